Context: an optimization exercise on an open-source flow, tuned for small area. The choices shown serve that exercise and are no tape-out recipe.
In this exercise RTL edits were held to simulation tests only and were not proved equivalent to the original.
Order is by start time. A run may have started before the one above it ended, and the first run may already hold edits.
The series may have gaps, and a smaller design here may also do less where the tests do not look.
Power figures rest on the tool's default switching activity, not on a simulated workload.

File: design/flow/sawtooth_wave.hex
00
00
00
00
00
00
00
00
00
00
00
00
00
00
00
00
01
01
01
01
01
01
01
01
01
01
01
01
01
01
01
01
02
02
02
02
02
02
02
02
02
02
02
02
02
02
02
02
03
03
03
03
03
03
03
03
03
03
03
03
03
03
03
03
04
04
04
04
04
04
04
04
04
04
04
04
04
04
04
04
05
05
05
05
05
05
05
05
05
05
05
05
05
05
05
05
06
06
06
06
06
06
06
06
06
06
06
06
06
06
06
06
07
07
07
07
07
07
07
07
07
07
07
07
07
07
07
07
08
08
08
08
08
08
08
08
08
08
08
08
08
08
08
08
09
09
09
09
09
09
09
09
09
09
09
09
09
09
09
09
0a
0a
0a
0a
0a
0a
0a
0a
0a
0a
0a
0a
0a
0a
0a
0a
0b
0b
0b
0b
0b
0b
0b
0b
0b
0b
0b
0b
0b
0b
0b
0b
0c
0c
0c
0c
0c
0c
0c
0c
0c
0c
0c
0c
0c
0c
0c
0c
0d
0d
0d
0d
0d
0d
0d
0d
0d
0d
0d
0d
0d
0d
0d
0d
0e
0e
0e
0e
0e
0e
0e
0e
0e
0e
0e
0e
0e
0e
0e
0e
0f
0f
0f
0f
0f
0f
0f
0f
0f
0f
0f
0f
0f
0f
0f
0f
10
10
10
10
10
10
10
10
10
10
10
10
10
10
10
10
11
11
11
11
11
11
11
11
11
11
11
11
11
11
11
11
12
12
12
12
12
12
12
12
12
12
12
12
12
12
12
12
13
13
13
13
13
13
13
13
13
13
13
13
13
13
13
13
14
14
14
14
14
14
14
14
14
14
14
14
14
14
14
14
15
15
15
15
15
15
15
15
15
15
15
15
15
15
15
15
16
16
16
16
16
16
16
16
16
16
16
16
16
16
16
16
17
17
17
17
17
17
17
17
17
17
17
17
17
17
17
17
18
18
18
18
18
18
18
18
18
18
18
18
18
18
18
18
19
19
19
19
19
19
19
19
19
19
19
19
19
19
19
19
1a
1a
1a
1a
1a
1a
1a
1a
1a
1a
1a
1a
1a
1a
1a
1a
1b
1b
1b
1b
1b
1b
1b
1b
1b
1b
1b
1b
1b
1b
1b
1b
1c
1c
1c
1c
1c
1c
1c
1c
1c
1c
1c
1c
1c
1c
1c
1c
1d
1d
1d
1d
1d
1d
1d
1d
1d
1d
1d
1d
1d
1d
1d
1d
1e
1e
1e
1e
1e
1e
1e
1e
1e
1e
1e
1e
1e
1e
1e
1e
1f
1f
1f
1f
1f
1f
1f
1f
1f
1f
1f
1f
1f
1f
1f
1f
20
20
20
20
20
20
20
20
20
20
20
20
20
20
20
20
21
21
21
21
21
21
21
21
21
21
21
21
21
21
21
21
22
22
22
22
22
22
22
22
22
22
22
22
22
22
22
22
23
23
23
23
23
23
23
23
23
23
23
23
23
23
23
23
24
24
24
24
24
24
24
24
24
24
24
24
24
24
24
24
25
25
25
25
25
25
25
25
25
25
25
25
25
25
25
25
26
26
26
26
26
26
26
26
26
26
26
26
26
26
26
26
27
27
27
27
27
27
27
27
27
27
27
27
27
27
27
27
28
28
28
28
28
28
28
28
28
28
28
28
28
28
28
28
29
29
29
29
29
29
29
29
29
29
29
29
29
29
29
29
2a
2a
2a
2a
2a
2a
2a
2a
2a
2a
2a
2a
2a
2a
2a
2a
2b
2b
2b
2b
2b
2b
2b
2b
2b
2b
2b
2b
2b
2b
2b
2b
2c
2c
2c
2c
2c
2c
2c
2c
2c
2c
2c
2c
2c
2c
2c
2c
2d
2d
2d
2d
2d
2d
2d
2d
2d
2d
2d
2d
2d
2d
2d
2d
2e
2e
2e
2e
2e
2e
2e
2e
2e
2e
2e
2e
2e
2e
2e
2e
2f
2f
2f
2f
2f
2f
2f
2f
2f
2f
2f
2f
2f
2f
2f
2f
30
30
30
30
30
30
30
30
30
30
30
30
30
30
30
30
31
31
31
31
31
31
31
31
31
31
31
31
31
31
31
31
32
32
32
32
32
32
32
32
32
32
32
32
32
32
32
32
33
33
33
33
33
33
33
33
33
33
33
33
33
33
33
33
34
34
34
34
34
34
34
34
34
34
34
34
34
34
34
34
35
35
35
35
35
35
35
35
35
35
35
35
35
35
35
35
36
36
36
36
36
36
36
36
36
36
36
36
36
36
36
36
37
37
37
37
37
37
37
37
37
37
37
37
37
37
37
37
38
38
38
38
38
38
38
38
38
38
38
38
38
38
38
38
39
39
39
39
39
39
39
39
39
39
39
39
39
39
39
39
3a
3a
3a
3a
3a
3a
3a
3a
3a
3a
3a
3a
3a
3a
3a
3a
3b
3b
3b
3b
3b
3b
3b
3b
3b
3b
3b
3b
3b
3b
3b
3b
3c
3c
3c
3c
3c
3c
3c
3c
3c
3c
3c
3c
3c
3c
3c
3c
3d
3d
3d
3d
3d
3d
3d
3d
3d
3d
3d
3d
3d
3d
3d
3d
3e
3e
3e
3e
3e
3e
3e
3e
3e
3e
3e
3e
3e
3e
3e
3e
3f
3f
3f
3f
3f
3f
3f
3f
3f
3f
3f
3f
3f
3f
3f
3f
40
40
40
40
40
40
40
40
40
40
40
40
40
40
40
40
41
41
41
41
41
41
41
41
41
41
41
41
41
41
41
41
42
42
42
42
42
42
42
42
42
42
42
42
42
42
42
42
43
43
43
43
43
43
43
43
43
43
43
43
43
43
43
43
44
44
44
44
44
44
44
44
44
44
44
44
44
44
44
44
45
45
45
45
45
45
45
45
45
45
45
45
45
45
45
45
46
46
46
46
46
46
46
46
46
46
46
46
46
46
46
46
47
47
47
47
47
47
47
47
47
47
47
47
47
47
47
47
48
48
48
48
48
48
48
48
48
48
48
48
48
48
48
48
49
49
49
49
49
49
49
49
49
49
49
49
49
49
49
49
4a
4a
4a
4a
4a
4a
4a
4a
4a
4a
4a
4a
4a
4a
4a
4a
4b
4b
4b
4b
4b
4b
4b
4b
4b
4b
4b
4b
4b
4b
4b
4b
4c
4c
4c
4c
4c
4c
4c
4c
4c
4c
4c
4c
4c
4c
4c
4c
4d
4d
4d
4d
4d
4d
4d
4d
4d
4d
4d
4d
4d
4d
4d
4d
4e
4e
4e
4e
4e
4e
4e
4e
4e
4e
4e
4e
4e
4e
4e
4e
4f
4f
4f
4f
4f
4f
4f
4f
4f
4f
4f
4f
4f
4f
4f
4f
50
50
50
50
50
50
50
50
50
50
50
50
50
50
50
50
51
51
51
51
51
51
51
51
51
51
51
51
51
51
51
51
52
52
52
52
52
52
52
52
52
52
52
52
52
52
52
52
53
53
53
53
53
53
53
53
53
53
53
53
53
53
53
53
54
54
54
54
54
54
54
54
54
54
54
54
54
54
54
54
55
55
55
55
55
55
55
55
55
55
55
55
55
55
55
55
56
56
56
56
56
56
56
56
56
56
56
56
56
56
56
56
57
57
57
57
57
57
57
57
57
57
57
57
57
57
57
57
58
58
58
58
58
58
58
58
58
58
58
58
58
58
58
58
59
59
59
59
59
59
59
59
59
59
59
59
59
59
59
59
5a
5a
5a
5a
5a
5a
5a
5a
5a
5a
5a
5a
5a
5a
5a
5a
5b
5b
5b
5b
5b
5b
5b
5b
5b
5b
5b
5b
5b
5b
5b
5b
5c
5c
5c
5c
5c
5c
5c
5c
5c
5c
5c
5c
5c
5c
5c
5c
5d
5d
5d
5d
5d
5d
5d
5d
5d
5d
5d
5d
5d
5d
5d
5d
5e
5e
5e
5e
5e
5e
5e
5e
5e
5e
5e
5e
5e
5e
5e
5e
5f
5f
5f
5f
5f
5f
5f
5f
5f
5f
5f
5f
5f
5f
5f
5f
60
60
60
60
60
60
60
60
60
60
60
60
60
60
60
60
61
61
61
61
61
61
61
61
61
61
61
61
61
61
61
61
62
62
62
62
62
62
62
62
62
62
62
62
62
62
62
62
63
63
63
63
63
63
63
63
63
63
63
63
63
63
63
63
64
64
64
64
64
64
64
64
64
64
64
64
64
64
64
64
65
65
65
65
65
65
65
65
65
65
65
65
65
65
65
65
66
66
66
66
66
66
66
66
66
66
66
66
66
66
66
66
67
67
67
67
67
67
67
67
67
67
67
67
67
67
67
67
68
68
68
68
68
68
68
68
68
68
68
68
68
68
68
68
69
69
69
69
69
69
69
69
69
69
69
69
69
69
69
69
6a
6a
6a
6a
6a
6a
6a
6a
6a
6a
6a
6a
6a
6a
6a
6a
6b
6b
6b
6b
6b
6b
6b
6b
6b
6b
6b
6b
6b
6b
6b
6b
6c
6c
6c
6c
6c
6c
6c
6c
6c
6c
6c
6c
6c
6c
6c
6c
6d
6d
6d
6d
6d
6d
6d
6d
6d
6d
6d
6d
6d
6d
6d
6d
6e
6e
6e
6e
6e
6e
6e
6e
6e
6e
6e
6e
6e
6e
6e
6e
6f
6f
6f
6f
6f
6f
6f
6f
6f
6f
6f
6f
6f
6f
6f
6f
70
70
70
70
70
70
70
70
70
70
70
70
70
70
70
70
71
71
71
71
71
71
71
71
71
71
71
71
71
71
71
71
72
72
72
72
72
72
72
72
72
72
72
72
72
72
72
72
73
73
73
73
73
73
73
73
73
73
73
73
73
73
73
73
74
74
74
74
74
74
74
74
74
74
74
74
74
74
74
74
75
75
75
75
75
75
75
75
75
75
75
75
75
75
75
75
76
76
76
76
76
76
76
76
76
76
76
76
76
76
76
76
77
77
77
77
77
77
77
77
77
77
77
77
77
77
77
77
78
78
78
78
78
78
78
78
78
78
78
78
78
78
78
78
79
79
79
79
79
79
79
79
79
79
79
79
79
79
79
79
7a
7a
7a
7a
7a
7a
7a
7a
7a
7a
7a
7a
7a
7a
7a
7a
7b
7b
7b
7b
7b
7b
7b
7b
7b
7b
7b
7b
7b
7b
7b
7b
7c
7c
7c
7c
7c
7c
7c
7c
7c
7c
7c
7c
7c
7c
7c
7c
7d
7d
7d
7d
7d
7d
7d
7d
7d
7d
7d
7d
7d
7d
7d
7d
7e
7e
7e
7e
7e
7e
7e
7e
7e
7e
7e
7e
7e
7e
7e
7e
7f
7f
7f
7f
7f
7f
7f
7f
7f
7f
7f
7f
7f
7f
7f
7f
80
80
80
80
80
80
80
80
80
80
80
80
80
80
80
80
81
81
81
81
81
81
81
81
81
81
81
81
81
81
81
81
82
82
82
82
82
82
82
82
82
82
82
82
82
82
82
82
83
83
83
83
83
83
83
83
83
83
83
83
83
83
83
83
84
84
84
84
84
84
84
84
84
84
84
84
84
84
84
84
85
85
85
85
85
85
85
85
85
85
85
85
85
85
85
85
86
86
86
86
86
86
86
86
86
86
86
86
86
86
86
86
87
87
87
87
87
87
87
87
87
87
87
87
87
87
87
87
88
88
88
88
88
88
88
88
88
88
88
88
88
88
88
88
89
89
89
89
89
89
89
89
89
89
89
89
89
89
89
89
8a
8a
8a
8a
8a
8a
8a
8a
8a
8a
8a
8a
8a
8a
8a
8a
8b
8b
8b
8b
8b
8b
8b
8b
8b
8b
8b
8b
8b
8b
8b
8b
8c
8c
8c
8c
8c
8c
8c
8c
8c
8c
8c
8c
8c
8c
8c
8c
8d
8d
8d
8d
8d
8d
8d
8d
8d
8d
8d
8d
8d
8d
8d
8d
8e
8e
8e
8e
8e
8e
8e
8e
8e
8e
8e
8e
8e
8e
8e
8e
8f
8f
8f
8f
8f
8f
8f
8f
8f
8f
8f
8f
8f
8f
8f
8f
90
90
90
90
90
90
90
90
90
90
90
90
90
90
90
90
91
91
91
91
91
91
91
91
91
91
91
91
91
91
91
91
92
92
92
92
92
92
92
92
92
92
92
92
92
92
92
92
93
93
93
93
93
93
93
93
93
93
93
93
93
93
93
93
94
94
94
94
94
94
94
94
94
94
94
94
94
94
94
94
95
95
95
95
95
95
95
95
95
95
95
95
95
95
95
95
96
96
96
96
96
96
96
96
96
96
96
96
96
96
96
96
97
97
97
97
97
97
97
97
97
97
97
97
97
97
97
97
98
98
98
98
98
98
98
98
98
98
98
98
98
98
98
98
99
99
99
99
99
99
99
99
99
99
99
99
99
99
99
99
9a
9a
9a
9a
9a
9a
9a
9a
9a
9a
9a
9a
9a
9a
9a
9a
9b
9b
9b
9b
9b
9b
9b
9b
9b
9b
9b
9b
9b
9b
9b
9b
9c
9c
9c
9c
9c
9c
9c
9c
9c
9c
9c
9c
9c
9c
9c
9c
9d
9d
9d
9d
9d
9d
9d
9d
9d
9d
9d
9d
9d
9d
9d
9d
9e
9e
9e
9e
9e
9e
9e
9e
9e
9e
9e
9e
9e
9e
9e
9e
9f
9f
9f
9f
9f
9f
9f
9f
9f
9f
9f
9f
9f
9f
9f
9f
a0
a0
a0
a0
a0
a0
a0
a0
a0
a0
a0
a0
a0
a0
a0
a0
a1
a1
a1
a1
a1
a1
a1
a1
a1
a1
a1
a1
a1
a1
a1
a1
a2
a2
a2
a2
a2
a2
a2
a2
a2
a2
a2
a2
a2
a2
a2
a2
a3
a3
a3
a3
a3
a3
a3
a3
a3
a3
a3
a3
a3
a3
a3
a3
a4
a4
a4
a4
a4
a4
a4
a4
a4
a4
a4
a4
a4
a4
a4
a4
a5
a5
a5
a5
a5
a5
a5
a5
a5
a5
a5
a5
a5
a5
a5
a5
a6
a6
a6
a6
a6
a6
a6
a6
a6
a6
a6
a6
a6
a6
a6
a6
a7
a7
a7
a7
a7
a7
a7
a7
a7
a7
a7
a7
a7
a7
a7
a7
a8
a8
a8
a8
a8
a8
a8
a8
a8
a8
a8
a8
a8
a8
a8
a8
a9
a9
a9
a9
a9
a9
a9
a9
a9
a9
a9
a9
a9
a9
a9
a9
aa
aa
aa
aa
aa
aa
aa
aa
aa
aa
aa
aa
aa
aa
aa
aa
ab
ab
ab
ab
ab
ab
ab
ab
ab
ab
ab
ab
ab
ab
ab
ab
ac
ac
ac
ac
ac
ac
ac
ac
ac
ac
ac
ac
ac
ac
ac
ac
ad
ad
ad
ad
ad
ad
ad
ad
ad
ad
ad
ad
ad
ad
ad
ad
ae
ae
ae
ae
ae
ae
ae
ae
ae
ae
ae
ae
ae
ae
ae
ae
af
af
af
af
af
af
af
af
af
af
af
af
af
af
af
af
b0
b0
b0
b0
b0
b0
b0
b0
b0
b0
b0
b0
b0
b0
b0
b0
b1
b1
b1
b1
b1
b1
b1
b1
b1
b1
b1
b1
b1
b1
b1
b1
b2
b2
b2
b2
b2
b2
b2
b2
b2
b2
b2
b2
b2
b2
b2
b2
b3
b3
b3
b3
b3
b3
b3
b3
b3
b3
b3
b3
b3
b3
b3
b3
b4
b4
b4
b4
b4
b4
b4
b4
b4
b4
b4
b4
b4
b4
b4
b4
b5
b5
b5
b5
b5
b5
b5
b5
b5
b5
b5
b5
b5
b5
b5
b5
b6
b6
b6
b6
b6
b6
b6
b6
b6
b6
b6
b6
b6
b6
b6
b6
b7
b7
b7
b7
b7
b7
b7
b7
b7
b7
b7
b7
b7
b7
b7
b7
b8
b8
b8
b8
b8
b8
b8
b8
b8
b8
b8
b8
b8
b8
b8
b8
b9
b9
b9
b9
b9
b9
b9
b9
b9
b9
b9
b9
b9
b9
b9
b9
ba
ba
ba
ba
ba
ba
ba
ba
ba
ba
ba
ba
ba
ba
ba
ba
bb
bb
bb
bb
bb
bb
bb
bb
bb
bb
bb
bb
bb
bb
bb
bb
bc
bc
bc
bc
bc
bc
bc
bc
bc
bc
bc
bc
bc
bc
bc
bc
bd
bd
bd
bd
bd
bd
bd
bd
bd
bd
bd
bd
bd
bd
bd
bd
be
be
be
be
be
be
be
be
be
be
be
be
be
be
be
be
bf
bf
bf
bf
bf
bf
bf
bf
bf
bf
bf
bf
bf
bf
bf
bf
c0
c0
c0
c0
c0
c0
c0
c0
c0
c0
c0
c0
c0
c0
c0
c0
c1
c1
c1
c1
c1
c1
c1
c1
c1
c1
c1
c1
c1
c1
c1
c1
c2
c2
c2
c2
c2
c2
c2
c2
c2
c2
c2
c2
c2
c2
c2
c2
c3
c3
c3
c3
c3
c3
c3
c3
c3
c3
c3
c3
c3
c3
c3
c3
c4
c4
c4
c4
c4
c4
c4
c4
c4
c4
c4
c4
c4
c4
c4
c4
c5
c5
c5
c5
c5
c5
c5
c5
c5
c5
c5
c5
c5
c5
c5
c5
c6
c6
c6
c6
c6
c6
c6
c6
c6
c6
c6
c6
c6
c6
c6
c6
c7
c7
c7
c7
c7
c7
c7
c7
c7
c7
c7
c7
c7
c7
c7
c7
c8
c8
c8
c8
c8
c8
c8
c8
c8
c8
c8
c8
c8
c8
c8
c8
c9
c9
c9
c9
c9
c9
c9
c9
c9
c9
c9
c9
c9
c9
c9
c9
ca
ca
ca
ca
ca
ca
ca
ca
ca
ca
ca
ca
ca
ca
ca
ca
cb
cb
cb
cb
cb
cb
cb
cb
cb
cb
cb
cb
cb
cb
cb
cb
cc
cc
cc
cc
cc
cc
cc
cc
cc
cc
cc
cc
cc
cc
cc
cc
cd
cd
cd
cd
cd
cd
cd
cd
cd
cd
cd
cd
cd
cd
cd
cd
ce
ce
ce
ce
ce
ce
ce
ce
ce
ce
ce
ce
ce
ce
ce
ce
cf
cf
cf
cf
cf
cf
cf
cf
cf
cf
cf
cf
cf
cf
cf
cf
d0
d0
d0
d0
d0
d0
d0
d0
d0
d0
d0
d0
d0
d0
d0
d0
d1
d1
d1
d1
d1
d1
d1
d1
d1
d1
d1
d1
d1
d1
d1
d1
d2
d2
d2
d2
d2
d2
d2
d2
d2
d2
d2
d2
d2
d2
d2
d2
d3
d3
d3
d3
d3
d3
d3
d3
d3
d3
d3
d3
d3
d3
d3
d3
d4
d4
d4
d4
d4
d4
d4
d4
d4
d4
d4
d4
d4
d4
d4
d4
d5
d5
d5
d5
d5
d5
d5
d5
d5
d5
d5
d5
d5
d5
d5
d5
d6
d6
d6
d6
d6
d6
d6
d6
d6
d6
d6
d6
d6
d6
d6
d6
d7
d7
d7
d7
d7
d7
d7
d7
d7
d7
d7
d7
d7
d7
d7
d7
d8
d8
d8
d8
d8
d8
d8
d8
d8
d8
d8
d8
d8
d8
d8
d8
d9
d9
d9
d9
d9
d9
d9
d9
d9
d9
d9
d9
d9
d9
d9
d9
da
da
da
da
da
da
da
da
da
da
da
da
da
da
da
da
db
db
db
db
db
db
db
db
db
db
db
db
db
db
db
db
dc
dc
dc
dc
dc
dc
dc
dc
dc
dc
dc
dc
dc
dc
dc
dc
dd
dd
dd
dd
dd
dd
dd
dd
dd
dd
dd
dd
dd
dd
dd
dd
de
de
de
de
de
de
de
de
de
de
de
de
de
de
de
de
df
df
df
df
df
df
df
df
df
df
df
df
df
df
df
df
e0
e0
e0
e0
e0
e0
e0
e0
e0
e0
e0
e0
e0
e0
e0
e0
e1
e1
e1
e1
e1
e1
e1
e1
e1
e1
e1
e1
e1
e1
e1
e1
e2
e2
e2
e2
e2
e2
e2
e2
e2
e2
e2
e2
e2
e2
e2
e2
e3
e3
e3
e3
e3
e3
e3
e3
e3
e3
e3
e3
e3
e3
e3
e3
e4
e4
e4
e4
e4
e4
e4
e4
e4
e4
e4
e4
e4
e4
e4
e4
e5
e5
e5
e5
e5
e5
e5
e5
e5
e5
e5
e5
e5
e5
e5
e5
e6
e6
e6
e6
e6
e6
e6
e6
e6
e6
e6
e6
e6
e6
e6
e6
e7
e7
e7
e7
e7
e7
e7
e7
e7
e7
e7
e7
e7
e7
e7
e7
e8
e8
e8
e8
e8
e8
e8
e8
e8
e8
e8
e8
e8
e8
e8
e8
e9
e9
e9
e9
e9
e9
e9
e9
e9
e9
e9
e9
e9
e9
e9
e9
ea
ea
ea
ea
ea
ea
ea
ea
ea
ea
ea
ea
ea
ea
ea
ea
eb
eb
eb
eb
eb
eb
eb
eb
eb
eb
eb
eb
eb
eb
eb
eb
ec
ec
ec
ec
ec
ec
ec
ec
ec
ec
ec
ec
ec
ec
ec
ec
ed
ed
ed
ed
ed
ed
ed
ed
ed
ed
ed
ed
ed
ed
ed
ed
ee
ee
ee
ee
ee
ee
ee
ee
ee
ee
ee
ee
ee
ee
ee
ee
ef
ef
ef
ef
ef
ef
ef
ef
ef
ef
ef
ef
ef
ef
ef
ef
f0
f0
f0
f0
f0
f0
f0
f0
f0
f0
f0
f0
f0
f0
f0
f0
f1
f1
f1
f1
f1
f1
f1
f1
f1
f1
f1
f1
f1
f1
f1
f1
f2
f2
f2
f2
f2
f2
f2
f2
f2
f2
f2
f2
f2
f2
f2
f2
f3
f3
f3
f3
f3
f3
f3
f3
f3
f3
f3
f3
f3
f3
f3
f3
f4
f4
f4
f4
f4
f4
f4
f4
f4
f4
f4
f4
f4
f4
f4
f4
f5
f5
f5
f5
f5
f5
f5
f5
f5
f5
f5
f5
f5
f5
f5
f5
f6
f6
f6
f6
f6
f6
f6
f6
f6
f6
f6
f6
f6
f6
f6
f6
f7
f7
f7
f7
f7
f7
f7
f7
f7
f7
f7
f7
f7
f7
f7
f7
f8
f8
f8
f8
f8
f8
f8
f8
f8
f8
f8
f8
f8
f8
f8
f8
f9
f9
f9
f9
f9
f9
f9
f9
f9
f9
f9
f9
f9
f9
f9
f9
fa
fa
fa
fa
fa
fa
fa
fa
fa
fa
fa
fa
fa
fa
fa
fa
fb
fb
fb
fb
fb
fb
fb
fb
fb
fb
fb
fb
fb
fb
fb
fb
fc
fc
fc
fc
fc
fc
fc
fc
fc
fc
fc
fc
fc
fc
fc
fc
fd
fd
fd
fd
fd
fd
fd
fd
fd
fd
fd
fd
fd
fd
fd
fd
fe
fe
fe
fe
fe
fe
fe
fe
fe
fe
fe
fe
fe
fe
fe
fe
ff
ff
ff
ff
ff
ff
ff
ff
ff
ff
ff
ff
ff
ff
ff
ff
File: design/flow/sine_wave.hex
80
80
80
80
80
80
81
81
81
81
81
82
82
82
82
82
83
83
83
83
83
84
84
84
84
84
85
85
85
85
85
86
86
86
86
86
87
87
87
87
87
88
88
88
88
88
88
89
89
89
89
89
8a
8a
8a
8a
8a
8b
8b
8b
8b
8b
8c
8c
8c
8c
8c
8d
8d
8d
8d
8d
8e
8e
8e
8e
8e
8f
8f
8f
8f
8f
8f
90
90
90
90
90
91
91
91
91
91
92
92
92
92
92
93
93
93
93
93
94
94
94
94
94
95
95
95
95
95
95
96
96
96
96
96
97
97
97
97
97
98
98
98
98
98
99
99
99
99
99
9a
9a
9a
9a
9a
9a
9b
9b
9b
9b
9b
9c
9c
9c
9c
9c
9d
9d
9d
9d
9d
9e
9e
9e
9e
9e
9e
9f
9f
9f
9f
9f
a0
a0
a0
a0
a0
a1
a1
a1
a1
a1
a2
a2
a2
a2
a2
a2
a3
a3
a3
a3
a3
a4
a4
a4
a4
a4
a5
a5
a5
a5
a5
a5
a6
a6
a6
a6
a6
a7
a7
a7
a7
a7
a7
a8
a8
a8
a8
a8
a9
a9
a9
a9
a9
aa
aa
aa
aa
aa
aa
ab
ab
ab
ab
ab
ac
ac
ac
ac
ac
ac
ad
ad
ad
ad
ad
ae
ae
ae
ae
ae
ae
af
af
af
af
af
b0
b0
b0
b0
b0
b0
b1
b1
b1
b1
b1
b2
b2
b2
b2
b2
b2
b3
b3
b3
b3
b3
b4
b4
b4
b4
b4
b4
b5
b5
b5
b5
b5
b5
b6
b6
b6
b6
b6
b7
b7
b7
b7
b7
b7
b8
b8
b8
b8
b8
b8
b9
b9
b9
b9
b9
ba
ba
ba
ba
ba
ba
bb
bb
bb
bb
bb
bb
bc
bc
bc
bc
bc
bc
bd
bd
bd
bd
bd
bd
be
be
be
be
be
bf
bf
bf
bf
bf
bf
c0
c0
c0
c0
c0
c0
c1
c1
c1
c1
c1
c1
c2
c2
c2
c2
c2
c2
c3
c3
c3
c3
c3
c3
c4
c4
c4
c4
c4
c4
c5
c5
c5
c5
c5
c5
c6
c6
c6
c6
c6
c6
c6
c7
c7
c7
c7
c7
c7
c8
c8
c8
c8
c8
c8
c9
c9
c9
c9
c9
c9
ca
ca
ca
ca
ca
ca
cb
cb
cb
cb
cb
cb
cb
cc
cc
cc
cc
cc
cc
cd
cd
cd
cd
cd
cd
cd
ce
ce
ce
ce
ce
ce
cf
cf
cf
cf
cf
cf
cf
d0
d0
d0
d0
d0
d0
d1
d1
d1
d1
d1
d1
d1
d2
d2
d2
d2
d2
d2
d2
d3
d3
d3
d3
d3
d3
d4
d4
d4
d4
d4
d4
d4
d5
d5
d5
d5
d5
d5
d5
d6
d6
d6
d6
d6
d6
d6
d7
d7
d7
d7
d7
d7
d7
d8
d8
d8
d8
d8
d8
d8
d9
d9
d9
d9
d9
d9
d9
da
da
da
da
da
da
da
da
db
db
db
db
db
db
db
dc
dc
dc
dc
dc
dc
dc
dd
dd
dd
dd
dd
dd
dd
dd
de
de
de
de
de
de
de
de
df
df
df
df
df
df
df
e0
e0
e0
e0
e0
e0
e0
e0
e1
e1
e1
e1
e1
e1
e1
e1
e2
e2
e2
e2
e2
e2
e2
e2
e3
e3
e3
e3
e3
e3
e3
e3
e4
e4
e4
e4
e4
e4
e4
e4
e4
e5
e5
e5
e5
e5
e5
e5
e5
e6
e6
e6
e6
e6
e6
e6
e6
e6
e7
e7
e7
e7
e7
e7
e7
e7
e8
e8
e8
e8
e8
e8
e8
e8
e8
e9
e9
e9
e9
e9
e9
e9
e9
e9
ea
ea
ea
ea
ea
ea
ea
ea
ea
ea
eb
eb
eb
eb
eb
eb
eb
eb
eb
ec
ec
ec
ec
ec
ec
ec
ec
ec
ec
ed
ed
ed
ed
ed
ed
ed
ed
ed
ed
ee
ee
ee
ee
ee
ee
ee
ee
ee
ee
ef
ef
ef
ef
ef
ef
ef
ef
ef
ef
ef
f0
f0
f0
f0
f0
f0
f0
f0
f0
f0
f0
f1
f1
f1
f1
f1
f1
f1
f1
f1
f1
f1
f2
f2
f2
f2
f2
f2
f2
f2
f2
f2
f2
f3
f3
f3
f3
f3
f3
f3
f3
f3
f3
f3
f3
f4
f4
f4
f4
f4
f4
f4
f4
f4
f4
f4
f4
f4
f5
f5
f5
f5
f5
f5
f5
f5
f5
f5
f5
f5
f5
f6
f6
f6
f6
f6
f6
f6
f6
f6
f6
f6
f6
f6
f6
f7
f7
f7
f7
f7
f7
f7
f7
f7
f7
f7
f7
f7
f7
f7
f8
f8
f8
f8
f8
f8
f8
f8
f8
f8
f8
f8
f8
f8
f8
f9
f9
f9
f9
f9
f9
f9
f9
f9
f9
f9
f9
f9
f9
f9
f9
f9
fa
fa
fa
fa
fa
fa
fa
fa
fa
fa
fa
fa
fa
fa
fa
fa
fa
fa
fa
fb
fb
fb
fb
fb
fb
fb
fb
fb
fb
fb
fb
fb
fb
fb
fb
fb
fb
fb
fb
fc
fc
fc
fc
fc
fc
fc
fc
fc
fc
fc
fc
fc
fc
fc
fc
fc
fc
fc
fc
fc
fc
fc
fc
fd
fd
fd
fd
fd
fd
fd
fd
fd
fd
fd
fd
fd
fd
fd
fd
fd
fd
fd
fd
fd
fd
fd
fd
fd
fd
fd
fd
fd
fe
fe
fe
fe
fe
fe
fe
fe
fe
fe
fe
fe
fe
fe
fe
fe
fe
fe
fe
fe
fe
fe
fe
fe
fe
fe
fe
fe
fe
fe
fe
fe
fe
fe
fe
fe
fe
fe
fe
fe
fe
fe
fe
ff
ff
ff
ff
ff
ff
ff
ff
ff
ff
ff
ff
ff
ff
ff
ff
ff
ff
ff
ff
ff
ff
ff
ff
ff
ff
ff
ff
ff
ff
ff
ff
ff
ff
ff
ff
ff
ff
ff
ff
ff
ff
ff
ff
ff
ff
ff
ff
ff
ff
ff
ff
ff
ff
ff
ff
ff
ff
ff
ff
ff
ff
ff
ff
ff
ff
ff
ff
ff
ff
ff
ff
ff
ff
ff
ff
ff
ff
ff
ff
ff
ff
ff
ff
ff
ff
ff
ff
ff
ff
ff
ff
ff
ff
ff
ff
ff
ff
ff
ff
ff
ff
ff
ff
ff
ff
ff
ff
ff
ff
ff
ff
ff
ff
ff
fe
fe
fe
fe
fe
fe
fe
fe
fe
fe
fe
fe
fe
fe
fe
fe
fe
fe
fe
fe
fe
fe
fe
fe
fe
fe
fe
fe
fe
fe
fe
fe
fe
fe
fe
fe
fe
fe
fe
fe
fe
fe
fe
fd
fd
fd
fd
fd
fd
fd
fd
fd
fd
fd
fd
fd
fd
fd
fd
fd
fd
fd
fd
fd
fd
fd
fd
fd
fd
fd
fd
fd
fc
fc
fc
fc
fc
fc
fc
fc
fc
fc
fc
fc
fc
fc
fc
fc
fc
fc
fc
fc
fc
fc
fc
fc
fb
fb
fb
fb
fb
fb
fb
fb
fb
fb
fb
fb
fb
fb
fb
fb
fb
fb
fb
fb
fa
fa
fa
fa
fa
fa
fa
fa
fa
fa
fa
fa
fa
fa
fa
fa
fa
fa
fa
f9
f9
f9
f9
f9
f9
f9
f9
f9
f9
f9
f9
f9
f9
f9
f9
f9
f8
f8
f8
f8
f8
f8
f8
f8
f8
f8
f8
f8
f8
f8
f8
f7
f7
f7
f7
f7
f7
f7
f7
f7
f7
f7
f7
f7
f7
f7
f6
f6
f6
f6
f6
f6
f6
f6
f6
f6
f6
f6
f6
f6
f5
f5
f5
f5
f5
f5
f5
f5
f5
f5
f5
f5
f5
f4
f4
f4
f4
f4
f4
f4
f4
f4
f4
f4
f4
f4
f3
f3
f3
f3
f3
f3
f3
f3
f3
f3
f3
f3
f2
f2
f2
f2
f2
f2
f2
f2
f2
f2
f2
f1
f1
f1
f1
f1
f1
f1
f1
f1
f1
f1
f0
f0
f0
f0
f0
f0
f0
f0
f0
f0
f0
ef
ef
ef
ef
ef
ef
ef
ef
ef
ef
ef
ee
ee
ee
ee
ee
ee
ee
ee
ee
ee
ed
ed
ed
ed
ed
ed
ed
ed
ed
ed
ec
ec
ec
ec
ec
ec
ec
ec
ec
ec
eb
eb
eb
eb
eb
eb
eb
eb
eb
ea
ea
ea
ea
ea
ea
ea
ea
ea
ea
e9
e9
e9
e9
e9
e9
e9
e9
e9
e8
e8
e8
e8
e8
e8
e8
e8
e8
e7
e7
e7
e7
e7
e7
e7
e7
e6
e6
e6
e6
e6
e6
e6
e6
e6
e5
e5
e5
e5
e5
e5
e5
e5
e4
e4
e4
e4
e4
e4
e4
e4
e4
e3
e3
e3
e3
e3
e3
e3
e3
e2
e2
e2
e2
e2
e2
e2
e2
e1
e1
e1
e1
e1
e1
e1
e1
e0
e0
e0
e0
e0
e0
e0
e0
df
df
df
df
df
df
df
de
de
de
de
de
de
de
de
dd
dd
dd
dd
dd
dd
dd
dd
dc
dc
dc
dc
dc
dc
dc
db
db
db
db
db
db
db
da
da
da
da
da
da
da
da
d9
d9
d9
d9
d9
d9
d9
d8
d8
d8
d8
d8
d8
d8
d7
d7
d7
d7
d7
d7
d7
d6
d6
d6
d6
d6
d6
d6
d5
d5
d5
d5
d5
d5
d5
d4
d4
d4
d4
d4
d4
d4
d3
d3
d3
d3
d3
d3
d2
d2
d2
d2
d2
d2
d2
d1
d1
d1
d1
d1
d1
d1
d0
d0
d0
d0
d0
d0
cf
cf
cf
cf
cf
cf
cf
ce
ce
ce
ce
ce
ce
cd
cd
cd
cd
cd
cd
cd
cc
cc
cc
cc
cc
cc
cb
cb
cb
cb
cb
cb
cb
ca
ca
ca
ca
ca
ca
c9
c9
c9
c9
c9
c9
c8
c8
c8
c8
c8
c8
c7
c7
c7
c7
c7
c7
c6
c6
c6
c6
c6
c6
c6
c5
c5
c5
c5
c5
c5
c4
c4
c4
c4
c4
c4
c3
c3
c3
c3
c3
c3
c2
c2
c2
c2
c2
c2
c1
c1
c1
c1
c1
c1
c0
c0
c0
c0
c0
c0
bf
bf
bf
bf
bf
bf
be
be
be
be
be
bd
bd
bd
bd
bd
bd
bc
bc
bc
bc
bc
bc
bb
bb
bb
bb
bb
bb
ba
ba
ba
ba
ba
ba
b9
b9
b9
b9
b9
b8
b8
b8
b8
b8
b8
b7
b7
b7
b7
b7
b7
b6
b6
b6
b6
b6
b5
b5
b5
b5
b5
b5
b4
b4
b4
b4
b4
b4
b3
b3
b3
b3
b3
b2
b2
b2
b2
b2
b2
b1
b1
b1
b1
b1
b0
b0
b0
b0
b0
b0
af
af
af
af
af
ae
ae
ae
ae
ae
ae
ad
ad
ad
ad
ad
ac
ac
ac
ac
ac
ac
ab
ab
ab
ab
ab
aa
aa
aa
aa
aa
aa
a9
a9
a9
a9
a9
a8
a8
a8
a8
a8
a7
a7
a7
a7
a7
a7
a6
a6
a6
a6
a6
a5
a5
a5
a5
a5
a5
a4
a4
a4
a4
a4
a3
a3
a3
a3
a3
a2
a2
a2
a2
a2
a2
a1
a1
a1
a1
a1
a0
a0
a0
a0
a0
9f
9f
9f
9f
9f
9e
9e
9e
9e
9e
9e
9d
9d
9d
9d
9d
9c
9c
9c
9c
9c
9b
9b
9b
9b
9b
9a
9a
9a
9a
9a
9a
99
99
99
99
99
98
98
98
98
98
97
97
97
97
97
96
96
96
96
96
95
95
95
95
95
95
94
94
94
94
94
93
93
93
93
93
92
92
92
92
92
91
91
91
91
91
90
90
90
90
90
8f
8f
8f
8f
8f
8f
8e
8e
8e
8e
8e
8d
8d
8d
8d
8d
8c
8c
8c
8c
8c
8b
8b
8b
8b
8b
8a
8a
8a
8a
8a
89
89
89
89
89
88
88
88
88
88
88
87
87
87
87
87
86
86
86
86
86
85
85
85
85
85
84
84
84
84
84
83
83
83
83
83
82
82
82
82
82
81
81
81
81
81
80
80
80
80
80
80
7f
7f
7f
7f
7f
7e
7e
7e
7e
7e
7d
7d
7d
7d
7d
7c
7c
7c
7c
7c
7b
7b
7b
7b
7b
7a
7a
7a
7a
7a
79
79
79
79
79
78
78
78
78
78
77
77
77
77
77
77
76
76
76
76
76
75
75
75
75
75
74
74
74
74
74
73
73
73
73
73
72
72
72
72
72
71
71
71
71
71
70
70
70
70
70
70
6f
6f
6f
6f
6f
6e
6e
6e
6e
6e
6d
6d
6d
6d
6d
6c
6c
6c
6c
6c
6b
6b
6b
6b
6b
6a
6a
6a
6a
6a
6a
69
69
69
69
69
68
68
68
68
68
67
67
67
67
67
66
66
66
66
66
65
65
65
65
65
65
64
64
64
64
64
63
63
63
63
63
62
62
62
62
62
61
61
61
61
61
61
60
60
60
60
60
5f
5f
5f
5f
5f
5e
5e
5e
5e
5e
5d
5d
5d
5d
5d
5d
5c
5c
5c
5c
5c
5b
5b
5b
5b
5b
5a
5a
5a
5a
5a
5a
59
59
59
59
59
58
58
58
58
58
58
57
57
57
57
57
56
56
56
56
56
55
55
55
55
55
55
54
54
54
54
54
53
53
53
53
53
53
52
52
52
52
52
51
51
51
51
51
51
50
50
50
50
50
4f
4f
4f
4f
4f
4f
4e
4e
4e
4e
4e
4d
4d
4d
4d
4d
4d
4c
4c
4c
4c
4c
4b
4b
4b
4b
4b
4b
4a
4a
4a
4a
4a
4a
49
49
49
49
49
48
48
48
48
48
48
47
47
47
47
47
47
46
46
46
46
46
45
45
45
45
45
45
44
44
44
44
44
44
43
43
43
43
43
43
42
42
42
42
42
42
41
41
41
41
41
40
40
40
40
40
40
3f
3f
3f
3f
3f
3f
3e
3e
3e
3e
3e
3e
3d
3d
3d
3d
3d
3d
3c
3c
3c
3c
3c
3c
3b
3b
3b
3b
3b
3b
3a
3a
3a
3a
3a
3a
39
39
39
39
39
39
39
38
38
38
38
38
38
37
37
37
37
37
37
36
36
36
36
36
36
35
35
35
35
35
35
34
34
34
34
34
34
34
33
33
33
33
33
33
32
32
32
32
32
32
32
31
31
31
31
31
31
30
30
30
30
30
30
30
2f
2f
2f
2f
2f
2f
2e
2e
2e
2e
2e
2e
2e
2d
2d
2d
2d
2d
2d
2d
2c
2c
2c
2c
2c
2c
2b
2b
2b
2b
2b
2b
2b
2a
2a
2a
2a
2a
2a
2a
29
29
29
29
29
29
29
28
28
28
28
28
28
28
27
27
27
27
27
27
27
26
26
26
26
26
26
26
25
25
25
25
25
25
25
25
24
24
24
24
24
24
24
23
23
23
23
23
23
23
22
22
22
22
22
22
22
22
21
21
21
21
21
21
21
21
20
20
20
20
20
20
20
1f
1f
1f
1f
1f
1f
1f
1f
1e
1e
1e
1e
1e
1e
1e
1e
1d
1d
1d
1d
1d
1d
1d
1d
1c
1c
1c
1c
1c
1c
1c
1c
1b
1b
1b
1b
1b
1b
1b
1b
1b
1a
1a
1a
1a
1a
1a
1a
1a
19
19
19
19
19
19
19
19
19
18
18
18
18
18
18
18
18
17
17
17
17
17
17
17
17
17
16
16
16
16
16
16
16
16
16
15
15
15
15
15
15
15
15
15
15
14
14
14
14
14
14
14
14
14
13
13
13
13
13
13
13
13
13
13
12
12
12
12
12
12
12
12
12
12
11
11
11
11
11
11
11
11
11
11
10
10
10
10
10
10
10
10
10
10
10
0f
0f
0f
0f
0f
0f
0f
0f
0f
0f
0f
0e
0e
0e
0e
0e
0e
0e
0e
0e
0e
0e
0d
0d
0d
0d
0d
0d
0d
0d
0d
0d
0d
0c
0c
0c
0c
0c
0c
0c
0c
0c
0c
0c
0c
0b
0b
0b
0b
0b
0b
0b
0b
0b
0b
0b
0b
0b
0a
0a
0a
0a
0a
0a
0a
0a
0a
0a
0a
0a
0a
09
09
09
09
09
09
09
09
09
09
09
09
09
09
08
08
08
08
08
08
08
08
08
08
08
08
08
08
08
07
07
07
07
07
07
07
07
07
07
07
07
07
07
07
06
06
06
06
06
06
06
06
06
06
06
06
06
06
06
06
06
05
05
05
05
05
05
05
05
05
05
05
05
05
05
05
05
05
05
05
04
04
04
04
04
04
04
04
04
04
04
04
04
04
04
04
04
04
04
04
03
03
03
03
03
03
03
03
03
03
03
03
03
03
03
03
03
03
03
03
03
03
03
03
02
02
02
02
02
02
02
02
02
02
02
02
02
02
02
02
02
02
02
02
02
02
02
02
02
02
02
02
02
01
01
01
01
01
01
01
01
01
01
01
01
01
01
01
01
01
01
01
01
01
01
01
01
01
01
01
01
01
01
01
01
01
01
01
01
01
01
01
01
01
01
01
00
00
00
00
00
00
00
00
00
00
00
00
00
00
00
00
00
00
00
00
00
00
00
00
00
00
00
00
00
00
00
00
00
00
00
00
00
00
00
00
00
00
00
00
00
00
00
00
00
00
00
00
00
00
00
00
00
00
00
00
00
00
00
00
00
00
00
00
00
00
00
00
00
00
00
00
00
00
00
00
00
00
00
00
00
00
00
00
00
00
00
00
00
00
00
00
00
00
00
00
00
00
00
00
00
00
00
00
00
00
00
00
00
00
00
01
01
01
01
01
01
01
01
01
01
01
01
01
01
01
01
01
01
01
01
01
01
01
01
01
01
01
01
01
01
01
01
01
01
01
01
01
01
01
01
01
01
01
02
02
02
02
02
02
02
02
02
02
02
02
02
02
02
02
02
02
02
02
02
02
02
02
02
02
02
02
02
03
03
03
03
03
03
03
03
03
03
03
03
03
03
03
03
03
03
03
03
03
03
03
03
04
04
04
04
04
04
04
04
04
04
04
04
04
04
04
04
04
04
04
04
05
05
05
05
05
05
05
05
05
05
05
05
05
05
05
05
05
05
05
06
06
06
06
06
06
06
06
06
06
06
06
06
06
06
06
06
07
07
07
07
07
07
07
07
07
07
07
07
07
07
07
08
08
08
08
08
08
08
08
08
08
08
08
08
08
08
09
09
09
09
09
09
09
09
09
09
09
09
09
09
0a
0a
0a
0a
0a
0a
0a
0a
0a
0a
0a
0a
0a
0b
0b
0b
0b
0b
0b
0b
0b
0b
0b
0b
0b
0b
0c
0c
0c
0c
0c
0c
0c
0c
0c
0c
0c
0c
0d
0d
0d
0d
0d
0d
0d
0d
0d
0d
0d
0e
0e
0e
0e
0e
0e
0e
0e
0e
0e
0e
0f
0f
0f
0f
0f
0f
0f
0f
0f
0f
0f
10
10
10
10
10
10
10
10
10
10
10
11
11
11
11
11
11
11
11
11
11
12
12
12
12
12
12
12
12
12
12
13
13
13
13
13
13
13
13
13
13
14
14
14
14
14
14
14
14
14
15
15
15
15
15
15
15
15
15
15
16
16
16
16
16
16
16
16
16
17
17
17
17
17
17
17
17
17
18
18
18
18
18
18
18
18
19
19
19
19
19
19
19
19
19
1a
1a
1a
1a
1a
1a
1a
1a
1b
1b
1b
1b
1b
1b
1b
1b
1b
1c
1c
1c
1c
1c
1c
1c
1c
1d
1d
1d
1d
1d
1d
1d
1d
1e
1e
1e
1e
1e
1e
1e
1e
1f
1f
1f
1f
1f
1f
1f
1f
20
20
20
20
20
20
20
21
21
21
21
21
21
21
21
22
22
22
22
22
22
22
22
23
23
23
23
23
23
23
24
24
24
24
24
24
24
25
25
25
25
25
25
25
25
26
26
26
26
26
26
26
27
27
27
27
27
27
27
28
28
28
28
28
28
28
29
29
29
29
29
29
29
2a
2a
2a
2a
2a
2a
2a
2b
2b
2b
2b
2b
2b
2b
2c
2c
2c
2c
2c
2c
2d
2d
2d
2d
2d
2d
2d
2e
2e
2e
2e
2e
2e
2e
2f
2f
2f
2f
2f
2f
30
30
30
30
30
30
30
31
31
31
31
31
31
32
32
32
32
32
32
32
33
33
33
33
33
33
34
34
34
34
34
34
34
35
35
35
35
35
35
36
36
36
36
36
36
37
37
37
37
37
37
38
38
38
38
38
38
39
39
39
39
39
39
39
3a
3a
3a
3a
3a
3a
3b
3b
3b
3b
3b
3b
3c
3c
3c
3c
3c
3c
3d
3d
3d
3d
3d
3d
3e
3e
3e
3e
3e
3e
3f
3f
3f
3f
3f
3f
40
40
40
40
40
40
41
41
41
41
41
42
42
42
42
42
42
43
43
43
43
43
43
44
44
44
44
44
44
45
45
45
45
45
45
46
46
46
46
46
47
47
47
47
47
47
48
48
48
48
48
48
49
49
49
49
49
4a
4a
4a
4a
4a
4a
4b
4b
4b
4b
4b
4b
4c
4c
4c
4c
4c
4d
4d
4d
4d
4d
4d
4e
4e
4e
4e
4e
4f
4f
4f
4f
4f
4f
50
50
50
50
50
51
51
51
51
51
51
52
52
52
52
52
53
53
53
53
53
53
54
54
54
54
54
55
55
55
55
55
55
56
56
56
56
56
57
57
57
57
57
58
58
58
58
58
58
59
59
59
59
59
5a
5a
5a
5a
5a
5a
5b
5b
5b
5b
5b
5c
5c
5c
5c
5c
5d
5d
5d
5d
5d
5d
5e
5e
5e
5e
5e
5f
5f
5f
5f
5f
60
60
60
60
60
61
61
61
61
61
61
62
62
62
62
62
63
63
63
63
63
64
64
64
64
64
65
65
65
65
65
65
66
66
66
66
66
67
67
67
67
67
68
68
68
68
68
69
69
69
69
69
6a
6a
6a
6a
6a
6a
6b
6b
6b
6b
6b
6c
6c
6c
6c
6c
6d
6d
6d
6d
6d
6e
6e
6e
6e
6e
6f
6f
6f
6f
6f
70
70
70
70
70
70
71
71
71
71
71
72
72
72
72
72
73
73
73
73
73
74
74
74
74
74
75
75
75
75
75
76
76
76
76
76
77
77
77
77
77
77
78
78
78
78
78
79
79
79
79
79
7a
7a
7a
7a
7a
7b
7b
7b
7b
7b
7c
7c
7c
7c
7c
7d
7d
7d
7d
7d
7e
7e
7e
7e
7e
7f
7f
7f
7f
7f
File: design/flow/square_wave.hex
ff
ff
ff
ff
ff
ff
ff
ff
ff
ff
ff
ff
ff
ff
ff
ff
ff
ff
ff
ff
ff
ff
ff
ff
ff
ff
ff
ff
ff
ff
ff
ff
ff
ff
ff
ff
ff
ff
ff
ff
ff
ff
ff
ff
ff
ff
ff
ff
ff
ff
ff
ff
ff
ff
ff
ff
ff
ff
ff
ff
ff
ff
ff
ff
ff
ff
ff
ff
ff
ff
ff
ff
ff
ff
ff
ff
ff
ff
ff
ff
ff
ff
ff
ff
ff
ff
ff
ff
ff
ff
ff
ff
ff
ff
ff
ff
ff
ff
ff
ff
ff
ff
ff
ff
ff
ff
ff
ff
ff
ff
ff
ff
ff
ff
ff
ff
ff
ff
ff
ff
ff
ff
ff
ff
ff
ff
ff
ff
ff
ff
ff
ff
ff
ff
ff
ff
ff
ff
ff
ff
ff
ff
ff
ff
ff
ff
ff
ff
ff
ff
ff
ff
ff
ff
ff
ff
ff
ff
ff
ff
ff
ff
ff
ff
ff
ff
ff
ff
ff
ff
ff
ff
ff
ff
ff
ff
ff
ff
ff
ff
ff
ff
ff
ff
ff
ff
ff
ff
ff
ff
ff
ff
ff
ff
ff
ff
ff
ff
ff
ff
ff
ff
ff
ff
ff
ff
ff
ff
ff
ff
ff
ff
ff
ff
ff
ff
ff
ff
ff
ff
ff
ff
ff
ff
ff
ff
ff
ff
ff
ff
ff
ff
ff
ff
ff
ff
ff
ff
ff
ff
ff
ff
ff
ff
ff
ff
ff
ff
ff
ff
ff
ff
ff
ff
ff
ff
ff
ff
ff
ff
ff
ff
ff
ff
ff
ff
ff
ff
ff
ff
ff
ff
ff
ff
ff
ff
ff
ff
ff
ff
ff
ff
ff
ff
ff
ff
ff
ff
ff
ff
ff
ff
ff
ff
ff
ff
ff
ff
ff
ff
ff
ff
ff
ff
ff
ff
ff
ff
ff
ff
ff
ff
ff
ff
ff
ff
ff
ff
ff
ff
ff
ff
ff
ff
ff
ff
ff
ff
ff
ff
ff
ff
ff
ff
ff
ff
ff
ff
ff
ff
ff
ff
ff
ff
ff
ff
ff
ff
ff
ff
ff
ff
ff
ff
ff
ff
ff
ff
ff
ff
ff
ff
ff
ff
ff
ff
ff
ff
ff
ff
ff
ff
ff
ff
ff
ff
ff
ff
ff
ff
ff
ff
ff
ff
ff
ff
ff
ff
ff
ff
ff
ff
ff
ff
ff
ff
ff
ff
ff
ff
ff
ff
ff
ff
ff
ff
ff
ff
ff
ff
ff
ff
ff
ff
ff
ff
ff
ff
ff
ff
ff
ff
ff
ff
ff
ff
ff
ff
ff
ff
ff
ff
ff
ff
ff
ff
ff
ff
ff
ff
ff
ff
ff
ff
ff
ff
ff
ff
ff
ff
ff
ff
ff
ff
ff
ff
ff
ff
ff
ff
ff
ff
ff
ff
ff
ff
ff
ff
ff
ff
ff
ff
ff
ff
ff
ff
ff
ff
ff
ff
ff
ff
ff
ff
ff
ff
ff
ff
ff
ff
ff
ff
ff
ff
ff
ff
ff
ff
ff
ff
ff
ff
ff
ff
ff
ff
ff
ff
ff
ff
ff
ff
ff
ff
ff
ff
ff
ff
ff
ff
ff
ff
ff
ff
ff
ff
ff
ff
ff
ff
ff
ff
ff
ff
ff
ff
ff
ff
ff
ff
ff
ff
ff
ff
ff
ff
ff
ff
ff
ff
ff
ff
ff
ff
ff
ff
ff
ff
ff
ff
ff
ff
ff
ff
ff
ff
ff
ff
ff
ff
ff
ff
ff
ff
ff
ff
ff
ff
ff
ff
ff
ff
ff
ff
ff
ff
ff
ff
ff
ff
ff
ff
ff
ff
ff
ff
ff
ff
ff
ff
ff
ff
ff
ff
ff
ff
ff
ff
ff
ff
ff
ff
ff
ff
ff
ff
ff
ff
ff
ff
ff
ff
ff
ff
ff
ff
ff
ff
ff
ff
ff
ff
ff
ff
ff
ff
ff
ff
ff
ff
ff
ff
ff
ff
ff
ff
ff
ff
ff
ff
ff
ff
ff
ff
ff
ff
ff
ff
ff
ff
ff
ff
ff
ff
ff
ff
ff
ff
ff
ff
ff
ff
ff
ff
ff
ff
ff
ff
ff
ff
ff
ff
ff
ff
ff
ff
ff
ff
ff
ff
ff
ff
ff
ff
ff
ff
ff
ff
ff
ff
ff
ff
ff
ff
ff
ff
ff
ff
ff
ff
ff
ff
ff
ff
ff
ff
ff
ff
ff
ff
ff
ff
ff
ff
ff
ff
ff
ff
ff
ff
ff
ff
ff
ff
ff
ff
ff
ff
ff
ff
ff
ff
ff
ff
ff
ff
ff
ff
ff
ff
ff
ff
ff
ff
ff
ff
ff
ff
ff
ff
ff
ff
ff
ff
ff
ff
ff
ff
ff
ff
ff
ff
ff
ff
ff
ff
ff
ff
ff
ff
ff
ff
ff
ff
ff
ff
ff
ff
ff
ff
ff
ff
ff
ff
ff
ff
ff
ff
ff
ff
ff
ff
ff
ff
ff
ff
ff
ff
ff
ff
ff
ff
ff
ff
ff
ff
ff
ff
ff
ff
ff
ff
ff
ff
ff
ff
ff
ff
ff
ff
ff
ff
ff
ff
ff
ff
ff
ff
ff
ff
ff
ff
ff
ff
ff
ff
ff
ff
ff
ff
ff
ff
ff
ff
ff
ff
ff
ff
ff
ff
ff
ff
ff
ff
ff
ff
ff
ff
ff
ff
ff
ff
ff
ff
ff
ff
ff
ff
ff
ff
ff
ff
ff
ff
ff
ff
ff
ff
ff
ff
ff
ff
ff
ff
ff
ff
ff
ff
ff
ff
ff
ff
ff
ff
ff
ff
ff
ff
ff
ff
ff
ff
ff
ff
ff
ff
ff
ff
ff
ff
ff
ff
ff
ff
ff
ff
ff
ff
ff
ff
ff
ff
ff
ff
ff
ff
ff
ff
ff
ff
ff
ff
ff
ff
ff
ff
ff
ff
ff
ff
ff
ff
ff
ff
ff
ff
ff
ff
ff
ff
ff
ff
ff
ff
ff
ff
ff
ff
ff
ff
ff
ff
ff
ff
ff
ff
ff
ff
ff
ff
ff
ff
ff
ff
ff
ff
ff
ff
ff
ff
ff
ff
ff
ff
ff
ff
ff
ff
ff
ff
ff
ff
ff
ff
ff
ff
ff
ff
ff
ff
ff
ff
ff
ff
ff
ff
ff
ff
ff
ff
ff
ff
ff
ff
ff
ff
ff
ff
ff
ff
ff
ff
ff
ff
ff
ff
ff
ff
ff
ff
ff
ff
ff
ff
ff
ff
ff
ff
ff
ff
ff
ff
ff
ff
ff
ff
ff
ff
ff
ff
ff
ff
ff
ff
ff
ff
ff
ff
ff
ff
ff
ff
ff
ff
ff
ff
ff
ff
ff
ff
ff
ff
ff
ff
ff
ff
ff
ff
ff
ff
ff
ff
ff
ff
ff
ff
ff
ff
ff
ff
ff
ff
ff
ff
ff
ff
ff
ff
ff
ff
ff
ff
ff
ff
ff
ff
ff
ff
ff
ff
ff
ff
ff
ff
ff
ff
ff
ff
ff
ff
ff
ff
ff
ff
ff
ff
ff
ff
ff
ff
ff
ff
ff
ff
ff
ff
ff
ff
ff
ff
ff
ff
ff
ff
ff
ff
ff
ff
ff
ff
ff
ff
ff
ff
ff
ff
ff
ff
ff
ff
ff
ff
ff
ff
ff
ff
ff
ff
ff
ff
ff
ff
ff
ff
ff
ff
ff
ff
ff
ff
ff
ff
ff
ff
ff
ff
ff
ff
ff
ff
ff
ff
ff
ff
ff
ff
ff
ff
ff
ff
ff
ff
ff
ff
ff
ff
ff
ff
ff
ff
ff
ff
ff
ff
ff
ff
ff
ff
ff
ff
ff
ff
ff
ff
ff
ff
ff
ff
ff
ff
ff
ff
ff
ff
ff
ff
ff
ff
ff
ff
ff
ff
ff
ff
ff
ff
ff
ff
ff
ff
ff
ff
ff
ff
ff
ff
ff
ff
ff
ff
ff
ff
ff
ff
ff
ff
ff
ff
ff
ff
ff
ff
ff
ff
ff
ff
ff
ff
ff
ff
ff
ff
ff
ff
ff
ff
ff
ff
ff
ff
ff
ff
ff
ff
ff
ff
ff
ff
ff
ff
ff
ff
ff
ff
ff
ff
ff
ff
ff
ff
ff
ff
ff
ff
ff
ff
ff
ff
ff
ff
ff
ff
ff
ff
ff
ff
ff
ff
ff
ff
ff
ff
ff
ff
ff
ff
ff
ff
ff
ff
ff
ff
ff
ff
ff
ff
ff
ff
ff
ff
ff
ff
ff
ff
ff
ff
ff
ff
ff
ff
ff
ff
ff
ff
ff
ff
ff
ff
ff
ff
ff
ff
ff
ff
ff
ff
ff
ff
ff
ff
ff
ff
ff
ff
ff
ff
ff
ff
ff
ff
ff
ff
ff
ff
ff
ff
ff
ff
ff
ff
ff
ff
ff
ff
ff
ff
ff
ff
ff
ff
ff
ff
ff
ff
ff
ff
ff
ff
ff
ff
ff
ff
ff
ff
ff
ff
ff
ff
ff
ff
ff
ff
ff
ff
ff
ff
ff
ff
ff
ff
ff
ff
ff
ff
ff
ff
ff
ff
ff
ff
ff
ff
ff
ff
ff
ff
ff
ff
ff
ff
ff
ff
ff
ff
ff
ff
ff
ff
ff
ff
ff
ff
ff
ff
ff
ff
ff
ff
ff
ff
ff
ff
ff
ff
ff
ff
ff
ff
ff
ff
ff
ff
ff
ff
ff
ff
ff
ff
ff
ff
ff
ff
ff
ff
ff
ff
ff
ff
ff
ff
ff
ff
ff
ff
ff
ff
ff
ff
ff
ff
ff
ff
ff
ff
ff
ff
ff
ff
ff
ff
ff
ff
ff
ff
ff
ff
ff
ff
ff
ff
ff
ff
ff
ff
ff
ff
ff
ff
ff
ff
ff
ff
ff
ff
ff
ff
ff
ff
ff
ff
ff
ff
ff
ff
ff
ff
ff
ff
ff
ff
ff
ff
ff
ff
ff
ff
ff
ff
ff
ff
ff
ff
ff
ff
ff
ff
ff
ff
ff
ff
ff
ff
ff
ff
ff
ff
ff
ff
ff
ff
ff
ff
ff
ff
ff
ff
ff
ff
ff
ff
ff
ff
ff
ff
ff
ff
ff
ff
ff
ff
ff
ff
ff
ff
ff
ff
ff
ff
ff
ff
ff
ff
ff
ff
ff
ff
ff
ff
ff
ff
ff
ff
ff
ff
ff
ff
ff
ff
ff
ff
ff
ff
ff
ff
ff
ff
ff
ff
ff
ff
ff
ff
ff
ff
ff
ff
ff
ff
ff
ff
ff
ff
ff
ff
ff
ff
ff
ff
ff
ff
ff
ff
ff
ff
ff
ff
ff
ff
ff
ff
ff
ff
ff
ff
ff
ff
ff
ff
ff
ff
ff
ff
ff
ff
ff
ff
ff
ff
ff
ff
ff
ff
ff
ff
ff
ff
ff
ff
ff
ff
ff
ff
ff
ff
ff
ff
ff
ff
ff
ff
ff
ff
ff
ff
ff
ff
ff
ff
ff
ff
ff
ff
ff
ff
ff
ff
ff
ff
ff
ff
ff
ff
ff
ff
ff
ff
ff
ff
ff
ff
ff
ff
ff
ff
ff
ff
ff
ff
ff
ff
ff
ff
ff
ff
ff
ff
ff
ff
ff
ff
ff
ff
ff
ff
ff
ff
ff
ff
ff
ff
ff
ff
ff
ff
ff
ff
ff
ff
ff
ff
ff
ff
ff
ff
ff
ff
ff
ff
ff
ff
ff
ff
ff
ff
ff
ff
ff
ff
ff
ff
ff
ff
ff
ff
ff
ff
ff
ff
ff
ff
ff
ff
ff
ff
ff
ff
ff
ff
ff
ff
ff
ff
ff
ff
ff
ff
ff
ff
ff
ff
ff
ff
ff
ff
ff
ff
ff
ff
ff
ff
ff
ff
ff
ff
ff
ff
ff
ff
ff
ff
ff
ff
ff
ff
ff
ff
ff
ff
ff
ff
ff
ff
ff
ff
ff
ff
ff
ff
ff
ff
ff
ff
ff
ff
ff
ff
ff
ff
ff
ff
ff
ff
ff
ff
ff
ff
ff
ff
ff
ff
ff
ff
ff
ff
ff
ff
ff
ff
ff
ff
ff
ff
ff
ff
ff
ff
ff
ff
ff
ff
ff
ff
ff
ff
ff
ff
ff
ff
ff
ff
ff
ff
ff
ff
ff
ff
ff
ff
ff
ff
ff
ff
ff
ff
ff
ff
ff
ff
ff
ff
ff
ff
ff
ff
ff
ff
ff
ff
ff
ff
ff
ff
ff
ff
ff
ff
ff
ff
ff
ff
ff
ff
ff
ff
ff
ff
ff
ff
ff
ff
ff
ff
ff
ff
ff
ff
ff
ff
ff
ff
ff
ff
ff
ff
ff
ff
ff
ff
ff
ff
ff
ff
ff
ff
ff
ff
ff
ff
ff
ff
ff
ff
ff
ff
ff
ff
ff
ff
ff
ff
ff
ff
ff
ff
ff
ff
ff
ff
00
00
00
00
00
00
00
00
00
00
00
00
00
00
00
00
00
00
00
00
00
00
00
00
00
00
00
00
00
00
00
00
00
00
00
00
00
00
00
00
00
00
00
00
00
00
00
00
00
00
00
00
00
00
00
00
00
00
00
00
00
00
00
00
00
00
00
00
00
00
00
00
00
00
00
00
00
00
00
00
00
00
00
00
00
00
00
00
00
00
00
00
00
00
00
00
00
00
00
00
00
00
00
00
00
00
00
00
00
00
00
00
00
00
00
00
00
00
00
00
00
00
00
00
00
00
00
00
00
00
00
00
00
00
00
00
00
00
00
00
00
00
00
00
00
00
00
00
00
00
00
00
00
00
00
00
00
00
00
00
00
00
00
00
00
00
00
00
00
00
00
00
00
00
00
00
00
00
00
00
00
00
00
00
00
00
00
00
00
00
00
00
00
00
00
00
00
00
00
00
00
00
00
00
00
00
00
00
00
00
00
00
00
00
00
00
00
00
00
00
00
00
00
00
00
00
00
00
00
00
00
00
00
00
00
00
00
00
00
00
00
00
00
00
00
00
00
00
00
00
00
00
00
00
00
00
00
00
00
00
00
00
00
00
00
00
00
00
00
00
00
00
00
00
00
00
00
00
00
00
00
00
00
00
00
00
00
00
00
00
00
00
00
00
00
00
00
00
00
00
00
00
00
00
00
00
00
00
00
00
00
00
00
00
00
00
00
00
00
00
00
00
00
00
00
00
00
00
00
00
00
00
00
00
00
00
00
00
00
00
00
00
00
00
00
00
00
00
00
00
00
00
00
00
00
00
00
00
00
00
00
00
00
00
00
00
00
00
00
00
00
00
00
00
00
00
00
00
00
00
00
00
00
00
00
00
00
00
00
00
00
00
00
00
00
00
00
00
00
00
00
00
00
00
00
00
00
00
00
00
00
00
00
00
00
00
00
00
00
00
00
00
00
00
00
00
00
00
00
00
00
00
00
00
00
00
00
00
00
00
00
00
00
00
00
00
00
00
00
00
00
00
00
00
00
00
00
00
00
00
00
00
00
00
00
00
00
00
00
00
00
00
00
00
00
00
00
00
00
00
00
00
00
00
00
00
00
00
00
00
00
00
00
00
00
00
00
00
00
00
00
00
00
00
00
00
00
00
00
00
00
00
00
00
00
00
00
00
00
00
00
00
00
00
00
00
00
00
00
00
00
00
00
00
00
00
00
00
00
00
00
00
00
00
00
00
00
00
00
00
00
00
00
00
00
00
00
00
00
00
00
00
00
00
00
00
00
00
00
00
00
00
00
00
00
00
00
00
00
00
00
00
00
00
00
00
00
00
00
00
00
00
00
00
00
00
00
00
00
00
00
00
00
00
00
00
00
00
00
00
00
00
00
00
00
00
00
00
00
00
00
00
00
00
00
00
00
00
00
00
00
00
00
00
00
00
00
00
00
00
00
00
00
00
00
00
00
00
00
00
00
00
00
00
00
00
00
00
00
00
00
00
00
00
00
00
00
00
00
00
00
00
00
00
00
00
00
00
00
00
00
00
00
00
00
00
00
00
00
00
00
00
00
00
00
00
00
00
00
00
00
00
00
00
00
00
00
00
00
00
00
00
00
00
00
00
00
00
00
00
00
00
00
00
00
00
00
00
00
00
00
00
00
00
00
00
00
00
00
00
00
00
00
00
00
00
00
00
00
00
00
00
00
00
00
00
00
00
00
00
00
00
00
00
00
00
00
00
00
00
00
00
00
00
00
00
00
00
00
00
00
00
00
00
00
00
00
00
00
00
00
00
00
00
00
00
00
00
00
00
00
00
00
00
00
00
00
00
00
00
00
00
00
00
00
00
00
00
00
00
00
00
00
00
00
00
00
00
00
00
00
00
00
00
00
00
00
00
00
00
00
00
00
00
00
00
00
00
00
00
00
00
00
00
00
00
00
00
00
00
00
00
00
00
00
00
00
00
00
00
00
00
00
00
00
00
00
00
00
00
00
00
00
00
00
00
00
00
00
00
00
00
00
00
00
00
00
00
00
00
00
00
00
00
00
00
00
00
00
00
00
00
00
00
00
00
00
00
00
00
00
00
00
00
00
00
00
00
00
00
00
00
00
00
00
00
00
00
00
00
00
00
00
00
00
00
00
00
00
00
00
00
00
00
00
00
00
00
00
00
00
00
00
00
00
00
00
00
00
00
00
00
00
00
00
00
00
00
00
00
00
00
00
00
00
00
00
00
00
00
00
00
00
00
00
00
00
00
00
00
00
00
00
00
00
00
00
00
00
00
00
00
00
00
00
00
00
00
00
00
00
00
00
00
00
00
00
00
00
00
00
00
00
00
00
00
00
00
00
00
00
00
00
00
00
00
00
00
00
00
00
00
00
00
00
00
00
00
00
00
00
00
00
00
00
00
00
00
00
00
00
00
00
00
00
00
00
00
00
00
00
00
00
00
00
00
00
00
00
00
00
00
00
00
00
00
00
00
00
00
00
00
00
00
00
00
00
00
00
00
00
00
00
00
00
00
00
00
00
00
00
00
00
00
00
00
00
00
00
00
00
00
00
00
00
00
00
00
00
00
00
00
00
00
00
00
00
00
00
00
00
00
00
00
00
00
00
00
00
00
00
00
00
00
00
00
00
00
00
00
00
00
00
00
00
00
00
00
00
00
00
00
00
00
00
00
00
00
00
00
00
00
00
00
00
00
00
00
00
00
00
00
00
00
00
00
00
00
00
00
00
00
00
00
00
00
00
00
00
00
00
00
00
00
00
00
00
00
00
00
00
00
00
00
00
00
00
00
00
00
00
00
00
00
00
00
00
00
00
00
00
00
00
00
00
00
00
00
00
00
00
00
00
00
00
00
00
00
00
00
00
00
00
00
00
00
00
00
00
00
00
00
00
00
00
00
00
00
00
00
00
00
00
00
00
00
00
00
00
00
00
00
00
00
00
00
00
00
00
00
00
00
00
00
00
00
00
00
00
00
00
00
00
00
00
00
00
00
00
00
00
00
00
00
00
00
00
00
00
00
00
00
00
00
00
00
00
00
00
00
00
00
00
00
00
00
00
00
00
00
00
00
00
00
00
00
00
00
00
00
00
00
00
00
00
00
00
00
00
00
00
00
00
00
00
00
00
00
00
00
00
00
00
00
00
00
00
00
00
00
00
00
00
00
00
00
00
00
00
00
00
00
00
00
00
00
00
00
00
00
00
00
00
00
00
00
00
00
00
00
00
00
00
00
00
00
00
00
00
00
00
00
00
00
00
00
00
00
00
00
00
00
00
00
00
00
00
00
00
00
00
00
00
00
00
00
00
00
00
00
00
00
00
00
00
00
00
00
00
00
00
00
00
00
00
00
00
00
00
00
00
00
00
00
00
00
00
00
00
00
00
00
00
00
00
00
00
00
00
00
00
00
00
00
00
00
00
00
00
00
00
00
00
00
00
00
00
00
00
00
00
00
00
00
00
00
00
00
00
00
00
00
00
00
00
00
00
00
00
00
00
00
00
00
00
00
00
00
00
00
00
00
00
00
00
00
00
00
00
00
00
00
00
00
00
00
00
00
00
00
00
00
00
00
00
00
00
00
00
00
00
00
00
00
00
00
00
00
00
00
00
00
00
00
00
00
00
00
00
00
00
00
00
00
00
00
00
00
00
00
00
00
00
00
00
00
00
00
00
00
00
00
00
00
00
00
00
00
00
00
00
00
00
00
00
00
00
00
00
00
00
00
00
00
00
00
00
00
00
00
00
00
00
00
00
00
00
00
00
00
00
00
00
00
00
00
00
00
00
00
00
00
00
00
00
00
00
00
00
00
00
00
00
00
00
00
00
00
00
00
00
00
00
00
00
00
00
00
00
00
00
00
00
00
00
00
00
00
00
00
00
00
00
00
00
00
00
00
00
00
00
00
00
00
00
00
00
00
00
00
00
00
00
00
00
00
00
00
00
00
00
00
00
00
00
00
00
00
00
00
00
00
00
00
00
00
00
00
00
00
00
00
00
00
00
00
00
00
00
00
00
00
00
00
00
00
00
00
00
00
00
00
00
00
00
00
00
00
00
00
00
00
00
00
00
00
00
00
00
00
00
00
00
00
00
00
00
00
00
00
00
00
00
00
00
00
00
00
00
00
00
00
00
00
00
00
00
00
00
00
00
00
00
00
00
00
00
00
00
00
00
00
00
00
00
00
00
00
00
00
00
00
00
00
00
00
00
00
00
00
00
00
00
00
00
00
00
00
00
00
00
00
00
00
00
00
00
00
00
00
00
00
00
00
00
00
00
00
00
00
00
00
00
00
00
00
00
00
00
00
00
00
00
00
00
00
00
00
00
00
00
00
00
00
00
00
00
00
00
00
00
00
00
00
00
00
00
00
00
00
00
00
00
00
00
00
00
00
00
00
00
00
00
00
00
00
00
00
00
00
00
00
00
00
00
00
00
00
00
00
00
00
00
00
00
00
00
00
00
00
00
00
00
00
00
00
00
00
00
00
00
00
00
00
00
00
00
00
00
00
00
00
00
00
00
00
00
00
00
00
00
00
00
00
00
00
00
00
00
00
00
00
00
00
00
00
00
00
00
00
00
00
00
00
00
00
00
00
00
00
00
00
00
00
00
00
00
00
File: design/flow/triangular_wave.hex
00
00
00
00
00
00
00
00
01
01
01
01
01
01
01
01
02
02
02
02
02
02
02
02
03
03
03
03
03
03
03
03
04
04
04
04
04
04
04
04
05
05
05
05
05
05
05
05
06
06
06
06
06
06
06
06
07
07
07
07
07
07
07
07
08
08
08
08
08
08
08
08
09
09
09
09
09
09
09
09
0a
0a
0a
0a
0a
0a
0a
0a
0b
0b
0b
0b
0b
0b
0b
0b
0c
0c
0c
0c
0c
0c
0c
0c
0d
0d
0d
0d
0d
0d
0d
0d
0e
0e
0e
0e
0e
0e
0e
0e
0f
0f
0f
0f
0f
0f
0f
0f
10
10
10
10
10
10
10
10
11
11
11
11
11
11
11
11
12
12
12
12
12
12
12
12
13
13
13
13
13
13
13
13
14
14
14
14
14
14
14
14
15
15
15
15
15
15
15
15
16
16
16
16
16
16
16
16
17
17
17
17
17
17
17
17
18
18
18
18
18
18
18
18
19
19
19
19
19
19
19
19
1a
1a
1a
1a
1a
1a
1a
1a
1b
1b
1b
1b
1b
1b
1b
1b
1c
1c
1c
1c
1c
1c
1c
1c
1d
1d
1d
1d
1d
1d
1d
1d
1e
1e
1e
1e
1e
1e
1e
1e
1f
1f
1f
1f
1f
1f
1f
1f
20
20
20
20
20
20
20
20
21
21
21
21
21
21
21
21
22
22
22
22
22
22
22
22
23
23
23
23
23
23
23
23
24
24
24
24
24
24
24
24
25
25
25
25
25
25
25
25
26
26
26
26
26
26
26
26
27
27
27
27
27
27
27
27
28
28
28
28
28
28
28
28
29
29
29
29
29
29
29
29
2a
2a
2a
2a
2a
2a
2a
2a
2b
2b
2b
2b
2b
2b
2b
2b
2c
2c
2c
2c
2c
2c
2c
2c
2d
2d
2d
2d
2d
2d
2d
2d
2e
2e
2e
2e
2e
2e
2e
2e
2f
2f
2f
2f
2f
2f
2f
2f
30
30
30
30
30
30
30
30
31
31
31
31
31
31
31
31
32
32
32
32
32
32
32
32
33
33
33
33
33
33
33
33
34
34
34
34
34
34
34
34
35
35
35
35
35
35
35
35
36
36
36
36
36
36
36
36
37
37
37
37
37
37
37
37
38
38
38
38
38
38
38
38
39
39
39
39
39
39
39
39
3a
3a
3a
3a
3a
3a
3a
3a
3b
3b
3b
3b
3b
3b
3b
3b
3c
3c
3c
3c
3c
3c
3c
3c
3d
3d
3d
3d
3d
3d
3d
3d
3e
3e
3e
3e
3e
3e
3e
3e
3f
3f
3f
3f
3f
3f
3f
3f
40
40
40
40
40
40
40
40
41
41
41
41
41
41
41
41
42
42
42
42
42
42
42
42
43
43
43
43
43
43
43
43
44
44
44
44
44
44
44
44
45
45
45
45
45
45
45
45
46
46
46
46
46
46
46
46
47
47
47
47
47
47
47
47
48
48
48
48
48
48
48
48
49
49
49
49
49
49
49
49
4a
4a
4a
4a
4a
4a
4a
4a
4b
4b
4b
4b
4b
4b
4b
4b
4c
4c
4c
4c
4c
4c
4c
4c
4d
4d
4d
4d
4d
4d
4d
4d
4e
4e
4e
4e
4e
4e
4e
4e
4f
4f
4f
4f
4f
4f
4f
4f
50
50
50
50
50
50
50
50
51
51
51
51
51
51
51
51
52
52
52
52
52
52
52
52
53
53
53
53
53
53
53
53
54
54
54
54
54
54
54
54
55
55
55
55
55
55
55
55
56
56
56
56
56
56
56
56
57
57
57
57
57
57
57
57
58
58
58
58
58
58
58
58
59
59
59
59
59
59
59
59
5a
5a
5a
5a
5a
5a
5a
5a
5b
5b
5b
5b
5b
5b
5b
5b
5c
5c
5c
5c
5c
5c
5c
5c
5d
5d
5d
5d
5d
5d
5d
5d
5e
5e
5e
5e
5e
5e
5e
5e
5f
5f
5f
5f
5f
5f
5f
5f
60
60
60
60
60
60
60
60
61
61
61
61
61
61
61
61
62
62
62
62
62
62
62
62
63
63
63
63
63
63
63
63
64
64
64
64
64
64
64
64
65
65
65
65
65
65
65
65
66
66
66
66
66
66
66
66
67
67
67
67
67
67
67
67
68
68
68
68
68
68
68
68
69
69
69
69
69
69
69
69
6a
6a
6a
6a
6a
6a
6a
6a
6b
6b
6b
6b
6b
6b
6b
6b
6c
6c
6c
6c
6c
6c
6c
6c
6d
6d
6d
6d
6d
6d
6d
6d
6e
6e
6e
6e
6e
6e
6e
6e
6f
6f
6f
6f
6f
6f
6f
6f
70
70
70
70
70
70
70
70
71
71
71
71
71
71
71
71
72
72
72
72
72
72
72
72
73
73
73
73
73
73
73
73
74
74
74
74
74
74
74
74
75
75
75
75
75
75
75
75
76
76
76
76
76
76
76
76
77
77
77
77
77
77
77
77
78
78
78
78
78
78
78
78
79
79
79
79
79
79
79
79
7a
7a
7a
7a
7a
7a
7a
7a
7b
7b
7b
7b
7b
7b
7b
7b
7c
7c
7c
7c
7c
7c
7c
7c
7d
7d
7d
7d
7d
7d
7d
7d
7e
7e
7e
7e
7e
7e
7e
7e
7f
7f
7f
7f
7f
7f
7f
7f
80
80
80
80
80
80
80
80
81
81
81
81
81
81
81
81
82
82
82
82
82
82
82
82
83
83
83
83
83
83
83
83
84
84
84
84
84
84
84
84
85
85
85
85
85
85
85
85
86
86
86
86
86
86
86
86
87
87
87
87
87
87
87
87
88
88
88
88
88
88
88
88
89
89
89
89
89
89
89
89
8a
8a
8a
8a
8a
8a
8a
8a
8b
8b
8b
8b
8b
8b
8b
8b
8c
8c
8c
8c
8c
8c
8c
8c
8d
8d
8d
8d
8d
8d
8d
8d
8e
8e
8e
8e
8e
8e
8e
8e
8f
8f
8f
8f
8f
8f
8f
8f
90
90
90
90
90
90
90
90
91
91
91
91
91
91
91
91
92
92
92
92
92
92
92
92
93
93
93
93
93
93
93
93
94
94
94
94
94
94
94
94
95
95
95
95
95
95
95
95
96
96
96
96
96
96
96
96
97
97
97
97
97
97
97
97
98
98
98
98
98
98
98
98
99
99
99
99
99
99
99
99
9a
9a
9a
9a
9a
9a
9a
9a
9b
9b
9b
9b
9b
9b
9b
9b
9c
9c
9c
9c
9c
9c
9c
9c
9d
9d
9d
9d
9d
9d
9d
9d
9e
9e
9e
9e
9e
9e
9e
9e
9f
9f
9f
9f
9f
9f
9f
9f
a0
a0
a0
a0
a0
a0
a0
a0
a1
a1
a1
a1
a1
a1
a1
a1
a2
a2
a2
a2
a2
a2
a2
a2
a3
a3
a3
a3
a3
a3
a3
a3
a4
a4
a4
a4
a4
a4
a4
a4
a5
a5
a5
a5
a5
a5
a5
a5
a6
a6
a6
a6
a6
a6
a6
a6
a7
a7
a7
a7
a7
a7
a7
a7
a8
a8
a8
a8
a8
a8
a8
a8
a9
a9
a9
a9
a9
a9
a9
a9
aa
aa
aa
aa
aa
aa
aa
aa
ab
ab
ab
ab
ab
ab
ab
ab
ac
ac
ac
ac
ac
ac
ac
ac
ad
ad
ad
ad
ad
ad
ad
ad
ae
ae
ae
ae
ae
ae
ae
ae
af
af
af
af
af
af
af
af
b0
b0
b0
b0
b0
b0
b0
b0
b1
b1
b1
b1
b1
b1
b1
b1
b2
b2
b2
b2
b2
b2
b2
b2
b3
b3
b3
b3
b3
b3
b3
b3
b4
b4
b4
b4
b4
b4
b4
b4
b5
b5
b5
b5
b5
b5
b5
b5
b6
b6
b6
b6
b6
b6
b6
b6
b7
b7
b7
b7
b7
b7
b7
b7
b8
b8
b8
b8
b8
b8
b8
b8
b9
b9
b9
b9
b9
b9
b9
b9
ba
ba
ba
ba
ba
ba
ba
ba
bb
bb
bb
bb
bb
bb
bb
bb
bc
bc
bc
bc
bc
bc
bc
bc
bd
bd
bd
bd
bd
bd
bd
bd
be
be
be
be
be
be
be
be
bf
bf
bf
bf
bf
bf
bf
bf
c0
c0
c0
c0
c0
c0
c0
c0
c1
c1
c1
c1
c1
c1
c1
c1
c2
c2
c2
c2
c2
c2
c2
c2
c3
c3
c3
c3
c3
c3
c3
c3
c4
c4
c4
c4
c4
c4
c4
c4
c5
c5
c5
c5
c5
c5
c5
c5
c6
c6
c6
c6
c6
c6
c6
c6
c7
c7
c7
c7
c7
c7
c7
c7
c8
c8
c8
c8
c8
c8
c8
c8
c9
c9
c9
c9
c9
c9
c9
c9
ca
ca
ca
ca
ca
ca
ca
ca
cb
cb
cb
cb
cb
cb
cb
cb
cc
cc
cc
cc
cc
cc
cc
cc
cd
cd
cd
cd
cd
cd
cd
cd
ce
ce
ce
ce
ce
ce
ce
ce
cf
cf
cf
cf
cf
cf
cf
cf
d0
d0
d0
d0
d0
d0
d0
d0
d1
d1
d1
d1
d1
d1
d1
d1
d2
d2
d2
d2
d2
d2
d2
d2
d3
d3
d3
d3
d3
d3
d3
d3
d4
d4
d4
d4
d4
d4
d4
d4
d5
d5
d5
d5
d5
d5
d5
d5
d6
d6
d6
d6
d6
d6
d6
d6
d7
d7
d7
d7
d7
d7
d7
d7
d8
d8
d8
d8
d8
d8
d8
d8
d9
d9
d9
d9
d9
d9
d9
d9
da
da
da
da
da
da
da
da
db
db
db
db
db
db
db
db
dc
dc
dc
dc
dc
dc
dc
dc
dd
dd
dd
dd
dd
dd
dd
dd
de
de
de
de
de
de
de
de
df
df
df
df
df
df
df
df
e0
e0
e0
e0
e0
e0
e0
e0
e1
e1
e1
e1
e1
e1
e1
e1
e2
e2
e2
e2
e2
e2
e2
e2
e3
e3
e3
e3
e3
e3
e3
e3
e4
e4
e4
e4
e4
e4
e4
e4
e5
e5
e5
e5
e5
e5
e5
e5
e6
e6
e6
e6
e6
e6
e6
e6
e7
e7
e7
e7
e7
e7
e7
e7
e8
e8
e8
e8
e8
e8
e8
e8
e9
e9
e9
e9
e9
e9
e9
e9
ea
ea
ea
ea
ea
ea
ea
ea
eb
eb
eb
eb
eb
eb
eb
eb
ec
ec
ec
ec
ec
ec
ec
ec
ed
ed
ed
ed
ed
ed
ed
ed
ee
ee
ee
ee
ee
ee
ee
ee
ef
ef
ef
ef
ef
ef
ef
ef
f0
f0
f0
f0
f0
f0
f0
f0
f1
f1
f1
f1
f1
f1
f1
f1
f2
f2
f2
f2
f2
f2
f2
f2
f3
f3
f3
f3
f3
f3
f3
f3
f4
f4
f4
f4
f4
f4
f4
f4
f5
f5
f5
f5
f5
f5
f5
f5
f6
f6
f6
f6
f6
f6
f6
f6
f7
f7
f7
f7
f7
f7
f7
f7
f8
f8
f8
f8
f8
f8
f8
f8
f9
f9
f9
f9
f9
f9
f9
f9
fa
fa
fa
fa
fa
fa
fa
fa
fb
fb
fb
fb
fb
fb
fb
fb
fc
fc
fc
fc
fc
fc
fc
fc
fd
fd
fd
fd
fd
fd
fd
fd
fe
fe
fe
fe
fe
fe
fe
fe
ff
ff
ff
ff
ff
ff
ff
ff
ff
ff
ff
ff
ff
ff
ff
ff
fe
fe
fe
fe
fe
fe
fe
fe
fd
fd
fd
fd
fd
fd
fd
fd
fc
fc
fc
fc
fc
fc
fc
fc
fb
fb
fb
fb
fb
fb
fb
fb
fa
fa
fa
fa
fa
fa
fa
fa
f9
f9
f9
f9
f9
f9
f9
f9
f8
f8
f8
f8
f8
f8
f8
f8
f7
f7
f7
f7
f7
f7
f7
f7
f6
f6
f6
f6
f6
f6
f6
f6
f5
f5
f5
f5
f5
f5
f5
f5
f4
f4
f4
f4
f4
f4
f4
f4
f3
f3
f3
f3
f3
f3
f3
f3
f2
f2
f2
f2
f2
f2
f2
f2
f1
f1
f1
f1
f1
f1
f1
f1
f0
f0
f0
f0
f0
f0
f0
f0
ef
ef
ef
ef
ef
ef
ef
ef
ee
ee
ee
ee
ee
ee
ee
ee
ed
ed
ed
ed
ed
ed
ed
ed
ec
ec
ec
ec
ec
ec
ec
ec
eb
eb
eb
eb
eb
eb
eb
eb
ea
ea
ea
ea
ea
ea
ea
ea
e9
e9
e9
e9
e9
e9
e9
e9
e8
e8
e8
e8
e8
e8
e8
e8
e7
e7
e7
e7
e7
e7
e7
e7
e6
e6
e6
e6
e6
e6
e6
e6
e5
e5
e5
e5
e5
e5
e5
e5
e4
e4
e4
e4
e4
e4
e4
e4
e3
e3
e3
e3
e3
e3
e3
e3
e2
e2
e2
e2
e2
e2
e2
e2
e1
e1
e1
e1
e1
e1
e1
e1
e0
e0
e0
e0
e0
e0
e0
e0
df
df
df
df
df
df
df
df
de
de
de
de
de
de
de
de
dd
dd
dd
dd
dd
dd
dd
dd
dc
dc
dc
dc
dc
dc
dc
dc
db
db
db
db
db
db
db
db
da
da
da
da
da
da
da
da
d9
d9
d9
d9
d9
d9
d9
d9
d8
d8
d8
d8
d8
d8
d8
d8
d7
d7
d7
d7
d7
d7
d7
d7
d6
d6
d6
d6
d6
d6
d6
d6
d5
d5
d5
d5
d5
d5
d5
d5
d4
d4
d4
d4
d4
d4
d4
d4
d3
d3
d3
d3
d3
d3
d3
d3
d2
d2
d2
d2
d2
d2
d2
d2
d1
d1
d1
d1
d1
d1
d1
d1
d0
d0
d0
d0
d0
d0
d0
d0
cf
cf
cf
cf
cf
cf
cf
cf
ce
ce
ce
ce
ce
ce
ce
ce
cd
cd
cd
cd
cd
cd
cd
cd
cc
cc
cc
cc
cc
cc
cc
cc
cb
cb
cb
cb
cb
cb
cb
cb
ca
ca
ca
ca
ca
ca
ca
ca
c9
c9
c9
c9
c9
c9
c9
c9
c8
c8
c8
c8
c8
c8
c8
c8
c7
c7
c7
c7
c7
c7
c7
c7
c6
c6
c6
c6
c6
c6
c6
c6
c5
c5
c5
c5
c5
c5
c5
c5
c4
c4
c4
c4
c4
c4
c4
c4
c3
c3
c3
c3
c3
c3
c3
c3
c2
c2
c2
c2
c2
c2
c2
c2
c1
c1
c1
c1
c1
c1
c1
c1
c0
c0
c0
c0
c0
c0
c0
c0
bf
bf
bf
bf
bf
bf
bf
bf
be
be
be
be
be
be
be
be
bd
bd
bd
bd
bd
bd
bd
bd
bc
bc
bc
bc
bc
bc
bc
bc
bb
bb
bb
bb
bb
bb
bb
bb
ba
ba
ba
ba
ba
ba
ba
ba
b9
b9
b9
b9
b9
b9
b9
b9
b8
b8
b8
b8
b8
b8
b8
b8
b7
b7
b7
b7
b7
b7
b7
b7
b6
b6
b6
b6
b6
b6
b6
b6
b5
b5
b5
b5
b5
b5
b5
b5
b4
b4
b4
b4
b4
b4
b4
b4
b3
b3
b3
b3
b3
b3
b3
b3
b2
b2
b2
b2
b2
b2
b2
b2
b1
b1
b1
b1
b1
b1
b1
b1
b0
b0
b0
b0
b0
b0
b0
b0
af
af
af
af
af
af
af
af
ae
ae
ae
ae
ae
ae
ae
ae
ad
ad
ad
ad
ad
ad
ad
ad
ac
ac
ac
ac
ac
ac
ac
ac
ab
ab
ab
ab
ab
ab
ab
ab
aa
aa
aa
aa
aa
aa
aa
aa
a9
a9
a9
a9
a9
a9
a9
a9
a8
a8
a8
a8
a8
a8
a8
a8
a7
a7
a7
a7
a7
a7
a7
a7
a6
a6
a6
a6
a6
a6
a6
a6
a5
a5
a5
a5
a5
a5
a5
a5
a4
a4
a4
a4
a4
a4
a4
a4
a3
a3
a3
a3
a3
a3
a3
a3
a2
a2
a2
a2
a2
a2
a2
a2
a1
a1
a1
a1
a1
a1
a1
a1
a0
a0
a0
a0
a0
a0
a0
a0
9f
9f
9f
9f
9f
9f
9f
9f
9e
9e
9e
9e
9e
9e
9e
9e
9d
9d
9d
9d
9d
9d
9d
9d
9c
9c
9c
9c
9c
9c
9c
9c
9b
9b
9b
9b
9b
9b
9b
9b
9a
9a
9a
9a
9a
9a
9a
9a
99
99
99
99
99
99
99
99
98
98
98
98
98
98
98
98
97
97
97
97
97
97
97
97
96
96
96
96
96
96
96
96
95
95
95
95
95
95
95
95
94
94
94
94
94
94
94
94
93
93
93
93
93
93
93
93
92
92
92
92
92
92
92
92
91
91
91
91
91
91
91
91
90
90
90
90
90
90
90
90
8f
8f
8f
8f
8f
8f
8f
8f
8e
8e
8e
8e
8e
8e
8e
8e
8d
8d
8d
8d
8d
8d
8d
8d
8c
8c
8c
8c
8c
8c
8c
8c
8b
8b
8b
8b
8b
8b
8b
8b
8a
8a
8a
8a
8a
8a
8a
8a
89
89
89
89
89
89
89
89
88
88
88
88
88
88
88
88
87
87
87
87
87
87
87
87
86
86
86
86
86
86
86
86
85
85
85
85
85
85
85
85
84
84
84
84
84
84
84
84
83
83
83
83
83
83
83
83
82
82
82
82
82
82
82
82
81
81
81
81
81
81
81
81
80
80
80
80
80
80
80
80
7f
7f
7f
7f
7f
7f
7f
7f
7e
7e
7e
7e
7e
7e
7e
7e
7d
7d
7d
7d
7d
7d
7d
7d
7c
7c
7c
7c
7c
7c
7c
7c
7b
7b
7b
7b
7b
7b
7b
7b
7a
7a
7a
7a
7a
7a
7a
7a
79
79
79
79
79
79
79
79
78
78
78
78
78
78
78
78
77
77
77
77
77
77
77
77
76
76
76
76
76
76
76
76
75
75
75
75
75
75
75
75
74
74
74
74
74
74
74
74
73
73
73
73
73
73
73
73
72
72
72
72
72
72
72
72
71
71
71
71
71
71
71
71
70
70
70
70
70
70
70
70
6f
6f
6f
6f
6f
6f
6f
6f
6e
6e
6e
6e
6e
6e
6e
6e
6d
6d
6d
6d
6d
6d
6d
6d
6c
6c
6c
6c
6c
6c
6c
6c
6b
6b
6b
6b
6b
6b
6b
6b
6a
6a
6a
6a
6a
6a
6a
6a
69
69
69
69
69
69
69
69
68
68
68
68
68
68
68
68
67
67
67
67
67
67
67
67
66
66
66
66
66
66
66
66
65
65
65
65
65
65
65
65
64
64
64
64
64
64
64
64
63
63
63
63
63
63
63
63
62
62
62
62
62
62
62
62
61
61
61
61
61
61
61
61
60
60
60
60
60
60
60
60
5f
5f
5f
5f
5f
5f
5f
5f
5e
5e
5e
5e
5e
5e
5e
5e
5d
5d
5d
5d
5d
5d
5d
5d
5c
5c
5c
5c
5c
5c
5c
5c
5b
5b
5b
5b
5b
5b
5b
5b
5a
5a
5a
5a
5a
5a
5a
5a
59
59
59
59
59
59
59
59
58
58
58
58
58
58
58
58
57
57
57
57
57
57
57
57
56
56
56
56
56
56
56
56
55
55
55
55
55
55
55
55
54
54
54
54
54
54
54
54
53
53
53
53
53
53
53
53
52
52
52
52
52
52
52
52
51
51
51
51
51
51
51
51
50
50
50
50
50
50
50
50
4f
4f
4f
4f
4f
4f
4f
4f
4e
4e
4e
4e
4e
4e
4e
4e
4d
4d
4d
4d
4d
4d
4d
4d
4c
4c
4c
4c
4c
4c
4c
4c
4b
4b
4b
4b
4b
4b
4b
4b
4a
4a
4a
4a
4a
4a
4a
4a
49
49
49
49
49
49
49
49
48
48
48
48
48
48
48
48
47
47
47
47
47
47
47
47
46
46
46
46
46
46
46
46
45
45
45
45
45
45
45
45
44
44
44
44
44
44
44
44
43
43
43
43
43
43
43
43
42
42
42
42
42
42
42
42
41
41
41
41
41
41
41
41
40
40
40
40
40
40
40
40
3f
3f
3f
3f
3f
3f
3f
3f
3e
3e
3e
3e
3e
3e
3e
3e
3d
3d
3d
3d
3d
3d
3d
3d
3c
3c
3c
3c
3c
3c
3c
3c
3b
3b
3b
3b
3b
3b
3b
3b
3a
3a
3a
3a
3a
3a
3a
3a
39
39
39
39
39
39
39
39
38
38
38
38
38
38
38
38
37
37
37
37
37
37
37
37
36
36
36
36
36
36
36
36
35
35
35
35
35
35
35
35
34
34
34
34
34
34
34
34
33
33
33
33
33
33
33
33
32
32
32
32
32
32
32
32
31
31
31
31
31
31
31
31
30
30
30
30
30
30
30
30
2f
2f
2f
2f
2f
2f
2f
2f
2e
2e
2e
2e
2e
2e
2e
2e
2d
2d
2d
2d
2d
2d
2d
2d
2c
2c
2c
2c
2c
2c
2c
2c
2b
2b
2b
2b
2b
2b
2b
2b
2a
2a
2a
2a
2a
2a
2a
2a
29
29
29
29
29
29
29
29
28
28
28
28
28
28
28
28
27
27
27
27
27
27
27
27
26
26
26
26
26
26
26
26
25
25
25
25
25
25
25
25
24
24
24
24
24
24
24
24
23
23
23
23
23
23
23
23
22
22
22
22
22
22
22
22
21
21
21
21
21
21
21
21
20
20
20
20
20
20
20
20
1f
1f
1f
1f
1f
1f
1f
1f
1e
1e
1e
1e
1e
1e
1e
1e
1d
1d
1d
1d
1d
1d
1d
1d
1c
1c
1c
1c
1c
1c
1c
1c
1b
1b
1b
1b
1b
1b
1b
1b
1a
1a
1a
1a
1a
1a
1a
1a
19
19
19
19
19
19
19
19
18
18
18
18
18
18
18
18
17
17
17
17
17
17
17
17
16
16
16
16
16
16
16
16
15
15
15
15
15
15
15
15
14
14
14
14
14
14
14
14
13
13
13
13
13
13
13
13
12
12
12
12
12
12
12
12
11
11
11
11
11
11
11
11
10
10
10
10
10
10
10
10
0f
0f
0f
0f
0f
0f
0f
0f
0e
0e
0e
0e
0e
0e
0e
0e
0d
0d
0d
0d
0d
0d
0d
0d
0c
0c
0c
0c
0c
0c
0c
0c
0b
0b
0b
0b
0b
0b
0b
0b
0a
0a
0a
0a
0a
0a
0a
0a
09
09
09
09
09
09
09
09
08
08
08
08
08
08
08
08
07
07
07
07
07
07
07
07
06
06
06
06
06
06
06
06
05
05
05
05
05
05
05
05
04
04
04
04
04
04
04
04
03
03
03
03
03
03
03
03
02
02
02
02
02
02
02
02
01
01
01
01
01
01
01
01
00
00
00
00
00
00
00
00
File: design/flow/run.sh
#!/bin/bash
# synth_recipe.tcl (not shown) runs the flow's synth.tcl, then flattens the netlist and writes it again
# the make line also repeats each setting of config.mk as NAME=value (left out here)
make -C /OpenROAD-flow-scripts/flow DESIGN_CONFIG=/design/flow/config.mk WORK_HOME=/design/flow/orfs CLKGATE_MAP_FILE= SYNTH_SCRIPT=/design/flow/synth_recipe.tcl finish
File: design/flow/config.mk
export PLATFORM = sky130hd
export DESIGN_NAME = dds_core
export DESIGN_NICKNAME = dds_core
export VERILOG_FILES = /design/flow/design.v
export SDC_FILE = /design/flow/constraint.sdc
export NUM_CORES = 4
export LEC_CHECK = 0
export CAP_MARGIN = 20
export CORE_MARGIN = 2
export CORE_UTILIZATION = 40
export SLEW_MARGIN = 20
export SYNTH_MEMORY_MAX_BITS = 65536
File: design/flow/constraint.sdc
create_clock -name core_clock -period 15.0 [get_ports {clk}]
set_input_delay 3.0000 -clock core_clock [delete_from_list [all_inputs] [get_ports {clk}]]
set_output_delay 3.0000 -clock core_clock [all_outputs]
set_load 0.01 [all_outputs]
File: design/flow/design.v
`timescale 1ns / 1ps
module sine_rom(
    input clk,
    input rst,
    input en,
    input[11:0] a,
    output[7:0] spo
    );
    reg[7:0] mem[0:4095];
    reg[11:0] a_q;
    initial $readmemh("sine_wave.hex", mem);
    always@(posedge clk)
    begin
        if (rst) a_q <= 12'd0;
        else if (en) a_q <= a;
    end
    assign spo = mem[a_q];
endmodule
module square_rom(
    input clk,
    input rst,
    input en,
    input[11:0] a,
    output[7:0] spo
    );
    reg[7:0] mem[0:4095];
    reg[11:0] a_q;
    initial $readmemh("square_wave.hex", mem);
    always@(posedge clk)
    begin
        if (rst) a_q <= 12'd0;
        else if (en) a_q <= a;
    end
    assign spo = mem[a_q];
endmodule
module triangle_rom(
    input clk,
    input rst,
    input en,
    input[11:0] a,
    output[7:0] spo
    );
    reg[7:0] mem[0:4095];
    reg[11:0] a_q;
    initial $readmemh("triangular_wave.hex", mem);
    always@(posedge clk)
    begin
        if (rst) a_q <= 12'd0;
        else if (en) a_q <= a;
    end
    assign spo = mem[a_q];
endmodule
module sawtooth_rom(
    input clk,
    input rst,
    input en,
    input[11:0] a,
    output[7:0] spo
    );
    reg[7:0] mem[0:4095];
    reg[11:0] a_q;
    initial $readmemh("sawtooth_wave.hex", mem);
    always@(posedge clk)
    begin
        if (rst) a_q <= 12'd0;
        else if (en) a_q <= a;
    end
    assign spo = mem[a_q];
endmodule
`timescale 1ns / 1ps
module mult(
    input CLK,
    input rst,
    input en,
    input signed[7:0] A,
    input signed[7:0] B,
    output reg signed[15:0] P
    );
    always@(posedge CLK)
    begin
        if (rst) P <= 16'sd0;
        else if (en) P <= A * B;
    end
endmodule
`timescale 1ns / 1ps
module full_adder(
    input clk,
    input rst,
    input en,
    input[11:0] freq_ctl,
    output[7:0] sine_wave,
    output[7:0] square_wave,
    output[7:0] triangle_wave,
    output[7:0] sawtooth_wave
    );
    reg[11:0] addr;
    always@(posedge clk)
    begin
        if (rst)
            addr <= 12'd0;
        else if (en)
            addr <= addr + freq_ctl;
    end
    sine_rom sine(
        .a(addr),
        .clk(clk),
        .rst(rst),
        .en(en),
        .spo(sine_wave)
    );
    square_rom square(
        .a(addr),
        .clk(clk),
        .rst(rst),
        .en(en),
        .spo(square_wave)
    );
    triangle_rom triangle(
        .a(addr),
        .clk(clk),
        .rst(rst),
        .en(en),
        .spo(triangle_wave)
    );
    sawtooth_rom sawtooth(
        .a(addr),
        .clk(clk),
        .rst(rst),
        .en(en),
        .spo(sawtooth_wave)
    );
endmodule
`timescale 1ns / 1ps
module wave_out(
    input clk,
    input rst,
    input en,
    input[1:0] wave_selector,
    input[11:0] freq_ctl,
    output reg[7:0] output_wave
    );
    wire[7:0] sin_input;
    wire[7:0] squ_input;
    wire[7:0] tri_input;
    wire[7:0] saw_input;
    full_adder full_adder_embed(
        .clk(clk),
        .rst(rst),
        .en(en),
        .freq_ctl(freq_ctl),
        .sine_wave(sin_input),
        .square_wave(squ_input),
        .triangle_wave(tri_input),
        .sawtooth_wave(saw_input)
        );
    always@(posedge clk)
    begin
        if (rst)
            output_wave <= 8'd0;
        else if (en)
        begin
            case(wave_selector)
                2'd0: output_wave <= sin_input;
                2'd1: output_wave <= squ_input;
                2'd2: output_wave <= tri_input;
                2'd3: output_wave <= saw_input;
            endcase
        end
    end
endmodule
`timescale 1ns / 1ps
module am_gen(
    input clk,
    input rst,
    input en,
    output signed[7:0] sin_s,
    output signed[7:0] sin_c
    );
    parameter freq_s = 7'd64;
    parameter freq_c = 11'd1920;
    parameter cnt_width = 8'd15;
    reg [cnt_width-1:0] cnt_s;
    reg [cnt_width-1:0] cnt_c;
    wire [11:0] addr_s;
    wire [11:0] addr_c;
    wire signed[7:0] raw_s;
    wire signed[7:0] raw_c;
    always @(posedge clk) 
    begin
        if (rst)
        begin
            cnt_s <= 0;
            cnt_c <= 0;
        end
        else if (en)
        begin
            cnt_s <= cnt_s + freq_s;
            cnt_c <= cnt_c + freq_c; 
        end
    end
    assign addr_s = cnt_s[cnt_width-1:cnt_width-12]; 
    assign addr_c = cnt_c[cnt_width-1:cnt_width-12]; 
    assign sin_s = raw_s + 8'd128;
    assign sin_c = raw_c + 8'd128;
    sine_rom sine_am_s(
        .a(addr_s),
        .clk(clk),
        .rst(rst),
        .en(en),
        .spo(raw_s)
    );
    sine_rom sine_am_c(
        .a(addr_c),
        .clk(clk),
        .rst(rst),
        .en(en),
        .spo(raw_c)
    );
endmodule
`timescale 1ns / 1ps
module am_out(
    input clk,
    input rst,
    input en,
    output reg[7:0] am_wave
    );
    wire[7:0] sc;
    wire[7:0] ss;
    wire[15:0] raw;
    reg[7:0] raw_tmp;
    am_gen am_gen_out(
        .clk(clk),
        .rst(rst),
        .en(en),
        .sin_s(ss),
        .sin_c(sc)
        );
    mult mult_am(
        .CLK(clk),
        .rst(rst),
        .en(en),
        .A(ss),
        .B(sc),
        .P(raw)
        );
    always@(*)
    begin
        raw_tmp = raw[15:8];
    end
    always@(posedge clk)
    begin
        if (rst)
            am_wave <= 8'd0;
        else if (en)
            am_wave <= raw_tmp + 8'd128;
    end
endmodule
`timescale 1ns / 1ps
module dac_mux(
    input mode,
    input[7:0] am,
    input[7:0] dds,
    output reg[7:0] dac
    );
    always@(*)
    begin
        if(mode == 1)
        begin
            dac = dds;
        end
        else
        begin
            dac = am;
        end
    end
endmodule
`timescale 1ns / 1ps
module theory_freq(
    input clk,
    input rst,
    input[11:0] freq_ctl,
    output reg[3:0] thou_count,
    output reg[3:0] hund_count,
    output reg[3:0] ten_count,
    output reg[3:0] one_count
    );
    reg[26:0] theo_freq;
    always@(posedge clk)
    begin
        if (rst)
        begin
            theo_freq <= 27'd0;
            one_count <= 4'd0;
            ten_count <= 4'd0;
            hund_count <= 4'd0;
            thou_count <= 4'd0;
        end
        else
        begin
            theo_freq <= freq_ctl * 10000 / 4096;
            one_count <= theo_freq % 10;
            ten_count <= theo_freq / 10 % 10;
            hund_count <= theo_freq / 100 % 10;
            thou_count <= theo_freq / 1000;
        end
    end
endmodule
`timescale 1ns / 1ps
module freq_ctl_data(
    input clk,
    input rst,
    input[11:0] freq_ctl,
    output reg[15:0] freq_ctl_data
    );
    reg[3:0] thou;
    reg[3:0] hund;
    reg[3:0] ten;
    reg[3:0] one;
    always@(posedge clk)
    begin
        if (rst)
        begin
            thou <= 4'd0;
            hund <= 4'd0;
            ten <= 4'd0;
            one <= 4'd0;
            freq_ctl_data <= 16'd0;
        end
        else
        begin
            one <= freq_ctl % 10;
            ten <= freq_ctl / 10 % 10;
            hund <= freq_ctl / 100 % 10;
            thou <= freq_ctl / 1000;
            freq_ctl_data[15:12] <= thou;
            freq_ctl_data[11:8] <= hund;
            freq_ctl_data[7:4] <= ten;
            freq_ctl_data[3:0] <= one;
        end
    end
endmodule
`timescale 1ns / 1ps
module dds_core(
    input clk,
    input rst,
    input mode,               
    input[1:0] wave_select,   
    input[11:0] freq_ctl,
    output[7:0] dac,
    output[15:0] theo_freq_bcd,
    output[15:0] freq_ctl_bcd
    );
    wire[7:0] dds_mux;
    wire[7:0] am_mux;
    wave_out wave_out_dds(
        .clk(clk),
        .rst(rst),
        .en(mode),
        .wave_selector(wave_select),
        .freq_ctl(freq_ctl),
        .output_wave(dds_mux)
        );
    am_out am_out_dynamic(
        .clk(clk),
        .rst(rst),
        .en(~mode),
        .am_wave(am_mux)
        );
    dac_mux dac_mux_dynamic(
        .mode(mode),
        .am(am_mux),
        .dds(dds_mux),
        .dac(dac)
        );
    theory_freq theory_freq_embed(
        .clk(clk),
        .rst(rst),
        .freq_ctl(freq_ctl),
        .thou_count(theo_freq_bcd[15:12]),
        .hund_count(theo_freq_bcd[11:8]),
        .ten_count(theo_freq_bcd[7:4]),
        .one_count(theo_freq_bcd[3:0])
        );
    freq_ctl_data freq_ctl_data_dds(
        .clk(clk),
        .rst(rst),
        .freq_ctl(freq_ctl),
        .freq_ctl_data(freq_ctl_bcd)
        );
endmodule
==> results by group, run 1 <==
Synth
  • FFs w/ async S/R, synth: 0
  • List of most frequent post-synthesis cells: nor2_1, nand2_1, a21oi_1
  • Syn Nets: 5072
  • EDFF count, synth: 0
  • Post-synth top area share: 0.113
  • Syn. warnings: 12
  • Sequential share of the synthesized area: 0.113
  • Most frequent cell after synthesis: nor2_1
  • Synth area leader: dfxtp_1
  • Ranking of synthesized cells by area: dfxtp_1, a21oi_1, ha_1
  • Synth Flop Type: dfxtp_1
  • Post-synthesis register bit count: 183
  • Post-synth cell types: 120
  • Mapped cell area: 32400 um^2
  • Cell count after synthesis: 4799
  • Post-Syn Area per Cell: 6.75 um^2

Power and ir drop
  • Pwr dens: 236 nW/um^2
  • Clk pwr share: 0.062
  • Pint: roughly 0.0035 W
  • Sw Pwr: 0.00458 W
  • IR drop worst, VDD: 0.411 mV
  • Logic pwr share: 0.860
  • Sw Ratio: 0.570
  • Seq pwr share: 0.078
  • Pleak: 13.3 nW

Timing
  • Slew headroom: 0.282
  • Period minus WS final: approximately 14 ns
  • Fin Setup TNS: 0 ns
  • Max Slew Vio Count: 0
  • Worst-margin pin slew: 1.07 ns
  • Final count of hold timing violations: 0
  • Max Clk Rate: 71.7 MHz
  • Final Cycle Share: 0.930
  • RSZ-0062 raised after global routing: false
  • Worst hold slack: between 0.4 and 0.5 ns
  • Setup Skew: 0.0247 ns
  • # setup viols final: 0

Routing
  • Vias per inst: 6.35
  • DR iter-0 viols: ~4400
  • Wirelength per Cell: 19.4 um
  • WL final: 110 mm
  • Routed vias: 36000
  • Pre-antenna DRT Iters: 6
  • Residual DRC count: 0
  • ANT nets after route: 0

Cells and area
  • FILL cells: 8469
  • Sequential cell area: 3660 um^2
  • P&R area growth vs syn: 5.27%
  • Fin nets: ~4900
  • Design Area, Final: around 34000 um^2
  • Final design utilization: 0.424
  • Layout cell share with drive strength beyond 1: 0.0627
  • Multi-input logic area: 26500 um^2

Clocking
  • Cts repair resizes: 0
  • CTS tree: yes
  • H-tree depth: 4
  • Clock sink count: about 180
  • Worst skew pair latency: 0.50 ns
  • CTS Buf Count: 17
  • Hold_buf cts: 0
  • CTS root buffer: clkbuf_16
  • Post-CTS Setup Inserts: 0
  • Maximum clock path buffer count: 2
  • Worst-path clk slew: 0.10 ns

Critical path
  • Endpoint class of the critical path: flip-flop
  • WP buf/inv: 5
  • Crit path kind: input port to flip-flop
  • Critical-path top delay cell: nor2_1
  • CP delay by family, top: compound AO/OA/AOI/OAI gates
  • Startpoint Class: input port
  • Max FO, Critical Path: 20
  • Worst stage delay on the critical path: 0.82 ns
  • Critical path's most frequent cell: nand2_1
  • CP arrival: 14.38 ns
  • Worst path required time: 15.43 ns

Die
  • Die width: 289 um
  • Core area: ~80000 um^2
  • Die ar.: about 83000 um^2
  • Die H: 289 um
  • Num ports: 57
  • Starting Density: 0.403
  • Site Rows: 104

Global route
  • Initial antenna violation count: 1
  • Vias in the first global route: 32700
  • Overflow after GRT: 0
  • Gr usage total: 0.256
  • First-pass GRT wire length: 178 mm
  • Largest net degree at the start of global routing: 91

Placement
  • Global placer's final weighted congestion: 0.950
  • DP Area: 33500 um^2
  • DP Wirelength: 78.2 mm
  • Port Buf Inserts: 55

Hold path
  • Type of the most critical hold path: flip-flop to flip-flop

Status
  • Status: no timing/DRC/antenna violations

Run
  • Max-cap check violation count: 0
## power by group through the flow
stage	Clock, W	Sequential [W]	Combinational [W]
CTS	0.000513	0.000627	0.00683
finish	0.000496	0.000627	0.00691
floorplan	0	0.000621	0.00550
global route	0.000528	0.000635	0.00774
global placement	0	0.000638	0.00677
detailed placement	0	0.000639	0.00680
## cells in the final DEF, fill, tap and decap left out, types with 39 or more instances in the layout
| master | instances |
|---|---|
| o211ai_1 | 85 |
| clkdlybuf4s50_1 | 53 |
| a221oi_1 | 43 |
| dfxtp_1 | 183 |
| a21o_1 | 39 |
| xnor2_1 | 153 |
| a211oi_1 | 74 |
| o22ai_1 | 63 |
| nand2_1 | 500 |
| o31ai_1 | 41 |
| or2_2 | 60 |
| a21oi_1 | 472 |
| fa_1 | 76 |
| nand4_1 | 46 |
| ha_1 | 180 |
| and2_1 | 59 |
| o21ai_0 | 412 |
| inv_1 | 198 |
| nor2b_1 | 52 |
| buf_4 | 80 |
| nor3_1 | 121 |
| nand3_1 | 123 |
| mux2i_1 | 89 |
| nor2_1 | 508 |
| a31oi_1 | 103 |
| xor2_1 | 44 |
## kinds of logic after synthesis
kind of cell	after synthesis	share of synthesized area
AO/OA/AOI/OAI	1768	0.357
AND/OR/NAND/NOR	1662	0.240
buffers and inverters	586	0.0699
adder cells (fa/ha/maj)	272	0.121
XOR/XNOR	203	0.0564
flip-flops	183	0.113
multiplexers	124	0.0427
other	1	0.000116
## path summary, 6_finish.rpt
kind,slack [ns],start,endpoint,depth (start not counted)
setup / recovery,1.05,freq_ctl[1],freq_ctl_data_dds.one[3],37
hold / removal,0.43,freq_ctl_data_dds.hund[1],freq_ctl_data_dds.freq_ctl_data[9],1
setup reg to reg,3.66,theory_freq_embed.theo_freq[12],theory_freq_embed.one_count[2],30
hold reg to reg,0.43,freq_ctl_data_dds.hund[1],freq_ctl_data_dds.freq_ctl_data[9],1
## flip-flops by register name, indices dropped and copies added (netlist names), 8 cells and up
name	flops
am_out_dynamic.am_gen_out.cnt_c	8
wave_out_dds.tri_input	8
freq_ctl_data_dds.freq_ctl_data	15
wave_out_dds.output_wave	8
wave_out_dds.full_adder_embed.sawtooth.a_q	12
am_out_dynamic.am_wave	8
wave_out_dds.sin_input	8
am_out_dynamic.mult_am.P	8
am_out_dynamic.am_gen_out.sine_am_c.a_q	8
wave_out_dds.saw_input	8
am_out_dynamic.am_gen_out.raw_s	8
am_out_dynamic.am_gen_out.sine_am_s.a_q	9
am_out_dynamic.am_gen_out.raw_c	8
wave_out_dds.full_adder_embed.addr	12
am_out_dynamic.am_gen_out.cnt_s	9
theory_freq_embed.theo_freq	14
## layer usage
metal	up-vias	wire length [um]	track usage
li1	17200	-	-
met1	16900	48600	0.355
met2	1666	49700	0.413
met3	239	8190	0.0310
met4	0	3180	0.0839
met5	-	0	0
## area by class of cell
type,count,share of cell area
clock inverters,14,0.00583
inverters,228,0.0251
repair buffers,134,0.0335
clock buffers,18,0.0126
multi-input cells,4030,0.777
well taps,1060,0.0389
diodes,1,0.0000734
flip-flops and latches,183,0.107
## stage by stage
stage,instances,setup slack (ns),power [W]
final,5668,1.05,0.00804
after global routing,5668,0.188,0.00890
after global placement,5635,0.840,0.00741
after floorplan,4799,3.43,0.00612
after CTS,5667,1.24,0.00797
after detailed placement,5635,0.733,0.00744
==> inputs of run 2 (changes only) <==
==> design/flow/design.v (replaced) <==
`timescale 1ns / 1ps
module dds_core(
    input clk,
    input rst,
    input mode,               
    input[1:0] wave_select,   
    input[11:0] freq_ctl,
    output[7:0] dac,
    output[15:0] theo_freq_bcd,
    output[15:0] freq_ctl_bcd
    );
    localparam [7167:0] QSIN = 7168'hfffffffffffffffffffffffffffffffffffffffffffffffffffffffffffffffffffffffffffffffffffffffffffffffffffffbf7efdfbf7efdfbf7efdfbf7efdfbf7efdfbf7efdfbf7efdfbf7efdfbf7efdfbf7efdfbf7efbf7efdfbf7efdfbf7efdfbf7efdfbf7efdfbf7efdfbf7efdfbf3e7cf9f3e7cf9f3e7cf9f3e7cf9f3e7cf9f3e7cf9efdfbf7efdfbf7efdfbf7efdfbf7efdfbf7ebd7af5ebd7af5ebd7af5ebd7af5ebd7af3e7cf9f3e7cf9f3e7cf9f3e7cf9f3e3c78f1e3c78f1e3c78f1e3c78efdfbf7efdfbf7efdfbf7efdfbf6eddbb76eddbb76eddbb76edd7af5ebd7af5ebd7af5ebd7a74e9d3a74e9d3a74e9d3a73e7cf9f3e7cf9f3e7cf9f2e5cb972e5cb972e5cb8f1e3c78f1e3c78f1e3c3870e1c3870e1c3870dfbf7efdfbf7efdfbf7eeddbb76eddbb76eddb76eddbb76eddbb76ecd9b366cd9b366cd9af5ebd7af5ebd7af56ad5ab56ad5ab56ad3a74e9d3a74e9d3a3468d1a3468d1a33e7cf9f3e7cf9f366cd9b366cd9b365cb972e5cb972e4c993264c993264c78f1e3c78f1e3c58b162c58b162c3870e1c3870e1c183060c183060bf7efdfbf7efdebd7af5ebd7af5dbb76eddbb76edcb972e5cb972ddbb76eddbb76ad5ab56ad5ab566cd9b366cd9b162c58b162c57af5ebd7af5eb56ad5ab56ad56ad5ab56ad5a952a54a952a53a74e9d3a74a952a54a952a3468d1a3468d0a142850a13e7cf9f3e7cf9d3a74e9d3a6cd9b366cd9b3264c993264b972e5cb972e54a952a54a93264c9932644891224488f1e3c78f1e3468d1a3468d162c58b162c48912244890e1c3870e1c2850a14285060c183060c0810204080fdfbf7efdfbe7cf9f3e7af5ebd7af5e3c78f1e3c76eddbb76edd3a74e9d3a72e5cb972e1c3870e1c376eddbb76ed9b366cd9ab56ad5ab568d1a3468d19b366cd9b264c993264c58b162c583060c18305ebd7af5eb972e5cb972d5ab56ad58b162c58b15ab56ad5aa54a952a54a54a952a542850a14274e9d3a74e993264c992a54a952a54891224488d1a3468d122448912242850a142810204080f9f3e7cf9e3c78f1e3c74e9d3a74e1c3870e1b366cd9b3468d1a3468c993264c983060c182e5cb972e58b162c58a952a54a952850a14284c993264c912244891122448912040810203c78f1e3c78e1c3870e1a3468d1a3060c183058b162c58a142850a1224489122040810204070e1c3870c183060c142850a142040810203060c1830408102040408102040000000000;
    localparam [4095:0] AMTAB = 4096'h80818283838482817e7b78767576777b7f84898d90908e8a847d756f6a696a6e757e8891989c9c9991877c70665f5d5f65707d8b98a1a7a7a3988b7b6c5f5652555d6b7b8d9ca9b0b1ab9f8f7c69594f4a4d5766798da0afb7b8b1a4927d68564a44475162778da2b2bbbdb6a9947e68554741434e5f758ca2b3bdbfb9ab978069554741434d5e748aa0b2bdbfb9ab98816b574942444e5e73899daeb9bbb6a997836e5b4e4748516072869aa9b3b5b1a696847160544f4f5763738495a2aaada9a0938474675d58585e6875828f9aa0a3a0998f84786e666363676e77818a91959795908a827b75716f6f72767b808488898a898784817e7d7c7c7c7d7e7f807f7e7e7d7c7c7d7e8183868889898784807b7672706f71757b828990949695908981776e686363666e78838f989fa29f998f8274685e59585d677483939fa9aca9a194847363574f4f5560708395a5b0b4b2a89986725f5148474e5b6e8297a9b5bab8ad9d88725e4d444249576b8197aab8bebcb19f8a735d4c42404755698096aab8bebcb2a18b755f4e43414755687e94a8b5bcbab1a18c77625147454a56687c91a3b0b7b6ae9f8c7966574d4b4f59697b8e9eaab0afa89c8c7b6a5d5553565f6c7b8b98a2a7a6a1978a7d70655f5d5f66707c8791989c9c9790887e756e6a696b6f757d848a8e908f8d89847f7b78767677797c7e818283838281808080;
    reg [11:0] acc;      
    reg [11:0] aq;       
    reg [7:0]  dds_q;    
    wire [10:0] h = aq[10:0];
    wire [10:0] j = ({1'b0, h[9:0] ^ {10{h[10]}}}) + {10'd0, h[10]};
    wire [6:0]  q = QSIN[j[9:0]*7 +: 7] | {7{j[10]}};
    wire        hz = (h == 11'd0);
    wire [7:0]  sine = (aq[11] & hz) ? 8'd128 : {~aq[11], q ^ {7{aq[11]}}};
    reg [7:0] wave;
    always @(*) begin
        case (wave_select)
            2'd0: wave = sine;
            2'd1: wave = {8{~aq[11]}};
            2'd2: wave = aq[10:3] ^ {8{aq[11]}};
            default: wave = aq[11:4];
        endcase
    end
    always @(posedge clk) begin
        if (rst) begin
            acc <= 12'd0;
            aq <= 12'd0;
            dds_q <= 8'd0;
        end else if (mode) begin
            acc <= acc + freq_ctl;
            aq <= acc;
            dds_q <= wave;
        end
    end
    reg [9:0] am_st;
    always @(posedge clk) begin
        if (rst)
            am_st <= {1'b1, 9'd509};
        else if (!mode) begin
            am_st[8:0] <= am_st[8:0] + 9'd1;
            am_st[9] <= am_st[9] & ~(&am_st[8:0]);
        end
    end
    wire [7:0] am = am_st[9] ? {am_st[1], 7'd0} : AMTAB[am_st[8:0]*8 +: 8];
    assign dac = mode ? dds_q : am;
    reg [11:0] fc1, fc2;
    reg rst_q;
    always @(posedge clk) begin
        fc1 <= freq_ctl;
        rst_q <= rst;
        fc2 <= (rst | rst_q) ? 12'd0 : fc1;
    end
    function [15:0] bin2bcd(input [11:0] v);
        integer i;
        reg [27:0] sh;
        begin
            sh = {16'd0, v};
            for (i = 0; i < 12; i = i + 1) begin
                if (sh[15:12] > 4) sh[15:12] = sh[15:12] + 4'd3;
                if (sh[19:16] > 4) sh[19:16] = sh[19:16] + 4'd3;
                if (sh[23:20] > 4) sh[23:20] = sh[23:20] + 4'd3;
                if (sh[27:24] > 4) sh[27:24] = sh[27:24] + 4'd3;
                sh = sh << 1;
            end
            bin2bcd = sh[27:12];
        end
    endfunction
    assign freq_ctl_bcd = bin2bcd(fc2);
    wire [14:0] p1 = {3'b0, fc2} + {1'b0, fc2, 2'b0};
    wire [10:0] r1 = p1[10:0];
    wire [13:0] p2 = {3'b0, r1} + {1'b0, r1, 2'b0};
    wire [9:0]  r2 = p2[9:0];
    wire [12:0] p3 = {3'b0, r2} + {1'b0, r2, 2'b0};
    wire [8:0]  r3 = p3[8:0];
    wire [11:0] p4 = {3'b0, r3} + {1'b0, r3, 2'b0};
    assign theo_freq_bcd = {p1[14:11], p2[13:10], p3[12:9], p4[11:8]};
endmodule
==> design/flow/flow/run.sh (new file) <==
#!/bin/bash
# Standard synthesis, then the combinational logic between the standard
# synthesis's registers is re-mapped by ABC with an area-oriented script
# (registers, their names and cell types are kept as they are), then the
# standard ORFS layout from floorplan to finish.
set -euo pipefail
R=$PWD/orfs/results/sky130hd/dds_core/base
bash standard.sh synth > synth.log 2>&1
cp $R/1_2_yosys.v $R/1_2_yosys_std.v
LIB=$FLOW_HOME/platforms/sky130hd/lib/sky130_fd_sc_hd__tt_025C_1v80.lib
DU="$(sed -n "/DONT_USE_CELLS +=/,/^#/p" $FLOW_HOME/platforms/sky130hd/config.mk | grep -o "sky130_fd_sc_hd__[a-z0-9_]*" | sed "s/^/-dont_use /" | tr "\n" " ") -dont_use sky130_fd_sc_hd__fa* -dont_use sky130_fd_sc_hd__ha*"
cat > resyn.ys <<EOF
read_liberty -ignore_miss_func $LIB
read_verilog $R/1_2_yosys_std.v
hierarchy -top $FLOW_TOP
setattr -mod -set keep_hierarchy 1 sky130_fd_sc_hd__*df*
flatten
hierarchy -top $FLOW_TOP
blackbox sky130_fd_sc_hd__*df*
delete t:\$scopeinfo
opt_clean -purge
opt_clean
abc -liberty $LIB $DU -script $PWD/flow/resyn.abc
opt_clean -purge
read_liberty -lib -ignore_miss_func $LIB
hilomap -singleton -hicell sky130_fd_sc_hd__conb_1 HI -locell sky130_fd_sc_hd__conb_1 LO
insbuf -buf sky130_fd_sc_hd__buf_4 A X
splitnets
opt_clean -purge
check -assert
tee -o resyn_stat.log stat -liberty $LIB
write_verilog -noattr -nohex -nodec -noexpr $R/1_2_yosys.v
EOF
yosys -s resyn.ys > resyn.log 2>&1
rm -f $R/1_synth.odb $R/1_synth.sdc
bash standard.sh > layout.log 2>&1
==> design/flow/flow/resyn.abc (new file) <==
strash
&get -n
&deepsyn -T 120
&put
strash
dch -f
map -a
==> design/flow/standard.sh (new file) <==
#!/bin/bash
# synth_recipe.tcl (not shown) runs the flow's synth.tcl, then flattens the netlist and writes it again
# the make line also repeats each setting of config.mk as NAME=value (left out here)
make -C /OpenROAD-flow-scripts/flow DESIGN_CONFIG=/design/flow/config.mk WORK_HOME=/design/flow/orfs CLKGATE_MAP_FILE= SYNTH_SCRIPT=/design/flow/synth_recipe.tcl "${@:-finish}"
--- a/design/flow/config.mk
+++ b/design/flow/config.mk
@@ -7,2 +7,3 @@
 export LEC_CHECK = 0
+export ABC_AREA = 1
 export CAP_MARGIN = 20
removed: design/flow/sawtooth_wave.hex
removed: design/flow/sine_wave.hex
removed: design/flow/square_wave.hex
removed: design/flow/triangular_wave.hex
removed: design/flow/run.sh
==> results by group, run 2 <==
Status
  • Status: no timing/DRC/antenna violations

Die
  • Core area: 21000 um^2 (-74%)
  • Starting Density: 0.406 (+0.00293)
  • Die width: 150 um (-48%)
  • Site Rows: 53 (-49%)
  • Num ports: 57 (unchanged)
  • Die H: 150 um (-48%)
  • Die ar.: 22400 um^2 (-73%)

Critical path
  • R2R cell count: 25 (-17%)
  • CP arrival: 6.65 ns (-7.73 ns)
  • Crit path kind: flip-flop to primary output
  • WP buf/inv: 13 (+8)
  • Worst R2R Setup Slack: 8.93 ns (+5.27 ns)
  • Critical-path top delay cell: clkdlybuf4s50_1
  • Startpoint Class: flip-flop
  • Worst stage delay on the critical path: 0.48 ns (-0.34 ns)
  • Crit path launch: fc2[10]
  • Stages on worst setup path: 42 (+14%)
  • Endpoint class of the critical path: primary output
  • R2r startpoint: aq[1]
  • Max FO, Critical Path: 5 (-75%)
  • Critical path's most frequent cell: clkinv_1
  • Worst path required time: 12.00 ns (-3.43 ns)
  • CP delay by family, top: simple AND/OR/NAND/NOR gates
  • Setup crit end: freq_ctl_bcd[2]
  • Reg2reg end: dds_q[1]

Synth
  • Syn. warnings: 1 (-11)
  • Cell count after synthesis: 1572 (-67%)
  • Post-Syn Area per Cell: 5.41 um^2 (-20%)
  • Syn Nets: 1589 (-69%)
  • Mapped cell area: 8500 um^2 (-74%)

Timing
  • Period minus WS final: 9.65 ns (-4.30 ns)
  • Fin Setup TNS: 0 ns (unchanged)
  • Final Cycle Share: 0.643 (-0.286)
  • Final count of hold timing violations: 0 (unchanged)
  • Worst-margin pin slew: 1.03 ns (-0.0358 ns)
  • Setup Skew: 0.00419 ns (-0.0205 ns)
  • Max Slew Vio Count: 0 (unchanged)
  • RSZ-0062 raised after global routing: false
  • Max Clk Rate: 104 MHz (+45%)
  • Slew headroom: 0.309 (+0.0264)
  • Setup ws final: 5.35 ns (+4.30 ns)
  • # setup viols final: 0 (unchanged)

Routing
  • WL final: 41.2 mm (-63%)
  • DR iter-0 viols: 1358 (-69%)
  • Vias per inst: 6.12 (-3.7%)
  • Residual DRC count: 0 (unchanged)
  • Routed vias: 11900 (-67%)
  • Pre-antenna DRT Iters: 7 (+1)
  • ANT nets after route: 0 (unchanged)
  • Wirelength per Cell: 21.2 um (+9.6%)

Placement
  • DP Worst Slack: 5.76 ns (+5.03 ns)
  • Port Buf Inserts: 55 (unchanged)
  • Global placer's final weighted congestion: 1.12 (+18%)
  • DP Wirelength: 31.6 mm (-60%)

Global route
  • Largest net degree at the start of global routing: 40 (-56%)
  • Overflow after GRT: 0 (unchanged)
  • Initial antenna violation count: 0 (-1)
  • First-pass GRT wire length: 62.4 mm (-65%)
  • Gr usage total: 0.361 (+0.105)
  • Vias in the first global route: 10800 (-67%)

Clocking
  • Clock sink count: 67 (-63%)
  • Maximum clock path buffer count: 2 (unchanged)
  • CTS tree: yes
  • Hold_buf cts: 0 (unchanged)
  • Cts repair resizes: 0 (unchanged)
  • Worst skew pair latency: 0.32 ns (-0.18 ns)
  • CTS Buf Count: 9 (-8)
  • Post-CTS Setup Inserts: 0 (unchanged)
  • Worst-path clk slew: 0.05 ns (-0.05 ns)
  • H-tree depth: 3 (-1)
  • CTS root buffer: clkbuf_16

Cells and area
  • Fin nets: 1676 (-66%)
  • P&R area growth vs syn: 15.6%
  • Layout cell share with drive strength beyond 1: 0.0349 (-0.0279)
  • Most frequent cells in the layout: nor2_1, clkinv_1, nand2_1
  • FILL cells: 2340 (-72%)
  • Commonest non-fill, non-tap cell in the layout: nor2_1

Hold path
  • Type of the most critical hold path: flip-flop to flip-flop

Power and ir drop
  • IR drop worst, VDD: 0.0886 mV (-78%)
  • Pleak: 3.66 nW (-73%)
  • Pwr dens: 121 nW/um^2 (-48%)

Run
  • Max-cap check violation count: 0 (unchanged)
==> run 2: final cells by class <==
class                           count  area (um^2)  share of cell area
Clock inverter                      6         43.8             0.00446
Timing Repair Buffer               78          723              0.0736
Antenna cell                        1         2.50            0.000255
Multi-Input combinational cell   1231         6130               0.623
Inverter                          272         1020               0.104
Sequential cell                    67         1340               0.136
Tap cell                          275          344              0.0350
Clock buffer                        9          225              0.0229
==> run 2: worst min path at each step <==
stage | to | slack [ns] | cells after the start | from
2_1_floorplan | fc2[0] | 0.39 | 2 | fc1[0]
3_3_place_gp | fc2[9] | 0.39 | 2 | fc1[9]
3_5_place_dp | fc2[10] | 0.39 | 2 | fc1[10]
4_1_cts | fc2[10] | 0.40 | 2 | fc1[10]
5_1_grt | fc2[10] | 0.42 | 2 | fc1[10]
6_report | fc2[9] | 0.40 | 2 | fc1[9]
==> run 2: power by group <==
| part | switching [W] | internal (W) | total, W |
|---|---|---|---|
| Clock | 0.0000747 | 0.000110 | 0.000185 |
| Sequential | 0.0000149 | 0.000191 | 0.000206 |
| Combinational | 0.000482 | 0.000322 | 0.000803 |
==> run 2: layer usage <==
metal | wire length, um | global-route usage | up-vias
met4 | 2630 | 0.179 | 0
met2 | 17700 | 0.562 | 837
met3 | 4880 | 0.0976 | 218
li1 | - | - | 5537
met5 | 0 | 0 | -
met1 | 16000 | 0.460 | 5276
==> run 2: worst reg2reg max path: cells and delay by family, from the launching register on <==
family          cells  cell delay (ns)
simple gates        9             2.10
compound gates      9             1.85
buf+inv             7             1.59
flops               1             0.36
==> run 2: through the flow <==
stage / power [W] / std cells / instance area, um^2 / hold slack [ns] / utilization
global placement: 0.000993 / 1923 / 9560 / 0.392 / 0.456
detailed placement: 0.000993 / 1923 / 9560 / 0.394 / 0.456
finish: 0.00119 / 1939 / 9830 / 0.404 / 0.469
CTS: 0.00118 / 1938 / 9830 / 0.403 / 0.469
floorplan: 0.000689 / 1572 / 8500 / 0.388 / -
global route: 0.00128 / 1938 / 9830 / 0.419 / 0.469
==> inputs of run 3 (changes only) <==
--- a/design/flow/design.v
+++ b/design/flow/design.v
@@ -12,3 +12,4 @@
     localparam [7167:0] QSIN = 7168'hfffffffffffffffffffffffffffffffffffffffffffffffffffffffffffffffffffffffffffffffffffffffffffffffffffffbf7efdfbf7efdfbf7efdfbf7efdfbf7efdfbf7efdfbf7efdfbf7efdfbf7efdfbf7efdfbf7efbf7efdfbf7efdfbf7efdfbf7efdfbf7efdfbf7efdfbf7efdfbf3e7cf9f3e7cf9f3e7cf9f3e7cf9f3e7cf9f3e7cf9efdfbf7efdfbf7efdfbf7efdfbf7efdfbf7ebd7af5ebd7af5ebd7af5ebd7af5ebd7af3e7cf9f3e7cf9f3e7cf9f3e7cf9f3e3c78f1e3c78f1e3c78f1e3c78efdfbf7efdfbf7efdfbf7efdfbf6eddbb76eddbb76eddbb76edd7af5ebd7af5ebd7af5ebd7a74e9d3a74e9d3a74e9d3a73e7cf9f3e7cf9f3e7cf9f2e5cb972e5cb972e5cb8f1e3c78f1e3c78f1e3c3870e1c3870e1c3870dfbf7efdfbf7efdfbf7eeddbb76eddbb76eddb76eddbb76eddbb76ecd9b366cd9b366cd9af5ebd7af5ebd7af56ad5ab56ad5ab56ad3a74e9d3a74e9d3a3468d1a3468d1a33e7cf9f3e7cf9f366cd9b366cd9b365cb972e5cb972e4c993264c993264c78f1e3c78f1e3c58b162c58b162c3870e1c3870e1c183060c183060bf7efdfbf7efdebd7af5ebd7af5dbb76eddbb76edcb972e5cb972ddbb76eddbb76ad5ab56ad5ab566cd9b366cd9b162c58b162c57af5ebd7af5eb56ad5ab56ad56ad5ab56ad5a952a54a952a53a74e9d3a74a952a54a952a3468d1a3468d0a142850a13e7cf9f3e7cf9d3a74e9d3a6cd9b366cd9b3264c993264b972e5cb972e54a952a54a93264c9932644891224488f1e3c78f1e3468d1a3468d162c58b162c48912244890e1c3870e1c2850a14285060c183060c0810204080fdfbf7efdfbe7cf9f3e7af5ebd7af5e3c78f1e3c76eddbb76edd3a74e9d3a72e5cb972e1c3870e1c376eddbb76ed9b366cd9ab56ad5ab568d1a3468d19b366cd9b264c993264c58b162c583060c18305ebd7af5eb972e5cb972d5ab56ad58b162c58b15ab56ad5aa54a952a54a54a952a542850a14274e9d3a74e993264c992a54a952a54891224488d1a3468d122448912242850a142810204080f9f3e7cf9e3c78f1e3c74e9d3a74e1c3870e1b366cd9b3468d1a3468c993264c983060c182e5cb972e58b162c58a952a54a952850a14284c993264c912244891122448912040810203c78f1e3c78e1c3870e1a3468d1a3060c183058b162c58a142850a1224489122040810204070e1c3870c183060c142850a142040810203060c1830408102040408102040000000000;
-    localparam [4095:0] AMTAB = 4096'h80818283838482817e7b78767576777b7f84898d90908e8a847d756f6a696a6e757e8891989c9c9991877c70665f5d5f65707d8b98a1a7a7a3988b7b6c5f5652555d6b7b8d9ca9b0b1ab9f8f7c69594f4a4d5766798da0afb7b8b1a4927d68564a44475162778da2b2bbbdb6a9947e68554741434e5f758ca2b3bdbfb9ab978069554741434d5e748aa0b2bdbfb9ab98816b574942444e5e73899daeb9bbb6a997836e5b4e4748516072869aa9b3b5b1a696847160544f4f5763738495a2aaada9a0938474675d58585e6875828f9aa0a3a0998f84786e666363676e77818a91959795908a827b75716f6f72767b808488898a898784817e7d7c7c7c7d7e7f807f7e7e7d7c7c7d7e8183868889898784807b7672706f71757b828990949695908981776e686363666e78838f989fa29f998f8274685e59585d677483939fa9aca9a194847363574f4f5560708395a5b0b4b2a89986725f5148474e5b6e8297a9b5bab8ad9d88725e4d444249576b8197aab8bebcb19f8a735d4c42404755698096aab8bebcb2a18b755f4e43414755687e94a8b5bcbab1a18c77625147454a56687c91a3b0b7b6ae9f8c7966574d4b4f59697b8e9eaab0afa89c8c7b6a5d5553565f6c7b8b98a2a7a6a1978a7d70655f5d5f66707c8791989c9c9790887e756e6a696b6f757d848a8e908f8d89847f7b78767677797c7e818283838281808080;
+    localparam [2047:0] AMQ = 2048'h8096aab8bebcb2a18b755f4e43414755687e94a8b5bcbab1a18c77625147454a56687c91a3b0b7b6ae9f8c7966574d4b4f59697b8e9eaab0afa89c8c7b6a5d5553565f6c7b8b98a2a7a6a1978a7d70655f5d5f66707c8791989c9c9790887e756e6a696b6f757d848a8e908f8d89847f7b78767677797c7e818283838281808080;
+    localparam [1023:0] AMC = 1024'h15103fcc004000c0014100000144400304455540c015555030055540000155550000055503f0105403fc315500f300010000c00040430f0014000c00455003f13000000000000c03c30300f3c3000330fc030ffc003cff30030cff000033ff000000000000000000000000000000000000000000000000000000000000000000;
     reg [11:0] acc;      
@@ -31,4 +32,9 @@
     always @(posedge clk) begin
+        if (rst)
+            acc <= 12'd0;
+        else
+            acc <= acc + (freq_ctl & {12{mode}});
+    end
+    always @(posedge clk) begin
         if (rst) begin
-            acc <= 12'd0;
             aq <= 12'd0;
@@ -36,3 +42,2 @@
         end else if (mode) begin
-            acc <= acc + freq_ctl;
             aq <= acc;
@@ -42,2 +47,3 @@
     reg [9:0] am_st;
+    wire am_en = ~mode;
     always @(posedge clk) begin
@@ -45,8 +51,14 @@
             am_st <= {1'b1, 9'd509};
-        else if (!mode) begin
-            am_st[8:0] <= am_st[8:0] + 9'd1;
-            am_st[9] <= am_st[9] & ~(&am_st[8:0]);
+        else begin
+            am_st[8:0] <= am_st[8:0] + {8'd0, am_en};
+            am_st[9] <= am_st[9] & ~(am_en & (&am_st[8:0]));
         end
     end
-    wire [7:0] am = am_st[9] ? {am_st[1], 7'd0} : AMTAB[am_st[8:0]*8 +: 8];
+    wire [8:0] ak = am_st[8:0];
+    wire       am_m = ak[7] & (ak[6:0] != 7'd0);
+    wire [7:0] am_rp = am_m ? (8'd0 - ak[7:0]) : ak[7:0];
+    wire [7:0] am_b = AMQ[am_rp*8 +: 8];
+    wire [1:0] am_c = AMC[ak*2 +: 2];
+    wire [7:0] am_v = (am_b ^ {8{ak[8] ^ am_m}}) + {{6{am_c[1]}}, am_c};
+    wire [7:0] am = am_st[9] ? {am_st[1], 7'd0} : am_v;
     assign dac = mode ? dds_q : am;
--- a/design/flow/flow/run.sh
+++ b/design/flow/flow/run.sh
@@ -35,2 +35,3 @@
 rm -f $R/1_synth.odb $R/1_synth.sdc
+export BUFFER_PORTS_ARGS="-buffer_cell sky130_fd_sc_hd__buf_1"
 bash standard.sh > layout.log 2>&1
==> design/flow/flow/resyn.abc (replaced) <==
strash
&get -n
&deepsyn -T 300
&put
strash
&get -n
&dch
&nf -a -p -F 8 -A 6 -R 1000
&put
--- a/design/flow/config.mk
+++ b/design/flow/config.mk
@@ -10,3 +10,6 @@
 export CORE_MARGIN = 2
-export CORE_UTILIZATION = 40
+export CORE_UTILIZATION = 45
+export CTS_BUF_LIST = sky130_fd_sc_hd__clkbuf_4 sky130_fd_sc_hd__clkbuf_8
+export CTS_CLUSTER_DIAMETER = 100
+export CTS_CLUSTER_SIZE = 30
 export SLEW_MARGIN = 20
==> results by group, run 3 <==
Placement
  • DP Wirelength: 16.5 mm (-48%)
  • Global placer's final weighted congestion: 0.977 (-13%)
  • Port Buf Inserts: 55 (unchanged)

Die
  • Site Rows: 46 (-13%)
  • Core area: 15900 um^2 (-24%)
  • Die ar.: 17300 um^2 (-23%)
  • Die H: 131 um (-12%)
  • Die width: 131 um (-12%)
  • Num ports: 57 (unchanged)
  • Starting Density: 0.460 (+0.0543)

Critical path
  • Worst path required time: 12.00 ns (about the same)
  • CP arrival: 7.60 ns (+0.95 ns)
  • Critical-path top delay cell: dfxtp_1
  • WP buf/inv: 3 (-10)
  • Max FO, Critical Path: 9 (+4)
  • Worst stage delay on the critical path: 0.49 ns (about the same)
  • Endpoint class of the critical path: primary output
  • Crit path kind: flip-flop to primary output
  • Startpoint Class: flip-flop
  • CP delay by family, top: compound AO/OA/AOI/OAI gates
  • Critical path's most frequent cell: nor2_1

Cells and area
  • Final design utilization: 0.512 (+0.0430)
  • Commonest non-fill, non-tap cell in the layout: nand2_1
  • Most frequent cells in the layout: nand2_1, o21ai_0, nor2_1
  • P&R area growth vs syn: 11.3%
  • Fin nets: 1203 (-28%)
  • Layout cell share with drive strength beyond 1: 0.0311 (-0.00381)
  • Ant diodes: 0 (-1)

Power and ir drop
  • Pleak: 2.90 nW (-21%)
  • Clk pwr share: 0.151 (-0.004)
  • Logic pwr share: 0.644 (-0.029)
  • Pint: 0.000531 W (-15%)
  • Seq pwr share: 0.205 (+0.033)
  • Sw Pwr: 0.000504 W (-12%)
  • Pwr Total: 0.00103 W (-13%)
  • Sw Ratio: 0.487 (+0.00863)
  • Pwr dens: 127 nW/um^2 (+4.7%)
  • IR drop worst, VDD: 0.0869 mV (-1.9%)

Global route
  • First-pass GRT wire length: 36.8 mm (-41%)
  • Vias in the first global route: 7464 (-31%)
  • Initial antenna violation count: 0 (unchanged)
  • Overflow after GRT: 0 (unchanged)
  • Largest net degree at the start of global routing: 38 (-5.0%)
  • Gr usage total: 0.249 (-0.113)

Timing
  • Slew headroom: 0.365 (+0.0561)
  • RSZ-0062 raised after global routing: false
  • Period minus WS final: 10.60 ns (+0.944 ns)
  • Fin Setup TNS: 0 ns (unchanged)
  • Setup Skew: 0.0113 ns (+0.00710 ns)
  • Final Cycle Share: 0.706 (+0.0630)
  • # setup viols final: 0 (unchanged)
  • Final count of hold timing violations: 0 (unchanged)
  • Max Slew Vio Count: 0 (unchanged)
  • Max Clk Rate: 94.4 MHz (-8.9%)
  • Worst-margin pin slew: 0.950 ns (-0.0835 ns)
  • Worst hold slack: 0.430 ns (+0.0258 ns)

Synth
  • Syn Nets: 1121 (-29%)
  • Cell count after synthesis: 1104 (-30%)
  • Syn. warnings: 1 (unchanged)
  • Post-Syn Area per Cell: 6.62 um^2 (+22%)
  • Mapped cell area: 7310 um^2 (-14%)

Hold path
  • Type of the most critical hold path: flip-flop to flip-flop

Routing
  • Wirelength per Cell: 15.7 um (-26%)
  • ANT nets after route: 0 (unchanged)
  • WL final: 22.1 mm (-46%)
  • Pre-antenna DRT Iters: 5 (-2)
  • DR iter-0 viols: 781 (-42%)
  • Vias per inst: 6.06 (-0.95%)
  • Routed vias: 8530 (-28%)
  • Residual DRC count: 0 (unchanged)

Clocking
  • CTS tree: yes
  • Clock sink count: 67 (unchanged)
  • Maximum clock path buffer count: 2 (unchanged)
  • Worst skew pair latency: 0.35 ns (+0.03 ns)
  • Hold_buf cts: 0 (unchanged)
  • Post-CTS Setup Inserts: 0 (unchanged)
  • Cts repair resizes: 0 (unchanged)
  • CTS root buffer: clkbuf_8
  • Worst-path clk slew: 0.07 ns (+0.02 ns)
  • H-tree depth: 3 (unchanged)
  • CTS Buf Count: 9 (unchanged)

Status
  • Status: no timing/DRC/antenna violations

Run
  • Max-cap check violation count: 0 (unchanged)
-- run 3: metrics by stage --
| stage | instances | cell area (um^2) | setup WS (ns) |
|---|---|---|---|
| finish | 1407 | 8130 | 4.40 |
| detailed placement | 1391 | 7920 | 4.82 |
| floorplan | 1104 | 7310 | 5.75 |
| CTS | 1407 | 8130 | 4.41 |
| global route | 1407 | 8130 | 3.40 |
| global placement | 1391 | 7920 | 5.02 |
-- run 3: path summary, 6_finish.rpt --
| kind | slack, ns | startpoint | end | cells past startpoint |
|---|---|---|---|---|
| setup / recovery | 4.40 | fc2[10] | freq_ctl_bcd[2] | 33 |
| hold / removal | 0.43 | fc1[9] | fc2[9] | 1 |
| setup reg to reg | 10.12 | aq[0] | dds_q[2] | 14 |
| hold reg to reg | 0.43 | fc1[9] | fc2[9] | 1 |
-- run 3: layout make-up --
class | count | area, um^2
Fill cell | 1675 | 7750
Multi-Input combinational cell | 1011 | 5880
Sequential cell | 67 | 1340
Timing Repair Buffer | 73 | 342
Tap cell | 216 | 270
Clock buffer | 10 | 138
Inverter | 24 | 90.1
Clock inverter | 6 | 72.6
-- run 3: worst register-to-register path: cells and delay by family, from the launching register on --
kind	cells	cell delay (ns)
flops	1	0.41
simple gates	7	2.33
compound gates	6	1.46
mux	1	0.58
-- run 3: per-layer routing --
metal  up-vias  share of wire  wire (um)  global-route usage
met5         -              0          0                   0
met4         0          0.026        573              0.0761
met3        62          0.069       1530              0.0359
met2       376           0.46      10100               0.404
met1      3835           0.45       9860               0.340
li1       4257              -          -                   -
-- run 3: power groups by stage --
| stage | Combinational [W] | Sequential [W] | Clock (W) |
|---|---|---|---|
| after floorplan | 0.000500 | 0.000210 | 0 |
| after global placement | 0.000656 | 0.000216 | 0 |
| after detailed placement | 0.000659 | 0.000216 | 0 |
| after CTS | 0.000662 | 0.000212 | 0.000161 |
| after global routing | 0.000741 | 0.000215 | 0.000169 |
| final | 0.000666 | 0.000212 | 0.000156 |
==> inputs of run 4 (changes only) <==
--- a/design/flow/design.v
+++ b/design/flow/design.v
@@ -21,3 +21,5 @@
     wire        hz = (h == 11'd0);
-    wire [7:0]  sine = (aq[11] & hz) ? 8'd128 : {~aq[11], q ^ {7{aq[11]}}};
+    wire       inv = aq[11] & ~(hz & ~wave_select[1]);
+    wire [6:0] lo = wave_select[1] ? aq[9:3] : q;
+    wire [7:0] st = {wave_select[1] & aq[10], lo} ^ {8{inv}};
     reg [7:0] wave;
@@ -25,5 +27,5 @@
         case (wave_select)
-            2'd0: wave = sine;
+            2'd0: wave = {~st[7], st[6:0]};
             2'd1: wave = {8{~aq[11]}};
-            2'd2: wave = aq[10:3] ^ {8{aq[11]}};
+            2'd2: wave = st;
             default: wave = aq[11:4];
--- a/design/flow/flow/run.sh
+++ b/design/flow/flow/run.sh
@@ -3,4 +3,5 @@
 # synthesis's registers is re-mapped by ABC with an area-oriented script
-# (registers, their names and cell types are kept as they are), then the
-# standard ORFS layout from floorplan to finish.
+# (registers, their names and cell types are kept as they are); ABC runs
+# with a few random seeds in parallel and the smallest netlist is kept.
+# Then the standard ORFS layout from floorplan to finish.
 set -euo pipefail
@@ -11,3 +12,5 @@
 DU="$(sed -n "/DONT_USE_CELLS +=/,/^#/p" $FLOW_HOME/platforms/sky130hd/config.mk | grep -o "sky130_fd_sc_hd__[a-z0-9_]*" | sed "s/^/-dont_use /" | tr "\n" " ") -dont_use sky130_fd_sc_hd__fa* -dont_use sky130_fd_sc_hd__ha*"
-cat > resyn.ys <<EOF
+for S in 0 1 2 3; do
+  sed "s/@SEED@/$S/" flow/resyn.abc > resyn_$S.abc
+  cat > resyn_$S.ys <<EOF
 read_liberty -ignore_miss_func $LIB
@@ -21,4 +24,3 @@
 opt_clean -purge
-opt_clean
-abc -liberty $LIB $DU -script $PWD/flow/resyn.abc
+abc -liberty $LIB $DU -script $PWD/resyn_$S.abc
 opt_clean -purge
@@ -30,6 +32,17 @@
 check -assert
-tee -o resyn_stat.log stat -liberty $LIB
-write_verilog -noattr -nohex -nodec -noexpr $R/1_2_yosys.v
+tee -o resyn_stat_$S.log stat -liberty $LIB
+write_verilog -noattr -nohex -nodec -noexpr $PWD/resyn_out_$S.v
 EOF
-yosys -s resyn.ys > resyn.log 2>&1
+  (yosys -s resyn_$S.ys > resyn_$S.log 2>&1 || true) &
+done
+wait
+best=""; bestA=""
+for S in 0 1 2 3; do
+  A=$(grep -i "chip area for module" resyn_stat_$S.log 2>/dev/null | awk '{print $NF}')
+  [ -n "$A" ] || continue
+  echo "seed $S area $A" >> resyn_pick.log
+  if [ -z "$best" ] || awk "BEGIN{exit !($A < $bestA)}"; then best=$S; bestA=$A; fi
+done
+echo "picked seed $best area $bestA" >> resyn_pick.log
+cp resyn_out_$best.v $R/1_2_yosys.v
 rm -f $R/1_synth.odb $R/1_synth.sdc
==> design/flow/flow/resyn.abc (replaced) <==
strash
&get -n
&deepsyn -T 300 -S @SEED@
&put
strash
&get -n
&dch
&nf -a -p -F 8 -A 6 -R 1000
&put
--- a/design/flow/config.mk
+++ b/design/flow/config.mk
@@ -11,5 +11,6 @@
 export CORE_UTILIZATION = 45
-export CTS_BUF_LIST = sky130_fd_sc_hd__clkbuf_4 sky130_fd_sc_hd__clkbuf_8
+export CTS_BUF_LIST = sky130_fd_sc_hd__clkbuf_4
 export CTS_CLUSTER_DIAMETER = 100
 export CTS_CLUSTER_SIZE = 30
+export GPL_TIMING_DRIVEN = 0
 export SLEW_MARGIN = 20
==> results by group, run 4 <==
Power and ir drop
  • Pwr Total: 0.000979 W (-5.3%)
  • Seq pwr share: 0.216 (+0.011)
  • Pleak: 2.91 nW (+0.49%)
  • Sw Ratio: 0.494 (+0.00728)
  • Sw Pwr: 0.000484 W (-3.9%)
  • Pint: 0.000495 W (-6.7%)
  • Pwr dens: 121 nW/um^2 (-4.5%)
  • Clk pwr share: 0.141 (-0.010)
  • Logic pwr share: 0.643 (about the same)
  • IR drop worst, VDD: 0.100 mV (+15%)

Placement
  • DP Wirelength: 17.0 mm (+2.8%)
  • DP Worst Slack: 5.16 ns (+0.337 ns)
  • Global placer's final weighted congestion: 0.979 (+0.26%)
  • Port Buf Inserts: 55 (unchanged)

Cells and area
  • Commonest non-fill, non-tap cell in the layout: nor2_1
  • Most frequent cells in the layout: nor2_1, nand2_1, a21oi_1
  • FILL cells: 1668 (-0.42%)
  • P&R area growth vs syn: 10.5%
  • Layout cell share with drive strength beyond 1: 0.0280 (-0.00308)
  • Fin nets: 1191 (-1.0%)
  • Ant diodes: 0 (unchanged)

Synth
  • Syn Nets: 1121 (unchanged)
  • Syn. warnings: 1 (unchanged)
  • Cell count after synthesis: 1104 (unchanged)
  • Mapped cell area: 7300 um^2 (-0.19%)
  • Post-Syn Area per Cell: 6.61 um^2 (-0.19%)

Timing
  • Max Clk Rate: 94.3 MHz (about the same)
  • Worst-margin pin slew: 1.04 ns (+0.0879 ns)
  • Slew headroom: 0.306 (-0.0588)
  • Setup ws final: 4.40 ns (-0.00610 ns)
  • Final count of hold timing violations: 0 (unchanged)
  • RSZ-0062 raised after global routing: false
  • Max Slew Vio Count: 0 (unchanged)
  • # setup viols final: 0 (unchanged)
  • Final Cycle Share: 0.707 (about the same)
  • Setup Skew: 0.0188 ns (+0.00750 ns)
  • Fin Setup TNS: 0 ns (unchanged)
  • Period minus WS final: 10.60 ns (+0.00610 ns)

Clocking
  • CTS Buf Count: 9 (unchanged)
  • Clock sink count: 67 (unchanged)
  • Post-CTS Setup Inserts: 0 (unchanged)
  • H-tree depth: 3 (unchanged)
  • Hold_buf cts: 0 (unchanged)
  • Maximum clock path buffer count: 2 (unchanged)
  • Worst skew pair latency: 0.42 ns (+0.07 ns)
  • CTS root buffer: clkbuf_4
  • Cts repair resizes: 0 (unchanged)
  • Worst-path clk slew: 0.13 ns (+0.06 ns)
  • CTS tree: yes

Die
  • Die width: 131 um (about the same)
  • Starting Density: 0.459 (-0.000866)
  • Die ar.: 17200 um^2 (-0.18%)
  • Site Rows: 46 (unchanged)
  • Core area: 15900 um^2 (unchanged)
  • Die H: 131 um (about the same)
  • Num ports: 57 (unchanged)

Critical path
  • Worst path required time: 12.00 ns (about the same)
  • Crit path kind: flip-flop to primary output
  • Max FO, Critical Path: 21 (+12)
  • CP arrival: 7.60 ns (about the same)
  • Startpoint Class: flip-flop
  • Critical-path top delay cell: dfxtp_1
  • Worst stage delay on the critical path: 0.87 ns (+0.38 ns)
  • Endpoint class of the critical path: primary output

Global route
  • First-pass GRT wire length: 37.5 mm (+1.9%)
  • Gr usage total: 0.256 (+0.00764)
  • Overflow after GRT: 0 (unchanged)
  • Vias in the first global route: 7667 (+2.7%)
  • Initial antenna violation count: 0 (unchanged)
  • Largest net degree at the start of global routing: 45 (+18%)

Routing
  • Routed vias: 8556 (+0.30%)
  • WL final: 22.9 mm (+3.4%)
  • DR iter-0 viols: 970 (+24%)
  • Vias per inst: 6.13 (+1.2%)
  • ANT nets after route: 0 (unchanged)
  • Pre-antenna DRT Iters: 6 (+1)
  • Wirelength per Cell: 16.4 um (+4.3%)
  • Residual DRC count: 0 (unchanged)

Run
  • Max-cap check violation count: 0 (unchanged)

Hold path
  • Type of the most critical hold path: flip-flop to flip-flop

Status
  • Status: no timing/DRC/antenna violations
-- run 4: layout make-up --
| cell class | instances | area (um^2) | share of cell area |
|---|---|---|---|
| Buffer | 2 | 15.0 | 0.00186 |
| Sequential cell | 67 | 1340 | 0.166 |
| Clock inverter | 7 | 100 | 0.0124 |
| Inverter | 30 | 113 | 0.0140 |
| Timing Repair Buffer | 59 | 263 | 0.0326 |
| Clock buffer | 9 | 67.6 | 0.00838 |
| Multi-Input combinational cell | 1005 | 5890 | 0.731 |
| Tap cell | 216 | 270 | 0.0335 |
-- run 4: worst max-delay path: cells and delay by family, from the launching register on --
kind,cells,cell delay (ns)
buffers and inverters,2,0.24
flip-flops,1,0.87
XOR/XNOR,2,0.43
AO/OA/AOI/OAI,6,1.32
AND/OR/NAND/NOR,15,3.90
adder cells (fa/ha/maj),1,0.41
-- run 4: final timing paths --
| path | from | endpoint | slack [ns] | cells after the start |
|---|---|---|---|---|
| setup / recovery | am_st[0] | dac[5] | 4.40 | 26 |
| hold / removal | fc1[4] | fc2[4] | 0.43 | 1 |
| setup reg to reg | aq[0] | dds_q[3] | 10.03 | 15 |
| hold reg to reg | fc1[4] | fc2[4] | 0.43 | 1 |
-- run 4: power groups by stage --
stage	logic, W	registers, W	clock network [W]
floorplan	0.000471	0.000208	0
finish	0.000630	0.000211	0.000138
detailed placement	0.000619	0.000215	0
global route	0.000698	0.000214	0.000149
global placement	0.000618	0.000214	0
CTS	0.000621	0.000211	0.000143
-- run 4: per-stage QoR --
step / hold WS (ns) / cells / cell area (um^2) / utilization
floorplan: 0.407 / 1104 / 7300 / -
global placement: 0.408 / 1375 / 7770 / 0.489
detailed placement: 0.412 / 1379 / 7890 / 0.497
CTS: 0.439 / 1395 / 8060 / 0.507
global route: 0.458 / 1395 / 8060 / 0.508
finish: 0.435 / 1395 / 8060 / 0.508
-- run 4: metal layers --
layer,wire [um],part of all wire,vias to the layer above,global-route usage
met3,1930,0.084,60,0.0386
met2,10100,0.44,422,0.413
li1,-,-,4191,-
met1,10300,0.45,3883,0.355
met5,0,0,-,0
met4,532,0.023,0,0.0737
==> inputs of run 5 (changes only) <==
--- a/design/flow/design.v
+++ b/design/flow/design.v
@@ -13,3 +13,3 @@
     localparam [2047:0] AMQ = 2048'h8096aab8bebcb2a18b755f4e43414755687e94a8b5bcbab1a18c77625147454a56687c91a3b0b7b6ae9f8c7966574d4b4f59697b8e9eaab0afa89c8c7b6a5d5553565f6c7b8b98a2a7a6a1978a7d70655f5d5f66707c8791989c9c9790887e756e6a696b6f757d848a8e908f8d89847f7b78767677797c7e818283838281808080;
-    localparam [1023:0] AMC = 1024'h15103fcc004000c0014100000144400304455540c015555030055540000155550000055503f0105403fc315500f300010000c00040430f0014000c00455003f13000000000000c03c30300f3c3000330fc030ffc003cff30030cff000033ff000000000000000000000000000000000000000000000000000000000000000000;
+    localparam [2047:0] AMC = 2048'h55550000055540301555500c0555444300044500000105000c000400cff0115000000000000000000000000000000000000000000000000000000000000000010000055503f0105403fc315500f300010000c00040430f0014000c00455003f1000000000000000000000000000000000000000000000000000000000000000003ff300003fcc30033fcf000ffc300fc3300030f3c03030f00c000000000003000000000000000000000000000000000000000000000000000000000000000000000000000000000000000000000000000000000000000000000000000000000;
     reg [11:0] acc;      
@@ -48,19 +48,33 @@
     end
-    reg [9:0] am_st;
+    reg [7:0] am_r;
+    reg am_d, am_h, am_f;
     wire am_en = ~mode;
     always @(posedge clk) begin
-        if (rst)
-            am_st <= {1'b1, 9'd509};
-        else begin
-            am_st[8:0] <= am_st[8:0] + {8'd0, am_en};
-            am_st[9] <= am_st[9] & ~(am_en & (&am_st[8:0]));
+        if (rst) begin
+            am_r <= 8'd3;
+            am_d <= 1'b1;
+            am_h <= 1'b1;
+            am_f <= 1'b1;
+        end else if (am_en) begin
+            if (!am_d) begin
+                if (am_r[7]) begin
+                    am_r <= 8'd127;
+                    am_d <= 1'b1;
+                end else
+                    am_r <= am_r + 8'd1;
+            end else begin
+                if (am_r == 8'd1) begin
+                    am_r <= 8'd0;
+                    am_d <= 1'b0;
+                    am_h <= ~am_h;
+                    am_f <= 1'b0;
+                end else
+                    am_r <= am_r - 8'd1;
+            end
         end
     end
-    wire [8:0] ak = am_st[8:0];
-    wire       am_m = ak[7] & (ak[6:0] != 7'd0);
-    wire [7:0] am_rp = am_m ? (8'd0 - ak[7:0]) : ak[7:0];
-    wire [7:0] am_b = AMQ[am_rp*8 +: 8];
-    wire [1:0] am_c = AMC[ak*2 +: 2];
-    wire [7:0] am_v = (am_b ^ {8{ak[8] ^ am_m}}) + {{6{am_c[1]}}, am_c};
-    wire [7:0] am = am_st[9] ? {am_st[1], 7'd0} : am_v;
+    wire [7:0] am_b = AMQ[am_r*8 +: 8];
+    wire [1:0] am_c = AMC[{am_h, am_d, am_r}*2 +: 2];
+    wire [7:0] am_v = (am_b ^ {8{am_h ^ am_d}}) + {{6{am_c[1]}}, am_c};
+    wire [7:0] am = am_f ? {~(am_r[1] & am_r[0]), 7'd0} : am_v;
     assign dac = mode ? dds_q : am;
--- a/design/flow/flow/run.sh
+++ b/design/flow/flow/run.sh
@@ -4,3 +4,3 @@
 # (registers, their names and cell types are kept as they are); ABC runs
-# with a few random seeds in parallel and the smallest netlist is kept.
+# with eight random seeds, four at a time, and the smallest netlist is kept.
 # Then the standard ORFS layout from floorplan to finish.
@@ -12,3 +12,4 @@
 DU="$(sed -n "/DONT_USE_CELLS +=/,/^#/p" $FLOW_HOME/platforms/sky130hd/config.mk | grep -o "sky130_fd_sc_hd__[a-z0-9_]*" | sed "s/^/-dont_use /" | tr "\n" " ") -dont_use sky130_fd_sc_hd__fa* -dont_use sky130_fd_sc_hd__ha*"
-for S in 0 1 2 3; do
+run_seed() {
+  S=$1
   sed "s/@SEED@/$S/" flow/resyn.abc > resyn_$S.abc
@@ -35,7 +36,10 @@
 EOF
-  (yosys -s resyn_$S.ys > resyn_$S.log 2>&1 || true) &
-done
+  yosys -s resyn_$S.ys > resyn_$S.log 2>&1 || true
+}
+for S in 0 1 2 3; do run_seed $S & done
+wait
+for S in 4 5 6 7; do run_seed $S & done
 wait
 best=""; bestA=""
-for S in 0 1 2 3; do
+for S in 0 1 2 3 4 5 6 7; do
   A=$(grep -i "chip area for module" resyn_stat_$S.log 2>/dev/null | awk '{print $NF}')
@@ -49,2 +53,3 @@
 export BUFFER_PORTS_ARGS="-buffer_cell sky130_fd_sc_hd__buf_1"
+export CTS_ARGS="-sink_clustering_enable -repair_clock_nets -dont_use_dummy_load -sink_clustering_size 30 -sink_clustering_max_diameter 100 -buf_list sky130_fd_sc_hd__clkbuf_8"
 bash standard.sh > layout.log 2>&1
==> design/flow/flow/resyn.abc (replaced) <==
strash
&get -n
&deepsyn -T 20 -S @SEED@
&put
strash
dch -f
amap -A 20 -F 4
--- a/design/flow/config.mk
+++ b/design/flow/config.mk
@@ -11,3 +11,3 @@
 export CORE_UTILIZATION = 45
-export CTS_BUF_LIST = sky130_fd_sc_hd__clkbuf_4
+export CTS_BUF_LIST = sky130_fd_sc_hd__clkbuf_8
 export CTS_CLUSTER_DIAMETER = 100
==> results by group, run 5 <==
Hold path
  • Worst Hold Launch: fc1[1]
  • Min-Delay Path Depth: 1 (unchanged)
  • Type of the most critical hold path: flip-flop to flip-flop
  • Sink of the worst hold path: fc2[1]

Clocking
  • Post-CTS Setup Inserts: 0 (unchanged)
  • CTS root buffer: clkbuf_8
  • CTS Buf Count: 9 (unchanged)
  • Hold_buf cts: 0 (unchanged)
  • CTS tree: yes
  • Cts repair resizes: 0 (unchanged)
  • Worst-path clk slew: 0.08 ns (-0.05 ns)
  • Maximum clock path buffer count: 2 (unchanged)
  • Worst skew pair latency: 0.35 ns (-0.07 ns)
  • H-tree depth: 3 (unchanged)
  • Clock sink count: 68 (+1.5%)

Cells and area
  • Most frequent cells in the layout: nor2_1, o21ai_0, clkinv_1
  • Layout cell share with drive strength beyond 1: 0.0141 (-0.0139)
  • Fin nets: 1299 (+9.1%)
  • Commonest non-fill, non-tap cell in the layout: nor2_1
  • P&R area growth vs syn: 9.00%
  • Ant diodes: 0 (unchanged)

Global route
  • M3 GR Usage: 0.0681 (+0.0295)
  • First-pass GRT wire length: 40.8 mm (+8.7%)
  • Largest net degree at the start of global routing: 29 (-36%)
  • Grt met2 use: 0.472 (+0.0593)
  • Busiest grt layer: met2
  • Initial antenna violation count: 0 (unchanged)
  • Met1 Use GR: 0.408 (+0.0527)
  • Vias in the first global route: 8201 (+7.0%)
  • Gr usage total: 0.303 (+0.0471)
  • Overflow after GRT: 0 (unchanged)

Placement
  • Port Buf Inserts: 55 (unchanged)
  • DP Wirelength: 19.7 mm (+16%)
  • DP Worst Slack: 5.55 ns (+0.389 ns)
  • Global placer's final weighted congestion: 1.01 (+3.5%)

Timing
  • Setup Skew: 0.0225 ns (+0.00369 ns)
  • Setup ws final: 5.12 ns (+0.724 ns)
  • Period minus WS final: 9.88 ns (-0.724 ns)
  • Slew headroom: 0.235 (-0.0712)
  • Final count of hold timing violations: 0 (unchanged)
  • Max Clk Rate: 101 MHz (+7.3%)
  • RSZ-0062 raised after global routing: false
  • Max Slew Vio Count: 0 (unchanged)
  • Worst-margin pin slew: 1.14 ns (+0.106 ns)
  • Final Cycle Share: 0.659 (-0.0483)
  • # setup viols final: 0 (unchanged)
  • Fin Setup TNS: 0 ns (unchanged)

Die
  • Die width: 129 um (-1.5%)
  • Die ar.: 16800 um^2 (-2.9%)
  • Num ports: 57 (unchanged)
  • Site Rows: 45 (-2.2%)
  • Core area: 15300 um^2 (-3.6%)
  • Starting Density: 0.462 (+0.00298)
  • Die H: 129 um (-1.5%)

Critical path
  • Worst R2R Setup Slack: 8.92 ns (-1.11 ns)
  • WP buf/inv: 11 (+9)
  • Worst stage delay on the critical path: 0.50 ns (-0.37 ns)
  • Startpoint Class: flip-flop
  • R2R cell count: 22 (+7)
  • R2r startpoint: aq[1]
  • Critical path's most frequent cell: clkinv_1
  • CP delay by family, top: simple AND/OR/NAND/NOR gates
  • Critical-path top delay cell: dfxtp_1
  • Endpoint class of the critical path: primary output
  • CP arrival: 6.88 ns (-0.72 ns)
  • Reg2reg end: dds_q[0]
  • Max FO, Critical Path: 8 (-62%)
  • Worst path required time: 12.00 ns (about the same)
  • Crit path kind: flip-flop to primary output

Power and ir drop
  • Pleak: 2.70 nW (-7.2%)
  • Pwr dens: 106 nW/um^2 (-13%)
  • IR drop worst, VDD: 0.0811 mV (-19%)

Synth
  • Post-Syn Area per Cell: 5.83 um^2 (-12%)
  • Syn Nets: 1231 (+9.8%)
  • Syn. warnings: 1 (unchanged)
  • Cell count after synthesis: 1214 (+10%)
  • Mapped cell area: 7080 um^2 (-3.0%)

Routing
  • Routed vias: 9243 (+8.0%)
  • Residual DRC count: 0 (unchanged)
  • Pre-antenna DRT Iters: 7 (+1)
  • DR iter-0 viols: 1289 (+33%)
  • Vias per inst: 6.20 (+1.1%)
  • WL final: 25.6 mm (+12%)
  • Wirelength per Cell: 17.2 um (+4.8%)
  • ANT nets after route: 0 (unchanged)

Status
  • Status: no timing/DRC/antenna violations

Run
  • Max-cap check violation count: 0 (unchanged)
## run 5: layer usage
metal,up-vias,wire length [um]
li1,4554,-
met1,4045,11000
met2,543,11000
met3,101,2520
met4,0,1010
met5,-,0
## run 5: how the worst max path moves through the flow
| stage | from | endpoint | depth (start not counted) |
|---|---|---|---|
| floorplan | fc2[11] | freq_ctl_bcd[2] | 41 |
| global route | fc2[11] | freq_ctl_bcd[2] | 42 |
| CTS | fc2[11] | freq_ctl_bcd[2] | 42 |
| global placement | fc2[11] | freq_ctl_bcd[2] | 42 |
| detailed placement | fc2[11] | freq_ctl_bcd[2] | 42 |
| finish | fc2[11] | freq_ctl_bcd[2] | 42 |
## run 5: per-stage QoR
step	hold slack, ns	cell area [um^2]	cells	power (W)	utilization
finish	0.419	7720	1491	0.000817	0.504
global route	0.439	7720	1491	0.000888	0.504
CTS	0.425	7710	1491	0.000811	0.503
detailed placement	0.421	7580	1482	0.000697	0.495
global placement	0.418	7550	1480	0.000696	0.493
floorplan	0.414	7080	1214	0.000565	-
## run 5: power breakdown
part	switching, W	total [W]	internal (W)
clock network	0.0000592	0.000113	0.0000534
logic	0.000335	0.000497	0.000162
registers	0.0000151	0.000208	0.000193
## run 5: final cells by class
cell class | count | area (um^2)
Buffer | 2 | 15.0
Clock buffer | 9 | 124
Fill cell | 1696 | 7600
Inverter | 161 | 604
Multi-Input combinational cell | 983 | 5120
Sequential cell | 68 | 1360
Tap cell | 211 | 264
Timing Repair Buffer | 57 | 226
==> inputs of run 6 (changes only) <==
--- a/design/flow/flow/run.sh
+++ b/design/flow/flow/run.sh
@@ -4,3 +4,4 @@
 # (registers, their names and cell types are kept as they are); ABC runs
-# with eight random seeds, four at a time, and the smallest netlist is kept.
+# with eight random seeds, four at a time, and the smallest netlist is kept;
+# a second round re-maps that netlist with four more seeds.
 # Then the standard ORFS layout from floorplan to finish.
@@ -13,3 +14,3 @@
 run_seed() {
-  S=$1
+  S=$1; IN=$2
   sed "s/@SEED@/$S/" flow/resyn.abc > resyn_$S.abc
@@ -17,3 +18,3 @@
 read_liberty -ignore_miss_func $LIB
-read_verilog $R/1_2_yosys_std.v
+read_verilog $IN
 hierarchy -top $FLOW_TOP
@@ -38,14 +39,23 @@
 }
-for S in 0 1 2 3; do run_seed $S & done
+pick() {
+  best=""; bestA=""
+  for S in "$@"; do
+    A=$(grep -i "chip area for module" resyn_stat_$S.log 2>/dev/null | awk '{print $NF}')
+    [ -n "$A" ] || continue
+    echo "seed $S area $A" >> resyn_pick.log
+    if [ -z "$best" ] || awk "BEGIN{exit !($A < $bestA)}"; then best=$S; bestA=$A; fi
+  done
+  echo "picked seed $best area $bestA" >> resyn_pick.log
+}
+# round 1: from the standard synthesis netlist
+for S in 0 1 2 3; do run_seed $S $R/1_2_yosys_std.v & done
 wait
-for S in 4 5 6 7; do run_seed $S & done
+for S in 4 5 6 7; do run_seed $S $R/1_2_yosys_std.v & done
 wait
-best=""; bestA=""
-for S in 0 1 2 3 4 5 6 7; do
-  A=$(grep -i "chip area for module" resyn_stat_$S.log 2>/dev/null | awk '{print $NF}')
-  [ -n "$A" ] || continue
-  echo "seed $S area $A" >> resyn_pick.log
-  if [ -z "$best" ] || awk "BEGIN{exit !($A < $bestA)}"; then best=$S; bestA=$A; fi
-done
-echo "picked seed $best area $bestA" >> resyn_pick.log
+pick 0 1 2 3 4 5 6 7
+cp resyn_out_$best.v resyn_round1.v
+# round 2: from the best round-1 netlist; keep it if nothing is smaller
+for S in 10 11 12 13; do run_seed $S $PWD/resyn_round1.v & done
+wait
+pick $best 10 11 12 13
 cp resyn_out_$best.v $R/1_2_yosys.v
@@ -53,3 +63,3 @@
 export BUFFER_PORTS_ARGS="-buffer_cell sky130_fd_sc_hd__buf_1"
-export CTS_ARGS="-sink_clustering_enable -repair_clock_nets -dont_use_dummy_load -sink_clustering_size 30 -sink_clustering_max_diameter 100 -buf_list sky130_fd_sc_hd__clkbuf_8"
+export CTS_ARGS="-sink_clustering_enable -repair_clock_nets -dont_use_dummy_load -sink_clustering_size 50 -sink_clustering_max_diameter 300 -buf_list sky130_fd_sc_hd__clkbuf_8"
 bash standard.sh > layout.log 2>&1
--- a/design/flow/config.mk
+++ b/design/flow/config.mk
@@ -12,4 +12,4 @@
 export CTS_BUF_LIST = sky130_fd_sc_hd__clkbuf_8
-export CTS_CLUSTER_DIAMETER = 100
-export CTS_CLUSTER_SIZE = 30
+export CTS_CLUSTER_DIAMETER = 300
+export CTS_CLUSTER_SIZE = 50
 export GPL_TIMING_DRIVEN = 0
==> results by group, run 6 <==
Cells and area
  • Most frequent cells in the layout: nor2_1, clkinv_1, o21ai_0
  • Commonest non-fill, non-tap cell in the layout: nor2_1
  • P&R area growth vs syn: 8.70%
  • Final design utilization: 0.504 (about the same)
  • Post-Layout Cell Count: 1509 (+1.2%)
  • Ant diodes: 0 (unchanged)
  • Fin nets: 1317 (+1.4%)
  • Layout cell share with drive strength beyond 1: 0.0116 (-0.00251)

Routing
  • Vias per inst: 6.16 (-0.67%)
  • Residual DRC count: 0 (unchanged)
  • Pre-antenna DRT Iters: 7 (unchanged)
  • DR iter-0 viols: 1036 (-20%)
  • Routed vias: 9292 (+0.53%)
  • Wirelength per Cell: 17.7 um (+2.8%)
  • WL final: 26.6 mm (+4.0%)
  • ANT nets after route: 0 (unchanged)

Timing
  • Period minus WS final: 10.32 ns (+0.445 ns)
  • Worst hold slack: 0.404 ns (-0.0155 ns)
  • Final count of hold timing violations: 0 (unchanged)
  • Max Clk Rate: 96.9 MHz (-4.3%)
  • Slew headroom: 0.293 (+0.0585)
  • Worst-margin pin slew: 1.06 ns (-0.0874 ns)
  • # setup viols final: 0 (unchanged)
  • Setup Skew: 0.0275 ns (+0.00502 ns)
  • Fin Setup TNS: 0 ns (unchanged)
  • RSZ-0062 raised after global routing: false
  • Max Slew Vio Count: 0 (unchanged)
  • Final Cycle Share: 0.688 (+0.0296)

Clocking
  • Cts repair resizes: 0 (unchanged)
  • Worst skew pair latency: 0.35 ns (about the same)
  • H-tree depth: 3 (unchanged)
  • Worst-path clk slew: 0.09 ns (about the same)
  • CTS root buffer: clkbuf_8
  • CTS Buf Count: 9 (unchanged)
  • Hold_buf cts: 0 (unchanged)
  • Clock sink count: 68 (unchanged)
  • Post-CTS Setup Inserts: 0 (unchanged)
  • CTS tree: yes
  • Maximum clock path buffer count: 2 (unchanged)

Status
  • Status: no timing/DRC/antenna violations

Global route
  • Initial antenna violation count: 0 (unchanged)
  • First-pass GRT wire length: 41.3 mm (+1.1%)
  • Largest net degree at the start of global routing: 35 (+21%)
  • Vias in the first global route: 8005 (-2.4%)
  • Gr usage total: 0.311 (+0.00754)
  • Overflow after GRT: 0 (unchanged)

Placement
  • Port Buf Inserts: 55 (unchanged)
  • DP Wirelength: 20.8 mm (+5.6%)
  • Global placer's final weighted congestion: 1.05 (+3.2%)
  • Placed cells: 1500 (+1.2%)

Power and ir drop
  • Sw Ratio: 0.504 (+0.00322)
  • Logic pwr share: 0.610 (+0.002)
  • Clk pwr share: 0.138 (about the same)
  • Seq pwr share: 0.251 (-0.003)
  • IR drop worst, VDD: 0.0733 mV (-9.7%)
  • Pleak: 2.77 nW (+2.4%)
  • Pwr dens: 107 nW/um^2 (+0.96%)
  • Pwr Total: 0.000822 W (+0.61%)
  • Sw Pwr: 0.000414 W (+1.3%)
  • Pint: 0.000408 W (about the same)

Critical path
  • Startpoint Class: flip-flop
  • Worst stage delay on the critical path: 0.50 ns (about the same)
  • Crit path kind: flip-flop to primary output
  • WP buf/inv: 7 (-4)
  • Critical path's most frequent cell: nor2_1
  • Endpoint class of the critical path: primary output
  • Critical-path top delay cell: dfxtp_1
  • CP arrival: 7.32 ns (+0.44 ns)
  • CP delay by family, top: compound AO/OA/AOI/OAI gates
  • Worst path required time: 12.00 ns (about the same)
  • Max FO, Critical Path: 9 (+1)

Synth
  • Post-Syn Area per Cell: 5.74 um^2 (-1.6%)
  • Mapped cell area: 7070 um^2 (about the same)
  • Cell count after synthesis: 1233 (+1.6%)
  • Syn. warnings: 1 (unchanged)
  • Syn Nets: 1250 (+1.5%)

Die
  • Site Rows: 45 (unchanged)
  • Num ports: 57 (unchanged)
  • Core area: 15300 um^2 (-0.37%)
  • Die ar.: 16700 um^2 (about the same)
  • Die H: 129 um (about the same)
  • Die width: 129 um (about the same)
  • Starting Density: 0.464 (+0.00138)

Hold path
  • Type of the most critical hold path: flip-flop to flip-flop

Run
  • Max-cap check violation count: 0 (unchanged)
## run 6: power groups by stage
stage,registers [W],clock network (W),logic [W]
3_5_place_dp,0.000210,0,0.000491
6_report,0.000207,0.000114,0.000502
5_1_grt,0.000208,0.000122,0.000561
3_3_place_gp,0.000210,0,0.000492
4_1_cts,0.000206,0.000116,0.000493
2_1_floorplan,0.000205,0,0.000362
## run 6: per-stage QoR
step | area, um^2 | setup slack [ns]
floorplan | 7070 | 6.06
global placement | 7540 | 5.28
detailed placement | 7570 | 5.15
CTS | 7690 | 4.76
global route | 7690 | 3.69
finish | 7690 | 4.68
## run 6: metal layers
| metal | GRT usage | vias up | part of all wire |
|---|---|---|---|
| li1 | - | 4563 | - |
| met1 | 0.400 | 4097 | 0.41 |
| met2 | 0.504 | 512 | 0.45 |
| met3 | 0.0553 | 120 | 0.094 |
| met4 | 0.149 | 0 | 0.046 |
| met5 | 0 | - | 0 |
## run 6: worst paths after layout
check,from,endpoint,slack [ns],cells past startpoint
max,fc2[11],freq_ctl_bcd[2],4.68,37
min,fc1[1],fc2[1],0.40,1
max reg2reg,aq[0],dds_q[4],8.58,23
min reg2reg,fc1[1],fc2[1],0.40,1
## run 6: final cells by class
| class | count | area, um^2 |
|---|---|---|
| repair buffers | 56 | 219 |
| well taps | 211 | 264 |
| fillers | 1657 | 7570 |
| inverters | 170 | 638 |
| multi-input cells | 993 | 5070 |
| flip-flops and latches | 68 | 1360 |
| plain buffers | 2 | 15.0 |
| clock buffers | 9 | 124 |
## run 6: worst register-to-register path: stages, from the launching register on
cell and delay, ns:
dfxtp_1 0.34, nor2_1 0.17, clkinv_1 0.12, nor2_1 0.37, clkinv_1 0.20, nor2_1 0.26
clkinv_1 0.15, nor2_1 0.31, clkinv_1 0.18, a31oi_1 0.82, clkinv_1 0.75, nor2_1 0.40
clkinv_1 0.27, nor2_1 0.23, o21ai_0 0.24, nand2_1 0.23, a21oi_1 0.12, o21a_1 0.16
a2111oi_0 0.31, nor2_1 0.09, a21oi_1 0.16, o221ai_1 0.12, a21oi_1 0.17, a211oi_1 0.07
==> inputs of run 7 (changes only) <==
--- a/design/flow/design.v
+++ b/design/flow/design.v
@@ -49,10 +49,10 @@
     reg [7:0] am_r;
-    reg am_d, am_h, am_f;
+    reg am_d, am_h;
     wire am_en = ~mode;
+    wire am_f = am_d & am_r[7];
     always @(posedge clk) begin
         if (rst) begin
-            am_r <= 8'd3;
+            am_r <= 8'd131;
             am_d <= 1'b1;
             am_h <= 1'b1;
-            am_f <= 1'b1;
         end else if (am_en) begin
@@ -65,3 +65,3 @@
             end else begin
-                if (am_r == 8'd1) begin
+                if (am_r[6:0] == 7'd1) begin
                     am_r <= 8'd0;
@@ -69,3 +69,2 @@
                     am_h <= ~am_h;
-                    am_f <= 1'b0;
                 end else
--- a/design/flow/flow/run.sh
+++ b/design/flow/flow/run.sh
@@ -30,3 +30,3 @@
 hilomap -singleton -hicell sky130_fd_sc_hd__conb_1 HI -locell sky130_fd_sc_hd__conb_1 LO
-insbuf -buf sky130_fd_sc_hd__buf_4 A X
+insbuf -buf sky130_fd_sc_hd__buf_1 A X
 splitnets
==> results by group, run 7 <==
Synth
  • Post-Syn Area per Cell: 5.77 um^2 (+0.55%)
  • Syn Nets: 1225 (-2.0%)
  • Cell count after synthesis: 1208 (-2.0%)
  • Mapped cell area: 6970 um^2 (-1.5%)
  • Syn. warnings: 1 (unchanged)

Cells and area
  • Post-Layout Cell Count: 1462 (-3.1%)
  • Fin nets: 1293 (-1.8%)
  • P&R area growth vs syn: 8.80% (about the same)
  • Layout cell share with drive strength beyond 1: 0.0126 (+0.00100)
  • Final design utilization: 0.501 (-0.00336)
  • Sequential cell area: 1340 um^2 (-1.5%)
  • Commonest non-fill, non-tap cell in the layout: nor2_1
  • Ant diodes: 0 (unchanged)
  • FILL cells: 1672 (+0.91%)
  • Multi-input logic area: 5040 um^2 (-0.49%)
  • Most frequent cells in the layout: nor2_1, clkinv_1, a21oi_1

Global route
  • Largest net degree at the start of global routing: 34 (-2.9%)
  • Overflow after GRT: 0 (unchanged)
  • First-pass GRT wire length: 41.1 mm (-0.37%)
  • Gr usage total: 0.310 (-0.000533)
  • Initial antenna violation count: 1 (+1)
  • Vias in the first global route: 7982 (-0.29%)

Timing
  • Fin Setup TNS: 0 ns (unchanged)
  • Max Slew Vio Count: 0 (unchanged)
  • Slew headroom: 0.327 (+0.0336)
  • Period minus WS final: 9.92 ns (-0.401 ns)
  • # setup viols final: 0 (unchanged)
  • Final count of hold timing violations: 0 (unchanged)
  • Worst-margin pin slew: 1.01 ns (-0.0479 ns)
  • Setup Skew: 0.0370 ns (+0.00953 ns)
  • RSZ-0062 raised after global routing: false
  • Final Cycle Share: 0.661 (-0.0268)
  • Max Clk Rate: 101 MHz (+4.0%)

Placement
  • Global placer's final weighted congestion: 1.01 (-3.8%)
  • Placed cells: 1453 (-3.1%)
  • DP Wirelength: 20.6 mm (-1.0%)
  • Port Buf Inserts: 55 (unchanged)

Clocking
  • Maximum clock path buffer count: 2 (unchanged)
  • Hold_buf cts: 0 (unchanged)
  • CTS tree: yes
  • Worst skew pair latency: 0.35 ns (about the same)
  • H-tree depth: 3 (unchanged)
  • Worst-path clk slew: 0.09 ns (about the same)
  • Cts repair resizes: 0 (unchanged)
  • Post-CTS Setup Inserts: 0 (unchanged)
  • Clock sink count: 67 (-1.5%)
  • CTS root buffer: clkbuf_8
  • CTS Buf Count: 9 (unchanged)

Routing
  • Routed vias: 9232 (-0.65%)
  • Vias per inst: 6.31 (+2.5%)
  • ANT nets after route: 0 (unchanged)
  • Pre-antenna DRT Iters: 6 (-1)
  • Wirelength per Cell: 18.2 um (+3.1%)
  • Residual DRC count: 0 (unchanged)
  • WL final: 26.6 mm (-0.11%)
  • DR iter-0 viols: 1001 (-3.4%)

Critical path
  • Critical path's most frequent cell: nand2_1
  • Crit path kind: flip-flop to primary output
  • CP arrival: 6.92 ns (-0.40 ns)
  • Worst stage delay on the critical path: 0.48 ns (-0.02 ns)
  • Critical-path top delay cell: dfxtp_1
  • Startpoint Class: flip-flop
  • Max FO, Critical Path: 9 (unchanged)
  • Worst path required time: 12.00 ns (about the same)
  • Endpoint class of the critical path: primary output

Die
  • Num ports: 57 (unchanged)
  • Starting Density: 0.460 (-0.00349)
  • Core area: 15100 um^2 (-0.74%)
  • Die H: 128 um (-0.72%)
  • Die ar.: 16500 um^2 (-1.4%)
  • Die width: 128 um (-0.72%)
  • Site Rows: 45 (unchanged)

Power and ir drop
  • Pwr dens: 107 nW/um^2 (about the same)
  • Pleak: 2.70 nW (-2.5%)
  • IR drop worst, VDD: 0.0550 mV (-25%)

Hold path
  • Type of the most critical hold path: flip-flop to flip-flop

Run
  • Max-cap check violation count: 0 (unchanged)

Status
  • Status: no timing/DRC/antenna violations
run 7: path summary, 6_finish.rpt:
check,startpoint,to,slack (ns),cells past startpoint
max,fc2[10],freq_ctl_bcd[6],5.08,38
min,fc1[3],fc2[3],0.40,1
max reg2reg,aq[0],dds_q[1],8.75,21
min reg2reg,fc1[3],fc2[3],0.40,1
run 7: final cells by class:
type / count / share of cell area
inverter: 160 / 0.0792
buffer: 2 / 0.000990
timing repair buffer: 57 / 0.0304
sequential: 67 / 0.177
multi-input combinational: 979 / 0.665
clock buffer: 9 / 0.0163
tap: 188 / 0.0310
run 7: per-stage QoR:
stage                     hold slack [ns]  setup WS [ns]  instance area (um^2)  power [W]
after floorplan                     0.414           6.40                  6970   0.000557
after global routing                0.426           4.31                  7580   0.000872
after CTS                           0.401           5.11                  7570   0.000801
after detailed placement            0.420           5.49                  7450   0.000688
after global placement              0.415           5.72                  7410   0.000687
final                               0.399           5.08                  7580   0.000811
run 7: critical path, delay by kind of cell, from the launching register on:
kind                   cells  cell delay [ns]
buffers and inverters      9             1.28
AOI/OAI and AO/OA         13             3.07
DFF                        1             0.48
and+or+nand+nor           16             1.80
run 7: per-layer routing:
layer,GRT usage,up-vias,part of all wire
met5,0,-,0.00041
met4,0.126,2,0.037
met3,0.0599,86,0.099
met2,0.487,529,0.43
met1,0.419,4120,0.43
li1,-,4495,-
run 7: report_power, final:
group / total [W] / internal, W / leakage [nW] / switching, W
Combinational: 0.000489 / 0.000159 / 2.08 / 0.000330
Clock: 0.000113 / 0.0000534 / 0.0647 / 0.0000598
Sequential: 0.000208 / 0.000191 / 0.555 / 0.0000175
Total: 0.000811 / 0.000403 / 2.70 / 0.000407
==> inputs of run 8 (changes only) <==
--- a/design/flow/flow/run.sh
+++ b/design/flow/flow/run.sh
@@ -4,4 +4,4 @@
 # (registers, their names and cell types are kept as they are); ABC runs
-# with eight random seeds, four at a time, and the smallest netlist is kept;
-# a second round re-maps that netlist with four more seeds.
+# with sixteen random seeds, four at a time, and the smallest netlist is kept;
+# a second round re-maps that netlist with eight more seeds.
 # Then the standard ORFS layout from floorplan to finish.
@@ -49,3 +49,3 @@
 }
-# round 1: from the standard synthesis netlist
+# round 1: from the standard synthesis netlist, sixteen seeds
 for S in 0 1 2 3; do run_seed $S $R/1_2_yosys_std.v & done
@@ -54,8 +54,14 @@
 wait
-pick 0 1 2 3 4 5 6 7
+for S in 8 9 20 21; do run_seed $S $R/1_2_yosys_std.v & done
+wait
+for S in 22 23 24 25; do run_seed $S $R/1_2_yosys_std.v & done
+wait
+pick 0 1 2 3 4 5 6 7 8 9 20 21 22 23 24 25
 cp resyn_out_$best.v resyn_round1.v
-# round 2: from the best round-1 netlist; keep it if nothing is smaller
+# round 2: from the best round-1 netlist, eight seeds; keep it if nothing is smaller
 for S in 10 11 12 13; do run_seed $S $PWD/resyn_round1.v & done
 wait
-pick $best 10 11 12 13
+for S in 14 15 16 17; do run_seed $S $PWD/resyn_round1.v & done
+wait
+pick $best 10 11 12 13 14 15 16 17
 cp resyn_out_$best.v $R/1_2_yosys.v
==> results by group, run 8 <==
Critical path
  • Max FO, Critical Path: 9 (unchanged)
  • R2r startpoint: aq[0]
  • WP buf/inv: 9 (unchanged)
  • Worst R2R Setup Slack: 8.75 ns (about the same)
  • Startpoint Class: flip-flop
  • Endpoint class of the critical path: primary output
  • Worst stage delay on the critical path: 0.48 ns (about the same)
  • R2R cell count: 21 (unchanged)
  • Reg2reg end: dds_q[1]
  • Critical-path top delay cell: dfxtp_1
  • Critical path's most frequent cell: nand2_1
  • Worst path required time: 12.00 ns (about the same)
  • CP arrival: 6.92 ns (about the same)
  • CP delay by family, top: compound AO/OA/AOI/OAI gates
  • Crit path kind: flip-flop to primary output

Routing
  • Pre-antenna DRT Iters: 6 (unchanged)
  • DR iter-0 viols: 1001 (unchanged)
  • Routed vias: 9232 (unchanged)
  • Wirelength per Cell: 18.2 um (unchanged)
  • Residual DRC count: 0 (unchanged)
  • Vias per inst: 6.31 (unchanged)
  • WL final: 26.6 mm (unchanged)
  • ANT nets after route: 0 (unchanged)

Power and ir drop
  • Pleak: 2.70 nW (unchanged)
  • IR drop worst, VDD: 0.0550 mV (unchanged)
  • Logic pwr share: 0.604 (about the same)
  • Pwr Total: 0.000811 W (unchanged)
  • Pint: 0.000403 W (unchanged)
  • Seq pwr share: 0.257 (about the same)
  • Sw Ratio: 0.503 (unchanged)
  • Pwr dens: 107 nW/um^2 (unchanged)
  • Clk pwr share: 0.140 (about the same)
  • Sw Pwr: 0.000407 W (unchanged)

Clocking
  • CTS tree: yes
  • Cts repair resizes: 0 (unchanged)
  • Hold_buf cts: 0 (unchanged)
  • H-tree depth: 3 (unchanged)
  • Post-CTS Setup Inserts: 0 (unchanged)
  • Maximum clock path buffer count: 2 (unchanged)
  • Worst-path clk slew: 0.09 ns (about the same)
  • Clock sink count: 67 (unchanged)
  • CTS Buf Count: 9 (unchanged)
  • Worst skew pair latency: 0.35 ns (about the same)
  • CTS root buffer: clkbuf_8

Cells and area
  • P&R area growth vs syn: 8.80% (unchanged)
  • Final design utilization: 0.501 (unchanged)
  • Ant diodes: 0 (unchanged)
  • Commonest non-fill, non-tap cell in the layout: nor2_1
  • FILL cells: 1672 (unchanged)
  • Post-Layout Cell Count: 1462 (unchanged)
  • Fin nets: 1293 (unchanged)
  • Most frequent cells in the layout: nor2_1, clkinv_1, a21oi_1
  • Layout cell share with drive strength beyond 1: 0.0126 (unchanged)

Hold path
  • Type of the most critical hold path: flip-flop to flip-flop
  • Sink of the worst hold path: fc2[3]
  • Min-Delay Path Depth: 1 (unchanged)
  • Worst Hold Launch: fc1[3]

Global route
  • First-pass GRT wire length: 41.1 mm (unchanged)
  • Initial antenna violation count: 1 (unchanged)
  • Largest net degree at the start of global routing: 34 (unchanged)
  • Vias in the first global route: 7982 (unchanged)
  • Gr usage total: 0.310 (unchanged)
  • Overflow after GRT: 0 (unchanged)

Timing
  • Setup ws final: 5.08 ns (unchanged)
  • Final Cycle Share: 0.661 (unchanged)
  • Max Clk Rate: 101 MHz (unchanged)
  • Final count of hold timing violations: 0 (unchanged)
  • Period minus WS final: 9.92 ns (unchanged)
  • Max Slew Vio Count: 0 (unchanged)
  • RSZ-0062 raised after global routing: false
  • Slew headroom: 0.327 (unchanged)
  • Setup Skew: 0.0370 ns (unchanged)
  • Worst-margin pin slew: 1.01 ns (unchanged)
  • # setup viols final: 0 (unchanged)
  • Fin Setup TNS: 0 ns (unchanged)

Synth
  • Mapped cell area: 6970 um^2 (unchanged)
  • Syn. warnings: 1 (unchanged)
  • Syn Nets: 1225 (unchanged)
  • Cell count after synthesis: 1208 (unchanged)
  • Post-Syn Area per Cell: 5.77 um^2 (unchanged)

Die
  • Num ports: 57 (unchanged)
  • Site Rows: 45 (unchanged)
  • Starting Density: 0.460 (unchanged)
  • Die width: 128 um (unchanged)
  • Core area: 15100 um^2 (unchanged)
  • Die ar.: 16500 um^2 (unchanged)
  • Die H: 128 um (unchanged)

Run
  • Max-cap check violation count: 0 (unchanged)

Placement
  • Placed cells: 1453 (unchanged)
  • DP Wirelength: 20.6 mm (unchanged)
  • Global placer's final weighted congestion: 1.01 (unchanged)
  • DP Worst Slack: 5.49 ns (unchanged)
  • Port Buf Inserts: 55 (unchanged)

Status
  • Status: no timing/DRC/antenna violations
[run 8: cell type report]
cell class	instances	area (um^2)	area share
multi-input combinational	979	5040	0.665
inverter	160	601	0.0792
buffer	2	7.51	0.000990
tap	188	235	0.0310
timing repair buffer	57	230	0.0304
sequential	67	1340	0.177
clock buffer	9	124	0.0163
[run 8: worst max-delay path by stage]
stage / depth (start not counted) / start / slack, ns / endpoint
after floorplan: 37 / fc2[10] / 6.40 / freq_ctl_bcd[6]
after global placement: 38 / fc2[10] / 5.72 / freq_ctl_bcd[6]
after detailed placement: 38 / fc2[10] / 5.49 / freq_ctl_bcd[6]
after CTS: 38 / fc2[10] / 5.11 / freq_ctl_bcd[6]
after global routing: 38 / fc2[10] / 4.31 / freq_ctl_bcd[6]
final: 38 / fc2[10] / 5.08 / freq_ctl_bcd[6]
[run 8: metrics by stage]
step                cell area, um^2  hold slack (ns)
global placement               7410            0.415
finish                         7580            0.399
CTS                            7570            0.401
floorplan                      6970            0.414
global route                   7580            0.426
detailed placement             7450            0.420
[run 8: power groups by stage]
stage                     Combinational, W  Clock, W  Sequential [W]
after floorplan                   0.000352         0        0.000205
after global placement            0.000476         0        0.000211
after detailed placement          0.000477         0        0.000211
after CTS                         0.000479  0.000115        0.000207
after global routing              0.000542  0.000121        0.000209
final                             0.000489  0.000113        0.000208
[run 8: routing by layer]
layer,GRT usage,vias to the layer above,wire (um)
li1,-,4495,-
met3,0.0599,86,2640
met2,0.487,529,11500
met5,0,-,11
met1,0.419,4120,11400
met4,0.126,2,984
[run 8: worst register-to-register path, delay by kind of cell, from the launching register on]
family,cells,cell delay [ns]
DFF,1,0.35
and+or+nand+nor,9,1.96
buffers and inverters,4,1.45
AOI/OAI and AO/OA,8,2.38
==> inputs of run 9 (changes only) <==
--- a/design/flow/design.v
+++ b/design/flow/design.v
@@ -86,2 +86,12 @@
     end
+    function [3:0] add3(input [3:0] d);
+        case (d)
+            4'd5: add3 = 4'd8;
+            4'd6: add3 = 4'd9;
+            4'd7: add3 = 4'd10;
+            4'd8: add3 = 4'd11;
+            4'd9: add3 = 4'd12;
+            default: add3 = d;
+        endcase
+    endfunction
     function [15:0] bin2bcd(input [11:0] v);
@@ -92,6 +102,6 @@
             for (i = 0; i < 12; i = i + 1) begin
-                if (sh[15:12] > 4) sh[15:12] = sh[15:12] + 4'd3;
-                if (sh[19:16] > 4) sh[19:16] = sh[19:16] + 4'd3;
-                if (sh[23:20] > 4) sh[23:20] = sh[23:20] + 4'd3;
-                if (sh[27:24] > 4) sh[27:24] = sh[27:24] + 4'd3;
+                sh[15:12] = add3(sh[15:12]);
+                sh[19:16] = add3(sh[19:16]);
+                sh[23:20] = add3(sh[23:20]);
+                sh[27:24] = add3(sh[27:24]);
                 sh = sh << 1;
==> results by group, run 9 <==
Critical path
  • Critical-path top delay cell: o21ai_0
  • Worst path required time: 12.00 ns (about the same)
  • Critical path's most frequent cell: nor2_1
  • CP arrival: 7.76 ns (+0.84 ns)
  • R2r startpoint: aq[0]
  • Max FO, Critical Path: 7 (-2)
  • R2R cell count: 25 (+19%)
  • Startpoint Class: flip-flop
  • Reg2reg end: dds_q[0]
  • Setup crit end: freq_ctl_bcd[5]
  • Worst R2R Setup Slack: 8.00 ns (-0.75 ns)
  • Crit path launch: fc2[9]
  • Crit path kind: flip-flop to primary output
  • Endpoint class of the critical path: primary output
  • Worst stage delay on the critical path: 0.53 ns (+0.05 ns)

Cells and area
  • Fin nets: 1290 (-0.23%)
  • P&R area growth vs syn: 8.50%
  • Ant diodes: 0 (unchanged)
  • Layout cell share with drive strength beyond 1: 0.0102 (-0.00233)
  • Most frequent cells in the layout: nor2_1, clkinv_1, o21ai_0
  • Commonest non-fill, non-tap cell in the layout: nor2_1

Die
  • Die H: 129 um (+0.18%)
  • Site Rows: 45 (unchanged)
  • Die ar.: 16600 um^2 (+0.35%)
  • Die width: 129 um (+0.18%)
  • Num ports: 57 (unchanged)
  • Core area: 15200 um^2 (+0.37%)
  • Starting Density: 0.460 (about the same)

Clocking
  • H-tree depth: 3 (unchanged)
  • Post-CTS Setup Inserts: 0 (unchanged)
  • Cts repair resizes: 0 (unchanged)
  • Worst-path clk slew: 0.08 ns (about the same)
  • CTS root buffer: clkbuf_8
  • Maximum clock path buffer count: 2 (unchanged)
  • Worst skew pair latency: 0.35 ns (about the same)
  • CTS Buf Count: 9 (unchanged)
  • CTS tree: yes
  • Hold_buf cts: 0 (unchanged)
  • Clock sink count: 67 (unchanged)

Placement
  • Global placer's final weighted congestion: 1.04 (+3.6%)
  • DP Wirelength: 19.9 mm (-3.6%)
  • Port Buf Inserts: 55 (unchanged)

Run
  • Max-cap check violation count: 0 (unchanged)

Routing
  • Routed vias: 9039 (-2.1%)
  • DR iter-0 viols: 1057 (+5.6%)
  • Vias per inst: 6.20 (-1.9%)
  • WL final: 25.8 mm (-3.1%)
  • Residual DRC count: 0 (unchanged)
  • Wirelength per Cell: 17.7 um (-2.9%)
  • Pre-antenna DRT Iters: 5 (-1)
  • ANT nets after route: 0 (unchanged)

Timing
  • Final count of hold timing violations: 0 (unchanged)
  • Worst-margin pin slew: 1.16 ns (+0.153 ns)
  • Fin Setup TNS: 0 ns (unchanged)
  • Final Cycle Share: 0.717 (+0.0559)
  • Setup Skew: 0.0263 ns (-0.0107 ns)
  • RSZ-0062 raised after global routing: false
  • Slew headroom: 0.226 (-0.101)
  • Max Slew Vio Count: 0 (unchanged)
  • Max Clk Rate: 92.9 MHz (-7.8%)
  • Period minus WS final: 10.76 ns (+0.838 ns)
  • # setup viols final: 0 (unchanged)

Power and ir drop
  • Pwr dens: 99.3 nW/um^2 (-7.1%)
  • Pwr Total: 0.000753 W (-7.1%)
  • IR drop worst, VDD: 0.0533 mV (-3.1%)
  • Pleak: 2.66 nW (-1.6%)

Global route
  • Vias in the first global route: 7905 (-0.96%)
  • Gr usage total: 0.303 (-0.00765)
  • Initial antenna violation count: 0 (-1)
  • Overflow after GRT: 0 (unchanged)
  • First-pass GRT wire length: 40.3 mm (-2.0%)
  • Largest net degree at the start of global routing: 32 (-5.9%)

Synth
  • Post-Syn Area per Cell: 5.80 um^2 (+0.53%)
  • Cell count after synthesis: 1206 (-0.17%)
  • Mapped cell area: 6990 um^2 (+0.36%)
  • Syn Nets: 1223 (-0.16%)
  • Syn. warnings: 1 (unchanged)

Status
  • Status: no timing/DRC/antenna violations

Hold path
  • Type of the most critical hold path: flip-flop to flip-flop
  • Min-Delay Path Depth: 1 (unchanged)
## run 9: cell count changes in the layout (fill, tap and decap cells not counted), sizes merged, moves of 7 or more
cell	change
a22oi	+9
nand2	-7
nor2	-7
nor3	-12
o21ai	+13
o22ai	-8
a31oi	+8
o211ai	-7
## run 9: final cells by class
cell class,count,area (um^2)
flip-flops and latches,67,1340
repair buffers,56,215
plain buffers,2,7.51
inverters,165,619
well taps,188,235
clock buffers,9,124
fillers,1659,7610
multi-input cells,972,5050
## run 9: worst min-delay path by stage
| stage | start | to | slack (ns) |
|---|---|---|---|
| 4_1_cts | fc1[2] | fc2[2] | 0.42 |
| 5_1_grt | fc1[2] | fc2[2] | 0.43 |
| 3_5_place_dp | fc1[10] | fc2[10] | 0.42 |
| 6_report | fc1[2] | fc2[2] | 0.43 |
| 2_1_floorplan | fc1[0] | fc2[0] | 0.41 |
| 3_3_place_gp | fc1[2] | fc2[2] | 0.41 |
## run 9: routing by layer
metal  global-route usage  part of all wire  vias up
li1                     -                 -     4503
met1                0.415              0.45     4021
met2                0.464              0.43      446
met3               0.0736             0.095       69
met4                0.107             0.029        0
met5                    0                 0        -
## run 9: report_power, final
group	switching, W	internal [W]	leakage [nW]
clock network	0.0000602	0.0000535	0.0647
logic	0.000293	0.000144	2.04
registers	0.0000130	0.000190	0.554
total	0.000366	0.000387	2.66
## run 9: worst max-delay path: cells and delay by family, from the launching register on
| kind | cells | cell delay, ns |
|---|---|---|
| AOI/OAI and AO/OA | 17 | 4.38 |
| and+or+nand+nor | 15 | 1.77 |
| buffers and inverters | 6 | 0.86 |
| DFF | 1 | 0.42 |
## run 9: stage by stage
stage                     instances  hold WS, ns  instance area [um^2]   util  setup WS [ns]
after detailed placement       1450        0.420                  7460  0.491           4.65
after global placement         1449        0.415                  7440  0.489           4.81
after floorplan                1206        0.414                  6990      -           5.68
final                          1459        0.427                  7590  0.499           4.24
after global routing           1459        0.434                  7590  0.499           3.09
after CTS                      1459        0.422                  7590  0.499           4.29

-- port drivers added, routing unchanged --
In the flow no input, the clock included, has a driving cell. The finished layouts below were timed again as built, in two steps.
Step 1 (the two cells are an assumption about what drives the block):
set clk [get_ports {clk}]
set_driving_cell -lib_cell sky130_fd_sc_hd__clkbuf_16 $clk
set_driving_cell -lib_cell sky130_fd_sc_hd__buf_2 [delete_from_list [all_inputs] $clk]
Step 2 adds t to the input delays and takes it off the output delays; t is the mean of the earliest and latest rising clock arrival at the registers after step 1. Input paths then give back, and output paths get back, about the clock's delay inside the block.
Three values: ideal, step 1, step 2; two values: the first two.
| run | t (ns) | setup WS [ns] | worst slew at a driven data input, ns | cell pins on the clock port's net |
|---|---|---|---|---|
| run 1 | 0.550 | 1.051 / 0.980 / 0.430 | 0.12 | 1 |
| run 2 | 0.354 | 5.348 / 5.316 / 5.671 | 0.05 | 1 |
| run 3 | 0.383 | 4.404 / 4.368 / 4.751 | 0.06 | 1 |
| run 4 | 0.438 | 4.397 / 4.368 / 4.806 | 0.06 | 1 |
| run 5 | 0.370 | 5.121 / 5.087 / 5.457 | 0.05 | 1 |
| run 6 | 0.370 | 4.677 / 4.639 / 5.009 | 0.07 | 1 |
| run 7 | 0.369 | 5.078 / 5.043 / 5.412 | 0.03 | 1 |
| run 8 | 0.369 | 5.078 / 5.043 / 5.412 | 0.03 | 1 |
| run 9 | 0.371 | 4.240 / 4.206 / 4.577 | 0.07 | 1 |
After both steps every run listed still meets setup and hold. The setup slack of run 1, which loses most, moves by -0.071 ns with the drivers and by -0.621 ns with both steps.
